Background: an optimization exercise with open tools, aiming at small area. Do not read the settings as production practice. In this exercise RTL edits were held to simulation tests only and were not proved equivalent to the original. The runs stand in the order in which they began. Some may have run side by side, so a run need not build on the results above it, and the first need not be the original design. The series may have gaps, and a smaller design here may also do less where the tests do not look. In runs 12 and 13 the design's own scripts or RTL, not TritonCTS, make the clock network. The flow treats the clock pin as an ideal source. Dropping or thinning the clock tree relies on that and would not hold on a real chip. Power figures rest on the tool's default switching activity, not on a simulated workload.

### design/flow/config.mk
export PLATFORM = sky130hd
export DESIGN_NAME = estacionamiento
export DESIGN_NICKNAME = estacionamiento
export VERILOG_FILES = /design/flow/design.v
export SDC_FILE = /design/flow/constraint.sdc
export NUM_CORES = 4
export LEC_CHECK = 0
export CAP_MARGIN = 20
export CORE_MARGIN = 2
export CORE_UTILIZATION = 40
export SLEW_MARGIN = 20
### design/flow/constraint.sdc
create_clock -name core_clock -period 5.0 [get_ports {clk}]
set_input_delay 1.0000 -clock core_clock [delete_from_list [all_inputs] [get_ports {clk}]]
set_output_delay 1.0000 -clock core_clock [all_outputs]
set_load 0.01 [all_outputs]
### design/flow/design.v
module estacionamiento (
    input wire clk,            
    input wire rst,            
    input wire ech,            
    output reg trigger_o,      
    output reg led_50cm,       
    output reg led_100cm,      
    output reg led_200cm,      
    output reg buzzer          
);
    parameter CLOCK_FREQ = 50000000;  
    parameter SOUND_SPEED = 34300;    
    parameter DISTANCE_50CM = 50;     
    parameter DISTANCE_60CM = 60;     
    parameter DISTANCE_100CM = 100;   
    parameter DISTANCE_110CM = 110;   
    parameter DISTANCE_200CM = 200;   
    parameter TIME_50CM  = (2 * DISTANCE_50CM * CLOCK_FREQ) / SOUND_SPEED;   
    parameter TIME_60CM  = (2 * DISTANCE_60CM * CLOCK_FREQ) / SOUND_SPEED;   
    parameter TIME_100CM = (2 * DISTANCE_100CM * CLOCK_FREQ) / SOUND_SPEED;  
    parameter TIME_110CM = (2 * DISTANCE_110CM * CLOCK_FREQ) / SOUND_SPEED;  
    parameter TIME_200CM = (2 * DISTANCE_200CM * CLOCK_FREQ) / SOUND_SPEED;  
    reg [31:0] echo_time;      
    reg measuring;             
    reg [23:0] trigger_count;  
    reg [31:0] delay_count;    
    always @(posedge clk) begin
        if (rst) begin
            trigger_count <= 0;
            delay_count <= 0;
            trigger_o <= 0;
        end else if (delay_count == 0) begin
            if (trigger_count == 0) begin
                trigger_o <= 1;  
                trigger_count <= CLOCK_FREQ / 100000;  
            end else if (trigger_count == 1) begin
                trigger_o <= 0;  
                trigger_count <= 0;
                delay_count <= CLOCK_FREQ / 16;  
            end else begin
                trigger_count <= trigger_count - 1;
            end
        end else begin
            delay_count <= delay_count - 1;
        end
    end
    always @(posedge clk) begin
        if (rst) begin
            measuring <= 0;
            echo_time <= 0;
            led_50cm <= 0;
            led_100cm <= 0;
            led_200cm <= 0;
            buzzer <= 0;
        end else if (trigger_o == 0 && ech == 1 && !measuring) begin
            measuring <= 1;
            echo_time <= 0;
        end else if (measuring) begin
            if (ech == 0) begin
                measuring <= 0;
                led_50cm <= 1;  
                led_100cm <= 1;
                led_200cm <= 1;
                buzzer <= 1;
                if (echo_time <= TIME_50CM) begin
                    led_50cm <= 0;
                    buzzer <= 0;  
                end else if (echo_time > TIME_50CM && echo_time < TIME_100CM) begin
                    led_100cm <= 0;
                end else if (echo_time > TIME_100CM) begin
                    led_200cm <= 0;
                end
            end else begin
                echo_time <= echo_time + 1;
            end
        end
    end
endmodule
### design/flow/run.sh
#!/bin/bash
# synth_recipe.tcl (not shown) runs the flow's synth.tcl, then flattens the netlist and writes it again
# the make line also repeats each setting of config.mk as NAME=value (left out here)
make -C /OpenROAD-flow-scripts/flow DESIGN_CONFIG=/design/flow/config.mk WORK_HOME=/design/flow/orfs CLKGATE_MAP_FILE= SYNTH_SCRIPT=/design/flow/synth_recipe.tcl finish
==> results of run 1 <==
tightest hold or removal path, cell delays in order (launching register included):
cell and delay [ns]:
sky130_fd_sc_hd__dfxtp_1 0.31, sky130_fd_sc_hd__nand2b_1 0.06, sky130_fd_sc_hd__a21oi_1 0.05
cells in the mapped netlist (all sizes together), types with 6 or more instances:
| cell | number |
|---|---|
| ha | 7 |
| inv | 16 |
| xnor2 | 25 |
| buf | 11 |
| nand2 | 29 |
| or3 | 8 |
| and3 | 6 |
| nor4 | 27 |
| a211oi | 9 |
| clkbuf | 10 |
| xor2 | 36 |
| a21oi | 22 |
| nor2 | 98 |
| nor3 | 33 |
| dfxtp | 93 |
| nand3 | 29 |
| or4 | 9 |
| nand4 | 17 |
| o21ai | 12 |
cells by family after synthesis:
logic type | synth area share (%)
AO/OA/AOI/OAI | 9.57
XOR/XNOR | 11.3
adder cells (fa/ha/maj) | 1.85
buffers and inverters | 3.48
flip-flops | 39.2
multiplexers | 0.211
AND/OR/NAND/NOR | 34.4
cell type report:
cell class,count,share of cell area [%]
timing repair buffer,10,1.90
tap,143,3.40
clock buffer,10,4.35
clock inverter,6,2.12
sequential,93,35.4
multi-input combinational,415,51.7
inverter,16,1.14
metal layers:
layer | global-route usage [%] | part of all wire (%) | vias up
met3 | 2.57 | 2.9 | 6
met5 | 0 | 0 | -
met1 | 23.7 | 52 | 1794
met4 | 6.91 | 0.97 | 0
li1 | - | - | 1953
met2 | 24.9 | 44 | 52
through the flow:
| step | hold WS, ns | setup slack (ns) | instance area (um2) |
|---|---|---|---|
| final | 0.469 | 1.80 | 5260 |
| after global routing | 0.478 | 1.38 | 5260 |
| after CTS | 0.469 | 1.69 | 5250 |
| after detailed placement | 0.460 | 1.73 | 4900 |
| after global placement | 0.454 | 1.74 | 4900 |
| after floorplan | 0.442 | 2.75 | 4750 |
state kept, by name (all words and copies together) (netlist names):
register / cells
delay_count: 32
echo_time: 32
trigger_count: 24
led_100cm: 1
led_200cm: 1
led_50cm: 1
measuring: 1
trigger_o: 1
worst paths after layout:
| check | startpoint | to | slack [ns] | cells past startpoint |
|---|---|---|---|---|
| worst max-delay path | delay_count[15]$_SDFFE_PP0P_ | trigger_o$_SDFFE_PP0P_ | 1.80 | 6 |
| worst min-delay path | led_200cm$_SDFFE_PP0P_ | led_200cm$_SDFFE_PP0P_ | 0.47 | 2 |
| worst max register to register | delay_count[15]$_SDFFE_PP0P_ | trigger_o$_SDFFE_PP0P_ | 1.80 | 6 |
| worst min register to register | led_200cm$_SDFFE_PP0P_ | led_200cm$_SDFFE_PP0P_ | 0.47 | 2 |
==> impl_metrics.xml, run 1 <==
<?xml version="1.0" encoding="UTF-8"?>
<metrics>
  <group name="setup_path">
    <metric name="critical-path-top-delay-family" unit="">simple AND/OR/NAND/NOR gates</metric>
    <metric name="crit_path_max_fanout" unit="">19</metric>
    <metric name="crit_path_max_incr_delay" unit="ns">0.87</metric>
    <metric name="crit_path_cell_trace" unit="">nor4_2 &gt; nand3_1 &gt; nor3_2 &gt; nand2_1 &gt; o21ai_4 &gt; o32ai_1</metric>
    <metric name="buffers_and_inverters_on_the_worst_path" unit="">0</metric>
    <metric name="worst_setup_path_category" unit="">reg -&gt; reg</metric>
    <metric name="critical_path_required" unit="ns">5.19</metric>
    <metric name="endpoint_kind" unit="">flop</metric>
    <metric name="slowest_stage" unit="">sky130_fd_sc_hd__nor3_2</metric>
    <metric name="critPathLaunchType" unit="">flop</metric>
    <metric name="cp.arrival" unit="ns">3.39</metric>
  </group>
  <group name="sta">
    <metric name="endpoints_failing_hold" unit="">0</metric>
    <metric name="timing.slew.headroom" unit="%">44.4</metric>
    <metric name="clock-skew-final" unit="ns">0.00780</metric>
    <metric name="max_slew.worst_pin.slew" unit="ns">0.829</metric>
    <metric name="setup_violations" unit="">0</metric>
    <metric name="fin_tns_setup" unit="ns">0</metric>
    <metric name="post-route-period-util" unit="%">64.0</metric>
    <metric name="finalMaxSlewViolations" unit="">0</metric>
    <metric name="maxClockFrequency" unit="GHz">0.312</metric>
    <metric name="grt_setup_unrepaired" unit="">no</metric>
    <metric name="post-route-min-period" unit="ns">3.20</metric>
  </group>
  <group name="routing">
    <metric name="avgRoutedWirePerCell" unit="um">14.2</metric>
    <metric name="first_iter_violations" unit="">275</metric>
    <metric name="remaining_drc_errors" unit="">0</metric>
    <metric name="vias_per_cell" unit="">5.49</metric>
    <metric name="detailedRoute.firstPassIterationCount" unit="">17</metric>
    <metric name="wirelength" unit="um">9830</metric>
    <metric name="num_vias" unit="">3805</metric>
    <metric name="number_of_nets_still_failing_antenna_checks_after_routing" unit="">0</metric>
  </group>
  <group name="clock_network">
    <metric name="max-clock-path-buffers" unit="">2</metric>
    <metric name="tritoncts_num_sinks" unit="">93</metric>
    <metric name="cts_setup_buffers" unit="">0</metric>
    <metric name="cts.reportedPaths.clkPinSlew" unit="ns">0.06</metric>
    <metric name="ctsHoldBuffers" unit="">0</metric>
    <metric name="h_tree_lvl_count" unit="">3</metric>
    <metric name="cts_resized" unit="">0</metric>
    <metric name="cts_root_buffer" unit="">sky130_fd_sc_hd__clkbuf_16</metric>
    <metric name="cts_made_buffers" unit="">9</metric>
    <metric name="clock_latency" unit="ns">0.34</metric>
    <metric name="clock_tree_from_tritoncts" unit="">yes</metric>
  </group>
  <group name="yosys">
    <metric name="netlist.top_cell.by_area" unit="">sky130_fd_sc_hd__dfxtp_1</metric>
    <metric name="netlist-cell-type-count" unit="">60</metric>
    <metric name="synth_top_area_share" unit="%">39.2</metric>
    <metric name="number_of_synthesized_register_bits" unit="">93</metric>
    <metric name="yosysWarnings" unit="">1</metric>
    <metric name="syn_area_per_cell" unit="um2">8.71</metric>
    <metric name="synth-async-reset-ratio" unit="%">0</metric>
    <metric name="yosys-top-cells-area" unit="">sky130_fd_sc_hd__dfxtp_1, sky130_fd_sc_hd__nor2_1, sky130_fd_sc_hd__xor2_1</metric>
    <metric name="synth_area" unit="um2">4750</metric>
    <metric name="postSynth.topFlopCell" unit="">sky130_fd_sc_hd__dfxtp_1</metric>
    <metric name="synthesis.nets" unit="">555</metric>
    <metric name="sequential_share_of_the_synthesized_area" unit="%">39.2</metric>
    <metric name="count_of_flip_flops_with_a_built_in_enable_after_synthesis" unit="">0</metric>
    <metric name="postSynthCellCount" unit="">545</metric>
  </group>
  <group name="final_layout">
    <metric name="multi_input_area" unit="um2">2720</metric>
    <metric name="num_antenna_cells" unit="">0</metric>
    <metric name="register_area" unit="um2">1860</metric>
    <metric name="layoutNonFillerInstCount" unit="">693</metric>
    <metric name="highest_count_cells_in_the_layout_ignoring_fill_and_taps" unit="">sky130_fd_sc_hd__nor2_1, sky130_fd_sc_hd__dfxtp_1, sky130_fd_sc_hd__xor2_1</metric>
    <metric name="layout-drive-gt1-share" unit="%">8.91</metric>
    <metric name="finish.net_count" unit="">555</metric>
    <metric name="commonest_non_fill_non_tap_cell_in_the_layout" unit="">sky130_fd_sc_hd__nor2_1</metric>
    <metric name="syn_to_final_growth" unit="%">10.8</metric>
    <metric name="fin_util" unit="%">45.7</metric>
    <metric name="num-fill-cells" unit="">1111</metric>
  </group>
  <group name="flow_run">
    <metric name="cap_violations" unit="">0</metric>
  </group>
  <group name="floorplanning">
    <metric name="rows" unit="">39</metric>
    <metric name="core-area" unit="um2">11500</metric>
    <metric name="die-width" unit="um">113</metric>
    <metric name="io_pins" unit="">8</metric>
    <metric name="initial_utilization" unit="%">41.2</metric>
    <metric name="fp.dieArea" unit="um2">12800</metric>
    <metric name="die_h" unit="um">113</metric>
  </group>
  <group name="outcome">
    <metric name="outcome" unit="">no timing/DRC/antenna violations</metric>
  </group>
  <group name="grt">
    <metric name="grt-ovfl-total" unit="">0</metric>
    <metric name="antenna_found_initial" unit="">0</metric>
    <metric name="number_of_global_route_vias_before_repair" unit="">3685</metric>
    <metric name="grt_pass1_wl" unit="um">17500</metric>
    <metric name="maximum_number_of_pins_on_one_net_before_global_route_repair" unit="">41</metric>
    <metric name="grt_use_total" unit="%">16.5</metric>
  </group>
  <group name="place">
    <metric name="numPlacedInstances" unit="">676</metric>
    <metric name="port_buffers" unit="">7</metric>
    <metric name="place.gp.congestion" unit="">0.804</metric>
    <metric name="post-dp-hpwl" unit="um">6790</metric>
  </group>
  <group name="worst_hold_path">
    <metric name="min-delay-path-class" unit="">reg -&gt; reg</metric>
  </group>
</metrics>
Power of run 1 is not shown: the default activity estimate is doubtful for this run.
==> run 2: changes to the inputs <==
==> design/flow/design.v (replaced) <==
module estacionamiento (
    input  wire clk,
    input  wire rst,
    input  wire ech,
    output reg  trigger_o,
    output reg  led_50cm,
    output reg  led_100cm,
    output reg  led_200cm,
    output wire buzzer
);
    localparam [21:0] TTAPS   = 22'h300000;
    localparam        TFINV   = 1'b0;
    localparam [21:0] TW_VAL  = 22'h15c1d0;
    localparam [21:0] TW_MASK = ~22'h010080;
    localparam [21:0] TF_VAL  = 22'h049955;
    localparam [21:0] TF_MASK = 22'h105400;
    localparam [21:0] TRST    = TW_VAL & TW_MASK;
    reg  [21:0] ts;
    wire tw  = ((ts ^ TW_VAL) & TW_MASK) == 22'd0;
    wire tf  = ((ts ^ TF_VAL) & TF_MASK) == 22'd0;
    wire tfb = (^(ts & TTAPS)) ^ TFINV;
    always @(posedge clk) begin
        if (rst)
            ts <= TRST;
        else if (tw)
            ts <= 22'd0;
        else
            ts <= {~ts[20:0], tfb};
        if (rst)
            trigger_o <= 1'b0;
        else
            trigger_o <= tw | (trigger_o & ~tf);
    end
    localparam [14:0] ETAPS   = 15'h4001;
    localparam        EFINV   = 1'b0;
    localparam [14:0] ED_VAL  = 15'h38c0;
    localparam [14:0] ED_MASK = ~15'h0418;
    localparam [1:0] IDLE = 2'b00, PH0 = 2'b01, PH1 = 2'b11, PH2 = 2'b10;
    reg  [1:0]  st;
    reg  [14:0] es;
    wire idle = (st == IDLE);
    wire ed   = ((es ^ ED_VAL) & ED_MASK) == 15'd0;
    wire efb  = (^(es & ETAPS)) ^ EFINV;
    wire done = !idle && !ech;
    always @(posedge clk) begin
        es <= (idle | ed) ? 15'd0 : {~es[13:0], efb};
        if (rst)
            st <= IDLE;
        else case (st)
            IDLE: st <= (ech && !trigger_o) ? PH0 : IDLE;
            PH0:  st <= !ech ? IDLE : ed ? PH1 : PH0;
            PH1:  st <= !ech ? IDLE : ed ? PH2 : PH1;
            default: st <= !ech ? IDLE : PH2;
        endcase
    end
    always @(posedge clk) begin
        if (rst) begin
            led_50cm  <= 1'b0;
            led_100cm <= 1'b0;
            led_200cm <= 1'b0;
        end else if (done) begin
            led_50cm  <= st != PH0;
            led_100cm <= !(st == PH1 && !ed);
            led_200cm <= st != PH2;
        end
    end
    assign buzzer = led_50cm;
endmodule
--- a/design/flow/config.mk
+++ b/design/flow/config.mk
@@ -8,4 +8,5 @@
 export CAP_MARGIN = 20
 export CORE_MARGIN = 2
 export CORE_UTILIZATION = 40
+export CTS_BUF_LIST = sky130_fd_sc_hd__clkbuf_4
 export SLEW_MARGIN = 20
==> impl_metrics.xml, run 2 <==
<?xml version="1.0" encoding="UTF-8"?>
<metrics>
  <group name="sta">
    <metric name="setup_violations" unit="">0</metric>
    <metric name="max_slew.worst_pin.slew" unit="ns">0.639</metric>
    <metric name="maxClockFrequency" unit="GHz">0.391</metric>
    <metric name="finalMaxSlewViolations" unit="">0</metric>
    <metric name="grt_setup_unrepaired" unit="">no</metric>
    <metric name="post-route-period-util" unit="%">51.1</metric>
    <metric name="timing.final.ws_setup" unit="ns">2.44</metric>
    <metric name="timing.slew.headroom" unit="%">57.3</metric>
    <metric name="fin_tns_setup" unit="ns">0</metric>
    <metric name="clock-skew-final" unit="ns">0.00563</metric>
    <metric name="endpoints_failing_hold" unit="">0</metric>
    <metric name="post-route-min-period" unit="ns">2.56</metric>
  </group>
  <group name="grt">
    <metric name="grt_pass1_wl" unit="um">4000</metric>
    <metric name="groute.layer.met1.usage" unit="%">15.1</metric>
    <metric name="grt-ovfl-total" unit="">0</metric>
    <metric name="antenna_found_initial" unit="">0</metric>
    <metric name="maximum_number_of_pins_on_one_net_before_global_route_repair" unit="">20</metric>
    <metric name="grt_use_total" unit="%">13.2</metric>
    <metric name="grt.busiest_layer" unit="">met2</metric>
    <metric name="number_of_global_route_vias_before_repair" unit="">920</metric>
    <metric name="grt_use_met2" unit="%">21.0</metric>
    <metric name="grt.met3_usage" unit="%">6.49</metric>
  </group>
  <group name="yosys">
    <metric name="netlist_top_cells_count" unit="">sky130_fd_sc_hd__dfxtp_1, sky130_fd_sc_hd__nor2_1, sky130_fd_sc_hd__a211oi_1</metric>
    <metric name="synthesis.nets" unit="">126</metric>
    <metric name="synth_top_area_share" unit="%">63.0</metric>
    <metric name="synth_area" unit="um2">1370</metric>
    <metric name="postSynthCellCount" unit="">122</metric>
    <metric name="yosysWarnings" unit="">1</metric>
    <metric name="synth.most_common_cell" unit="">sky130_fd_sc_hd__dfxtp_1</metric>
    <metric name="postSynth.topFlopCell" unit="">sky130_fd_sc_hd__dfxtp_1</metric>
    <metric name="syn_area_per_cell" unit="um2">11.2</metric>
    <metric name="sequential_share_of_the_synthesized_area" unit="%">63.0</metric>
    <metric name="count_of_flip_flops_with_a_built_in_enable_after_synthesis" unit="">0</metric>
    <metric name="number_of_synthesized_register_bits" unit="">43</metric>
    <metric name="synth-async-reset-ratio" unit="%">0</metric>
    <metric name="netlist-cell-type-count" unit="">36</metric>
    <metric name="netlist.top_cell.by_area" unit="">sky130_fd_sc_hd__dfxtp_1</metric>
    <metric name="yosys-top-cells-area" unit="">sky130_fd_sc_hd__dfxtp_1, sky130_fd_sc_hd__nor2_1, sky130_fd_sc_hd__a211oi_1</metric>
  </group>
  <group name="setup_path">
    <metric name="crit_path_cell_trace" unit="">clkdlybuf4s50_1 &gt; or4_1 &gt; nor3_2 &gt; a22oi_1</metric>
    <metric name="slowest_stage" unit="">sky130_fd_sc_hd__clkdlybuf4s50_1</metric>
    <metric name="critical-path-top-delay-family" unit="">simple AND/OR/NAND/NOR gates</metric>
    <metric name="endpoint_kind" unit="">flop</metric>
    <metric name="crit_path_max_fanout" unit="">19</metric>
    <metric name="critical_path_required" unit="ns">5.21</metric>
    <metric name="crit_path_max_incr_delay" unit="ns">0.73</metric>
    <metric name="worst_setup_path_category" unit="">in -&gt; reg</metric>
    <metric name="cp.arrival" unit="ns">2.77</metric>
    <metric name="buffers_and_inverters_on_the_worst_path" unit="">1</metric>
    <metric name="critPathLaunchType" unit="">primary input</metric>
  </group>
  <group name="floorplanning">
    <metric name="core-area" unit="um2">3310</metric>
    <metric name="io_pins" unit="">8</metric>
    <metric name="die-width" unit="um">62.4</metric>
    <metric name="fp.dieArea" unit="um2">3900</metric>
    <metric name="initial_utilization" unit="%">41.3</metric>
    <metric name="rows" unit="">21</metric>
    <metric name="die_h" unit="um">62.4</metric>
  </group>
  <group name="final_layout">
    <metric name="finish.net_count" unit="">134</metric>
    <metric name="syn_to_final_growth" unit="%">11.3</metric>
    <metric name="largest-register" unit="">ts</metric>
    <metric name="num-fill-cells" unit="">331</metric>
    <metric name="layout-drive-gt1-share" unit="%">9.16</metric>
    <metric name="multi_input_area" unit="um2">455</metric>
    <metric name="top_registers" unit="">ts x22, es x15, st x2</metric>
    <metric name="largest_reg_flops" unit="">22</metric>
    <metric name="register_area" unit="um2">861</metric>
    <metric name="post-route-cell-area" unit="um2">1520</metric>
    <metric name="num_antenna_cells" unit="">0</metric>
    <metric name="commonest_non_fill_non_tap_cell_in_the_layout" unit="">sky130_fd_sc_hd__dfxtp_1</metric>
    <metric name="highest_count_cells_in_the_layout_ignoring_fill_and_taps" unit="">sky130_fd_sc_hd__dfxtp_1, sky130_fd_sc_hd__nor2_1, sky130_fd_sc_hd__a211oi_1</metric>
  </group>
  <group name="clock_network">
    <metric name="cts_resized" unit="">0</metric>
    <metric name="cts_root_buffer" unit="">sky130_fd_sc_hd__clkbuf_4</metric>
    <metric name="cts.reportedPaths.clkPinSlew" unit="ns">0.12</metric>
    <metric name="max-clock-path-buffers" unit="">2</metric>
    <metric name="cts_setup_buffers" unit="">0</metric>
    <metric name="ctsHoldBuffers" unit="">0</metric>
    <metric name="tritoncts_num_sinks" unit="">43</metric>
    <metric name="clock_latency" unit="ns">0.34</metric>
    <metric name="h_tree_lvl_count" unit="">2</metric>
    <metric name="clock_tree_from_tritoncts" unit="">yes</metric>
    <metric name="cts_made_buffers" unit="">5</metric>
  </group>
  <group name="pwr">
    <metric name="static_leakage_power" unit="uW">0.000582</metric>
    <metric name="power.density" unit="nW/um2">373</metric>
    <metric name="peakVddDrop" unit="mV">0.204</metric>
  </group>
  <group name="flow_run">
    <metric name="cap_violations" unit="">0</metric>
  </group>
  <group name="routing">
    <metric name="number_of_nets_still_failing_antenna_checks_after_routing" unit="">0</metric>
    <metric name="detailedRoute.firstPassIterationCount" unit="">4</metric>
    <metric name="avgRoutedWirePerCell" unit="um">12.6</metric>
    <metric name="vias_per_cell" unit="">5.07</metric>
    <metric name="remaining_drc_errors" unit="">0</metric>
    <metric name="wirelength" unit="um">2230</metric>
    <metric name="num_vias" unit="">897</metric>
    <metric name="first_iter_violations" unit="">57</metric>
  </group>
  <group name="worst_hold_path">
    <metric name="min-delay-path-class" unit="">reg -&gt; reg</metric>
  </group>
  <group name="place">
    <metric name="post-dp-hpwl" unit="um">1560</metric>
    <metric name="port_buffers" unit="">7</metric>
    <metric name="post-place-ws" unit="ns">2.04</metric>
    <metric name="place.gp.congestion" unit="">0.719</metric>
    <metric name="place_area" unit="um2">1460</metric>
  </group>
  <group name="outcome">
    <metric name="outcome" unit="">no timing/DRC/antenna violations</metric>
  </group>
</metrics>
run 2: cell count changes in the layout (fill, tap and decap cells not counted), sizes merged, moves of 26 or more:
cell | before | now
nor4 | 27 | 1
xor2 | 36 | 0
nand2 | 29 | 2
nor2 | 98 | 22
nor3 | 33 | 3
dfxtp | 93 | 43
nand3 | 29 | 0
run 2: per-layer routing:
layer | wire length (um) | vias up | share of wire, %
li1 | - | 452 | -
met1 | 1000 | 429 | 45
met2 | 1090 | 11 | 49
met3 | 87 | 5 | 3.9
met4 | 42 | 0 | 1.9
met5 | 0 | - | 0
run 2: worst register-to-register path: stages, from the launching register on:
cell and delay, ns:
sky130_fd_sc_hd__dfxtp_1 0.34, sky130_fd_sc_hd__or4_4 0.57, sky130_fd_sc_hd__o32ai_4 0.51, sky130_fd_sc_hd__nor2_1 0.11
run 2: per-stage QoR:
stage	std cells	hold slack (ns)	total power (uW)	util [%]
floorplan	122	0.368	401	-
global placement	169	0.374	411	44.2
detailed placement	169	0.380	412	44.2
CTS	177	0.394	576	45.9
global route	177	0.414	600	45.9
finish	177	0.390	567	45.9
run 2: area by class of cell:
| cell class | instances | area share [%] |
|---|---|---|
| Multi-Input combinational cell | 68 | 30.0 |
| Clock inverter | 2 | 0.823 |
| Timing Repair Buffer | 7 | 4.61 |
| Sequential cell | 43 | 56.6 |
| Inverter | 5 | 1.23 |
| Tap cell | 46 | 3.79 |
| Clock buffer | 6 | 2.96 |
run 2: power breakdown:
part / total, uW / internal (uW) / switching (uW) / leakage [uW]
Sequential: 370 / 360 / 10.2 / 0.000355
Combinational: 33.6 / 15.0 / 18.6 / 0.000195
Clock: 164 / 59.7 / 104 / 0.0000317
run 2: cell families after synthesis:
kind of cell / Yosys count / synth area share, %
AOI/OAI and AO/OA: 27 / 16.3
xor gates and xnor gates: 1 / 0.641
adders and majority gates: 1 / 0.916
buffers and inverters: 11 / 3.66
DFF: 43 / 63.0
and+or+nand+nor: 39 / 15.5
run 2: path summary, 6_finish.rpt:
| kind | start | depth (start not counted) | endpoint | slack, ns |
|---|---|---|---|---|
| setup / recovery | rst | 4 | ts[4]$_SDFF_PP1_ | 2.44 |
| hold / removal | es[4]$_SDFF_PP0_ | 1 | es[5]$_SDFF_PP0_ | 0.39 |
| setup reg to reg | es[5]$_SDFF_PP0_ | 3 | es[0]$_SDFF_PP0_ | 3.36 |
| hold reg to reg | es[4]$_SDFF_PP0_ | 1 | es[5]$_SDFF_PP0_ | 0.39 |
==> run 3: changes to the inputs <==
--- a/design/flow/config.mk
+++ b/design/flow/config.mk
@@ -8,5 +8,4 @@
 export CAP_MARGIN = 20
 export CORE_MARGIN = 2
 export CORE_UTILIZATION = 40
-export CTS_BUF_LIST = sky130_fd_sc_hd__clkbuf_4
 export SLEW_MARGIN = 20
==> impl_metrics.xml, run 3 <==
<?xml version="1.0" encoding="UTF-8"?>
<metrics>
  <group name="yosys">
    <metric name="yosys-top-cells-area" unit="">sky130_fd_sc_hd__dfxtp_1, sky130_fd_sc_hd__nor2_1, sky130_fd_sc_hd__a211oi_1</metric>
    <metric name="post_synth_xor_area_fraction" unit="%">0.641</metric>
    <metric name="synth_top_family_by_area" unit="">compound AO/OA/AOI/OAI gates</metric>
    <metric name="synth.most_common_cell" unit="">sky130_fd_sc_hd__dfxtp_1</metric>
    <metric name="sequential_share_of_the_synthesized_area" unit="%">63.0</metric>
    <metric name="synth-async-reset-ratio" unit="%">0</metric>
    <metric name="synth_area" unit="um2">1370</metric>
    <metric name="postSynthCellCount" unit="">122</metric>
    <metric name="synth_compound_area_share" unit="%">16.3</metric>
    <metric name="count_of_flip_flops_with_a_built_in_enable_after_synthesis" unit="">0</metric>
    <metric name="synthesis.nets" unit="">126</metric>
    <metric name="netlist_top_cells_count" unit="">sky130_fd_sc_hd__dfxtp_1, sky130_fd_sc_hd__nor2_1, sky130_fd_sc_hd__a211oi_1</metric>
    <metric name="synth-adder-area-share" unit="%">0.916</metric>
    <metric name="synth_top_area_share" unit="%">63.0</metric>
    <metric name="syn_area_per_cell" unit="um2">11.2</metric>
    <metric name="number_of_synthesized_register_bits" unit="">43</metric>
    <metric name="netlist.top_cell.by_area" unit="">sky130_fd_sc_hd__dfxtp_1</metric>
    <metric name="yosysWarnings" unit="">1</metric>
    <metric name="synth_simple_gate_area_share" unit="%">15.5</metric>
    <metric name="postSynth.topFlopCell" unit="">sky130_fd_sc_hd__dfxtp_1</metric>
    <metric name="yosys-mux-area-fraction" unit="%">0</metric>
    <metric name="netlist-cell-type-count" unit="">36</metric>
  </group>
  <group name="final_layout">
    <metric name="highest_count_cells_in_the_layout_ignoring_fill_and_taps" unit="">sky130_fd_sc_hd__dfxtp_1, sky130_fd_sc_hd__nor2_1, sky130_fd_sc_hd__a211oi_1</metric>
    <metric name="commonest_non_fill_non_tap_cell_in_the_layout" unit="">sky130_fd_sc_hd__dfxtp_1</metric>
    <metric name="num-fill-cells" unit="">332</metric>
    <metric name="largest-register" unit="">ts</metric>
    <metric name="layout-drive-gt1-share" unit="%">8.40</metric>
    <metric name="largest_reg_flops" unit="">22</metric>
    <metric name="top_registers" unit="">ts x22, es x15, st x2</metric>
    <metric name="syn_to_final_growth" unit="%">11.0</metric>
    <metric name="finish.net_count" unit="">134</metric>
    <metric name="register_area" unit="um2">861</metric>
    <metric name="multi_input_area" unit="um2">455</metric>
    <metric name="num_antenna_cells" unit="">0</metric>
    <metric name="fin_util" unit="%">45.8</metric>
  </group>
  <group name="setup_path">
    <metric name="worst_setup_path_category" unit="">in -&gt; reg</metric>
    <metric name="worstReg2RegEnd" unit="">es[0]$_SDFF_PP0_</metric>
    <metric name="critPathLaunchType" unit="">primary input</metric>
    <metric name="critPathCapture" unit="">ts[6]$_SDFF_PP1_</metric>
    <metric name="cp_startpoint" unit="">rst</metric>
    <metric name="r2r_cell_count" unit="">3</metric>
    <metric name="r2r_setup_slack" unit="ns">3.36</metric>
    <metric name="endpoint_kind" unit="">flop</metric>
    <metric name="timing.rr.start" unit="">es[5]$_SDFF_PP0_</metric>
    <metric name="critical_path_required" unit="ns">5.22</metric>
    <metric name="crit_path_max_fanout" unit="">19</metric>
    <metric name="cp.arrival" unit="ns">2.76</metric>
  </group>
  <group name="clock_network">
    <metric name="clock_tree_from_tritoncts" unit="">yes</metric>
    <metric name="tritoncts_num_sinks" unit="">43</metric>
    <metric name="ctsHoldBuffers" unit="">0</metric>
    <metric name="clock_latency" unit="ns">0.35</metric>
    <metric name="h_tree_lvl_count" unit="">2</metric>
    <metric name="cts_setup_buffers" unit="">0</metric>
    <metric name="cts_resized" unit="">0</metric>
    <metric name="cts.reportedPaths.clkPinSlew" unit="ns">0.12</metric>
    <metric name="max-clock-path-buffers" unit="">2</metric>
    <metric name="cts_root_buffer" unit="">sky130_fd_sc_hd__clkbuf_4</metric>
    <metric name="cts_made_buffers" unit="">5</metric>
  </group>
  <group name="routing">
    <metric name="vias_per_cell" unit="">5.06</metric>
    <metric name="detail_route.wirelength.met1" unit="um">1000</metric>
    <metric name="number_of_nets_still_failing_antenna_checks_after_routing" unit="">0</metric>
    <metric name="top_layer_used_by_detailed_routing" unit="">met4</metric>
    <metric name="remaining_drc_errors" unit="">0</metric>
    <metric name="met3_length" unit="um">87</metric>
    <metric name="wirelength" unit="um">2250</metric>
    <metric name="avgRoutedWirePerCell" unit="um">12.7</metric>
    <metric name="first_iter_violations" unit="">56</metric>
    <metric name="wl_met2" unit="um">1110</metric>
    <metric name="num_vias" unit="">895</metric>
    <metric name="detailedRoute.firstPassIterationCount" unit="">4</metric>
  </group>
  <group name="grt">
    <metric name="antenna_found_initial" unit="">0</metric>
    <metric name="number_of_global_route_vias_before_repair" unit="">930</metric>
    <metric name="grt_use_total" unit="%">13.4</metric>
    <metric name="grt_pass1_wl" unit="um">4050</metric>
    <metric name="maximum_number_of_pins_on_one_net_before_global_route_repair" unit="">20</metric>
    <metric name="grt-ovfl-total" unit="">0</metric>
  </group>
  <group name="place">
    <metric name="place.gp.congestion" unit="">0.719</metric>
    <metric name="post-dp-hpwl" unit="um">1560</metric>
    <metric name="post-place-ws" unit="ns">2.04</metric>
    <metric name="port_buffers" unit="">7</metric>
  </group>
  <group name="outcome">
    <metric name="outcome" unit="">no timing/DRC/antenna violations</metric>
  </group>
  <group name="pwr">
    <metric name="power_frac_clock" unit="%">28.3</metric>
    <metric name="peakVddDrop" unit="mV">0.201</metric>
    <metric name="sequentialPowerShare" unit="%">65.7</metric>
    <metric name="power.net_switching" unit="uW">134</metric>
    <metric name="p_sw_share" unit="%">23.8</metric>
    <metric name="static_leakage_power" unit="uW">0.000578</metric>
    <metric name="power.combinational.fraction" unit="%">6.0</metric>
    <metric name="power.density" unit="nW/um2">371</metric>
    <metric name="report.power.total" unit="uW">563</metric>
    <metric name="internal_power" unit="uW">429</metric>
  </group>
  <group name="sta">
    <metric name="endpoints_failing_hold" unit="">0</metric>
    <metric name="grt_setup_unrepaired" unit="">no</metric>
    <metric name="timing.final.ws_setup" unit="ns">2.45</metric>
    <metric name="post-route-min-period" unit="ns">2.55</metric>
    <metric name="fin_tns_setup" unit="ns">0</metric>
    <metric name="max_slew.worst_pin.slew" unit="ns">0.645</metric>
    <metric name="finalMaxSlewViolations" unit="">0</metric>
    <metric name="clock-skew-final" unit="ns">0.00964</metric>
    <metric name="post-route-period-util" unit="%">51.0</metric>
    <metric name="timing.slew.headroom" unit="%">56.9</metric>
    <metric name="setup_violations" unit="">0</metric>
    <metric name="maxClockFrequency" unit="GHz">0.392</metric>
  </group>
  <group name="floorplanning">
    <metric name="io_pins" unit="">8</metric>
    <metric name="rows" unit="">21</metric>
    <metric name="die-width" unit="um">62.4</metric>
    <metric name="initial_utilization" unit="%">41.3</metric>
    <metric name="die_h" unit="um">62.4</metric>
    <metric name="core-area" unit="um2">3310</metric>
    <metric name="fp.dieArea" unit="um2">3900</metric>
  </group>
  <group name="worst_hold_path">
    <metric name="min-delay-path-class" unit="">reg -&gt; reg</metric>
    <metric name="timing.hold.worst.start" unit="">es[4]$_SDFF_PP0_</metric>
  </group>
  <group name="flow_run">
    <metric name="cap_violations" unit="">0</metric>
  </group>
</metrics>
-- run 3: logic make-up after synthesis --
kind of cell | Yosys count
DFF | 43
and+or+nand+nor | 39
AOI/OAI and AO/OA | 27
buffers and inverters | 11
xor gates and xnor gates | 1
adders and majority gates | 1
-- run 3: worst min-delay path by stage --
stage                   endpoint  cells past startpoint
3_5_place_dp    es[5]$_SDFF_PP0_                      1
5_1_grt        ts[17]$_SDFF_PP0_                      1
3_3_place_gp    es[4]$_SDFF_PP0_                      1
2_1_floorplan  ts[15]$_SDFF_PP1_                      1
4_1_cts         es[5]$_SDFF_PP0_                      1
6_report        es[5]$_SDFF_PP0_                      1
-- run 3: layer usage --
metal  up-vias  track usage [%]
met3         5             6.49
li1        450                -
met4         0             5.83
met2        11             21.2
met5         -                0
met1       429             15.3
-- run 3: final cells by class --
type                            count  area share [%]
Clock buffer                        6            2.72
Inverter                            5            1.24
Clock inverter                      2           0.825
Tap cell                           46            3.80
Sequential cell                    43            56.8
Timing Repair Buffer                7            4.62
Multi-Input combinational cell     68            30.0
-- run 3: power by group through the flow --
stage	Sequential [uW]	Combinational (uW)	Clock, uW
floorplan	375	25.7	0
global placement	378	32.9	0
detailed placement	378	34.3	0
CTS	370	34.4	167
global route	372	38.3	185
finish	370	33.6	160
-- run 3: metrics by stage --
| step | hold WS, ns | instances | cell area [um2] |
|---|---|---|---|
| after detailed placement | 0.380 | 169 | 1460 |
| after floorplan | 0.368 | 122 | 1370 |
| final | 0.390 | 177 | 1520 |
| after global placement | 0.374 | 169 | 1460 |
| after CTS | 0.394 | 177 | 1520 |
| after global routing | 0.414 | 177 | 1520 |
-- run 3: critical path, cell delays in order --
cell                              delay [ns]
sky130_fd_sc_hd__clkdlybuf4s50_1        0.73
sky130_fd_sc_hd__or4_1                  0.56
sky130_fd_sc_hd__nor3_2                 0.35
sky130_fd_sc_hd__a22oi_1                0.12
==> run 4: changes to the inputs <==
==> design/flow/flow/run.sh (new file) <==
#!/bin/bash
# Own layout flow: the standard ORFS flow (standard.sh), with
#  - an area-oriented ABC mapping script in place of ORFS's speed script,
#  - the smallest buffer for the port buffers,
#  - CTS without dummy loads, from one buffer size.
# Every tool's full output stays in orfs/logs/...; this script's own output
# goes to run_flow.log in the work folder.
set -euo pipefail
W=$PWD
exec > "$W/run_flow.log" 2>&1
rm -rf "$W/scripts_local"
cp -r "$FLOW_HOME/scripts" "$W/scripts_local"
cp "$W/flow/abc_area.script" "$W/scripts_local/abc_speed.script"
export SCRIPTS_DIR="$W/scripts_local"
export BUFFER_PORTS_ARGS="-buffer_cell sky130_fd_sc_hd__buf_1"
export CTS_ARGS="-sink_clustering_enable -repair_clock_nets -dont_use_dummy_load"
bash "$W/standard.sh"
==> design/flow/flow/abc_area.script (new file) <==
strash
dch
map -a
topo
==> design/flow/standard.sh (new file) <==
#!/bin/bash
# synth_recipe.tcl (not shown) runs the flow's synth.tcl, then flattens the netlist and writes it again
# the make line also repeats each setting of config.mk as NAME=value (left out here)
make -C /OpenROAD-flow-scripts/flow DESIGN_CONFIG=/design/flow/config.mk WORK_HOME=/design/flow/orfs CLKGATE_MAP_FILE= SYNTH_SCRIPT=/design/flow/synth_recipe.tcl "${@:-finish}"
removed: design/flow/run.sh
==> impl_metrics.xml, run 4 <==
<?xml version="1.0" encoding="UTF-8"?>
<metrics>
  <group name="worst_hold_path">
    <metric name="holdPathStages" unit="">1</metric>
    <metric name="min-delay-path-class" unit="">reg -&gt; reg</metric>
    <metric name="timing.hold.worst.start" unit="">es[10]$_SDFF_PP0_</metric>
  </group>
  <group name="routing">
    <metric name="num_vias" unit="">813</metric>
    <metric name="avgRoutedWirePerCell" unit="um">11.4</metric>
    <metric name="wirelength" unit="um">1940</metric>
    <metric name="top_layer_used_by_detailed_routing" unit="">met4</metric>
    <metric name="vias_per_cell" unit="">4.78</metric>
    <metric name="remaining_drc_errors" unit="">0</metric>
    <metric name="first_iter_violations" unit="">41</metric>
    <metric name="wl_met2" unit="um">857</metric>
    <metric name="met3_length" unit="um">100</metric>
    <metric name="detailedRoute.firstPassIterationCount" unit="">4</metric>
    <metric name="detail_route.wirelength.met1" unit="um">922</metric>
    <metric name="number_of_nets_still_failing_antenna_checks_after_routing" unit="">0</metric>
  </group>
  <group name="yosys">
    <metric name="postSynthCellCount" unit="">125</metric>
    <metric name="synth_area" unit="um2">1250</metric>
    <metric name="yosys-top-cells-area" unit="">sky130_fd_sc_hd__dfxtp_1, sky130_fd_sc_hd__nor2_1, sky130_fd_sc_hd__o21ai_0</metric>
    <metric name="netlist-cell-type-count" unit="">19</metric>
    <metric name="synth-async-reset-ratio" unit="%">0</metric>
    <metric name="number_of_synthesized_register_bits" unit="">43</metric>
    <metric name="postSynth.topFlopCell" unit="">sky130_fd_sc_hd__dfxtp_1</metric>
    <metric name="synthesis.nets" unit="">129</metric>
    <metric name="netlist.top_cell.by_area" unit="">sky130_fd_sc_hd__dfxtp_1</metric>
    <metric name="count_of_flip_flops_with_a_built_in_enable_after_synthesis" unit="">0</metric>
    <metric name="yosysWarnings" unit="">1</metric>
    <metric name="syn_area_per_cell" unit="um2">9.97</metric>
    <metric name="synth_top_area_share" unit="%">69.1</metric>
    <metric name="synth.most_common_cell" unit="">sky130_fd_sc_hd__dfxtp_1</metric>
    <metric name="netlist_top_cells_count" unit="">sky130_fd_sc_hd__dfxtp_1, sky130_fd_sc_hd__nor2_1, sky130_fd_sc_hd__clkinv_1</metric>
    <metric name="sequential_share_of_the_synthesized_area" unit="%">69.1</metric>
  </group>
  <group name="setup_path">
    <metric name="buffers_and_inverters_on_the_worst_path" unit="">1</metric>
    <metric name="critPathLaunchType" unit="">flop</metric>
    <metric name="worst_path_most_repeated_cell" unit="">sky130_fd_sc_hd__nor2_1</metric>
    <metric name="worst_setup_path_category" unit="">reg -&gt; reg</metric>
    <metric name="crit_path_max_fanout" unit="">15</metric>
    <metric name="critical-path-top-delay-family" unit="">simple AND/OR/NAND/NOR gates</metric>
    <metric name="cp.arrival" unit="ns">2.17</metric>
    <metric name="endpoint_kind" unit="">flop</metric>
    <metric name="r2r_cell_count" unit="">7</metric>
    <metric name="timing.critical_path.depth" unit="">7</metric>
    <metric name="timing.rr.start" unit="">ts[20]$_SDFF_PP1_</metric>
    <metric name="cp_startpoint" unit="">ts[20]$_SDFF_PP1_</metric>
    <metric name="critical_path_required" unit="ns">5.20</metric>
    <metric name="crit_path_cell_trace" unit="">ha_1 &gt; nor3b_1 &gt; nand4_1 &gt; nor2_1 &gt; clkinv_1 &gt; nand2_1 &gt; nor2_1</metric>
    <metric name="slowest_stage" unit="">sky130_fd_sc_hd__dfxtp_1</metric>
    <metric name="crit_path_max_incr_delay" unit="ns">0.39</metric>
  </group>
  <group name="place">
    <metric name="port_buffers" unit="">7</metric>
    <metric name="place.gp.congestion" unit="">0.767</metric>
    <metric name="post-place-ws" unit="ns">2.86</metric>
    <metric name="post-dp-hpwl" unit="um">1360</metric>
  </group>
  <group name="pwr">
    <metric name="report.power.total" unit="uW">530</metric>
    <metric name="static_leakage_power" unit="uW">0.000535</metric>
    <metric name="power.density" unit="nW/um2">392</metric>
    <metric name="peakVddDrop" unit="mV">0.186</metric>
  </group>
  <group name="clock_network">
    <metric name="max-clock-path-buffers" unit="">2</metric>
    <metric name="h_tree_lvl_count" unit="">2</metric>
    <metric name="cts.reportedPaths.clkPinSlew" unit="ns">0.11</metric>
    <metric name="cts_setup_buffers" unit="">0</metric>
    <metric name="ctsHoldBuffers" unit="">0</metric>
    <metric name="cts_resized" unit="">0</metric>
    <metric name="clock_latency" unit="ns">0.34</metric>
    <metric name="clock_tree_from_tritoncts" unit="">yes</metric>
    <metric name="cts_root_buffer" unit="">sky130_fd_sc_hd__clkbuf_4</metric>
    <metric name="cts_made_buffers" unit="">5</metric>
    <metric name="tritoncts_num_sinks" unit="">43</metric>
  </group>
  <group name="grt">
    <metric name="maximum_number_of_pins_on_one_net_before_global_route_repair" unit="">16</metric>
    <metric name="number_of_global_route_vias_before_repair" unit="">801</metric>
    <metric name="antenna_found_initial" unit="">0</metric>
    <metric name="grt_use_total" unit="%">13.8</metric>
    <metric name="grt_pass1_wl" unit="um">3370</metric>
    <metric name="grt-ovfl-total" unit="">0</metric>
  </group>
  <group name="floorplanning">
    <metric name="die_h" unit="um">59.8</metric>
    <metric name="core-area" unit="um2">3000</metric>
    <metric name="io_pins" unit="">8</metric>
    <metric name="initial_utilization" unit="%">41.5</metric>
    <metric name="fp.dieArea" unit="um2">3580</metric>
    <metric name="die-width" unit="um">59.8</metric>
    <metric name="rows" unit="">20</metric>
  </group>
  <group name="final_layout">
    <metric name="largest_reg_flops" unit="">22</metric>
    <metric name="num_antenna_cells" unit="">0</metric>
    <metric name="finish.net_count" unit="">143</metric>
    <metric name="register_area" unit="um2">861</metric>
    <metric name="syn_to_final_growth" unit="%">8.43</metric>
    <metric name="highest_count_cells_in_the_layout_ignoring_fill_and_taps" unit="">sky130_fd_sc_hd__dfxtp_1, sky130_fd_sc_hd__nor2_1, sky130_fd_sc_hd__clkinv_1</metric>
    <metric name="top_registers" unit="">ts x22, es x15, st x2</metric>
    <metric name="largest-register" unit="">ts</metric>
    <metric name="layout-drive-gt1-share" unit="%">5.11</metric>
    <metric name="num-fill-cells" unit="">300</metric>
    <metric name="commonest_non_fill_non_tap_cell_in_the_layout" unit="">sky130_fd_sc_hd__dfxtp_1</metric>
    <metric name="multi_input_area" unit="um2">344</metric>
  </group>
  <group name="sta">
    <metric name="grt_setup_unrepaired" unit="">no</metric>
    <metric name="maxClockFrequency" unit="GHz">0.508</metric>
    <metric name="post-route-period-util" unit="%">39.4</metric>
    <metric name="max_slew.worst_pin.slew" unit="ns">0.479</metric>
    <metric name="post-route-min-period" unit="ns">1.97</metric>
    <metric name="whs" unit="ns">0.392</metric>
    <metric name="timing.final.ws_setup" unit="ns">3.03</metric>
    <metric name="timing.slew.headroom" unit="%">68.0</metric>
    <metric name="endpoints_failing_hold" unit="">0</metric>
    <metric name="clock-skew-final" unit="ns">0.0213</metric>
    <metric name="finalMaxSlewViolations" unit="">0</metric>
    <metric name="fin_tns_setup" unit="ns">0</metric>
    <metric name="setup_violations" unit="">0</metric>
  </group>
  <group name="flow_run">
    <metric name="cap_violations" unit="">0</metric>
  </group>
  <group name="outcome">
    <metric name="outcome" unit="">no timing/DRC/antenna violations</metric>
  </group>
</metrics>
## run 4: cell types whose count changed in the layout (fill, tap and decap cells not counted), moves of 2 or more
cell / before / now
sky130_fd_sc_hd__clkdlybuf4s50_1: 7 / 0
sky130_fd_sc_hd__a211oi_1: 10 / 1
sky130_fd_sc_hd__buf_1: 0 / 7
sky130_fd_sc_hd__a22oi_1: 6 / 0
sky130_fd_sc_hd__nand2_1: 2 / 8
sky130_fd_sc_hd__inv_1: 4 / 0
sky130_fd_sc_hd__clkinv_1: 1 / 9
sky130_fd_sc_hd__o21ai_0: 1 / 8
sky130_fd_sc_hd__nor3_2: 2 / 0
sky130_fd_sc_hd__a21oi_1: 2 / 4
sky130_fd_sc_hd__nor3b_1: 0 / 2
sky130_fd_sc_hd__nor2_1: 22 / 35
sky130_fd_sc_hd__nor4_1: 1 / 3
## run 4: cells by family (layout without fill, tap and decap cells)
family	count (synthesis)	after routing	share of synthesized area, %
flops	43	43	69.1
compound gates	15	15	6.83
simple gates	56	56	19.8
fa+ha+maj	1	1	1.00
buf+inv	10	22	3.31
## run 4: final timing paths
path                            end  slack (ns)
hold / removal    es[11]$_SDFF_PP0_        0.39
hold reg to reg   es[11]$_SDFF_PP0_        0.39
setup / recovery  ts[19]$_SDFF_PP0_        3.03
setup reg to reg  ts[19]$_SDFF_PP0_        3.03
## run 4: report_power, final
part           switching, uW  internal [uW]  leakage (uW)  total, uW
Sequential              9.54            360      0.000355        369
Clock                   91.4           47.0     0.0000230        138
Combinational           13.4           8.61      0.000157       22.0
Total                    114            415      0.000535        530
## run 4: metrics by stage
stage / instance area (um2) / util (%) / cells
4_1_cts: 1350 / 45.0 / 170
3_5_place_dp: 1310 / 43.8 / 165
6_report: 1350 / 45.0 / 170
5_1_grt: 1350 / 45.0 / 170
2_1_floorplan: 1250 / - / 125
3_3_place_gp: 1310 / 43.8 / 165
## run 4: layer usage
layer	track usage (%)	up-vias
li1	-	438
met1	14.8	363
met2	20.8	8
met3	7.79	4
met4	8.57	0
met5	0	-
## run 4: final cells by class
| cell class | instances | area share, % |
|---|---|---|
| Tap cell | 33 | 3.06 |
| Timing Repair Buffer | 8 | 2.50 |
| Sequential cell | 43 | 63.7 |
| Clock buffer | 5 | 2.78 |
| Multi-Input combinational cell | 72 | 25.5 |
| Inverter | 9 | 2.50 |
## run 4: worst register-to-register path, cell delays in order (launching register included)
cell	delay [ns]
sky130_fd_sc_hd__dfxtp_1	0.39
sky130_fd_sc_hd__ha_1	0.16
sky130_fd_sc_hd__nor3b_1	0.20
sky130_fd_sc_hd__nand4_1	0.12
sky130_fd_sc_hd__nor2_1	0.33
sky130_fd_sc_hd__clkinv_1	0.14
sky130_fd_sc_hd__nand2_1	0.39
sky130_fd_sc_hd__nor2_1	0.10
==> run 5: changes to the inputs <==
==> design/flow/flow/run.sh (replaced) <==
#!/bin/bash
# Own layout flow: the standard ORFS flow (standard.sh), with
#  - an area-oriented ABC mapping script in place of ORFS's speed script,
#  - the smallest buffer for the port buffers,
set -euo pipefail
W=$PWD
exec > "$W/run_flow.log" 2>&1
rm -rf "$W/scripts_local"
cp -r "$FLOW_HOME/scripts" "$W/scripts_local"
cp "$W/flow/abc_area.script" "$W/scripts_local/abc_speed.script"
python3 - "$W/scripts_local/cts.tcl" "$W/flow/post_cts.tcl" <<'PY'
import sys
p, post = sys.argv[1], sys.argv[2]
s = open(p).read()
anchor = "log_cmd clock_tree_synthesis {*}$cts_args\n"
assert anchor in s
s = s.replace(anchor, anchor + "source " + post + "\n")
open(p, "w").write(s)
PY
export SCRIPTS_DIR="$W/scripts_local"
export BUFFER_PORTS_ARGS="-buffer_cell sky130_fd_sc_hd__buf_1"
export CTS_ARGS="-sink_clustering_enable -repair_clock_nets -dont_use_dummy_load"
bash "$W/standard.sh"
==> design/flow/flow/post_cts.tcl (new file) <==
set block [ord::get_db_block]
set clknet [$block findNet clk]
set roots {}
foreach it [$clknet getITerms] { lappend roots [$it getInst] }
if {[llength $roots] == 1} {
  set root [lindex $roots 0]
  set out_net ""
  foreach it [$root getITerms] {
    if {[$it isOutputSignal]} { set out_net [$it getNet] }
  }
  set loads {}
  foreach it [$out_net getITerms] {
    if {[$it getInst] != $root} { lappend loads $it }
  }
  set all_bufs 1
  foreach it $loads {
    if {![string match "sky130_fd_sc_hd__clkbuf_*" [[[$it getInst] getMaster] getName]]} { set all_bufs 0 }
  }
  if {$all_bufs && [llength $loads] <= 4} {
    puts "post_cts: removing root [$root getName], clk drives [llength $loads] leaf buffers"
    foreach it $loads { $it disconnect; $it connect $clknet }
    foreach it [$root getITerms] { $it disconnect }
    odb::dbInst_destroy $root
    odb::dbNet_destroy $out_net
  } else {
    puts "post_cts: root kept ([llength $loads] loads, all buffers: $all_bufs)"
  }
}
==> impl_metrics.xml, run 5 <==
<?xml version="1.0" encoding="UTF-8"?>
<metrics>
  <group name="pwr">
    <metric name="peakVddDrop" unit="mV">0.173</metric>
    <metric name="power_frac_clock" unit="%">22.7</metric>
    <metric name="internal_power" unit="uW">407</metric>
    <metric name="power.density" unit="nW/um2">377</metric>
    <metric name="p_sw_share" unit="%">19.7</metric>
    <metric name="sequentialPowerShare" unit="%">72.9</metric>
    <metric name="power.net_switching" unit="uW">99.6</metric>
    <metric name="power.combinational.fraction" unit="%">4.3</metric>
    <metric name="static_leakage_power" unit="uW">0.000531</metric>
  </group>
  <group name="sta">
    <metric name="fin_tns_setup" unit="ns">0</metric>
    <metric name="maxClockFrequency" unit="GHz">0.506</metric>
    <metric name="timing.slew.headroom" unit="%">68.0</metric>
    <metric name="post-route-period-util" unit="%">39.5</metric>
    <metric name="setup_violations" unit="">0</metric>
    <metric name="grt_setup_unrepaired" unit="">no</metric>
    <metric name="finalMaxSlewViolations" unit="">0</metric>
    <metric name="post-route-min-period" unit="ns">1.98</metric>
    <metric name="clock-skew-final" unit="ns">0.0205</metric>
    <metric name="endpoints_failing_hold" unit="">0</metric>
    <metric name="max_slew.worst_pin.slew" unit="ns">0.479</metric>
    <metric name="whs" unit="ns">0.391</metric>
  </group>
  <group name="grt">
    <metric name="grt_use_total" unit="%">13.0</metric>
    <metric name="maximum_number_of_pins_on_one_net_before_global_route_repair" unit="">16</metric>
    <metric name="grt_pass1_wl" unit="um">3330</metric>
    <metric name="antenna_found_initial" unit="">0</metric>
    <metric name="grt-ovfl-total" unit="">0</metric>
    <metric name="number_of_global_route_vias_before_repair" unit="">800</metric>
  </group>
  <group name="final_layout">
    <metric name="largest-register" unit="">ts</metric>
    <metric name="commonest_non_fill_non_tap_cell_in_the_layout" unit="">sky130_fd_sc_hd__dfxtp_1</metric>
    <metric name="syn_to_final_growth" unit="%">7.83</metric>
    <metric name="num-fill-cells" unit="">299</metric>
    <metric name="layout-drive-gt1-share" unit="%">4.41</metric>
    <metric name="finish.net_count" unit="">142</metric>
    <metric name="num_antenna_cells" unit="">0</metric>
    <metric name="largest_reg_flops" unit="">22</metric>
    <metric name="top_registers" unit="">ts x22, es x15, st x2</metric>
    <metric name="highest_count_cells_in_the_layout_ignoring_fill_and_taps" unit="">sky130_fd_sc_hd__dfxtp_1, sky130_fd_sc_hd__nor2_1, sky130_fd_sc_hd__clkinv_1</metric>
  </group>
  <group name="yosys">
    <metric name="post_synth_xor_area_fraction" unit="%">0</metric>
    <metric name="syn_area_per_cell" unit="um2">9.97</metric>
    <metric name="netlist-cell-type-count" unit="">19</metric>
    <metric name="sequential_share_of_the_synthesized_area" unit="%">69.1</metric>
    <metric name="netlist_top_cells_count" unit="">sky130_fd_sc_hd__dfxtp_1, sky130_fd_sc_hd__nor2_1, sky130_fd_sc_hd__clkinv_1</metric>
    <metric name="synth_simple_gate_area_share" unit="%">19.8</metric>
    <metric name="netlist.top_cell.by_area" unit="">sky130_fd_sc_hd__dfxtp_1</metric>
    <metric name="postSynth.topFlopCell" unit="">sky130_fd_sc_hd__dfxtp_1</metric>
    <metric name="yosysWarnings" unit="">1</metric>
    <metric name="synth.most_common_cell" unit="">sky130_fd_sc_hd__dfxtp_1</metric>
    <metric name="synth_top_area_share" unit="%">69.1</metric>
    <metric name="count_of_flip_flops_with_a_built_in_enable_after_synthesis" unit="">0</metric>
    <metric name="synth-adder-area-share" unit="%">1.00</metric>
    <metric name="number_of_synthesized_register_bits" unit="">43</metric>
    <metric name="synth_compound_area_share" unit="%">6.83</metric>
    <metric name="synthesis.nets" unit="">129</metric>
    <metric name="postSynthCellCount" unit="">125</metric>
    <metric name="yosys-mux-area-fraction" unit="%">0</metric>
    <metric name="synth_area" unit="um2">1250</metric>
    <metric name="yosys-top-cells-area" unit="">sky130_fd_sc_hd__dfxtp_1, sky130_fd_sc_hd__nor2_1, sky130_fd_sc_hd__o21ai_0</metric>
    <metric name="synth-async-reset-ratio" unit="%">0</metric>
    <metric name="synth_top_family_by_area" unit="">simple AND/OR/NAND/NOR gates</metric>
  </group>
  <group name="clock_network">
    <metric name="cts_setup_buffers" unit="">0</metric>
    <metric name="clock_latency" unit="ns">0.17</metric>
    <metric name="ctsHoldBuffers" unit="">0</metric>
    <metric name="cts.reportedPaths.clkPinSlew" unit="ns">0.10</metric>
    <metric name="tritoncts_num_sinks" unit="">43</metric>
    <metric name="cts_resized" unit="">0</metric>
  </group>
  <group name="setup_path">
    <metric name="critical_path_required" unit="ns">5.03</metric>
    <metric name="cp.arrival" unit="ns">2.01</metric>
    <metric name="buffers_and_inverters_on_the_worst_path" unit="">2</metric>
    <metric name="r2r_setup_slack" unit="ns">3.03</metric>
    <metric name="timing.rr.start" unit="">ts[20]$_SDFF_PP1_</metric>
    <metric name="endpoint_kind" unit="">flop</metric>
    <metric name="worst_setup_path_category" unit="">in -&gt; reg</metric>
    <metric name="crit_path_cell_trace" unit="">buf_1 &gt; clkinv_1 &gt; nand2_1 &gt; nor2_1</metric>
    <metric name="r2r_cell_count" unit="">7</metric>
    <metric name="critPathLaunchType" unit="">primary input</metric>
    <metric name="critical-path-top-delay-family" unit="">simple AND/OR/NAND/NOR gates</metric>
    <metric name="worstReg2RegEnd" unit="">ts[19]$_SDFF_PP0_</metric>
    <metric name="critPathCapture" unit="">ts[19]$_SDFF_PP0_</metric>
    <metric name="slowest_stage" unit="">sky130_fd_sc_hd__nand2_1</metric>
    <metric name="cp_startpoint" unit="">rst</metric>
    <metric name="timing.critical_path.depth" unit="">4</metric>
    <metric name="crit_path_max_fanout" unit="">15</metric>
    <metric name="crit_path_max_incr_delay" unit="ns">0.44</metric>
  </group>
  <group name="outcome">
    <metric name="outcome" unit="">no timing/DRC/antenna violations</metric>
  </group>
  <group name="place">
    <metric name="port_buffers" unit="">7</metric>
    <metric name="post-dp-hpwl" unit="um">1360</metric>
    <metric name="place.gp.congestion" unit="">0.767</metric>
  </group>
  <group name="floorplanning">
    <metric name="fp.dieArea" unit="um2">3580</metric>
    <metric name="core-area" unit="um2">3000</metric>
    <metric name="rows" unit="">20</metric>
    <metric name="io_pins" unit="">8</metric>
    <metric name="initial_utilization" unit="%">41.5</metric>
    <metric name="die-width" unit="um">59.8</metric>
    <metric name="die_h" unit="um">59.8</metric>
  </group>
  <group name="flow_run">
    <metric name="cap_violations" unit="">0</metric>
  </group>
  <group name="routing">
    <metric name="number_of_nets_still_failing_antenna_checks_after_routing" unit="">0</metric>
    <metric name="num_vias" unit="">811</metric>
    <metric name="avgRoutedWirePerCell" unit="um">11.1</metric>
    <metric name="wirelength" unit="um">1880</metric>
    <metric name="first_iter_violations" unit="">39</metric>
    <metric name="vias_per_cell" unit="">4.80</metric>
    <metric name="detailedRoute.firstPassIterationCount" unit="">4</metric>
    <metric name="remaining_drc_errors" unit="">0</metric>
  </group>
  <group name="worst_hold_path">
    <metric name="min-delay-path-class" unit="">reg -&gt; reg</metric>
  </group>
</metrics>
-- run 5: per-stage QoR --
stage                     cell area (um2)  setup slack, ns  power [uW]  instances  util, %
after floorplan                      1250             3.39         390        125        -
after global placement               1310             2.96         398        165     43.8
after global routing                 1340             2.68         532        169     44.8
after detailed placement             1310             2.86         399        165     43.8
final                                1340             3.02         506        169     44.8
after CTS                            1340             3.00         513        169     44.8
-- run 5: worst min path at each step --
stage / start / end / slack (ns) / cells past startpoint
global placement: es[4]$_SDFF_PP0_ / es[5]$_SDFF_PP0_ / 0.37 / 1
CTS: es[4]$_SDFF_PP0_ / es[5]$_SDFF_PP0_ / 0.39 / 1
finish: es[4]$_SDFF_PP0_ / es[5]$_SDFF_PP0_ / 0.39 / 1
global route: es[4]$_SDFF_PP0_ / es[5]$_SDFF_PP0_ / 0.40 / 1
detailed placement: es[10]$_SDFF_PP0_ / es[11]$_SDFF_PP0_ / 0.38 / 1
floorplan: es[10]$_SDFF_PP0_ / es[11]$_SDFF_PP0_ / 0.37 / 1
-- run 5: kinds of logic (layout without fill, tap and decap cells) --
family,after synthesis,in the layout
simple gates,56,56
fa+ha+maj,1,1
compound gates,15,15
buf+inv,10,21
flops,43,43
-- run 5: per-layer routing --
layer | GRT usage [%] | up-vias | wire (um)
met2 | 20.8 | 7 | 849
li1 | - | 436 | -
met3 | 3.90 | 6 | 49
met5 | 0 | - | 0
met1 | 14.8 | 362 | 914
met4 | 8.57 | 0 | 62
-- run 5: power groups by stage --
stage	Clock (uW)	Sequential, uW	Combinational (uW)
floorplan	0	375	15.7
global placement	0	377	21.5
detailed placement	0	377	22.3
CTS	121	369	22.5
global route	134	372	26.5
finish	115	369	22.0
-- run 5: worst register-to-register path, stage by stage, from the launching register on --
cell                       delay [ns]
sky130_fd_sc_hd__dfxtp_1         0.39
sky130_fd_sc_hd__ha_1            0.16
sky130_fd_sc_hd__nor3b_1         0.20
sky130_fd_sc_hd__nand4_1         0.12
sky130_fd_sc_hd__nor2_1          0.33
sky130_fd_sc_hd__clkinv_1        0.14
sky130_fd_sc_hd__nand2_1         0.39
sky130_fd_sc_hd__nor2_1          0.10
-- run 5: cell type report --
class | count | area (um2) | share of cell area, %
Sequential cell | 43 | 861 | 64.1
Multi-Input combinational cell | 72 | 344 | 25.6
Tap cell | 33 | 41.3 | 3.07
Timing Repair Buffer | 8 | 33.8 | 2.51
Inverter | 9 | 33.8 | 2.51
Clock buffer | 4 | 30.0 | 2.23
==> run 6: changes to the inputs <==
--- a/design/flow/config.mk
+++ b/design/flow/config.mk
@@ -7,5 +7,5 @@
 export LEC_CHECK = 0
 export CAP_MARGIN = 20
 export CORE_MARGIN = 2
-export CORE_UTILIZATION = 40
+export CORE_UTILIZATION = 60
 export SLEW_MARGIN = 20
==> impl_metrics.xml, run 6 <==
<?xml version="1.0" encoding="UTF-8"?>
<metrics>
  <group name="yosys">
    <metric name="syn_area_per_cell" unit="um2">9.97</metric>
    <metric name="synth-adder-area-share" unit="%">1.00</metric>
    <metric name="synth-async-reset-ratio" unit="%">0</metric>
    <metric name="yosys-top-cells-area" unit="">sky130_fd_sc_hd__dfxtp_1, sky130_fd_sc_hd__nor2_1, sky130_fd_sc_hd__o21ai_0</metric>
    <metric name="synth.most_common_cell" unit="">sky130_fd_sc_hd__dfxtp_1</metric>
    <metric name="netlist-cell-type-count" unit="">19</metric>
    <metric name="post_synth_xor_area_fraction" unit="%">0</metric>
    <metric name="postSynth.topFlopCell" unit="">sky130_fd_sc_hd__dfxtp_1</metric>
    <metric name="count_of_flip_flops_with_a_built_in_enable_after_synthesis" unit="">0</metric>
    <metric name="netlist.top_cell.by_area" unit="">sky130_fd_sc_hd__dfxtp_1</metric>
    <metric name="synthesis.nets" unit="">129</metric>
    <metric name="synth_simple_gate_area_share" unit="%">19.8</metric>
    <metric name="sequential_share_of_the_synthesized_area" unit="%">69.1</metric>
    <metric name="postSynthCellCount" unit="">125</metric>
    <metric name="yosysWarnings" unit="">1</metric>
    <metric name="synth_area" unit="um2">1250</metric>
    <metric name="synth_top_family_by_area" unit="">simple AND/OR/NAND/NOR gates</metric>
    <metric name="yosys-mux-area-fraction" unit="%">0</metric>
    <metric name="synth_compound_area_share" unit="%">6.83</metric>
    <metric name="netlist_top_cells_count" unit="">sky130_fd_sc_hd__dfxtp_1, sky130_fd_sc_hd__nor2_1, sky130_fd_sc_hd__clkinv_1</metric>
    <metric name="synth_top_area_share" unit="%">69.1</metric>
    <metric name="number_of_synthesized_register_bits" unit="">43</metric>
  </group>
  <group name="grt">
    <metric name="grt_use_total" unit="%">17.3</metric>
    <metric name="grt_pass1_wl" unit="um">3230</metric>
    <metric name="grt-ovfl-total" unit="">0</metric>
    <metric name="number_of_global_route_vias_before_repair" unit="">755</metric>
    <metric name="maximum_number_of_pins_on_one_net_before_global_route_repair" unit="">16</metric>
    <metric name="antenna_found_initial" unit="">0</metric>
  </group>
  <group name="final_layout">
    <metric name="finish.net_count" unit="">142</metric>
    <metric name="multi_input_area" unit="um2">344</metric>
    <metric name="largest-register" unit="">ts</metric>
    <metric name="commonest_non_fill_non_tap_cell_in_the_layout" unit="">sky130_fd_sc_hd__dfxtp_1</metric>
    <metric name="layoutNonFillerInstCount" unit="">163</metric>
    <metric name="num_antenna_cells" unit="">0</metric>
    <metric name="layout-drive-gt1-share" unit="%">4.41</metric>
    <metric name="register_area" unit="um2">861</metric>
    <metric name="top_registers" unit="">ts x22, es x15, st x2</metric>
    <metric name="largest_reg_flops" unit="">22</metric>
    <metric name="syn_to_final_growth" unit="%">7.23</metric>
    <metric name="num-fill-cells" unit="">171</metric>
    <metric name="highest_count_cells_in_the_layout_ignoring_fill_and_taps" unit="">sky130_fd_sc_hd__dfxtp_1, sky130_fd_sc_hd__nor2_1, sky130_fd_sc_hd__clkinv_1</metric>
  </group>
  <group name="sta">
    <metric name="post-route-min-period" unit="ns">1.93</metric>
    <metric name="finalMaxSlewViolations" unit="">0</metric>
    <metric name="maxClockFrequency" unit="GHz">0.517</metric>
    <metric name="grt_setup_unrepaired" unit="">no</metric>
    <metric name="clock-skew-final" unit="ns">0.0230</metric>
    <metric name="setup_violations" unit="">0</metric>
    <metric name="max_slew.worst_pin.slew" unit="ns">0.452</metric>
    <metric name="post-route-period-util" unit="%">38.6</metric>
    <metric name="timing.slew.headroom" unit="%">69.8</metric>
    <metric name="endpoints_failing_hold" unit="">0</metric>
    <metric name="fin_tns_setup" unit="ns">0</metric>
  </group>
  <group name="pwr">
    <metric name="sequentialPowerShare" unit="%">73.0</metric>
    <metric name="p_sw_share" unit="%">19.6</metric>
    <metric name="power.combinational.fraction" unit="%">4.4</metric>
    <metric name="power.net_switching" unit="uW">99.1</metric>
    <metric name="internal_power" unit="uW">407</metric>
    <metric name="power.density" unit="nW/um2">378</metric>
    <metric name="power_frac_clock" unit="%">22.7</metric>
    <metric name="peakVddDrop" unit="mV">0.256</metric>
    <metric name="static_leakage_power" unit="uW">0.000531</metric>
  </group>
  <group name="clock_network">
    <metric name="cts_resized" unit="">0</metric>
    <metric name="tritoncts_num_sinks" unit="">43</metric>
    <metric name="clock_latency" unit="ns">0.17</metric>
    <metric name="ctsHoldBuffers" unit="">0</metric>
    <metric name="cts.reportedPaths.clkPinSlew" unit="ns">0.10</metric>
    <metric name="cts_setup_buffers" unit="">0</metric>
  </group>
  <group name="floorplanning">
    <metric name="io_pins" unit="">8</metric>
    <metric name="rows" unit="">16</metric>
    <metric name="die_h" unit="um">49.6</metric>
    <metric name="core-area" unit="um2">1960</metric>
    <metric name="initial_utilization" unit="%">63.5</metric>
    <metric name="die-width" unit="um">49.6</metric>
    <metric name="fp.dieArea" unit="um2">2460</metric>
  </group>
  <group name="worst_hold_path">
    <metric name="hold-path-endpoint" unit="">es[11]$_SDFF_PP0_</metric>
    <metric name="min-delay-path-class" unit="">reg -&gt; reg</metric>
    <metric name="timing.hold.worst.start" unit="">es[10]$_SDFF_PP0_</metric>
    <metric name="holdPathStages" unit="">1</metric>
  </group>
  <group name="setup_path">
    <metric name="cp.arrival" unit="ns">1.97</metric>
    <metric name="critical-path-top-delay-family" unit="">simple AND/OR/NAND/NOR gates</metric>
    <metric name="crit_path_cell_trace" unit="">ha_1 &gt; nor3b_1 &gt; nand4_1 &gt; nor2_1 &gt; clkinv_1 &gt; nand2_1 &gt; nor2_1</metric>
    <metric name="crit_path_max_fanout" unit="">15</metric>
    <metric name="slowest_stage" unit="">sky130_fd_sc_hd__dfxtp_1</metric>
    <metric name="worstReg2RegEnd" unit="">ts[0]$_SDFF_PP0_</metric>
    <metric name="crit_path_max_incr_delay" unit="ns">0.38</metric>
    <metric name="buffers_and_inverters_on_the_worst_path" unit="">1</metric>
    <metric name="critical_path_required" unit="ns">5.04</metric>
    <metric name="critPathLaunchType" unit="">flop</metric>
    <metric name="timing.rr.start" unit="">ts[20]$_SDFF_PP1_</metric>
    <metric name="worst_path_most_repeated_cell" unit="">sky130_fd_sc_hd__nor2_1</metric>
    <metric name="r2r_cell_count" unit="">7</metric>
    <metric name="endpoint_kind" unit="">flop</metric>
    <metric name="timing.critical_path.depth" unit="">7</metric>
    <metric name="r2r_setup_slack" unit="ns">3.07</metric>
    <metric name="worst_setup_path_category" unit="">reg -&gt; reg</metric>
  </group>
  <group name="place">
    <metric name="post-dp-hpwl" unit="um">1340</metric>
    <metric name="port_buffers" unit="">7</metric>
    <metric name="place.gp.congestion" unit="">0.783</metric>
    <metric name="numPlacedInstances" unit="">159</metric>
  </group>
  <group name="routing">
    <metric name="num_vias" unit="">821</metric>
    <metric name="vias_per_cell" unit="">5.04</metric>
    <metric name="wirelength" unit="um">1810</metric>
    <metric name="remaining_drc_errors" unit="">0</metric>
    <metric name="number_of_nets_still_failing_antenna_checks_after_routing" unit="">0</metric>
    <metric name="detailedRoute.firstPassIterationCount" unit="">4</metric>
    <metric name="avgRoutedWirePerCell" unit="um">11.1</metric>
    <metric name="first_iter_violations" unit="">15</metric>
  </group>
  <group name="flow_run">
    <metric name="cap_violations" unit="">0</metric>
  </group>
  <group name="outcome">
    <metric name="outcome" unit="">no timing/DRC/antenna violations</metric>
  </group>
</metrics>
## run 6: worst max path at each step
stage,to,from
final,ts[0]$_SDFF_PP0_,ts[20]$_SDFF_PP1_
after CTS,ts[0]$_SDFF_PP0_,ts[20]$_SDFF_PP1_
after global routing,ts[0]$_SDFF_PP0_,ts[20]$_SDFF_PP1_
after floorplan,ts[0]$_SDFF_PP0_,rst
after global placement,ts[0]$_SDFF_PP0_,rst
after detailed placement,ts[0]$_SDFF_PP0_,rst
## run 6: logic make-up (layout without fill, tap and decap cells)
kind of cell             after synthesis  in the layout
AND/OR/NAND/NOR                       56             56
buffers and inverters                 10             21
flip-flops                            43             43
AO/OA/AOI/OAI                         15             15
adder cells (fa/ha/maj)                1              1
## run 6: power by group through the flow
stage	registers [uW]	logic, uW	clock network, uW
6_report	369	22.1	115
5_1_grt	371	26.6	129
4_1_cts	369	22.6	119
3_5_place_dp	377	22.5	0
3_3_place_gp	377	21.8	0
2_1_floorplan	375	15.7	0
## run 6: stage by stage
step                      cell area [um2]  hold WS [ns]  setup WS (ns)  utilization, %  total power (uW)
after floorplan                      1250         0.368           3.39               -               390
final                                1340         0.393           3.07            68.1               506
after CTS                            1340         0.396           3.05            68.1               511
after detailed placement             1310         0.380           2.91            66.6               399
after global routing                 1340         0.405           2.83            68.1               527
after global placement               1310         0.374           2.97            66.6               398
## run 6: layout make-up
type	count	share of cell area (%)
clock buffers	4	2.25
inverters	9	2.53
multi-input cells	72	25.7
flip-flops and latches	43	64.4
well taps	27	2.53
repair buffers	8	2.53
## run 6: per-layer routing
layer / vias to the layer above / track usage, % / share of wire (%)
met5: - / 0 / 0
met4: 0 / 8.33 / 2.1
met3: 5 / 3.64 / 3.0
met2: 12 / 28.2 / 42
met1: 369 / 21.9 / 53
li1: 435 / - / -
==> run 7: changes to the inputs <==
--- a/design/flow/design.v
+++ b/design/flow/design.v
@@ -8,12 +8,12 @@
     output reg  led_200cm,
     output wire buzzer
 );
-    localparam [21:0] TTAPS   = 22'h300000;
+    localparam [21:0] TTAPS   = 22'h200100;
     localparam        TFINV   = 1'b0;
-    localparam [21:0] TW_VAL  = 22'h15c1d0;
-    localparam [21:0] TW_MASK = ~22'h010080;
-    localparam [21:0] TF_VAL  = 22'h049955;
-    localparam [21:0] TF_MASK = 22'h105400;
+    localparam [21:0] TW_VAL  = 22'h3fc808;
+    localparam [21:0] TW_MASK = ~22'h84;
+    localparam [21:0] TF_VAL  = 22'h1070de;
+    localparam [21:0] TF_MASK = 22'h83a8;
     localparam [21:0] TRST    = TW_VAL & TW_MASK;
     reg  [21:0] ts;
     wire tw  = ((ts ^ TW_VAL) & TW_MASK) == 22'd0;
@@ -34,7 +34,7 @@
     localparam [14:0] ETAPS   = 15'h4001;
     localparam        EFINV   = 1'b0;
     localparam [14:0] ED_VAL  = 15'h38c0;
-    localparam [14:0] ED_MASK = ~15'h0418;
+    localparam [14:0] ED_MASK = ~15'h818;
     localparam [1:0] IDLE = 2'b00, PH0 = 2'b01, PH1 = 2'b11, PH2 = 2'b10;
     reg  [1:0]  st;
     reg  [14:0] es;
--- a/design/flow/config.mk
+++ b/design/flow/config.mk
@@ -7,5 +7,5 @@
 export LEC_CHECK = 0
 export CAP_MARGIN = 20
 export CORE_MARGIN = 2
-export CORE_UTILIZATION = 60
+export CORE_UTILIZATION = 40
 export SLEW_MARGIN = 20
==> impl_metrics.xml, run 7 <==
<?xml version="1.0" encoding="UTF-8"?>
<metrics>
  <group name="place">
    <metric name="port_buffers" unit="">7</metric>
    <metric name="place_area" unit="um2">1290</metric>
    <metric name="place.gp.congestion" unit="">0.828</metric>
    <metric name="post-dp-hpwl" unit="um">1240</metric>
  </group>
  <group name="yosys">
    <metric name="postSynthCellCount" unit="">122</metric>
    <metric name="synthesis.nets" unit="">125</metric>
    <metric name="sequential_share_of_the_synthesized_area" unit="%">70.2</metric>
    <metric name="number_of_synthesized_register_bits" unit="">43</metric>
    <metric name="postSynth.topFlopCell" unit="">sky130_fd_sc_hd__dfxtp_1</metric>
    <metric name="netlist.top_cell.by_area" unit="">sky130_fd_sc_hd__dfxtp_1</metric>
    <metric name="synth.most_common_cell" unit="">sky130_fd_sc_hd__dfxtp_1</metric>
    <metric name="yosysWarnings" unit="">1</metric>
    <metric name="synth_top_area_share" unit="%">70.2</metric>
    <metric name="netlist_top_cells_count" unit="">sky130_fd_sc_hd__dfxtp_1, sky130_fd_sc_hd__nor2_1, sky130_fd_sc_hd__nand2_1</metric>
    <metric name="count_of_flip_flops_with_a_built_in_enable_after_synthesis" unit="">0</metric>
    <metric name="synth_area" unit="um2">1230</metric>
    <metric name="netlist-cell-type-count" unit="">17</metric>
    <metric name="syn_area_per_cell" unit="um2">10.1</metric>
    <metric name="synth-async-reset-ratio" unit="%">0</metric>
    <metric name="yosys-top-cells-area" unit="">sky130_fd_sc_hd__dfxtp_1, sky130_fd_sc_hd__nor2_1, sky130_fd_sc_hd__nand2_1</metric>
  </group>
  <group name="final_layout">
    <metric name="num-fill-cells" unit="">294</metric>
    <metric name="top_registers" unit="">ts x22, es x15, st x2</metric>
    <metric name="num_antenna_cells" unit="">0</metric>
    <metric name="syn_to_final_growth" unit="%">7.96</metric>
    <metric name="commonest_non_fill_non_tap_cell_in_the_layout" unit="">sky130_fd_sc_hd__dfxtp_1</metric>
    <metric name="largest_reg_flops" unit="">22</metric>
    <metric name="highest_count_cells_in_the_layout_ignoring_fill_and_taps" unit="">sky130_fd_sc_hd__dfxtp_1, sky130_fd_sc_hd__nor2_1, sky130_fd_sc_hd__nand2_1</metric>
    <metric name="largest-register" unit="">ts</metric>
    <metric name="post-route-cell-area" unit="um2">1320</metric>
    <metric name="layout-drive-gt1-share" unit="%">6.02</metric>
    <metric name="finish.net_count" unit="">138</metric>
  </group>
  <group name="setup_path">
    <metric name="cp.arrival" unit="ns">2.11</metric>
    <metric name="timing.rr.start" unit="">ts[1]$_SDFF_PP0_</metric>
    <metric name="slowest_stage" unit="">sky130_fd_sc_hd__o21ai_1</metric>
    <metric name="worst_setup_path_category" unit="">in -&gt; reg</metric>
    <metric name="r2r_setup_slack" unit="ns">3.06</metric>
    <metric name="crit_path_max_fanout" unit="">12</metric>
    <metric name="critPathCapture" unit="">ts[10]$_SDFF_PP0_</metric>
    <metric name="endpoint_kind" unit="">flop</metric>
    <metric name="worstReg2RegEnd" unit="">ts[10]$_SDFF_PP0_</metric>
    <metric name="crit_path_max_incr_delay" unit="ns">0.49</metric>
    <metric name="crit_path_cell_trace" unit="">buf_1 &gt; clkinv_1 &gt; o21ai_1 &gt; nor2_1</metric>
    <metric name="critical_path_required" unit="ns">5.03</metric>
    <metric name="r2r_cell_count" unit="">4</metric>
    <metric name="cp_startpoint" unit="">rst</metric>
    <metric name="critPathLaunchType" unit="">primary input</metric>
  </group>
  <group name="sta">
    <metric name="setup_violations" unit="">0</metric>
    <metric name="max_slew.worst_pin.slew" unit="ns">0.726</metric>
    <metric name="fin_tns_setup" unit="ns">0</metric>
    <metric name="endpoints_failing_hold" unit="">0</metric>
    <metric name="finalMaxSlewViolations" unit="">0</metric>
    <metric name="post-route-period-util" unit="%">41.6</metric>
    <metric name="clock-skew-final" unit="ns">0.0313</metric>
    <metric name="timing.slew.headroom" unit="%">51.3</metric>
    <metric name="grt_setup_unrepaired" unit="">no</metric>
    <metric name="post-route-min-period" unit="ns">2.08</metric>
    <metric name="maxClockFrequency" unit="GHz">0.481</metric>
  </group>
  <group name="flow_run">
    <metric name="cap_violations" unit="">0</metric>
  </group>
  <group name="clock_network">
    <metric name="clock_latency" unit="ns">0.18</metric>
    <metric name="ctsHoldBuffers" unit="">0</metric>
    <metric name="cts_resized" unit="">0</metric>
    <metric name="cts.reportedPaths.clkPinSlew" unit="ns">0.10</metric>
    <metric name="tritoncts_num_sinks" unit="">43</metric>
    <metric name="cts_setup_buffers" unit="">0</metric>
  </group>
  <group name="routing">
    <metric name="wirelength" unit="um">1720</metric>
    <metric name="num_vias" unit="">792</metric>
    <metric name="number_of_nets_still_failing_antenna_checks_after_routing" unit="">0</metric>
    <metric name="detailedRoute.firstPassIterationCount" unit="">4</metric>
    <metric name="vias_per_cell" unit="">4.77</metric>
    <metric name="avgRoutedWirePerCell" unit="um">10.4</metric>
    <metric name="remaining_drc_errors" unit="">0</metric>
    <metric name="first_iter_violations" unit="">54</metric>
  </group>
  <group name="floorplanning">
    <metric name="core-area" unit="um2">2980</metric>
    <metric name="io_pins" unit="">8</metric>
    <metric name="die-width" unit="um">59.4</metric>
    <metric name="die_h" unit="um">59.4</metric>
    <metric name="initial_utilization" unit="%">41.2</metric>
    <metric name="rows" unit="">20</metric>
    <metric name="fp.dieArea" unit="um2">3520</metric>
  </group>
  <group name="worst_hold_path">
    <metric name="min-delay-path-class" unit="">reg -&gt; reg</metric>
    <metric name="holdPathStages" unit="">1</metric>
  </group>
  <group name="grt">
    <metric name="antenna_found_initial" unit="">0</metric>
    <metric name="grt_use_total" unit="%">11.7</metric>
    <metric name="number_of_global_route_vias_before_repair" unit="">689</metric>
    <metric name="grt_pass1_wl" unit="um">3020</metric>
    <metric name="maximum_number_of_pins_on_one_net_before_global_route_repair" unit="">16</metric>
    <metric name="grt-ovfl-total" unit="">0</metric>
  </group>
  <group name="pwr">
    <metric name="power.density" unit="nW/um2">387</metric>
    <metric name="peakVddDrop" unit="mV">0.139</metric>
    <metric name="static_leakage_power" unit="uW">0.000526</metric>
  </group>
  <group name="outcome">
    <metric name="outcome" unit="">no timing/DRC/antenna violations</metric>
  </group>
</metrics>
-- run 7: changes by cell type after synthesis, sizes merged, moves of 2 or more --
cell | previous run | this run
nand4 | 2 | 5
o21ai | 8 | 6
nand2 | 8 | 13
clkinv | 9 | 5
-- run 7: how the worst min path moves through the flow --
stage / start / end / slack [ns]
floorplan: ts[17]$_SDFF_PP1_ / ts[18]$_SDFF_PP1_ / 0.37
global placement: es[11]$_SDFF_PP0_ / es[12]$_SDFF_PP0_ / 0.37
detailed placement: es[4]$_SDFF_PP0_ / es[5]$_SDFF_PP0_ / 0.37
CTS: es[11]$_SDFF_PP0_ / es[12]$_SDFF_PP0_ / 0.39
global route: es[11]$_SDFF_PP0_ / es[12]$_SDFF_PP0_ / 0.39
finish: es[11]$_SDFF_PP0_ / es[12]$_SDFF_PP0_ / 0.38
-- run 7: routing by layer --
layer	wire [um]	GRT usage, %	vias to the layer above
met3	91	3.93	6
li1	-	-	423
met4	51	7.79	0
met5	0	0	-
met2	661	14.6	13
met1	917	16.6	350
-- run 7: layout make-up --
class	count	area, um2	share of cell area, %
clock buffers	4	30.0	2.27
inverters	5	18.8	1.42
multi-input cells	73	339	25.6
flip-flops and latches	43	861	65.0
well taps	33	41.3	3.12
repair buffers	8	33.8	2.55
-- run 7: power breakdown --
| group | internal, uW | switching (uW) |
|---|---|---|
| registers | 363 | 10.9 |
| clock network | 38.4 | 77.8 |
| logic | 9.19 | 13.4 |
-- run 7: cells by family after synthesis --
family / count (synthesis) / synth area share, %
AO/OA/AOI/OAI: 12 / 5.41
flip-flops: 43 / 70.2
AND/OR/NAND/NOR: 60 / 21.5
XOR/XNOR: 1 / 0.714
buffers and inverters: 6 / 2.14
-- run 7: critical path: cells and delay by family --
family / cells / cell delay (ns)
AO/OA/AOI/OAI: 1 / 0.49
buffers and inverters: 2 / 0.51
AND/OR/NAND/NOR: 1 / 0.09
-- run 7: metrics by stage --
stage               hold slack [ns]  utilization, %  cells  worst slack (ns)  power [uW]
finish                        0.383            44.5    166              2.92         512
global route                  0.393            44.5    166              2.73         537
CTS                           0.386            44.5    166              2.76         516
detailed placement            0.373            43.4    162              2.67         404
global placement              0.371            43.4    162              2.74         403
floorplan                     0.366               -    122              3.11         395
==> run 8: changes to the inputs <==
--- a/design/flow/flow/post_cts.tcl
+++ b/design/flow/flow/post_cts.tcl
@@ -26,3 +26,23 @@
     puts "post_cts: root kept ([llength $loads] loads, all buffers: $all_bufs)"
   }
 }
+
+# Upsize any leaf clock buffer whose sinks would see a slow clock edge
+# (estimated from placement; the routed slew comes out within a few ps).
+set_propagated_clock [all_clocks]
+estimate_parasitics -placement
+foreach it [$clknet getITerms] {
+  set inst [$it getInst]
+  set name [$inst getName]
+  foreach size {8 16} {
+    set worst 0
+    foreach p [get_pins -of [get_nets -of [get_pins $name/X]] -filter "direction==input"] {
+      set s [get_property $p slew_max]
+      if {$s > $worst} { set worst $s }
+    }
+    puts "post_cts: leaf $name [[$inst getMaster] getName] worst sink slew $worst"
+    if {$worst <= 0.110} break
+    replace_cell $name sky130_fd_sc_hd__clkbuf_$size
+    estimate_parasitics -placement
+  }
+}
==> impl_metrics.xml, run 8 <==
<?xml version="1.0" encoding="UTF-8"?>
<metrics>
  <group name="yosys">
    <metric name="count_of_flip_flops_with_a_built_in_enable_after_synthesis" unit="">0</metric>
    <metric name="netlist-cell-type-count" unit="">17</metric>
    <metric name="number_of_synthesized_register_bits" unit="">43</metric>
    <metric name="netlist.top_cell.by_area" unit="">sky130_fd_sc_hd__dfxtp_1</metric>
    <metric name="synth_area" unit="um2">1230</metric>
    <metric name="syn_area_per_cell" unit="um2">10.1</metric>
    <metric name="netlist_top_cells_count" unit="">sky130_fd_sc_hd__dfxtp_1, sky130_fd_sc_hd__nor2_1, sky130_fd_sc_hd__nand2_1</metric>
    <metric name="synth.most_common_cell" unit="">sky130_fd_sc_hd__dfxtp_1</metric>
    <metric name="yosys-top-cells-area" unit="">sky130_fd_sc_hd__dfxtp_1, sky130_fd_sc_hd__nor2_1, sky130_fd_sc_hd__nand2_1</metric>
    <metric name="synth-async-reset-ratio" unit="%">0</metric>
    <metric name="yosysWarnings" unit="">1</metric>
    <metric name="postSynth.topFlopCell" unit="">sky130_fd_sc_hd__dfxtp_1</metric>
    <metric name="synthesis.nets" unit="">125</metric>
    <metric name="synth_top_area_share" unit="%">70.2</metric>
    <metric name="postSynthCellCount" unit="">122</metric>
    <metric name="sequential_share_of_the_synthesized_area" unit="%">70.2</metric>
  </group>
  <group name="flow_run">
    <metric name="cap_violations" unit="">0</metric>
  </group>
  <group name="setup_path">
    <metric name="crit_path_max_fanout" unit="">12</metric>
    <metric name="worstReg2RegEnd" unit="">ts[10]$_SDFF_PP0_</metric>
    <metric name="cp.arrival" unit="ns">2.11</metric>
    <metric name="critical-path-top-delay-family" unit="">buffers and inverters</metric>
    <metric name="buffers_and_inverters_on_the_worst_path" unit="">2</metric>
    <metric name="slowest_stage" unit="">sky130_fd_sc_hd__o21ai_1</metric>
    <metric name="r2r_setup_slack" unit="ns">3.05</metric>
    <metric name="timing.rr.start" unit="">ts[1]$_SDFF_PP0_</metric>
    <metric name="endpoint_kind" unit="">flop</metric>
    <metric name="critPathLaunchType" unit="">primary input</metric>
    <metric name="worst_setup_path_category" unit="">in -&gt; reg</metric>
    <metric name="cp_startpoint" unit="">rst</metric>
    <metric name="crit_path_cell_trace" unit="">buf_1 &gt; clkinv_1 &gt; o21ai_1 &gt; nor2_1</metric>
    <metric name="critPathCapture" unit="">ts[10]$_SDFF_PP0_</metric>
    <metric name="r2r_cell_count" unit="">4</metric>
    <metric name="timing.critical_path.depth" unit="">4</metric>
    <metric name="crit_path_max_incr_delay" unit="ns">0.50</metric>
    <metric name="critical_path_required" unit="ns">5.03</metric>
  </group>
  <group name="routing">
    <metric name="remaining_drc_errors" unit="">0</metric>
    <metric name="number_of_nets_still_failing_antenna_checks_after_routing" unit="">0</metric>
    <metric name="wl_met2" unit="um">660</metric>
    <metric name="detailedRoute.firstPassIterationCount" unit="">4</metric>
    <metric name="avgRoutedWirePerCell" unit="um">10.3</metric>
    <metric name="top_layer_used_by_detailed_routing" unit="">met4</metric>
    <metric name="vias_per_cell" unit="">4.78</metric>
    <metric name="first_iter_violations" unit="">44</metric>
    <metric name="detail_route.wirelength.met1" unit="um">915</metric>
    <metric name="wirelength" unit="um">1710</metric>
    <metric name="met3_length" unit="um">81</metric>
    <metric name="num_vias" unit="">793</metric>
  </group>
  <group name="grt">
    <metric name="antenna_found_initial" unit="">0</metric>
    <metric name="number_of_global_route_vias_before_repair" unit="">693</metric>
    <metric name="grt_pass1_wl" unit="um">3020</metric>
    <metric name="grt_use_total" unit="%">11.7</metric>
    <metric name="maximum_number_of_pins_on_one_net_before_global_route_repair" unit="">16</metric>
    <metric name="grt-ovfl-total" unit="">0</metric>
  </group>
  <group name="floorplanning">
    <metric name="io_pins" unit="">8</metric>
    <metric name="fp.dieArea" unit="um2">3520</metric>
    <metric name="rows" unit="">20</metric>
    <metric name="die-width" unit="um">59.4</metric>
    <metric name="die_h" unit="um">59.4</metric>
    <metric name="initial_utilization" unit="%">41.2</metric>
    <metric name="core-area" unit="um2">2980</metric>
  </group>
  <group name="sta">
    <metric name="setup_violations" unit="">0</metric>
    <metric name="post-route-period-util" unit="%">41.7</metric>
    <metric name="timing.final.ws_setup" unit="ns">2.92</metric>
    <metric name="maxClockFrequency" unit="GHz">0.480</metric>
    <metric name="fin_tns_setup" unit="ns">0</metric>
    <metric name="max_slew.worst_pin.slew" unit="ns">0.725</metric>
    <metric name="timing.slew.headroom" unit="%">51.3</metric>
    <metric name="endpoints_failing_hold" unit="">0</metric>
    <metric name="grt_setup_unrepaired" unit="">no</metric>
    <metric name="clock-skew-final" unit="ns">0.0185</metric>
    <metric name="post-route-min-period" unit="ns">2.08</metric>
    <metric name="whs" unit="ns">0.385</metric>
    <metric name="finalMaxSlewViolations" unit="">0</metric>
  </group>
  <group name="final_layout">
    <metric name="largest-register" unit="">ts</metric>
    <metric name="layout-drive-gt1-share" unit="%">6.02</metric>
    <metric name="commonest_non_fill_non_tap_cell_in_the_layout" unit="">sky130_fd_sc_hd__dfxtp_1</metric>
    <metric name="top_registers" unit="">ts x22, es x15, st x2</metric>
    <metric name="layoutNonFillerInstCount" unit="">166</metric>
    <metric name="finish.net_count" unit="">138</metric>
    <metric name="syn_to_final_growth" unit="%">8.98</metric>
    <metric name="num-fill-cells" unit="">294</metric>
    <metric name="highest_count_cells_in_the_layout_ignoring_fill_and_taps" unit="">sky130_fd_sc_hd__dfxtp_1, sky130_fd_sc_hd__nor2_1, sky130_fd_sc_hd__nand2_1</metric>
    <metric name="num_antenna_cells" unit="">0</metric>
    <metric name="largest_reg_flops" unit="">22</metric>
  </group>
  <group name="pwr">
    <metric name="static_leakage_power" unit="uW">0.000531</metric>
    <metric name="peakVddDrop" unit="mV">0.139</metric>
    <metric name="power.density" unit="nW/um2">396</metric>
  </group>
  <group name="place">
    <metric name="numPlacedInstances" unit="">162</metric>
    <metric name="post-place-ws" unit="ns">2.67</metric>
    <metric name="port_buffers" unit="">7</metric>
    <metric name="place.gp.congestion" unit="">0.828</metric>
    <metric name="post-dp-hpwl" unit="um">1240</metric>
  </group>
  <group name="clock_network">
    <metric name="clock_latency" unit="ns">0.15</metric>
    <metric name="cts_setup_buffers" unit="">0</metric>
    <metric name="tritoncts_num_sinks" unit="">43</metric>
    <metric name="cts_resized" unit="">0</metric>
    <metric name="cts.reportedPaths.clkPinSlew" unit="ns">0.10</metric>
    <metric name="ctsHoldBuffers" unit="">0</metric>
  </group>
  <group name="worst_hold_path">
    <metric name="holdPathStages" unit="">1</metric>
    <metric name="min-delay-path-class" unit="">reg -&gt; reg</metric>
  </group>
  <group name="outcome">
    <metric name="outcome" unit="">no timing/DRC/antenna violations</metric>
  </group>
</metrics>
## run 8: cell counts after synthesis
Identical to the previous run, type by type.
## run 8: worst min-delay path by stage
| stage | startpoint | end | slack (ns) |
|---|---|---|---|
| global route | es[4]$_SDFF_PP0_ | es[5]$_SDFF_PP0_ | 0.40 |
| finish | es[4]$_SDFF_PP0_ | es[5]$_SDFF_PP0_ | 0.38 |
| CTS | es[4]$_SDFF_PP0_ | es[5]$_SDFF_PP0_ | 0.39 |
| detailed placement | es[4]$_SDFF_PP0_ | es[5]$_SDFF_PP0_ | 0.37 |
| global placement | es[11]$_SDFF_PP0_ | es[12]$_SDFF_PP0_ | 0.37 |
| floorplan | ts[17]$_SDFF_PP1_ | ts[18]$_SDFF_PP1_ | 0.37 |
## run 8: routing by layer
layer,track usage [%],up-vias
met2,14.8,11
li1,-,425
met1,16.5,351
met3,3.93,6
met4,7.79,0
met5,0,-
## run 8: layout make-up
cell class | count | area (um2) | share of cell area, %
clock buffer | 4 | 42.5 | 3.18
tap | 33 | 41.3 | 3.09
timing repair buffer | 8 | 33.8 | 2.53
multi-input combinational | 73 | 339 | 25.4
inverter | 5 | 18.8 | 1.40
sequential | 43 | 861 | 64.4
## run 8: per-stage QoR
stage | total power, uW | cell area, um2 | util, %
final | 529 | 1340 | 44.9
after CTS | 534 | 1340 | 44.9
after global placement | 403 | 1290 | 43.4
after detailed placement | 404 | 1290 | 43.4
after global routing | 554 | 1340 | 44.9
after floorplan | 395 | 1230 | -
## run 8: logic make-up after synthesis
group | after synthesis | share of synthesized area (%)
AND/OR/NAND/NOR | 60 | 21.5
flip-flops | 43 | 70.2
AO/OA/AOI/OAI | 12 | 5.41
buffers and inverters | 6 | 2.14
XOR/XNOR | 1 | 0.714
## run 8: worst register-to-register path, cell delays in order (launching register included)
cell	delay [ns]
sky130_fd_sc_hd__dfxtp_1	0.32
sky130_fd_sc_hd__nor4_1	0.31
sky130_fd_sc_hd__or3b_2	0.49
sky130_fd_sc_hd__o21ai_1	0.59
sky130_fd_sc_hd__nor2_1	0.10
## run 8: where the power goes
group | total [uW] | leakage (uW) | switching (uW) | internal (uW)
Combinational | 22.6 | 0.000151 | 13.5 | 9.19
Clock | 133 | 0.0000236 | 77.4 | 55.7
Sequential | 374 | 0.000357 | 10.9 | 363
Total | 529 | 0.000531 | 102 | 427
==> run 9: changes to the inputs <==
--- a/design/flow/flow/post_cts.tcl
+++ b/design/flow/flow/post_cts.tcl
@@ -41,7 +41,7 @@
       if {$s > $worst} { set worst $s }
     }
     puts "post_cts: leaf $name [[$inst getMaster] getName] worst sink slew $worst"
-    if {$worst <= 0.110} break
+    if {$worst <= 0.115} break
     replace_cell $name sky130_fd_sc_hd__clkbuf_$size
     estimate_parasitics -placement
   }
==> impl_metrics.xml, run 9 <==
<?xml version="1.0" encoding="UTF-8"?>
<metrics>
  <group name="yosys">
    <metric name="yosys-top-cells-area" unit="">sky130_fd_sc_hd__dfxtp_1, sky130_fd_sc_hd__nor2_1, sky130_fd_sc_hd__nand2_1</metric>
    <metric name="postSynthCellCount" unit="">122</metric>
    <metric name="synth.most_common_cell" unit="">sky130_fd_sc_hd__dfxtp_1</metric>
    <metric name="yosysWarnings" unit="">1</metric>
    <metric name="postSynth.topFlopCell" unit="">sky130_fd_sc_hd__dfxtp_1</metric>
    <metric name="syn_area_per_cell" unit="um2">10.1</metric>
    <metric name="sequential_share_of_the_synthesized_area" unit="%">70.2</metric>
    <metric name="netlist.top_cell.by_area" unit="">sky130_fd_sc_hd__dfxtp_1</metric>
    <metric name="count_of_flip_flops_with_a_built_in_enable_after_synthesis" unit="">0</metric>
    <metric name="synth-async-reset-ratio" unit="%">0</metric>
    <metric name="netlist_top_cells_count" unit="">sky130_fd_sc_hd__dfxtp_1, sky130_fd_sc_hd__nor2_1, sky130_fd_sc_hd__nand2_1</metric>
    <metric name="netlist-cell-type-count" unit="">17</metric>
    <metric name="synthesis.nets" unit="">125</metric>
    <metric name="number_of_synthesized_register_bits" unit="">43</metric>
    <metric name="synth_top_area_share" unit="%">70.2</metric>
    <metric name="synth_area" unit="um2">1230</metric>
  </group>
  <group name="final_layout">
    <metric name="fin_util" unit="%">44.7</metric>
    <metric name="highest_count_cells_in_the_layout_ignoring_fill_and_taps" unit="">sky130_fd_sc_hd__dfxtp_1, sky130_fd_sc_hd__nor2_1, sky130_fd_sc_hd__nand2_1</metric>
    <metric name="syn_to_final_growth" unit="%">8.47</metric>
    <metric name="num_antenna_cells" unit="">0</metric>
    <metric name="num-fill-cells" unit="">293</metric>
    <metric name="commonest_non_fill_non_tap_cell_in_the_layout" unit="">sky130_fd_sc_hd__dfxtp_1</metric>
    <metric name="largest-register" unit="">ts</metric>
    <metric name="layout-drive-gt1-share" unit="%">6.02</metric>
    <metric name="finish.net_count" unit="">138</metric>
    <metric name="top_registers" unit="">ts x22, es x15, st x2</metric>
    <metric name="post-route-cell-area" unit="um2">1330</metric>
    <metric name="largest_reg_flops" unit="">22</metric>
  </group>
  <group name="sta">
    <metric name="max_slew.worst_pin.slew" unit="ns">0.725</metric>
    <metric name="whs" unit="ns">0.383</metric>
    <metric name="fin_tns_setup" unit="ns">0</metric>
    <metric name="finalMaxSlewViolations" unit="">0</metric>
    <metric name="clock-skew-final" unit="ns">0.0230</metric>
    <metric name="setup_violations" unit="">0</metric>
    <metric name="post-route-min-period" unit="ns">2.08</metric>
    <metric name="post-route-period-util" unit="%">41.7</metric>
    <metric name="timing.final.ws_setup" unit="ns">2.92</metric>
    <metric name="timing.slew.headroom" unit="%">51.3</metric>
    <metric name="endpoints_failing_hold" unit="">0</metric>
    <metric name="maxClockFrequency" unit="GHz">0.480</metric>
    <metric name="grt_setup_unrepaired" unit="">no</metric>
  </group>
  <group name="setup_path">
    <metric name="r2r_cell_count" unit="">4</metric>
    <metric name="crit_path_max_fanout" unit="">12</metric>
    <metric name="cp.arrival" unit="ns">2.11</metric>
    <metric name="critical_path_required" unit="ns">5.03</metric>
    <metric name="buffers_and_inverters_on_the_worst_path" unit="">2</metric>
    <metric name="slowest_stage" unit="">sky130_fd_sc_hd__o21ai_1</metric>
    <metric name="crit_path_max_incr_delay" unit="ns">0.50</metric>
    <metric name="critPathCapture" unit="">ts[10]$_SDFF_PP0_</metric>
    <metric name="critical-path-top-delay-family" unit="">buffers and inverters</metric>
    <metric name="r2r_setup_slack" unit="ns">3.05</metric>
    <metric name="timing.critical_path.depth" unit="">4</metric>
    <metric name="endpoint_kind" unit="">flop</metric>
    <metric name="worstReg2RegEnd" unit="">ts[10]$_SDFF_PP0_</metric>
    <metric name="worst_setup_path_category" unit="">in -&gt; reg</metric>
    <metric name="crit_path_cell_trace" unit="">buf_1 &gt; clkinv_1 &gt; o21ai_1 &gt; nor2_1</metric>
    <metric name="cp_startpoint" unit="">rst</metric>
    <metric name="critPathLaunchType" unit="">primary input</metric>
    <metric name="timing.rr.start" unit="">ts[1]$_SDFF_PP0_</metric>
  </group>
  <group name="outcome">
    <metric name="outcome" unit="">no timing/DRC/antenna violations</metric>
  </group>
  <group name="floorplanning">
    <metric name="core-area" unit="um2">2980</metric>
    <metric name="io_pins" unit="">8</metric>
    <metric name="initial_utilization" unit="%">41.2</metric>
    <metric name="rows" unit="">20</metric>
    <metric name="die-width" unit="um">59.4</metric>
    <metric name="die_h" unit="um">59.4</metric>
    <metric name="fp.dieArea" unit="um2">3520</metric>
  </group>
  <group name="grt">
    <metric name="grt-ovfl-total" unit="">0</metric>
    <metric name="grt_use_total" unit="%">11.7</metric>
    <metric name="number_of_global_route_vias_before_repair" unit="">693</metric>
    <metric name="maximum_number_of_pins_on_one_net_before_global_route_repair" unit="">16</metric>
    <metric name="antenna_found_initial" unit="">0</metric>
    <metric name="grt_pass1_wl" unit="um">3020</metric>
  </group>
  <group name="pwr">
    <metric name="power.density" unit="nW/um2">391</metric>
    <metric name="peakVddDrop" unit="mV">0.139</metric>
    <metric name="static_leakage_power" unit="uW">0.000529</metric>
  </group>
  <group name="clock_network">
    <metric name="cts_resized" unit="">0</metric>
    <metric name="cts.reportedPaths.clkPinSlew" unit="ns">0.10</metric>
    <metric name="ctsHoldBuffers" unit="">0</metric>
    <metric name="tritoncts_num_sinks" unit="">43</metric>
    <metric name="cts_setup_buffers" unit="">0</metric>
    <metric name="clock_latency" unit="ns">0.16</metric>
  </group>
  <group name="worst_hold_path">
    <metric name="min-delay-path-class" unit="">reg -&gt; reg</metric>
  </group>
  <group name="routing">
    <metric name="avgRoutedWirePerCell" unit="um">10.3</metric>
    <metric name="number_of_nets_still_failing_antenna_checks_after_routing" unit="">0</metric>
    <metric name="vias_per_cell" unit="">4.76</metric>
    <metric name="num_vias" unit="">790</metric>
    <metric name="remaining_drc_errors" unit="">0</metric>
    <metric name="wirelength" unit="um">1710</metric>
    <metric name="detailedRoute.firstPassIterationCount" unit="">3</metric>
    <metric name="first_iter_violations" unit="">44</metric>
  </group>
  <group name="place">
    <metric name="post-dp-hpwl" unit="um">1240</metric>
    <metric name="port_buffers" unit="">7</metric>
    <metric name="place.gp.congestion" unit="">0.828</metric>
    <metric name="place_area" unit="um2">1290</metric>
    <metric name="post-place-ws" unit="ns">2.67</metric>
  </group>
  <group name="flow_run">
    <metric name="cap_violations" unit="">0</metric>
  </group>
</metrics>
[run 9: cell counts after synthesis]
Identical to the previous run, type by type.
[run 9: worst reg2reg max path: stages (launching register included)]
cell and delay, ns:
sky130_fd_sc_hd__dfxtp_1 0.32, sky130_fd_sc_hd__nor4_1 0.31, sky130_fd_sc_hd__or3b_2 0.49, sky130_fd_sc_hd__o21ai_1 0.59, sky130_fd_sc_hd__nor2_1 0.10
[run 9: through the flow]
| stage | std cells | power, uW |
|---|---|---|
| detailed placement | 162 | 404 |
| CTS | 166 | 525 |
| global placement | 162 | 403 |
| floorplan | 122 | 395 |
| finish | 166 | 521 |
| global route | 166 | 545 |
[run 9: how the worst min path moves through the flow]
stage                             end  slack (ns)  depth (start not counted)         startpoint
finish              es[12]$_SDFF_PP0_        0.38                          1  es[11]$_SDFF_PP0_
global route        es[12]$_SDFF_PP0_        0.39                          1  es[11]$_SDFF_PP0_
CTS                 es[12]$_SDFF_PP0_        0.39                          1  es[11]$_SDFF_PP0_
detailed placement   es[5]$_SDFF_PP0_        0.37                          1   es[4]$_SDFF_PP0_
global placement    es[12]$_SDFF_PP0_        0.37                          1  es[11]$_SDFF_PP0_
floorplan           ts[18]$_SDFF_PP1_        0.37                          1  ts[17]$_SDFF_PP1_
[run 9: kinds of logic (layout without fill, tap and decap cells)]
family	count (synthesis)	in the layout	share of synthesized area [%]
xor+xnor	1	1	0.714
compound gates	12	12	5.41
simple gates	60	60	21.5
buf+inv	6	17	2.14
flops	43	43	70.2
[run 9: cell type report]
class | instances | area, um2 | area share [%]
sequential | 43 | 861 | 64.7
multi-input combinational | 73 | 339 | 25.5
clock buffer | 4 | 36.3 | 2.73
tap | 33 | 41.3 | 3.10
inverter | 5 | 18.8 | 1.41
timing repair buffer | 8 | 33.8 | 2.54
[run 9: where the power goes]
part / internal, uW / switching (uW)
clock network: 47.1 / 77.4
registers: 363 / 10.9
logic: 9.19 / 13.4
total: 419 / 102
[run 9: layer usage]
metal / up-vias / GRT usage [%] / share of wire, %
met5: - / 0 / 0
met4: 0 / 7.79 / 3.0
met3: 6 / 3.93 / 4.7
met2: 11 / 14.8 / 38
met1: 348 / 16.5 / 54
li1: 425 / - / -
==> run 10: changes to the inputs <==
--- a/design/flow/config.mk
+++ b/design/flow/config.mk
@@ -5,7 +5,7 @@
 export SDC_FILE = /design/flow/constraint.sdc
 export NUM_CORES = 4
 export LEC_CHECK = 0
-export CAP_MARGIN = 20
+export CAP_MARGIN = 0
 export CORE_MARGIN = 2
 export CORE_UTILIZATION = 40
-export SLEW_MARGIN = 20
+export SLEW_MARGIN = 0
==> impl_metrics.xml, run 10 <==
<?xml version="1.0" encoding="UTF-8"?>
<metrics>
  <group name="routing">
    <metric name="wirelength" unit="um">1710</metric>
    <metric name="num_vias" unit="">792</metric>
    <metric name="avgRoutedWirePerCell" unit="um">10.3</metric>
    <metric name="detailedRoute.firstPassIterationCount" unit="">3</metric>
    <metric name="vias_per_cell" unit="">4.77</metric>
    <metric name="first_iter_violations" unit="">44</metric>
    <metric name="remaining_drc_errors" unit="">0</metric>
    <metric name="number_of_nets_still_failing_antenna_checks_after_routing" unit="">0</metric>
  </group>
  <group name="yosys">
    <metric name="synth_area" unit="um2">1230</metric>
    <metric name="yosys-top-cells-area" unit="">sky130_fd_sc_hd__dfxtp_1, sky130_fd_sc_hd__nor2_1, sky130_fd_sc_hd__nand2_1</metric>
    <metric name="sequential_share_of_the_synthesized_area" unit="%">70.2</metric>
    <metric name="number_of_synthesized_register_bits" unit="">43</metric>
    <metric name="netlist-cell-type-count" unit="">17</metric>
    <metric name="synth.most_common_cell" unit="">sky130_fd_sc_hd__dfxtp_1</metric>
    <metric name="count_of_flip_flops_with_a_built_in_enable_after_synthesis" unit="">0</metric>
    <metric name="synth_top_area_share" unit="%">70.2</metric>
    <metric name="synth-async-reset-ratio" unit="%">0</metric>
    <metric name="postSynth.topFlopCell" unit="">sky130_fd_sc_hd__dfxtp_1</metric>
    <metric name="postSynthCellCount" unit="">122</metric>
    <metric name="netlist_top_cells_count" unit="">sky130_fd_sc_hd__dfxtp_1, sky130_fd_sc_hd__nor2_1, sky130_fd_sc_hd__nand2_1</metric>
    <metric name="syn_area_per_cell" unit="um2">10.1</metric>
    <metric name="synthesis.nets" unit="">125</metric>
    <metric name="netlist.top_cell.by_area" unit="">sky130_fd_sc_hd__dfxtp_1</metric>
    <metric name="yosysWarnings" unit="">1</metric>
  </group>
  <group name="setup_path">
    <metric name="worst_setup_path_category" unit="">reg -&gt; reg</metric>
    <metric name="r2r_cell_count" unit="">4</metric>
    <metric name="r2r_setup_slack" unit="ns">2.75</metric>
    <metric name="endpoint_kind" unit="">flop</metric>
    <metric name="worstReg2RegEnd" unit="">ts[10]$_SDFF_PP0_</metric>
    <metric name="crit_path_max_fanout" unit="">12</metric>
    <metric name="timing.rr.start" unit="">ts[1]$_SDFF_PP0_</metric>
    <metric name="cp.arrival" unit="ns">2.26</metric>
    <metric name="critPathLaunchType" unit="">flop</metric>
    <metric name="critical_path_required" unit="ns">5.01</metric>
  </group>
  <group name="final_layout">
    <metric name="commonest_non_fill_non_tap_cell_in_the_layout" unit="">sky130_fd_sc_hd__dfxtp_1</metric>
    <metric name="top_registers" unit="">ts x22, es x15, st x2</metric>
    <metric name="num-fill-cells" unit="">293</metric>
    <metric name="fin_util" unit="%">44.7</metric>
    <metric name="num_antenna_cells" unit="">0</metric>
    <metric name="syn_to_final_growth" unit="%">8.47</metric>
    <metric name="finish.net_count" unit="">138</metric>
    <metric name="layout-drive-gt1-share" unit="%">6.02</metric>
    <metric name="largest_reg_flops" unit="">22</metric>
    <metric name="highest_count_cells_in_the_layout_ignoring_fill_and_taps" unit="">sky130_fd_sc_hd__dfxtp_1, sky130_fd_sc_hd__nor2_1, sky130_fd_sc_hd__nand2_1</metric>
    <metric name="largest-register" unit="">ts</metric>
  </group>
  <group name="grt">
    <metric name="grt_pass1_wl" unit="um">3020</metric>
    <metric name="antenna_found_initial" unit="">0</metric>
    <metric name="grt_use_total" unit="%">11.7</metric>
    <metric name="number_of_global_route_vias_before_repair" unit="">693</metric>
    <metric name="grt-ovfl-total" unit="">0</metric>
    <metric name="maximum_number_of_pins_on_one_net_before_global_route_repair" unit="">16</metric>
  </group>
  <group name="floorplanning">
    <metric name="initial_utilization" unit="%">41.2</metric>
    <metric name="die_h" unit="um">59.4</metric>
    <metric name="io_pins" unit="">8</metric>
    <metric name="fp.dieArea" unit="um2">3520</metric>
    <metric name="die-width" unit="um">59.4</metric>
    <metric name="core-area" unit="um2">2980</metric>
    <metric name="rows" unit="">20</metric>
  </group>
  <group name="sta">
    <metric name="maxClockFrequency" unit="GHz">0.444</metric>
    <metric name="setup_violations" unit="">0</metric>
    <metric name="post-route-min-period" unit="ns">2.25</metric>
    <metric name="grt_setup_unrepaired" unit="">no</metric>
    <metric name="timing.final.ws_setup" unit="ns">2.75</metric>
    <metric name="endpoints_failing_hold" unit="">0</metric>
    <metric name="clock-skew-final" unit="ns">0.0230</metric>
    <metric name="max_slew.worst_pin.slew" unit="ns">1.13</metric>
    <metric name="finalMaxSlewViolations" unit="">0</metric>
    <metric name="timing.slew.headroom" unit="%">24.1</metric>
    <metric name="post-route-period-util" unit="%">45.0</metric>
    <metric name="fin_tns_setup" unit="ns">0</metric>
  </group>
  <group name="worst_hold_path">
    <metric name="min-delay-path-class" unit="">reg -&gt; reg</metric>
    <metric name="timing.hold.worst.start" unit="">es[11]$_SDFF_PP0_</metric>
    <metric name="holdPathStages" unit="">1</metric>
    <metric name="hold-path-endpoint" unit="">es[12]$_SDFF_PP0_</metric>
  </group>
  <group name="place">
    <metric name="post-dp-hpwl" unit="um">1240</metric>
    <metric name="port_buffers" unit="">7</metric>
    <metric name="place.gp.congestion" unit="">0.828</metric>
    <metric name="post-place-ws" unit="ns">2.67</metric>
  </group>
  <group name="outcome">
    <metric name="outcome" unit="">no timing/DRC/antenna violations</metric>
  </group>
  <group name="clock_network">
    <metric name="clock_latency" unit="ns">0.16</metric>
    <metric name="cts.reportedPaths.clkPinSlew" unit="ns">0.10</metric>
    <metric name="cts_resized" unit="">0</metric>
    <metric name="tritoncts_num_sinks" unit="">43</metric>
    <metric name="cts_setup_buffers" unit="">0</metric>
    <metric name="ctsHoldBuffers" unit="">0</metric>
  </group>
  <group name="pwr">
    <metric name="static_leakage_power" unit="uW">0.000529</metric>
    <metric name="peakVddDrop" unit="mV">0.139</metric>
    <metric name="power.density" unit="nW/um2">391</metric>
  </group>
  <group name="flow_run">
    <metric name="cap_violations" unit="">0</metric>
  </group>
</metrics>
run 10: metrics by stage:
| stage | cell area (um2) | instances | power [uW] | hold slack [ns] |
|---|---|---|---|---|
| final | 1330 | 166 | 521 | 0.383 |
| after CTS | 1330 | 166 | 525 | 0.386 |
| after global placement | 1290 | 162 | 403 | 0.371 |
| after global routing | 1330 | 166 | 545 | 0.393 |
| after detailed placement | 1290 | 162 | 404 | 0.373 |
| after floorplan | 1230 | 122 | 395 | 0.366 |
run 10: worst max-delay path by stage:
stage	start	end	slack, ns	cells past startpoint
after floorplan	ts[1]$_SDFF_PP0_	ts[0]$_SDFF_PP0_	3.11	4
after global placement	rst	ts[13]$_SDFF_PP0_	2.74	4
after detailed placement	rst	ts[10]$_SDFF_PP0_	2.67	4
after CTS	ts[1]$_SDFF_PP0_	ts[10]$_SDFF_PP0_	2.76	4
after global routing	ts[1]$_SDFF_PP0_	ts[7]$_SDFF_PP0_	2.56	4
final	ts[1]$_SDFF_PP0_	ts[10]$_SDFF_PP0_	2.75	4
run 10: cells by family (layout without fill, tap and decap cells):
| logic type | Yosys count | in the layout | share of synthesized area (%) |
|---|---|---|---|
| simple gates | 60 | 60 | 21.5 |
| buf+inv | 6 | 17 | 2.14 |
| flops | 43 | 43 | 70.2 |
| compound gates | 12 | 12 | 5.41 |
| xor+xnor | 1 | 1 | 0.714 |
run 10: power by group:
group,total [uW],switching (uW),internal [uW]
Combinational,22.6,13.4,9.24
Sequential,373,10.9,363
Clock,124,77.4,47.1
Total,521,102,419
run 10: per-layer routing:
| layer | vias to the layer above | GRT usage, % | routed length, um |
|---|---|---|---|
| li1 | 425 | - | - |
| met1 | 350 | 16.5 | 920 |
| met2 | 11 | 14.8 | 654 |
| met3 | 6 | 3.93 | 81 |
| met4 | 0 | 7.79 | 51 |
| met5 | - | 0 | 0 |
run 10: worst max-delay path, cell delays in order, from the launching register on:
cell,delay [ns]
sky130_fd_sc_hd__dfxtp_1,0.32
sky130_fd_sc_hd__nor4_1,0.31
sky130_fd_sc_hd__or3b_2,0.49
sky130_fd_sc_hd__o21ai_0,0.89
sky130_fd_sc_hd__nor2_1,0.09
run 10: area by class of cell:
class	instances	area, um2	area share (%)
inverter	5	18.8	1.41
timing repair buffer	8	33.8	2.54
clock buffer	4	36.3	2.73
multi-input combinational	73	339	25.5
sequential	43	861	64.7
tap	33	41.3	3.10
==> run 11: changes to the inputs <==
--- a/design/flow/flow/run.sh
+++ b/design/flow/flow/run.sh
@@ -17,6 +17,16 @@
 s = s.replace(anchor, anchor + "source " + post + "\n")
 open(p, "w").write(s)
 PY
+# Remove synthesis buffers before placement even without timing-driven placement.
+python3 - "$W/scripts_local/global_place.tcl" <<'PY'
+import sys
+p = sys.argv[1]
+s = open(p).read()
+old = "if { $::env(GPL_TIMING_DRIVEN) } {\n  remove_buffers\n}\n"
+assert old in s
+s = s.replace(old, "remove_buffers\n")
+open(p, "w").write(s)
+PY
 export SCRIPTS_DIR="$W/scripts_local"
 export BUFFER_PORTS_ARGS="-buffer_cell sky130_fd_sc_hd__buf_1"
 export CTS_ARGS="-sink_clustering_enable -repair_clock_nets -dont_use_dummy_load"
--- a/design/flow/config.mk
+++ b/design/flow/config.mk
@@ -8,4 +8,5 @@
 export CAP_MARGIN = 0
 export CORE_MARGIN = 2
 export CORE_UTILIZATION = 40
+export GPL_TIMING_DRIVEN = 0
 export SLEW_MARGIN = 0
==> impl_metrics.xml, run 11 <==
<?xml version="1.0" encoding="UTF-8"?>
<metrics>
  <group name="routing">
    <metric name="vias_per_cell" unit="">4.84</metric>
    <metric name="avgRoutedWirePerCell" unit="um">10.9</metric>
    <metric name="remaining_drc_errors" unit="">0</metric>
    <metric name="number_of_nets_still_failing_antenna_checks_after_routing" unit="">0</metric>
    <metric name="first_iter_violations" unit="">23</metric>
    <metric name="detailedRoute.firstPassIterationCount" unit="">3</metric>
    <metric name="num_vias" unit="">799</metric>
    <metric name="wirelength" unit="um">1810</metric>
  </group>
  <group name="grt">
    <metric name="grt.busiest_layer" unit="">met2</metric>
    <metric name="grt-ovfl-total" unit="">0</metric>
    <metric name="grt.met3_usage" unit="%">6.55</metric>
    <metric name="groute.layer.met1.usage" unit="%">13.1</metric>
    <metric name="number_of_global_route_vias_before_repair" unit="">753</metric>
    <metric name="grt_use_total" unit="%">11.7</metric>
    <metric name="grt_pass1_wl" unit="um">2970</metric>
    <metric name="maximum_number_of_pins_on_one_net_before_global_route_repair" unit="">16</metric>
    <metric name="antenna_found_initial" unit="">0</metric>
    <metric name="grt_use_met2" unit="%">18.4</metric>
  </group>
  <group name="place">
    <metric name="place.gp.congestion" unit="">0.722</metric>
    <metric name="place_area" unit="um2">1290</metric>
    <metric name="port_buffers" unit="">7</metric>
    <metric name="post-dp-hpwl" unit="um">1360</metric>
    <metric name="numPlacedInstances" unit="">161</metric>
  </group>
  <group name="sta">
    <metric name="finalMaxSlewViolations" unit="">0</metric>
    <metric name="maxClockFrequency" unit="GHz">0.456</metric>
    <metric name="clock-skew-final" unit="ns">0.0252</metric>
    <metric name="max_slew.worst_pin.slew" unit="ns">1.15</metric>
    <metric name="timing.slew.headroom" unit="%">22.9</metric>
    <metric name="setup_violations" unit="">0</metric>
    <metric name="whs" unit="ns">0.390</metric>
    <metric name="post-route-period-util" unit="%">43.8</metric>
    <metric name="post-route-min-period" unit="ns">2.19</metric>
    <metric name="grt_setup_unrepaired" unit="">no</metric>
    <metric name="endpoints_failing_hold" unit="">0</metric>
    <metric name="fin_tns_setup" unit="ns">0</metric>
  </group>
  <group name="floorplanning">
    <metric name="core-area" unit="um2">2980</metric>
    <metric name="io_pins" unit="">8</metric>
    <metric name="die-width" unit="um">59.4</metric>
    <metric name="fp.dieArea" unit="um2">3520</metric>
    <metric name="die_h" unit="um">59.4</metric>
    <metric name="initial_utilization" unit="%">41.2</metric>
    <metric name="rows" unit="">20</metric>
  </group>
  <group name="final_layout">
    <metric name="layout-drive-gt1-share" unit="%">5.30</metric>
    <metric name="layoutNonFillerInstCount" unit="">165</metric>
    <metric name="register_area" unit="um2">861</metric>
    <metric name="top_registers" unit="">ts x22, es x15, st x2</metric>
    <metric name="fin_util" unit="%">44.4</metric>
    <metric name="multi_input_area" unit="um2">339</metric>
    <metric name="num_antenna_cells" unit="">0</metric>
    <metric name="num-fill-cells" unit="">311</metric>
    <metric name="largest-register" unit="">ts</metric>
    <metric name="finish.net_count" unit="">137</metric>
    <metric name="commonest_non_fill_non_tap_cell_in_the_layout" unit="">sky130_fd_sc_hd__dfxtp_1</metric>
    <metric name="post-route-cell-area" unit="um2">1320</metric>
    <metric name="syn_to_final_growth" unit="%">7.86</metric>
    <metric name="highest_count_cells_in_the_layout_ignoring_fill_and_taps" unit="">sky130_fd_sc_hd__dfxtp_1, sky130_fd_sc_hd__nor2_1, sky130_fd_sc_hd__nand2_1</metric>
    <metric name="largest_reg_flops" unit="">22</metric>
  </group>
  <group name="outcome">
    <metric name="outcome" unit="">no timing/DRC/antenna violations</metric>
  </group>
  <group name="yosys">
    <metric name="synthesis.nets" unit="">125</metric>
    <metric name="number_of_synthesized_register_bits" unit="">43</metric>
    <metric name="count_of_flip_flops_with_a_built_in_enable_after_synthesis" unit="">0</metric>
    <metric name="syn_area_per_cell" unit="um2">10.1</metric>
    <metric name="synth-async-reset-ratio" unit="%">0</metric>
    <metric name="synth_area" unit="um2">1230</metric>
    <metric name="yosysWarnings" unit="">1</metric>
    <metric name="synth_top_area_share" unit="%">70.2</metric>
    <metric name="sequential_share_of_the_synthesized_area" unit="%">70.2</metric>
    <metric name="yosys-top-cells-area" unit="">sky130_fd_sc_hd__dfxtp_1, sky130_fd_sc_hd__nor2_1, sky130_fd_sc_hd__nand2_1</metric>
    <metric name="synth.most_common_cell" unit="">sky130_fd_sc_hd__dfxtp_1</metric>
    <metric name="netlist_top_cells_count" unit="">sky130_fd_sc_hd__dfxtp_1, sky130_fd_sc_hd__nor2_1, sky130_fd_sc_hd__nand2_1</metric>
    <metric name="netlist.top_cell.by_area" unit="">sky130_fd_sc_hd__dfxtp_1</metric>
    <metric name="netlist-cell-type-count" unit="">17</metric>
    <metric name="postSynth.topFlopCell" unit="">sky130_fd_sc_hd__dfxtp_1</metric>
    <metric name="postSynthCellCount" unit="">122</metric>
  </group>
  <group name="setup_path">
    <metric name="crit_path_max_fanout" unit="">12</metric>
    <metric name="crit_path_cell_trace" unit="">nor4_1 &gt; or3b_2 &gt; o21ai_0 &gt; nor2_1</metric>
    <metric name="critPathLaunchType" unit="">flop</metric>
    <metric name="slowest_stage" unit="">sky130_fd_sc_hd__o21ai_0</metric>
    <metric name="cp.arrival" unit="ns">2.20</metric>
    <metric name="crit_path_max_incr_delay" unit="ns">0.90</metric>
    <metric name="endpoint_kind" unit="">flop</metric>
    <metric name="worst_setup_path_category" unit="">reg -&gt; reg</metric>
    <metric name="critical_path_required" unit="ns">5.01</metric>
  </group>
  <group name="clock_network">
    <metric name="clock_latency" unit="ns">0.16</metric>
    <metric name="cts_setup_buffers" unit="">0</metric>
    <metric name="ctsHoldBuffers" unit="">0</metric>
    <metric name="cts_resized" unit="">0</metric>
    <metric name="cts.reportedPaths.clkPinSlew" unit="ns">0.10</metric>
    <metric name="tritoncts_num_sinks" unit="">43</metric>
  </group>
  <group name="worst_hold_path">
    <metric name="min-delay-path-class" unit="">reg -&gt; reg</metric>
  </group>
  <group name="pwr">
    <metric name="static_leakage_power" unit="uW">0.000525</metric>
    <metric name="power.density" unit="nW/um2">392</metric>
    <metric name="peakVddDrop" unit="mV">0.161</metric>
  </group>
  <group name="flow_run">
    <metric name="cap_violations" unit="">0</metric>
  </group>
</metrics>
## run 11: cell counts after synthesis
Identical to the previous run, type by type.
## run 11: kinds of logic after synthesis
| group | synth area share [%] |
|---|---|
| and+or+nand+nor | 21.5 |
| DFF | 70.2 |
| AOI/OAI and AO/OA | 5.41 |
| buffers and inverters | 2.14 |
| xor gates and xnor gates | 0.714 |
## run 11: through the flow
step,setup WS (ns),total power (uW)
3_3_place_gp,2.71,403
6_report,2.81,518
2_1_floorplan,3.11,395
5_1_grt,2.57,541
3_5_place_dp,2.66,405
4_1_cts,2.75,525
## run 11: power breakdown
part           internal [uW]  switching [uW]  leakage, uW  total, uW
Combinational           8.91            13.6     0.000147       22.5
Clock                   47.0            75.2    0.0000210        122
Sequential               363            10.7     0.000357        373
## run 11: final cells by class
class | count | area share, %
sequential | 43 | 65.1
multi-input combinational | 73 | 25.6
tap | 33 | 3.12
clock buffer | 4 | 2.74
timing repair buffer | 7 | 1.99
inverter | 5 | 1.42
## run 11: worst paths after layout
path | cells after the start | endpoint | from | slack, ns
setup / recovery | 4 | ts[6]$_SDFF_PP0_ | ts[1]$_SDFF_PP0_ | 2.81
hold / removal | 1 | es[5]$_SDFF_PP0_ | es[4]$_SDFF_PP0_ | 0.39
setup reg to reg | 4 | ts[6]$_SDFF_PP0_ | ts[1]$_SDFF_PP0_ | 2.81
hold reg to reg | 1 | es[5]$_SDFF_PP0_ | es[4]$_SDFF_PP0_ | 0.39
## run 11: layer usage
metal  up-vias  share of wire, %
met5         -                 0
met4         0               1.6
met3         2               4.4
met2        13                47
met1       360                47
li1        424                 -
## run 11: critical path, delay by kind of cell (launching register included)
family	cells	cell delay, ns
AOI/OAI and AO/OA	1	0.90
and+or+nand+nor	3	0.80
DFF	1	0.33
==> run 12: changes to the inputs <==
==> design/flow/flow/run.sh (replaced) <==
#!/bin/bash
# Own layout flow: the standard ORFS flow (standard.sh) on a local copy of
# the ORFS scripts, with these changes:
#  - an area-oriented ABC mapping script in place of ORFS's speed script;
#  - the smallest buffer (buf_1) for the port buffers;
#  - synthesis buffers removed before global placement (which runs without
#    timing-driven mode, so it adds no buffers of its own);
#  - the clock tree built by flow/clock_tree.tcl instead of TritonCTS: the
#    flip-flops are split into 4 groups of near-equal size by location, each
#    driven by one clock buffer at its centre, and the clock port drives those
#    4 buffers.
# Every tool's full output stays in orfs/logs/...; this script's own output
# goes to run_flow.log in the work folder.
set -euo pipefail
W=$PWD
exec > "$W/run_flow.log" 2>&1
rm -rf "$W/scripts_local"
cp -r "$FLOW_HOME/scripts" "$W/scripts_local"
cp "$W/flow/abc_area.script" "$W/scripts_local/abc_speed.script"
python3 - "$W/scripts_local" "$W/flow/clock_tree.tcl" <<'PY'
import sys
d, tree = sys.argv[1], sys.argv[2]
def patch(name, old, new):
    p = d + "/" + name
    s = open(p).read()
    assert old in s, (name, old)
    open(p, "w").write(s.replace(old, new))
patch("cts.tcl", "log_cmd clock_tree_synthesis {*}$cts_args\n", "source " + tree + "\n")
patch("global_place.tcl", "if { $::env(GPL_TIMING_DRIVEN) } {\n  remove_buffers\n}\n", "remove_buffers\n")
PY
export SCRIPTS_DIR="$W/scripts_local"
export BUFFER_PORTS_ARGS="-buffer_cell sky130_fd_sc_hd__buf_1"
bash "$W/standard.sh"
==> design/flow/flow/clock_tree.tcl (new file) <==
# Manual clock tree: split the clock sinks into K groups of near-equal size by
# location (capacity-limited k-means) and drive each group from one clock
# buffer at its centroid; the clock port then drives only those K buffers.
proc manual_clock_tree { K bufcell } {
  set block [ord::get_db_block]
  set dbu [$block getDbUnitsPerMicron]
  set clknet [$block findNet clk]
  set pts {}
  foreach it [$clknet getITerms] {
    set b [[$it getInst] getBBox]
    lappend pts [list [expr {([$b xMin]+[$b xMax])/2.0}] [expr {([$b yMin]+[$b yMax])/2.0}] [[$it getInst] getName] [[$it getMTerm] getName]]
  }
  set n [llength $pts]
  set cap [expr {int(ceil(double($n)/$K))}]
  set sorted [lsort -real -index 0 $pts]
  set cs {}
  for {set k 0} {$k < $K} {incr k} {
    set p [lindex $sorted [expr {int(($k + 0.5) * $n / $K)}]]
    lappend cs [list [lindex $p 0] [lindex $p 1]]
  }
  for {set iter 0} {$iter < 30} {incr iter} {
    set pairs {}
    for {set i 0} {$i < $n} {incr i} {
      set p [lindex $pts $i]
      for {set k 0} {$k < $K} {incr k} {
        set c [lindex $cs $k]
        lappend pairs [list [expr {abs([lindex $p 0]-[lindex $c 0]) + abs([lindex $p 1]-[lindex $c 1])}] $i $k]
      }
    }
    set pairs [lsort -real -index 0 $pairs]
    array unset asg; array unset cnt
    for {set k 0} {$k < $K} {incr k} { set cnt($k) 0 }
    foreach pr $pairs {
      lassign $pr d i k
      if {[info exists asg($i)] || $cnt($k) >= $cap} continue
      set asg($i) $k; incr cnt($k)
    }
    set ncs {}
    for {set k 0} {$k < $K} {incr k} {
      set sx 0; set sy 0; set m 0
      for {set i 0} {$i < $n} {incr i} { if {$asg($i) == $k} { set p [lindex $pts $i]; set sx [expr {$sx+[lindex $p 0]}]; set sy [expr {$sy+[lindex $p 1]}]; incr m } }
      if {$m > 0} { lappend ncs [list [expr {$sx/$m}] [expr {$sy/$m}]] } else { lappend ncs [lindex $cs $k] }
    }
    set cs $ncs
  }
  for {set k 0} {$k < $K} {incr k} {
    set pins {}
    for {set i 0} {$i < $n} {incr i} { if {$asg($i) == $k} { set p [lindex $pts $i]; lappend pins [get_pins "[lindex $p 2]/[lindex $p 3]"] } }
    if {[llength $pins] == 0} continue
    set c [lindex $cs $k]
    insert_buffer -buffer_cell $bufcell -net clk -load_pins $pins \
      -location [list [expr {[lindex $c 0]/$dbu}] [expr {[lindex $c 1]/$dbu}]] \
      -buffer_name clkbuf_leaf_$k -net_name clknet_leaf_$k
    puts "clock group $k: [llength $pins] sinks"
  }
  foreach net [$block getNets] {
    if {[string match clknet_leaf_* [$net getName]] || [$net getName] eq "clk"} { $net setSigType CLOCK }
  }
}

manual_clock_tree 4 sky130_fd_sc_hd__clkbuf_4

# Upsize any leaf clock buffer whose sinks would see a slow clock edge
# (estimated from placement; the routed slew comes out within a few ps).
set_propagated_clock [all_clocks]
estimate_parasitics -placement
foreach it [[[ord::get_db_block] findNet clk] getITerms] {
  set inst [$it getInst]
  set name [$inst getName]
  foreach size {8 16} {
    set worst 0
    foreach p [get_pins -of [get_nets -of [get_pins $name/X]] -filter "direction==input"] {
      set s [get_property $p slew_max]
      if {$s > $worst} { set worst $s }
    }
    puts "clock_tree: leaf $name [[$inst getMaster] getName] worst sink slew $worst"
    if {$worst <= 0.115} break
    replace_cell $name sky130_fd_sc_hd__clkbuf_$size
    estimate_parasitics -placement
  }
}
removed: design/flow/flow/post_cts.tcl
==> impl_metrics.xml, run 12 <==
<?xml version="1.0" encoding="UTF-8"?>
<metrics>
  <group name="sta">
    <metric name="finalMaxSlewViolations" unit="">0</metric>
    <metric name="post-route-period-util" unit="%">43.8</metric>
    <metric name="setup_violations" unit="">0</metric>
    <metric name="max_slew.worst_pin.slew" unit="ns">1.15</metric>
    <metric name="timing.slew.headroom" unit="%">22.5</metric>
    <metric name="grt_setup_unrepaired" unit="">no</metric>
    <metric name="clock-skew-final" unit="ns">0.00365</metric>
    <metric name="maxClockFrequency" unit="GHz">0.457</metric>
    <metric name="post-route-min-period" unit="ns">2.19</metric>
    <metric name="fin_tns_setup" unit="ns">0</metric>
    <metric name="endpoints_failing_hold" unit="">0</metric>
  </group>
  <group name="floorplanning">
    <metric name="initial_utilization" unit="%">41.2</metric>
    <metric name="io_pins" unit="">8</metric>
    <metric name="die-width" unit="um">59.4</metric>
    <metric name="rows" unit="">20</metric>
    <metric name="fp.dieArea" unit="um2">3520</metric>
    <metric name="die_h" unit="um">59.4</metric>
    <metric name="core-area" unit="um2">2980</metric>
  </group>
  <group name="setup_path">
    <metric name="critical_path_required" unit="ns">5.02</metric>
    <metric name="critPathLaunchType" unit="">flop</metric>
    <metric name="worst_setup_path_category" unit="">reg -&gt; reg</metric>
    <metric name="cp.arrival" unit="ns">2.20</metric>
    <metric name="crit_path_max_fanout" unit="">12</metric>
    <metric name="endpoint_kind" unit="">flop</metric>
  </group>
  <group name="final_layout">
    <metric name="fin_util" unit="%">44.2</metric>
    <metric name="largest_reg_flops" unit="">22</metric>
    <metric name="num_antenna_cells" unit="">0</metric>
    <metric name="syn_to_final_growth" unit="%">7.35</metric>
    <metric name="finish.net_count" unit="">137</metric>
    <metric name="highest_count_cells_in_the_layout_ignoring_fill_and_taps" unit="">sky130_fd_sc_hd__dfxtp_1, sky130_fd_sc_hd__nor2_1, sky130_fd_sc_hd__nand2_1</metric>
    <metric name="largest-register" unit="">ts</metric>
    <metric name="top_registers" unit="">ts x22, es x15, st x2</metric>
    <metric name="commonest_non_fill_non_tap_cell_in_the_layout" unit="">sky130_fd_sc_hd__dfxtp_1</metric>
    <metric name="layout-drive-gt1-share" unit="%">5.30</metric>
  </group>
  <group name="yosys">
    <metric name="synthesis.nets" unit="">125</metric>
    <metric name="synth_area" unit="um2">1230</metric>
    <metric name="yosys-top-cells-area" unit="">sky130_fd_sc_hd__dfxtp_1, sky130_fd_sc_hd__nor2_1, sky130_fd_sc_hd__nand2_1</metric>
    <metric name="count_of_flip_flops_with_a_built_in_enable_after_synthesis" unit="">0</metric>
    <metric name="number_of_synthesized_register_bits" unit="">43</metric>
    <metric name="synth-async-reset-ratio" unit="%">0</metric>
    <metric name="postSynthCellCount" unit="">122</metric>
    <metric name="netlist_top_cells_count" unit="">sky130_fd_sc_hd__dfxtp_1, sky130_fd_sc_hd__nor2_1, sky130_fd_sc_hd__nand2_1</metric>
    <metric name="postSynth.topFlopCell" unit="">sky130_fd_sc_hd__dfxtp_1</metric>
    <metric name="netlist-cell-type-count" unit="">17</metric>
    <metric name="yosysWarnings" unit="">1</metric>
    <metric name="syn_area_per_cell" unit="um2">10.1</metric>
    <metric name="netlist.top_cell.by_area" unit="">sky130_fd_sc_hd__dfxtp_1</metric>
    <metric name="synth_top_area_share" unit="%">70.2</metric>
    <metric name="sequential_share_of_the_synthesized_area" unit="%">70.2</metric>
    <metric name="synth.most_common_cell" unit="">sky130_fd_sc_hd__dfxtp_1</metric>
  </group>
  <group name="clock_network">
    <metric name="clock_latency" unit="ns">0.16</metric>
    <metric name="cts_setup_buffers" unit="">0</metric>
    <metric name="cts_resized" unit="">0</metric>
    <metric name="ctsHoldBuffers" unit="">0</metric>
    <metric name="cts.reportedPaths.clkPinSlew" unit="ns">0.10</metric>
  </group>
  <group name="place">
    <metric name="place.gp.congestion" unit="">0.722</metric>
    <metric name="post-dp-hpwl" unit="um">1360</metric>
    <metric name="port_buffers" unit="">7</metric>
  </group>
  <group name="routing">
    <metric name="wirelength" unit="um">1800</metric>
    <metric name="avgRoutedWirePerCell" unit="um">10.9</metric>
    <metric name="number_of_nets_still_failing_antenna_checks_after_routing" unit="">0</metric>
    <metric name="first_iter_violations" unit="">28</metric>
    <metric name="vias_per_cell" unit="">4.89</metric>
    <metric name="remaining_drc_errors" unit="">0</metric>
    <metric name="num_vias" unit="">807</metric>
    <metric name="detailedRoute.firstPassIterationCount" unit="">2</metric>
  </group>
  <group name="grt">
    <metric name="grt_use_total" unit="%">10.5</metric>
    <metric name="number_of_global_route_vias_before_repair" unit="">762</metric>
    <metric name="grt-ovfl-total" unit="">0</metric>
    <metric name="antenna_found_initial" unit="">0</metric>
    <metric name="maximum_number_of_pins_on_one_net_before_global_route_repair" unit="">16</metric>
    <metric name="grt_pass1_wl" unit="um">3010</metric>
  </group>
  <group name="worst_hold_path">
    <metric name="min-delay-path-class" unit="">reg -&gt; reg</metric>
  </group>
  <group name="outcome">
    <metric name="outcome" unit="">no timing/DRC/antenna violations</metric>
  </group>
  <group name="pwr">
    <metric name="power.density" unit="nW/um2">388</metric>
    <metric name="peakVddDrop" unit="mV">0.109</metric>
    <metric name="static_leakage_power" unit="uW">0.000522</metric>
  </group>
  <group name="flow_run">
    <metric name="cap_violations" unit="">0</metric>
  </group>
</metrics>
==> run 12: worst paths after layout <==
path | startpoint | to | slack [ns] | cells after the start
setup / recovery | ts[1]$_SDFF_PP0_ | ts[0]$_SDFF_PP0_ | 2.81 | 4
hold / removal | es[4]$_SDFF_PP0_ | es[5]$_SDFF_PP0_ | 0.39 | 1
setup reg to reg | ts[1]$_SDFF_PP0_ | ts[0]$_SDFF_PP0_ | 2.81 | 4
hold reg to reg | es[4]$_SDFF_PP0_ | es[5]$_SDFF_PP0_ | 0.39 | 1
==> run 12: layout make-up, clock buffers not listed <==
cell class	count	area (um2)
fill	307	1660
sequential	43	861
multi-input combinational	73	339
tap	33	41.3
timing repair buffer	7	26.3
inverter	5	18.8
==> run 12: stage by stage <==
stage	instance area [um2]	setup WS [ns]	hold WS (ns)	power [uW]	std cells
CTS	1320	2.75	0.395	516	165
finish	1320	2.81	0.391	511	165
global placement	1290	2.71	0.370	403	161
floorplan	1230	3.11	0.366	395	122
detailed placement	1290	2.66	0.376	405	161
global route	1320	2.57	0.418	534	165
==> run 12: kinds of logic (layout without fill, tap and decap cells) <==
kind of cell	Yosys count	after routing	share of synthesized area, %
AOI/OAI and AO/OA	12	12	5.41
xor gates and xnor gates	1	1	0.714
buffers and inverters	6	16	2.14
DFF	43	43	70.2
and+or+nand+nor	60	60	21.5
==> run 12: where the power goes <==
group          internal [uW]  leakage [uW]  switching (uW)
Sequential               363      0.000357            10.7
Combinational           8.92      0.000147            13.6
Clock                   38.4     0.0000184            76.8
Total                    410      0.000522             101
==> run 12: routing by layer <==
metal	vias to the layer above	part of all wire [%]	GRT usage [%]
met1	371	47	13.2
li1	421	-	-
met5	-	0	0
met3	3	5.2	1.97
met2	12	46	18.7
met4	0	1.6	1.95
==> run 12: critical path, stage by stage (launching register included) <==
cell	delay, ns
sky130_fd_sc_hd__dfxtp_1	0.33
sky130_fd_sc_hd__nor4_1	0.26
sky130_fd_sc_hd__or3b_2	0.47
sky130_fd_sc_hd__o21ai_0	0.90
sky130_fd_sc_hd__nor2_1	0.08
==> run 13: changes to the inputs <==
--- a/design/flow/flow/clock_tree.tcl
+++ b/design/flow/flow/clock_tree.tcl
@@ -58,7 +58,7 @@
   }
 }
 
-manual_clock_tree 4 sky130_fd_sc_hd__clkbuf_4
+manual_clock_tree 3 sky130_fd_sc_hd__clkbuf_4
 
 # Upsize any leaf clock buffer whose sinks would see a slow clock edge
 # (estimated from placement; the routed slew comes out within a few ps).
--- a/design/flow/config.mk
+++ b/design/flow/config.mk
@@ -7,6 +7,7 @@
 export LEC_CHECK = 0
 export CAP_MARGIN = 0
 export CORE_MARGIN = 2
-export CORE_UTILIZATION = 40
+export CORE_UTILIZATION = 70
 export GPL_TIMING_DRIVEN = 0
+export PLACE_DENSITY = 0.9
 export SLEW_MARGIN = 0
==> impl_metrics.xml, run 13 <==
<?xml version="1.0" encoding="UTF-8"?>
<metrics>
  <group name="grt">
    <metric name="groute.layer.met1.usage" unit="%">26.0</metric>
    <metric name="grt_use_met2" unit="%">36.9</metric>
    <metric name="maximum_number_of_pins_on_one_net_before_global_route_repair" unit="">16</metric>
    <metric name="grt_pass1_wl" unit="um">3240</metric>
    <metric name="number_of_global_route_vias_before_repair" unit="">775</metric>
    <metric name="grt.busiest_layer" unit="">met2</metric>
    <metric name="grt-ovfl-total" unit="">0</metric>
    <metric name="grt_use_total" unit="%">20.8</metric>
    <metric name="grt.met3_usage" unit="%">3.57</metric>
    <metric name="antenna_found_initial" unit="">0</metric>
  </group>
  <group name="final_layout">
    <metric name="register_area" unit="um2">861</metric>
    <metric name="num_antenna_cells" unit="">0</metric>
    <metric name="commonest_non_fill_non_tap_cell_in_the_layout" unit="">sky130_fd_sc_hd__dfxtp_1</metric>
    <metric name="syn_to_final_growth" unit="%">6.12</metric>
    <metric name="fin_util" unit="%">77.0</metric>
    <metric name="top_registers" unit="">ts x22, es x15, st x2</metric>
    <metric name="layout-drive-gt1-share" unit="%">4.58</metric>
    <metric name="num-fill-cells" unit="">115</metric>
    <metric name="multi_input_area" unit="um2">339</metric>
    <metric name="largest-register" unit="">ts</metric>
    <metric name="largest_reg_flops" unit="">22</metric>
    <metric name="highest_count_cells_in_the_layout_ignoring_fill_and_taps" unit="">sky130_fd_sc_hd__dfxtp_1, sky130_fd_sc_hd__nor2_1, sky130_fd_sc_hd__nand2_1</metric>
    <metric name="finish.net_count" unit="">136</metric>
  </group>
  <group name="sta">
    <metric name="max_slew.worst_pin.slew" unit="ns">1.17</metric>
    <metric name="grt_setup_unrepaired" unit="">no</metric>
    <metric name="post-route-min-period" unit="ns">2.25</metric>
    <metric name="timing.slew.headroom" unit="%">21.1</metric>
    <metric name="fin_tns_setup" unit="ns">0</metric>
    <metric name="setup_violations" unit="">0</metric>
    <metric name="endpoints_failing_hold" unit="">0</metric>
    <metric name="maxClockFrequency" unit="GHz">0.445</metric>
    <metric name="finalMaxSlewViolations" unit="">0</metric>
    <metric name="clock-skew-final" unit="ns">0.0220</metric>
    <metric name="post-route-period-util" unit="%">44.9</metric>
  </group>
  <group name="routing">
    <metric name="avgRoutedWirePerCell" unit="um">13.6</metric>
    <metric name="vias_per_cell" unit="">5.74</metric>
    <metric name="number_of_nets_still_failing_antenna_checks_after_routing" unit="">0</metric>
    <metric name="detailedRoute.firstPassIterationCount" unit="">4</metric>
    <metric name="first_iter_violations" unit="">18</metric>
    <metric name="num_vias" unit="">850</metric>
    <metric name="remaining_drc_errors" unit="">0</metric>
    <metric name="wirelength" unit="um">2020</metric>
  </group>
  <group name="floorplanning">
    <metric name="rows" unit="">15</metric>
    <metric name="initial_utilization" unit="%">72.6</metric>
    <metric name="die-width" unit="um">45.9</metric>
    <metric name="io_pins" unit="">8</metric>
    <metric name="die_h" unit="um">45.9</metric>
    <metric name="core-area" unit="um2">1690</metric>
    <metric name="fp.dieArea" unit="um2">2100</metric>
  </group>
  <group name="pwr">
    <metric name="power.density" unit="nW/um2">400</metric>
    <metric name="peakVddDrop" unit="mV">0.279</metric>
    <metric name="static_leakage_power" unit="uW">0.000523</metric>
  </group>
  <group name="yosys">
    <metric name="yosys-top-cells-area" unit="">sky130_fd_sc_hd__dfxtp_1, sky130_fd_sc_hd__nor2_1, sky130_fd_sc_hd__nand2_1</metric>
    <metric name="postSynthCellCount" unit="">122</metric>
    <metric name="netlist_top_cells_count" unit="">sky130_fd_sc_hd__dfxtp_1, sky130_fd_sc_hd__nor2_1, sky130_fd_sc_hd__nand2_1</metric>
    <metric name="synth.most_common_cell" unit="">sky130_fd_sc_hd__dfxtp_1</metric>
    <metric name="netlist-cell-type-count" unit="">17</metric>
    <metric name="yosysWarnings" unit="">1</metric>
    <metric name="number_of_synthesized_register_bits" unit="">43</metric>
    <metric name="syn_area_per_cell" unit="um2">10.1</metric>
    <metric name="netlist.top_cell.by_area" unit="">sky130_fd_sc_hd__dfxtp_1</metric>
    <metric name="synth_top_area_share" unit="%">70.2</metric>
    <metric name="synth_area" unit="um2">1230</metric>
    <metric name="sequential_share_of_the_synthesized_area" unit="%">70.2</metric>
    <metric name="postSynth.topFlopCell" unit="">sky130_fd_sc_hd__dfxtp_1</metric>
    <metric name="synthesis.nets" unit="">125</metric>
    <metric name="count_of_flip_flops_with_a_built_in_enable_after_synthesis" unit="">0</metric>
    <metric name="synth-async-reset-ratio" unit="%">0</metric>
  </group>
  <group name="clock_network">
    <metric name="ctsHoldBuffers" unit="">0</metric>
    <metric name="cts_resized" unit="">0</metric>
    <metric name="clock_latency" unit="ns">0.17</metric>
    <metric name="cts_setup_buffers" unit="">0</metric>
    <metric name="cts.reportedPaths.clkPinSlew" unit="ns">0.11</metric>
  </group>
  <group name="worst_hold_path">
    <metric name="hold-path-endpoint" unit="">es[12]$_SDFF_PP0_</metric>
    <metric name="timing.hold.worst.start" unit="">es[11]$_SDFF_PP0_</metric>
    <metric name="min-delay-path-class" unit="">reg -&gt; reg</metric>
    <metric name="holdPathStages" unit="">1</metric>
  </group>
  <group name="setup_path">
    <metric name="worstReg2RegEnd" unit="">ts[6]$_SDFF_PP0_</metric>
    <metric name="crit_path_max_incr_delay" unit="ns">0.92</metric>
    <metric name="cp_startpoint" unit="">ts[1]$_SDFF_PP0_</metric>
    <metric name="worst_setup_path_category" unit="">reg -&gt; reg</metric>
    <metric name="critPathLaunchType" unit="">flop</metric>
    <metric name="r2r_cell_count" unit="">4</metric>
    <metric name="slowest_stage" unit="">sky130_fd_sc_hd__o21ai_0</metric>
    <metric name="timing.rr.start" unit="">ts[1]$_SDFF_PP0_</metric>
    <metric name="crit_path_cell_trace" unit="">nor4_1 &gt; or3b_2 &gt; o21ai_0 &gt; nor2_1</metric>
    <metric name="critical_path_required" unit="ns">5.01</metric>
    <metric name="crit_path_max_fanout" unit="">12</metric>
    <metric name="endpoint_kind" unit="">flop</metric>
    <metric name="cp.arrival" unit="ns">2.26</metric>
    <metric name="r2r_setup_slack" unit="ns">2.75</metric>
  </group>
  <group name="outcome">
    <metric name="outcome" unit="">no timing/DRC/antenna violations</metric>
  </group>
  <group name="place">
    <metric name="port_buffers" unit="">7</metric>
    <metric name="place.gp.congestion" unit="">0.736</metric>
    <metric name="post-dp-hpwl" unit="um">1340</metric>
  </group>
  <group name="flow_run">
    <metric name="cap_violations" unit="">0</metric>
  </group>
</metrics>
==> run 13: where the power goes <==
| group | internal (uW) | switching [uW] |
|---|---|---|
| clock network | 46.5 | 77.0 |
| registers | 363 | 11.4 |
| logic | 8.93 | 14.7 |
==> run 13: worst max-delay path by stage <==
stage          slack [ns]               end  depth (start not counted)
2_1_floorplan        3.11  ts[0]$_SDFF_PP0_                          4
3_3_place_gp         2.74  ts[8]$_SDFF_PP0_                          4
3_5_place_dp         2.60  ts[6]$_SDFF_PP0_                          4
4_1_cts              2.78  ts[6]$_SDFF_PP0_                          4
5_1_grt              2.55  ts[8]$_SDFF_PP0_                          4
6_report             2.75  ts[6]$_SDFF_PP0_                          4
==> run 13: layer usage <==
layer	wire (um)	vias up
met2	963	25
met3	96	7
met1	920	397
met4	37	0
met5	0	-
li1	-	421
==> run 13: cell type report, clock buffers not listed <==
class | count | share of cell area (%)
inverter | 5 | 1.44
multi-input combinational | 73 | 26.1
sequential | 43 | 66.2
tap | 17 | 1.63
timing repair buffer | 7 | 2.02
==> run 13: stage by stage <==
| stage | cell area (um2) | power, uW | worst slack (ns) | hold slack, ns | cells |
|---|---|---|---|---|---|
| 2_1_floorplan | 1230 | 395 | 3.11 | 0.366 | 122 |
| 3_3_place_gp | 1270 | 402 | 2.74 | 0.370 | 145 |
| 3_5_place_dp | 1270 | 405 | 2.60 | 0.378 | 145 |
| 4_1_cts | 1300 | 522 | 2.78 | 0.395 | 148 |
| 5_1_grt | 1300 | 542 | 2.55 | 0.412 | 148 |
| 6_report | 1300 | 521 | 2.75 | 0.397 | 148 |
==> run 13: kinds of logic after synthesis <==
logic type | synth area share (%)
buffers and inverters | 2.14
XOR/XNOR | 0.714
AO/OA/AOI/OAI | 5.41
AND/OR/NAND/NOR | 21.5
flip-flops | 70.2
==> run 13: worst max-delay path, delay by kind of cell, from the launching register on <==
family | cells | cell delay (ns)
AO/OA/AOI/OAI | 1 | 0.92
flip-flops | 1 | 0.33
AND/OR/NAND/NOR | 3 | 0.87

## what the ideal ports hide
No port has a modelled driver above. Below, the same layouts with a new extraction and two added sets of constraints. Step 1 assumes that a clkbuf_16 drives the clock port and a buf_2 every other input. Step 2 moves the port delays by t, midway between the first and last clock arrival at a register: inputs arrive t later, outputs are due t later. That takes back most of the time a late clock gives input paths. a / b / c = ideal / step 1 / step 2; a / b = the first two.
run	t (ns)	slack for setup (ns)	hold slack, ns	worst setup path at the end	latest minus earliest clock arrival (ns)
run 1	0.370	1.799 / 1.799 / 1.799	0.469 / 0.469 / 0.469	register to register	0.009 / 0.008
run 2	0.363	2.444 / 2.445 / 2.081	0.390 / 0.390 / 0.390	input to register	0.011 / 0.011
run 3	0.365	2.451 / 2.451 / 2.086	0.390 / 0.390 / 0.390	input to register	0.015 / 0.015
run 4	0.358	3.032 / 3.032 / 2.841	0.392 / 0.392 / 0.392	input to register	0.021 / 0.022
run 5	0.202	3.023 / 3.032 / 2.842	0.391 / 0.391 / 0.391	input to register	0.021 / 0.021
run 6	0.199	3.068 / 3.068 / 2.906	0.393 / 0.393 / 0.393	input to register	0.023 / 0.023
run 7	0.204	2.920 / 2.934 / 2.731	0.383 / 0.383 / 0.383	input to register	0.031 / 0.031
run 8	0.189	2.917 / 2.936 / 2.748	0.385 / 0.385 / 0.385	input to register	0.027 / 0.027
run 9	0.193	2.917 / 2.934 / 2.741	0.383 / 0.383 / 0.383	input to register	0.023 / 0.023
run 10	0.193	2.748 / 2.748 / 2.702	0.383 / 0.383 / 0.383	input to register	0.023 / 0.023
run 11	0.191	2.808 / 2.808 / 2.697	0.390 / 0.390 / 0.390	input to register	0.025 / 0.026
run 12	0.201	2.812 / 2.812 / 2.710	0.391 / 0.391 / 0.391	input to register	0.004 / 0.004
run 13	0.192	2.753 / 2.753 / 2.614	0.397 / 0.397 / 0.397	input to register	0.022 / 0.022
After both steps setup and hold are still met in every run listed. For run 3, which loses most, drivers alone change the setup slack by 0.000 ns; drivers and shift together by -0.365 ns.
